Context: an optimization exercise on an open-source flow, tuned for small area. The choices shown serve that exercise and are no tape-out recipe. RTL that was checked went through simulation tests only; none was proved equivalent to the original. Order is by start time. A run may have started before the one above it ended, and the first run may already hold edits. The series may have gaps, and a smaller design here may also do less where the tests do not look. For runs 1, 2 and 8, only the layout was checked, not whether the RTL still works. The flow treats the clock pin as an ideal source, which a real chip does not have. Power is estimated from default activity; no workload was simulated.

`design/flow/run.sh`:
```
#!/bin/bash
# synth_recipe.tcl (not shown) runs the flow's synth.tcl, then flattens the netlist and writes it again
# the make line also repeats each setting of config.mk as NAME=value (left out here)
make -C /OpenROAD-flow-scripts/flow DESIGN_CONFIG=/design/flow/config.mk WORK_HOME=/design/flow/orfs CLKGATE_MAP_FILE= SYNTH_SCRIPT=/design/flow/synth_recipe.tcl finish
```
`design/flow/config.mk`:
```
export PLATFORM = sky130hd
export DESIGN_NAME = top_tx_srrc
export DESIGN_NICKNAME = top_tx_srrc
export VERILOG_FILES = /design/flow/design.v
export SDC_FILE = /design/flow/constraint.sdc
export NUM_CORES = 4
export LEC_CHECK = 0
export CAP_MARGIN = 20
export CORE_MARGIN = 2
export CORE_UTILIZATION = 40
export SLEW_MARGIN = 20
```
`design/flow/constraint.sdc`:
```
create_clock -name core_clock -period 12.0 [get_ports {clock}]
set_input_delay 2.4000 -clock core_clock [delete_from_list [all_inputs] [get_ports {clock}]]
set_output_delay 2.4000 -clock core_clock [all_outputs]
set_load 0.01 [all_outputs]
```
`design/flow/design.v`:
```
module prbsx
  #(
    parameter NB_PRBS         = 9         ,  
    parameter PRBS_LOW_ORDER  = 5  ,  
    parameter PRBS_HIGH_ORDER = 9 ,  
    parameter PRBS_SEED       = 9'h1AA        
	)
    (
    output    out_data  ,  
    input     in_enable ,  
    input     in_reset  ,  
    input     clock        
     );
   reg [NB_PRBS - 1 : 0] data;   
   assign                out_data = data[NB_PRBS-1];
   always @(posedge clock) begin:rnum
	  if(in_reset)
	    data <= PRBS_SEED;
      else 
        if(in_enable)
	      data <= {data[NB_PRBS-2 -: NB_PRBS-1], data[PRBS_HIGH_ORDER-1] ^ data[PRBS_LOW_ORDER-1]};
        else
          data <= data;
   end
endmodule  
module tx_fcsg
  #(
    parameter NB_PERIOD_COUNTER     = 10     ,  
    parameter LOG2_8MHZ             = 2             ,  
    parameter LOG2_1oTMHZ_QPSK      = 5         
    )
	(
    output reg  out_ctrl_valid_8MHz   ,  
    output reg  out_ctrl_valid_1oTMHz ,  
    input wire  in_reset              ,  
    input wire  clock                    
   );
   (* USE_DSP48="YES" *)
   reg [NB_PERIOD_COUNTER             - 1 : 0] period_counter     ;  
   wire [NB_PERIOD_COUNTER            - 1 : 0] limit_counter      ;  
   assign limit_counter = {{NB_PERIOD_COUNTER-LOG2_1oTMHZ_QPSK{1'b0}},{LOG2_1oTMHZ_QPSK{1'b1}}};
   always@(posedge clock) begin: countReg
      if(in_reset) begin
         period_counter <= {NB_PERIOD_COUNTER{1'b0}};
      end
      else begin
         if(period_counter == limit_counter)
             period_counter <= {NB_PERIOD_COUNTER{1'b0}};
         else
           period_counter <= period_counter + {{NB_PERIOD_COUNTER-1{1'b0}},{1'b1}};
        end
   end  
   always@(posedge clock) begin:OutModel
	  if(in_reset) begin
         out_ctrl_valid_8MHz          <= 1'b0;
         out_ctrl_valid_1oTMHz        <= 1'b0;
	  end
	  else begin
         out_ctrl_valid_8MHz   <= (period_counter[LOG2_8MHZ-1:0]  == {LOG2_8MHZ{1'b0}})  ? 1'b1 : 1'b0; 
         out_ctrl_valid_1oTMHz <= (period_counter[LOG2_1oTMHZ_QPSK-1:0] == {LOG2_1oTMHZ_QPSK{1'b0}})      ? 1'b1 : 1'b0;
      end
   end  
endmodule
module tx_srrc
  #(
    parameter NUM_COEF           = 512        ,  
    parameter DATA_BUFFER_LEN    = 8 ,  
    parameter NB_COEF            = 14         ,  
    parameter NBF_COEF           = 12        ,  
    parameter NB_OUT_SRRC        = 14          ,  
    parameter NBF_OUT_SRRC       = 12            
    )
    (
    output [NB_OUT_SRRC - 1 : 0]    out_srrc                ,  
    input                           in_srrc                 ,  
    input                           in_reset                ,  
    input                           in_enable               ,  
    input                           ctrl_valid_8MHz         ,  
    input                           ctrl_valid_1oTMHz       ,  
    input                           clock                      
     );
   localparam N_PARALLEL	    = 2                               ;  
   localparam NB_ROW			    = 6                               ;  
   localparam NB_COL			    = 3                               ;  
   localparam ROW_COEFF			 = NUM_COEF/DATA_BUFFER_LEN        ;  
   localparam NB_ACCUM_PROD    = NB_COEF + (DATA_BUFFER_LEN-1)   ;  
   localparam NBF_ACCUM_PROD   = NBF_COEF                        ;  
   localparam NBI_ACCUM_PROD   = NB_ACCUM_PROD - NBF_ACCUM_PROD  ;  
   localparam NBI_COEF         = NB_COEF - NBF_COEF              ;  
   localparam NBI_OUT_SRRC     = NB_OUT_SRRC - NBF_OUT_SRRC      ;  
   reg [DATA_BUFFER_LEN               - 1 : 0] 	 shift_inp_srrc		                   ;  
   reg [DATA_BUFFER_LEN               - 1 : 0] 	 shift_samp                             ;  
   wire                                          shift_samp_rew[N_PARALLEL - 1 : 0]     ;  
   wire [NUM_COEF*NB_COEF             - 1 : 0] 	 coeff_vec                              ;  
   wire [(DATA_BUFFER_LEN*NB_COEF)    - 1 : 0] 	 shift_coef[ROW_COEFF      - 1 : 0]     ;  
   wire signed [NB_ACCUM_PROD         - 1 : 0] 	 prod_sam_coef[N_PARALLEL  - 1 : 0]     ;  
   wire signed [NB_ACCUM_PROD         - 1 : 0] 	 accum_prod[N_PARALLEL     - 1 : 0]     ;  
   reg signed [NB_ACCUM_PROD          - 1 : 0] 	 r_accum_prod[N_PARALLEL   - 1 : 0]     ;  
   reg signed [NB_ACCUM_PROD          - 1 : 0] 	 r_srrc                                 ;  
   reg signed [NB_ACCUM_PROD          - 1 : 0] 	 r_srrc_tmp                             ;  
   wire                                          pos_sat                                ;  
   wire                                          neg_sat                                ;  
   reg [NB_ROW                        - 1 : 0] 	 ptr_row                                ;  
   reg [NB_COL                        - 1 : 0] 	 ptr_col                                ;  
   wire [NB_ROW                       - 1 : 0] 	 step                                   ;  
   integer                                       ptr_sum				                      ;  
assign coeff_vec = {
         {14'd8192},
           {14'd0},
           {14'd8192},
           {14'd0},
           {14'd4096},
           {14'd8192},
           {14'd0},
           {14'd8192},
           {14'd16382},
           {14'd9},
           {14'd16362},
           {14'd59},
           {14'd4094},
           {14'd16327},
           {14'd22},
           {14'd16376},
           {14'd16379},
           {14'd18},
           {14'd16338},
           {14'd121},
           {14'd4089},
           {14'd16271},
           {14'd43},
           {14'd16367},
           {14'd16376},
           {14'd28},
           {14'd16315},
           {14'd185},
           {14'd4080},
           {14'd16218},
           {14'd64},
           {14'd16359},
           {14'd16373},
           {14'd38},
           {14'd16290},
           {14'd251},
           {14'd4068},
           {14'd16167},
           {14'd84},
           {14'd16351},
           {14'd16369},
           {14'd48},
           {14'd16265},
           {14'd319},
           {14'd4052},
           {14'd16118},
           {14'd103},
           {14'd16343},
           {14'd16366},
           {14'd58},
           {14'd16240},
           {14'd389},
           {14'd4034},
           {14'd16072},
           {14'd122},
           {14'd16336},
           {14'd16363},
           {14'd69},
           {14'd16215},
           {14'd461},
           {14'd4011},
           {14'd16028},
           {14'd140},
           {14'd16329},
           {14'd16359},
           {14'd79},
           {14'd16189},
           {14'd534},
           {14'd3986},
           {14'd15986},
           {14'd157},
           {14'd16322},
           {14'd16355},
           {14'd90},
           {14'd16163},
           {14'd609},
           {14'd3957},
           {14'd15947},
           {14'd173},
           {14'd16316},
           {14'd16352},
           {14'd101},
           {14'd16137},
           {14'd685},
           {14'd3925},
           {14'd15910},
           {14'd188},
           {14'd16310},
           {14'd16348},
           {14'd112},
           {14'd16111},
           {14'd763},
           {14'd3890},
           {14'd15876},
           {14'd202},
           {14'd16305},
           {14'd16344},
           {14'd122},
           {14'd16085},
           {14'd842},
           {14'd3851},
           {14'd15844},
           {14'd216},
           {14'd16300},
           {14'd16340},
           {14'd133},
           {14'd16059},
           {14'd923},
           {14'd3810},
           {14'd15814},
           {14'd228},
           {14'd16295},
           {14'd16336},
           {14'd144},
           {14'd16033},
           {14'd1005},
           {14'd3765},
           {14'd15787},
           {14'd240},
           {14'd16291},
           {14'd16332},
           {14'd155},
           {14'd16007},
           {14'd1088},
           {14'd3718},
           {14'd15762},
           {14'd250},
           {14'd16287},
           {14'd16329},
           {14'd165},
           {14'd15981},
           {14'd1172},
           {14'd3668},
           {14'd15739},
           {14'd260},
           {14'd16284},
           {14'd16325},
           {14'd176},
           {14'd15956},
           {14'd1256},
           {14'd3615},
           {14'd15719},
           {14'd269},
           {14'd16281},
           {14'd16321},
           {14'd186},
           {14'd15931},
           {14'd1342},
           {14'd3559},
           {14'd15701},
           {14'd276},
           {14'd16278},
           {14'd16317},
           {14'd196},
           {14'd15907},
           {14'd1428},
           {14'd3501},
           {14'd15686},
           {14'd283},
           {14'd16276},
           {14'd16313},
           {14'd206},
           {14'd15883},
           {14'd1515},
           {14'd3440},
           {14'd15672},
           {14'd289},
           {14'd16274},
           {14'd16309},
           {14'd216},
           {14'd15860},
           {14'd1602},
           {14'd3377},
           {14'd15661},
           {14'd294},
           {14'd16272},
           {14'd16306},
           {14'd225},
           {14'd15838},
           {14'd1689},
           {14'd3311},
           {14'd15652},
           {14'd298},
           {14'd16271},
           {14'd16302},
           {14'd234},
           {14'd15816},
           {14'd1777},
           {14'd3244},
           {14'd15645},
           {14'd302},
           {14'd16270},
           {14'd16299},
           {14'd243},
           {14'd15795},
           {14'd1864},
           {14'd3174},
           {14'd15640},
           {14'd304},
           {14'd16269},
           {14'd16295},
           {14'd251},
           {14'd15775},
           {14'd1952},
           {14'd3102},
           {14'd15637},
           {14'd306},
           {14'd16269},
           {14'd16292},
           {14'd259},
           {14'd15756},
           {14'd2039},
           {14'd3028},
           {14'd15636},
           {14'd306},
           {14'd16269},
           {14'd16289},
           {14'd266},
           {14'd15739},
           {14'd2126},
           {14'd2953},
           {14'd15637},
           {14'd306},
           {14'd16270},
           {14'd16286},
           {14'd273},
           {14'd15722},
           {14'd2213},
           {14'd2876},
           {14'd15640},
           {14'd305},
           {14'd16271},
           {14'd16284},
           {14'd279},
           {14'd15707},
           {14'd2299},
           {14'd2797},
           {14'd15645},
           {14'd304},
           {14'd16272},
           {14'd16281},
           {14'd285},
           {14'd15693},
           {14'd2384},
           {14'd2717},
           {14'd15651},
           {14'd301},
           {14'd16273},
           {14'd16279},
           {14'd290},
           {14'd15680},
           {14'd2469},
           {14'd2635},
           {14'd15659},
           {14'd298},
           {14'd16275},
           {14'd16277},
           {14'd295},
           {14'd15669},
           {14'd2553},
           {14'd2553},
           {14'd15669},
           {14'd295},
           {14'd16277},
           {14'd16275},
           {14'd298},
           {14'd15659},
           {14'd2635},
           {14'd2469},
           {14'd15680},
           {14'd290},
           {14'd16279},
           {14'd16273},
           {14'd301},
           {14'd15651},
           {14'd2717},
           {14'd2384},
           {14'd15693},
           {14'd285},
           {14'd16281},
           {14'd16272},
           {14'd304},
           {14'd15645},
           {14'd2797},
           {14'd2299},
           {14'd15707},
           {14'd279},
           {14'd16284},
           {14'd16271},
           {14'd305},
           {14'd15640},
           {14'd2876},
           {14'd2213},
           {14'd15722},
           {14'd273},
           {14'd16286},
           {14'd16270},
           {14'd306},
           {14'd15637},
           {14'd2953},
           {14'd2126},
           {14'd15739},
           {14'd266},
           {14'd16289},
           {14'd16269},
           {14'd306},
           {14'd15636},
           {14'd3028},
           {14'd2039},
           {14'd15756},
           {14'd259},
           {14'd16292},
           {14'd16269},
           {14'd306},
           {14'd15637},
           {14'd3102},
           {14'd1952},
           {14'd15775},
           {14'd251},
           {14'd16295},
           {14'd16269},
           {14'd304},
           {14'd15640},
           {14'd3174},
           {14'd1864},
           {14'd15795},
           {14'd243},
           {14'd16299},
           {14'd16270},
           {14'd302},
           {14'd15645},
           {14'd3244},
           {14'd1777},
           {14'd15816},
           {14'd234},
           {14'd16302},
           {14'd16271},
           {14'd298},
           {14'd15652},
           {14'd3311},
           {14'd1689},
           {14'd15838},
           {14'd225},
           {14'd16306},
           {14'd16272},
           {14'd294},
           {14'd15661},
           {14'd3377},
           {14'd1602},
           {14'd15860},
           {14'd216},
           {14'd16309},
           {14'd16274},
           {14'd289},
           {14'd15672},
           {14'd3440},
           {14'd1515},
           {14'd15883},
           {14'd206},
           {14'd16313},
           {14'd16276},
           {14'd283},
           {14'd15686},
           {14'd3501},
           {14'd1428},
           {14'd15907},
           {14'd196},
           {14'd16317},
           {14'd16278},
           {14'd276},
           {14'd15701},
           {14'd3559},
           {14'd1342},
           {14'd15931},
           {14'd186},
           {14'd16321},
           {14'd16281},
           {14'd269},
           {14'd15719},
           {14'd3615},
           {14'd1256},
           {14'd15956},
           {14'd176},
           {14'd16325},
           {14'd16284},
           {14'd260},
           {14'd15739},
           {14'd3668},
           {14'd1172},
           {14'd15981},
           {14'd165},
           {14'd16329},
           {14'd16287},
           {14'd250},
           {14'd15762},
           {14'd3718},
           {14'd1088},
           {14'd16007},
           {14'd155},
           {14'd16332},
           {14'd16291},
           {14'd240},
           {14'd15787},
           {14'd3765},
           {14'd1005},
           {14'd16033},
           {14'd144},
           {14'd16336},
           {14'd16295},
           {14'd228},
           {14'd15814},
           {14'd3810},
           {14'd923},
           {14'd16059},
           {14'd133},
           {14'd16340},
           {14'd16300},
           {14'd216},
           {14'd15844},
           {14'd3851},
           {14'd842},
           {14'd16085},
           {14'd122},
           {14'd16344},
           {14'd16305},
           {14'd202},
           {14'd15876},
           {14'd3890},
           {14'd763},
           {14'd16111},
           {14'd112},
           {14'd16348},
           {14'd16310},
           {14'd188},
           {14'd15910},
           {14'd3925},
           {14'd685},
           {14'd16137},
           {14'd101},
           {14'd16352},
           {14'd16316},
           {14'd173},
           {14'd15947},
           {14'd3957},
           {14'd609},
           {14'd16163},
           {14'd90},
           {14'd16355},
           {14'd16322},
           {14'd157},
           {14'd15986},
           {14'd3986},
           {14'd534},
           {14'd16189},
           {14'd79},
           {14'd16359},
           {14'd16329},
           {14'd140},
           {14'd16028},
           {14'd4011},
           {14'd461},
           {14'd16215},
           {14'd69},
           {14'd16363},
           {14'd16336},
           {14'd122},
           {14'd16072},
           {14'd4034},
           {14'd389},
           {14'd16240},
           {14'd58},
           {14'd16366},
           {14'd16343},
           {14'd103},
           {14'd16118},
           {14'd4052},
           {14'd319},
           {14'd16265},
           {14'd48},
           {14'd16369},
           {14'd16351},
           {14'd84},
           {14'd16167},
           {14'd4068},
           {14'd251},
           {14'd16290},
           {14'd38},
           {14'd16373},
           {14'd16359},
           {14'd64},
           {14'd16218},
           {14'd4080},
           {14'd185},
           {14'd16315},
           {14'd28},
           {14'd16376},
           {14'd16367},
           {14'd43},
           {14'd16271},
           {14'd4089},
           {14'd121},
           {14'd16338},
           {14'd18},
           {14'd16379},
           {14'd16376},
           {14'd22},
           {14'd16327},
           {14'd4094},
           {14'd59},
           {14'd16362},
           {14'd9},
           {14'd16382}
           };
   generate
      genvar                ptr_row_c; 
      genvar                ptr_col_c; 
      for(ptr_row_c=0;ptr_row_c<ROW_COEFF;ptr_row_c=ptr_row_c+1) begin:gen_matrix_row
	     for(ptr_col_c=0;ptr_col_c<DATA_BUFFER_LEN;ptr_col_c=ptr_col_c+1) begin:gen_matrix_col
            assign shift_coef[ptr_row_c][(ptr_col_c+1)*NB_COEF-1 -: NB_COEF] = coeff_vec[(((ptr_row_c*DATA_BUFFER_LEN)+(ptr_col_c+1))*NB_COEF)-1 -: NB_COEF];
	     end
      end
   endgenerate
   always@(posedge clock) begin: shiftModel
      if(in_reset) begin
         shift_inp_srrc <= {DATA_BUFFER_LEN{1'b0}};
         shift_samp     <= {DATA_BUFFER_LEN{1'b0}};
      end
      else if(in_enable) begin
         if(ctrl_valid_1oTMHz==1'b1) begin
            shift_inp_srrc <= {{shift_inp_srrc[(DATA_BUFFER_LEN-1)-1 -: DATA_BUFFER_LEN-1]},in_srrc};   
	        shift_samp     <= shift_inp_srrc;
	     end
	     else begin
	        shift_inp_srrc <= shift_inp_srrc;
	        shift_samp     <= {{shift_samp[(DATA_BUFFER_LEN-N_PARALLEL)-1 -: (DATA_BUFFER_LEN-N_PARALLEL)]},
			                   {shift_samp[DATA_BUFFER_LEN-1 -: N_PARALLEL]}};
         end
      end  
      else begin
	     shift_inp_srrc <= shift_inp_srrc;
	     shift_samp     <= shift_samp;
      end  
   end  
   generate
      genvar          ptr_parallel;
      for(ptr_parallel=0; ptr_parallel<N_PARALLEL; ptr_parallel=ptr_parallel+1) begin:gen_regs
	     always@(posedge clock) begin
	        if(in_reset) begin
       	       r_accum_prod[ptr_parallel]   <= {NB_ACCUM_PROD{1'b0}}   ;
	        end
	        else begin
               if(in_enable) begin
		          if(ctrl_valid_8MHz==1'b1) begin
		             r_accum_prod[ptr_parallel]   <= {NB_ACCUM_PROD{1'b0}}   ;
		          end
		          else begin
		             r_accum_prod[ptr_parallel]   <=  accum_prod[ptr_parallel]   ;
		          end
               end  
	        end  
	     end  
      end  
   endgenerate
   always@(posedge clock) begin:ptrModels     
      if(in_reset) begin
         r_srrc         <= {NB_ACCUM_PROD{1'b0}}   ;
      end
      else begin
         if(in_enable) begin
	        if(ctrl_valid_8MHz==1'b1) begin
	           r_srrc        <= r_srrc_tmp;
	        end
	        else begin
	           r_srrc        <= r_srrc                              ;
	        end
         end  
         else begin
            r_srrc        <= r_srrc;
         end  
      end  
      if(in_reset) begin
         ptr_row       <= {NB_ROW{1'b0}};
         ptr_col       <= {NB_COL{1'b0}};
      end
      else if(in_enable) begin
	     if(ctrl_valid_1oTMHz==1'b1) begin
            ptr_row       <= {NB_ROW{1'b0}};
         end
         else if(ctrl_valid_8MHz==1'b1) begin
            ptr_row       <= ptr_row + step;
	     end
	     else begin
	        ptr_row       <= ptr_row;
         end
	     if(ctrl_valid_8MHz==1'b1) begin
	        ptr_col       <= {NB_COL{1'b0}}                ;
	     end
	     else begin
	        ptr_col       <= ptr_col + {{NB_COL-1{1'b0}},{1'b1}} ;
	     end
      end  
      else begin
         ptr_row       <= ptr_row;
         ptr_col       <= ptr_col;
      end  
   end  
   assign step  = {6'b01000};
   generate
      genvar ptr_parall;
      for(ptr_parall=0; ptr_parall<N_PARALLEL; ptr_parall=ptr_parall+1) begin:gen_prod_0_
         wire [NB_COL - 1 : 0] col_idx = N_PARALLEL*ptr_col+ptr_parall;
         assign prod_sam_coef[ptr_parall]  = {{NBI_ACCUM_PROD-NBI_COEF{shift_coef[ptr_row][((DATA_BUFFER_LEN-col_idx)*NB_COEF)-1]}},
					                          shift_coef[ptr_row][((DATA_BUFFER_LEN-col_idx)*NB_COEF)-1 -: NB_COEF]};
	      assign shift_samp_rew[ptr_parall] = shift_samp[DATA_BUFFER_LEN-ptr_parall-1];
         assign accum_prod[ptr_parall] = (shift_samp_rew[ptr_parall]) ? 
 					                     r_accum_prod[ptr_parall] - prod_sam_coef[ptr_parall] :
					                     r_accum_prod[ptr_parall] + prod_sam_coef[ptr_parall] ;
      end   
   endgenerate
   always@(*) begin
      r_srrc_tmp = {NB_ACCUM_PROD{1'b0}};
      for(ptr_sum=0; ptr_sum<N_PARALLEL; ptr_sum=ptr_sum+1) begin:gen_sum
	     r_srrc_tmp = r_srrc_tmp + accum_prod[ptr_sum];
      end
   end
   assign pos_sat   = (~r_srrc[NB_ACCUM_PROD-1]) &   (|r_srrc[NB_ACCUM_PROD-2 -: NBI_ACCUM_PROD-NBI_OUT_SRRC]);
   assign neg_sat   = ( r_srrc[NB_ACCUM_PROD-1]) & (~(&r_srrc[NB_ACCUM_PROD-2 -: NBI_ACCUM_PROD-NBI_OUT_SRRC]));
   assign out_srrc  = (pos_sat)?{{1'b0},{NB_OUT_SRRC-1{1'b1}}} :
		              (neg_sat)?{{1'b1},{NB_OUT_SRRC-1{1'b0}}} :
		              r_srrc[NBI_OUT_SRRC+NBF_ACCUM_PROD-1 -: NB_OUT_SRRC];
endmodule  
module top_tx_srrc #(
                     parameter NB_PRBS                 = 9,                   
                     parameter PRBS_LOW_ORDER          = 5,            
                     parameter PRBS_HIGH_ORDER         = 9,           
                     parameter PRBS_SEED_I             = 9'h1AA,              
                     parameter PRBS_SEED_Q             = 9'h1FE,              
                     parameter SRRC_TX_NUM_COEF        = 512,          
                     parameter SRRC_TX_DATA_BUFFER_LEN = 8,   
                     parameter NB_SRRC_TX_COEF         = 14,           
                     parameter NBF_SRRC_TX_COEF        = 12,          
                     parameter NB_SRRC_TX_OUT          = 14,            
                     parameter NBF_SRRC_TX_OUT         = 12            
                     )(
                      output [NB_SRRC_TX_OUT - 1 : 0]      o_data_i,                     
                      output [NB_SRRC_TX_OUT - 1 : 0]      o_data_q,                     
                      input                                i_prbs_enable,                
                      input                                i_enable_srrc,                
                      input                                i_soft_reset,                 
                      input                                clock                         
                   );
   wire                              fcsg_ctrl_valid_8MHz;        
   wire                              fcsg_ctrl_valid_1oTMHz;      
   wire                              prbsi_data;                  
   wire                              prbsq_data;                  
   reg                               prbs_enable;                 
   reg                               enable_srrc;                 
   reg                               soft_reset;                  
   always@(posedge clock) begin: regInput
      prbs_enable            <= i_prbs_enable;
      enable_srrc            <= i_enable_srrc;
      soft_reset             <= ~i_soft_reset;
   end
   prbsx #(
           .NB_PRBS         (NB_PRBS        ),
           .PRBS_LOW_ORDER  (PRBS_LOW_ORDER ),
           .PRBS_HIGH_ORDER (PRBS_HIGH_ORDER),
           .PRBS_SEED       (PRBS_SEED_I    )
	         )
   u_prbsx_ber_I(
                 .out_data  (prbsi_data                          ),
                 .in_enable (prbs_enable & fcsg_ctrl_valid_1oTMHz),
                 .in_reset  (soft_reset                          ),
                 .clock     (clock                               )
                 );
   prbsx #(
           .NB_PRBS         (NB_PRBS        ),
           .PRBS_LOW_ORDER  (PRBS_LOW_ORDER ),
           .PRBS_HIGH_ORDER (PRBS_HIGH_ORDER),
           .PRBS_SEED       (PRBS_SEED_Q    )
	         )
   u_prbsx_ber_Q(
                 .out_data  (prbsq_data                          ),
                 .in_enable (prbs_enable & fcsg_ctrl_valid_1oTMHz),
                 .in_reset  (soft_reset                          ),
                 .clock     (clock                               )
                 );
   tx_srrc #(
             .NUM_COEF                     (SRRC_TX_NUM_COEF                  ),
             .DATA_BUFFER_LEN              (SRRC_TX_DATA_BUFFER_LEN           ),
             .NB_COEF                      (NB_SRRC_TX_COEF                   ),
             .NBF_COEF                     (NBF_SRRC_TX_COEF                  ),
             .NB_OUT_SRRC                  (NB_SRRC_TX_OUT                    ),
             .NBF_OUT_SRRC                 (NBF_SRRC_TX_OUT                   )
             )
   u_tx_srrc_I(
               .out_srrc                  (o_data_i                          ),
               .in_srrc                   (prbsi_data                        ),
               .in_reset                  (soft_reset                        ),
               .in_enable                 (enable_srrc                       ),
               .ctrl_valid_8MHz           (fcsg_ctrl_valid_8MHz              ),
               .ctrl_valid_1oTMHz         (fcsg_ctrl_valid_1oTMHz            ),
               .clock                     (clock                             )
               );
   tx_srrc #(
             .NUM_COEF                     (SRRC_TX_NUM_COEF                  ),
             .DATA_BUFFER_LEN              (SRRC_TX_DATA_BUFFER_LEN           ),
             .NB_COEF                      (NB_SRRC_TX_COEF                   ),
             .NBF_COEF                     (NBF_SRRC_TX_COEF                  ),
             .NB_OUT_SRRC                  (NB_SRRC_TX_OUT                    ),
             .NBF_OUT_SRRC                 (NBF_SRRC_TX_OUT                   )
             )
   u_tx_srrc_Q(
               .out_srrc                  (o_data_q                          ),
               .in_srrc                   (prbsq_data                        ),
               .in_reset                  (soft_reset                        ),
               .in_enable                 (enable_srrc                       ),
               .ctrl_valid_8MHz           (fcsg_ctrl_valid_8MHz              ),
               .ctrl_valid_1oTMHz         (fcsg_ctrl_valid_1oTMHz            ),
               .clock                     (clock                             )
               );
   tx_fcsg
     u_tx_fcsg(
               .out_ctrl_valid_8MHz     (fcsg_ctrl_valid_8MHz  ),
               .out_ctrl_valid_1oTMHz   (fcsg_ctrl_valid_1oTMHz),
               .in_reset                (soft_reset            ),
               .clock                   (clock                 )
               );
endmodule  
```
==> results.py, run 1 <==
metrics = {
    "timing": {
        "max_slew_margin": 0.126,
        "finalCritPeriodShare": 0.786,
        "slew_violations": 0,
        "setup_tns_ns": 0,
        "setup_viol": 0,
        "fin_skew_ns": 0.0156,
        "final_hold_viol_count": 0,
        "max_freq_ghz": 0.106,
        "grt_setup_unrepaired": "no",
        "fin_crit_ns": 9.43,
        "tightest_slew_ns": 1.31,
        "hold_ws_ns": 0.454,
    },
    "worst_setup_path": {
        "r2r-end": "u_tx_srrc_I.r_srrc[20]$_SDFFE_PP0P_",
        "r2r_start": "u_tx_srrc_I.ptr_col[0]$_SDFFE_PP0P_",
        "endpoint_kind": "flop",
        "crit_slowest_cell": "nor2b_1",
        "critPathKind": "flop to flop",
        "cpMostUsedCell": "a2111oi_0",
        "crit_path_max_fanout": 40,
        "reg2reg_depth": 31,
        "crit_required_ns": 12.42,
        "setup.worst_path.start_class": "flop",
        "worstSetupEndpoint": "u_tx_srrc_I.r_srrc[20]$_SDFFE_PP0P_",
        "critPathLaunch": "u_tx_srrc_I.ptr_col[0]$_SDFFE_PP0P_",
        "r2r_slack_ns": 2.57,
        "cpPeakStageDelay_ns": 0.78,
        "critical_path_arrival_ns": 9.85,
    },
    "floorplanning": {
        "dieArea_sq_um": 68300,
        "fp.coreArea_sq_um": 65600,
        "die_w_um": 261,
        "rows": 94,
        "start_util": 0.404,
        "die_h_um": 261,
        "pin_count": 32,
    },
    "outcome": {
        "run_status": "complete, no violations",
    },
    "clocking": {
        "clk_path_buf_depth": 3,
        "cts_made_buffers": 23,
        "postCtsSetupRepairBufs": 0,
        "cts_root_buf": "clkbuf_16",
        "cts_tree": "built",
        "cts_resized": 0,
        "clk_pin_slew_ns": 0.06,
        "holdBufCountCts": 0,
        "insertion_delay_ns": 0.54,
        "clkSinkCount": 201,
        "htree_num_levels": 1,
    },
    "finish": {
        "nets": 3840,
        "final_cell_mix": "a21oi_1 (473), nor2_1 (383), nand2_1 (356), o21ai_0 (343), dfxtp_1 (191)",
        "final_common_cell": "a21oi_1",
        "syn_to_final_growth_pct": 4.46,
        "fillers": 7060,
        "final_area_sq_um": 27700,
        "layout-drive-gt1-share": 0.0621,
    },
    "detailed_routing": {
        "drt_iter0_drc": 5231,
        "first_pass_iters": 10,
        "drc": 0,
        "num_vias": 31100,
        "ant_nets": 0,
        "viasPerCell": 6.80,
        "wl_um": 116000,
        "wl_per_cell_um": 25.4,
    },
    "synth": {
        "syn_avg_cell_area_sq_um": 6.77,
        "syn_inst": 3916,
        "synth_area_leaders": "dfxtp_1 (15%), a21oi_1 (8.9%), ha_1 (6.8%)",
        "synth_top_area_share": 0.152,
        "synth_edf_count": 0,
        "syn_area_sq_um": 26500,
        "ys_ff_latch": 201,
        "synthArstFlopShare": 0,
        "yosysSeqAreaShare": 0.152,
        "synthFlopType": "dfxtp_1",
        "yosysTopAreaCell": "dfxtp_1",
        "synth_warnings": 6,
        "synth_fp_nets": 4070,
        "yosysUniqueCellTypes": 110,
    },
    "placed_design": {
        "gp_congestion": 1.05,
        "dpl-instance-area_sq_um": 26900,
        "portBuffers": 31,
        "hpwl_um": 76700,
    },
    "min_path": {
        "holdPathStages": 2,
        "min_path_type": "flop to flop",
    },
    "power": {
        "power_density_nw_per_um2": 286,
        "p_leak_nw": 10.2,
        "ir_drop_mv": 0.211,
    },
    "global_routing": {
        "overflow": 0,
        "grt_usage": 0.325,
        "antenna_found_initial": 3,
        "grt_pass1_wl_um": 175000,
        "first_global_vias": 28500,
        "grt_max_degree": 156,
    },
    "flow_run": {
        "maxCapViolations": 0,
    },
}
-- critical path: cells and delay by family, from the launching register on --
| kind | cells | cell delay (ns) |
|---|---|---|
| compound gates | 13 | 3.61 |
| simple gates | 10 | 2.83 |
| fa+ha+maj | 3 | 1.11 |
| buf+inv | 3 | 0.87 |
| flops | 1 | 0.48 |
| xor+xnor | 2 | 0.37 |
-- through the flow --
step / cells / total power [mW] / setup WS, ns / utilization
floorplan: 3916 / 5.38 / 3.58 / -
global placement: 4524 / 7.01 / 2.96 / 0.409
detailed placement: 4524 / 7.01 / 2.98 / 0.409
CTS: 4566 / 7.82 / 2.90 / 0.421
global route: 4567 / 8.59 / 1.92 / 0.422
finish: 4568 / 7.90 / 2.57 / 0.422
-- cell usage after synthesis (59+ instances only) --
cell	count
nor2_1	384
inv_1	83
buf_2	104
nor3_1	95
dfxtp_1	201
a31oi_1	63
o21ai_0	343
nand3_1	89
nor2b_1	128
ha_1	144
nand2_1	356
a211oi_1	86
xor2_1	59
o22ai_1	62
xnor2_1	125
clkbuf_1	201
a21oi_1	473
-- cell families after synthesis --
logic type,after synthesis,synth area share
fa+ha+maj,151,0.0729
flops,201,0.152
xor+xnor,193,0.0677
simple gates,1321,0.240
buf+inv,469,0.0810
mux,37,0.0146
compound gates,1544,0.372
-- power breakdown --
part           internal (mW)  switching (mW)
Clock                  0.437           0.318
Sequential             0.822           0.114
Combinational           2.62            3.59
-- final cells by class --
cell class | instances | area (sq um) | share of cell area
multi-input cells | 3246 | 20400 | 0.736
flip-flops and latches | 201 | 4050 | 0.146
well taps | 864 | 1080 | 0.0391
repair buffers | 126 | 1030 | 0.0373
clock buffers | 30 | 663 | 0.0240
inverters | 88 | 330 | 0.0119
clock inverters | 12 | 141 | 0.00511
diodes | 1 | 2.50 | 0.0000904
-- layer usage --
| metal | up-vias | routed length [um] | GRT usage |
|---|---|---|---|
| met5 | - | 13 | 0 |
| met4 | 2 | 8430 | 0.196 |
| met3 | 628 | 14200 | 0.0869 |
| met2 | 2176 | 47700 | 0.482 |
| met1 | 14300 | 45700 | 0.421 |
| li1 | 14000 | - | - |
-- how the worst min path moves through the flow --
stage	from	endpoint
6_report	u_tx_srrc_Q.r_srrc[4]$_SDFFE_PP0P_	u_tx_srrc_Q.r_srrc[4]$_SDFFE_PP0P_
2_1_floorplan	u_tx_fcsg.period_counter[0]$_SDFF_PP0_	u_tx_fcsg.period_counter[0]$_SDFF_PP0_
3_5_place_dp	u_prbsx_ber_I.data[3]$_SDFFE_PP1P_	u_prbsx_ber_I.data[4]$_SDFFE_PP0P_
4_1_cts	u_tx_srrc_I.r_srrc[10]$_SDFFE_PP0P_	u_tx_srrc_I.r_srrc[10]$_SDFFE_PP0P_
5_1_grt	u_tx_srrc_Q.shift_inp_srrc[7]$_SDFFE_PP0P_	u_tx_srrc_Q.shift_inp_srrc[7]$_SDFFE_PP0P_
3_3_place_gp	u_tx_srrc_I.shift_inp_srrc[7]$_SDFFE_PP0P_	u_tx_srrc_I.shift_inp_srrc[7]$_SDFFE_PP0P_
-- state kept, by name, indices dropped and copies added, names as in the netlist, 2 cells and up --
| signal | count |
|---|---|
| u_tx_srrc_I.r_accum_prod | 42 |
| u_tx_srrc_Q.r_accum_prod | 42 |
| u_tx_srrc_I.r_srrc | 21 |
| u_tx_srrc_Q.r_srrc | 21 |
| u_tx_fcsg.period_counter | 10 |
| u_prbsx_ber_I.data | 9 |
| u_prbsx_ber_Q.data | 9 |
| u_tx_srrc_I.shift_inp_srrc | 8 |
| u_tx_srrc_I.shift_samp | 8 |
| u_tx_srrc_Q.shift_inp_srrc | 8 |
| u_tx_srrc_Q.shift_samp | 8 |
| u_tx_srrc_I.ptr_row | 3 |
| u_tx_srrc_Q.ptr_row | 3 |
| u_tx_srrc_I.ptr_col | 2 |
| u_tx_srrc_Q.ptr_col | 2 |
==> inputs of run 2 (changes only) <==
==> design/flow/design.v (replaced) <==
module prbsx (
    output     out_data_i ,  
    output     out_data_q ,  
    input      in_enable  ,  
    input      in_reset   ,  
    input      clock         
    );
   reg [9-1:0] data;
   assign out_data_i = data[8];
   assign out_data_q = data[6] ^ data[5];
   always @(posedge clock) begin
      if (in_reset)
        data <= 9'h1AA;
      else if (in_enable)
        data <= {data[7:0], data[8] ^ data[4]};
   end
endmodule
module tx_fcsg (
    output      out_ctrl_valid_8MHz   ,  
    output      out_ctrl_valid_1oTMHz ,  
    input wire  in_reset              ,  
    input wire  clock                    
   );
   reg [4:0] period_counter;
   always @(posedge clock) begin
      if (in_reset)
        period_counter <= 5'd0;
      else
        period_counter <= period_counter + 5'd1;
   end
   assign out_ctrl_valid_8MHz   = (period_counter[1:0] == 2'd1);
   assign out_ctrl_valid_1oTMHz = (period_counter      == 5'd1);
endmodule
module tx_srrc_rom (
    input      [4:0]  addr,    
    output reg [13:0] t_sum,
    output reg [13:0] t_dif
);
   always @(*) begin
      case (addr)
        5'd0 : begin t_sum = 14'h000e; t_dif = 14'h3fe2; end
        5'd1 : begin t_sum = 14'h0fc5; t_dif = 14'h2fc9; end
        5'd2 : begin t_sum = 14'h0025; t_dif = 14'h0051; end
        5'd3 : begin t_sum = 14'h0007; t_dif = 14'h000b; end
        5'd4 : begin t_sum = 14'h0069; t_dif = 14'h3f0f; end
        5'd5 : begin t_sum = 14'h0dc0; t_dif = 14'h2ed6; end
        5'd6 : begin t_sum = 14'h0184; t_dif = 14'h033e; end
        5'd7 : begin t_sum = 14'h003d; t_dif = 14'h0077; end
        5'd8 : begin t_sum = 14'h00a6; t_dif = 14'h3e8c; end
        5'd9 : begin t_sum = 14'h0b86; t_dif = 14'h2f48; end
        5'd10: begin t_sum = 14'h033c; t_dif = 14'h0694; end
        5'd11: begin t_sum = 14'h0075; t_dif = 14'h00eb; end
        5'd12: begin t_sum = 14'h00bf; t_dif = 14'h3e5b; end
        5'd13: begin t_sum = 14'h0933; t_dif = 14'h30f7; end
        5'd14: begin t_sum = 14'h053f; t_dif = 14'h0a01; end
        5'd15: begin t_sum = 14'h00a2; t_dif = 14'h0154; end
        5'd16: begin t_sum = 14'h00b9; t_dif = 14'h3e75; end
        5'd17: begin t_sum = 14'h06e5; t_dif = 14'h339b; end
        5'd18: begin t_sum = 14'h0776; t_dif = 14'h0d20; end
        5'd19: begin t_sum = 14'h00bd; t_dif = 14'h0197; end
        5'd20: begin t_sum = 14'h0098; t_dif = 14'h3ec4; end
        5'd21: begin t_sum = 14'h04b9; t_dif = 14'h36d7; end
        5'd22: begin t_sum = 14'h09c9; t_dif = 14'h0f8f; end
        5'd23: begin t_sum = 14'h00bc; t_dif = 14'h01a0; end
        5'd24: begin t_sum = 14'h0067; t_dif = 14'h3f31; end
        5'd25: begin t_sum = 14'h02c7; t_dif = 14'h3a47; end
        5'd26: begin t_sum = 14'h0c18; t_dif = 14'h10f4; end
        5'd27: begin t_sum = 14'h0099; t_dif = 14'h015b; end
        5'd28: begin t_sum = 14'h0030; t_dif = 14'h3fa6; end
        5'd29: begin t_sum = 14'h0124; t_dif = 14'h3d8a; end
        5'd30: begin t_sum = 14'h0e47; t_dif = 14'h110f; end
        5'd31: begin t_sum = 14'h0055; t_dif = 14'h00c3; end
        default: begin t_sum = 14'h0000; t_dif = 14'h0000; end
      endcase
   end
endmodule
module top_tx_srrc (
    output [13:0] o_data_i,
    output [13:0] o_data_q,
    input         i_prbs_enable,
    input         i_enable_srrc,
    input         i_soft_reset,
    input         clock
    );
   reg prbs_enable;
   reg enable_srrc;
   reg soft_reset;
   always @(posedge clock) begin
      prbs_enable <= i_prbs_enable;
      enable_srrc <= i_enable_srrc;
      soft_reset  <= ~i_soft_reset;
   end
   wire v8, v1;
   wire bit_i, bit_q;
   tx_fcsg u_tx_fcsg (
      .out_ctrl_valid_8MHz   (v8),
      .out_ctrl_valid_1oTMHz (v1),
      .in_reset              (soft_reset),
      .clock                 (clock)
   );
   prbsx u_prbsx (
      .out_data_i (bit_i),
      .out_data_q (bit_q),
      .in_enable  (prbs_enable & v1),
      .in_reset   (soft_reset),
      .clock      (clock)
   );
   reg [2:0] ph;     
   reg [1:0] pcol;   
   reg [1:0] rot;    
   always @(posedge clock) begin
      if (soft_reset) begin
         ph   <= 3'd0;
         pcol <= 2'd0;
         rot  <= 2'd0;
      end
      else if (enable_srrc) begin
         if (v1)
           ph <= 3'd0;
         else if (v8)
           ph <= ph + 3'd1;
         pcol <= v8 ? 2'd0 : pcol + 2'd1;
         rot  <= v1 ? 2'd0 : rot + 2'd1;
      end
   end
   wire [13:0] t_sum, t_dif;
   tx_srrc_rom u_rom (
      .addr  ({ph, pcol}),
      .t_sum (t_sum),
      .t_dif (t_dif)
   );
   tx_srrc_ch u_ch_i (
      .out_srrc (o_data_i),
      .in_srrc  (bit_i),
      .t_sum    (t_sum),
      .t_dif    (t_dif),
      .rot      (rot),
      .in_reset (soft_reset),
      .in_enable(enable_srrc),
      .v8       (v8),
      .v1       (v1),
      .clock    (clock)
   );
   tx_srrc_ch u_ch_q (
      .out_srrc (o_data_q),
      .in_srrc  (bit_q),
      .t_sum    (t_sum),
      .t_dif    (t_dif),
      .rot      (rot),
      .in_reset (soft_reset),
      .in_enable(enable_srrc),
      .v8       (v8),
      .v1       (v1),
      .clock    (clock)
   );
endmodule
module tx_srrc_ch (
    output reg [13:0] out_srrc,
    input             in_srrc,
    input      [13:0] t_sum,
    input      [13:0] t_dif,
    input      [1:0]  rot,
    input             in_reset,
    input             in_enable,
    input             v8,
    input             v1,
    input             clock
    );
   reg [7:0]  shift_inp;   
   reg        drop;        
   reg [20:0] accum;
   reg b0, b1;
   always @(*) begin
      case (rot)
        2'd0: begin b0 = drop;         b1 = shift_inp[7]; end
        2'd1: begin b0 = shift_inp[6]; b1 = shift_inp[5]; end
        2'd2: begin b0 = shift_inp[4]; b1 = shift_inp[3]; end
        default: begin b0 = shift_inp[2]; b1 = shift_inp[1]; end
      endcase
   end
   wire [13:0] mag  = (b0 ^ b1) ? t_dif : t_sum;
   wire [13:0] tx   = mag ^ {14{b0}};
   wire [20:0] sum  = accum + {{7{tx[13]}}, tx} + {20'd0, b0};
   wire pos_sat = ~sum[20] &  (|sum[19:13]);
   wire neg_sat =  sum[20] & ~(&sum[19:13]);
   wire [13:0] sat = pos_sat ? 14'h1fff : neg_sat ? 14'h2000 : sum[13:0];
   always @(posedge clock) begin
      if (in_reset) begin
         shift_inp <= 8'd0;
         drop      <= 1'b0;
         accum     <= 21'd0;
         out_srrc  <= 14'd0;
      end
      else if (in_enable) begin
         if (v1) begin
            shift_inp <= {shift_inp[6:0], in_srrc};
            drop      <= shift_inp[7];
         end
         accum <= v8 ? 21'd0 : sum;
         if (v8)
           out_srrc <= sat;
      end
   end
endmodule
--- a/design/flow/config.mk
+++ b/design/flow/config.mk
@@ -5,6 +5,7 @@
 export SDC_FILE = /design/flow/constraint.sdc
 export NUM_CORES = 4
 export LEC_CHECK = 0
+export ABC_AREA = 1
 export CAP_MARGIN = 20
 export CORE_MARGIN = 2
 export CORE_UTILIZATION = 40
==> run 2 against run 1 <==
Effect of this change:
- still clean
- synthesized area down 68%
- sequential power decreased by 53%
- register-to-register slack gained 4.2 ns
- clock power shrank 57%
- die area shrank 67%
- largest cell class unchanged
==> results.py, run 2 <==
metrics = {
    "outcome": {
        "run_status": "complete, no violations",
    },
    "synth": {
        "syn_inst": 1268,
        "syn_avg_cell_area_sq_um": 6.68,
        "yosysUniqueCellTypes": 51,
        "synth_warnings": 5,
        "synth_area_leaders": "dfxtp_1 (26%), nand2_1 (14%), ha_1 (9.6%)",
        "synth_most_common_cell": "nand2_1",
        "yosysTopAreaCell": "dfxtp_1",
        "syn_area_sq_um": 8470,
        "ys_ff_latch": 112,
        "synth_edf_count": 0,
        "synthArstFlopShare": 0,
        "yosys-top-cells-count": "nand2_1 (326), a21oi_1 (125), inv_1 (114)",
        "synthFlopType": "dfxtp_1",
        "synth_top_area_share": 0.265,
        "synth_fp_nets": 1339,
        "yosysSeqAreaShare": 0.265,
    },
    "worst_setup_path": {
        "critical_path_arrival_ns": 5.41,
        "critPathKind": "flop to flop",
        "worstSetupEndpoint": "u_ch_q.out_srrc[2]$_SDFFE_PP0P_",
        "crit_path_max_fanout": 20,
        "crit_chain": "inv_1 > ha_1 > nand2_1 > nand2_1 > o21ai_1 > buf_4 > inv_1 > xor2_2 > o21ai_0 > xor2_1 > fa_1 > nand3b_1 > nand2_1 > nand2_1 > nand2_1 > nand3_1 > nand3_1 > nand4_1 > nor2_1 > nand2_1 > nor2_1 > nand3_1 > a21oi_2 > a21oi_1",
        "r2r_start": "rot[0]$_SDFFE_PP0P_",
        "cpPeakStageDelay_ns": 0.65,
        "endpoint_kind": "flop",
        "r2r_slack_ns": 6.81,
        "critPathLaunch": "rot[0]$_SDFFE_PP0P_",
        "cpMostUsedCell": "nand2_1",
        "reg2reg_depth": 24,
        "crit_required_ns": 12.22,
        "setup.worst_path.start_class": "flop",
        "crit_slowest_cell": "a21oi_2",
        "r2r-end": "u_ch_q.out_srrc[2]$_SDFFE_PP0P_",
    },
    "finish": {
        "nets": 1340,
        "syn_to_final_growth_pct": 9.63,
        "layout-drive-gt1-share": 0.0911,
        "diodes": 0,
        "reg_top3": "u_ch_i.accum (21), u_ch_q.accum (21)",
        "final_common_cell": "nand2_1",
        "fin_util": 0.445,
        "fillers": 2180,
        "final_cell_mix": "nand2_1 (326), a21oi_1 (125), inv_1 (114), o21ai_0 (113), dfxtp_1 (111)",
    },
    "detailed_routing": {
        "num_vias": 8142,
        "wl_um": 23100,
        "viasPerCell": 5.26,
        "first_pass_iters": 5,
        "wl_per_cell_um": 14.9,
        "ant_nets": 0,
        "drt_iter0_drc": 672,
        "drc": 0,
    },
    "placed_design": {
        "portBuffers": 31,
        "hpwl_um": 17400,
        "gp_congestion": 0.959,
    },
    "clocking": {
        "clk_pin_slew_ns": 0.09,
        "htree_num_levels": 3,
        "clk_path_buf_depth": 2,
        "clkSinkCount": 112,
        "insertion_delay_ns": 0.37,
        "cts_tree": "built",
        "cts_root_buf": "clkbuf_16",
        "cts_made_buffers": 9,
        "cts_resized": 0,
        "postCtsSetupRepairBufs": 0,
        "holdBufCountCts": 0,
    },
    "floorplanning": {
        "pin_count": 32,
        "die_w_um": 150,
        "fp.coreArea_sq_um": 20900,
        "start_util": 0.406,
        "rows": 53,
        "dieArea_sq_um": 22400,
        "die_h_um": 150,
    },
    "timing": {
        "max_freq_ghz": 0.193,
        "hold_ws_ns": 0.461,
        "max_slew_margin": 0.408,
        "final_hold_viol_count": 0,
        "setup_viol": 0,
        "fin_crit_ns": 5.19,
        "fin_skew_ns": 0.0112,
        "tightest_slew_ns": 0.888,
        "setup_tns_ns": 0,
        "slew_violations": 0,
        "grt_setup_unrepaired": "no",
        "finalCritPeriodShare": 0.433,
    },
    "min_path": {
        "min_path_type": "flop to flop",
    },
    "global_routing": {
        "grt_pass1_wl_um": 38000,
        "first_global_vias": 7469,
        "antenna_found_initial": 0,
        "overflow": 0,
        "grt_usage": 0.212,
        "grt_max_degree": 55,
    },
    "power": {
        "p_leak_nw": 4.16,
        "ir_drop_mv": 0.0757,
        "power_density_nw_per_um2": 165,
    },
    "flow_run": {
        "maxCapViolations": 0,
    },
}
-- run 2: cell types whose count changed after synthesis, moves of 113 or more --
cell,delta
clkbuf_1,-159
xnor2_1,-113
a21oi_1,-348
o21ai_0,-230
nor2b_1,-128
nor2_1,-290
-- run 2: final cells by class --
type	instances	area, sq um	area share
flip-flops and latches	112	2240	0.242
multi-input cells	985	5550	0.597
inverters	120	450	0.0485
well taps	275	344	0.0370
repair buffers	41	385	0.0415
clock inverters	7	93.8	0.0101
clock buffers	9	225	0.0242
-- run 2: where the power goes --
part	switching (mW)	internal, mW	total (mW)
Combinational	0.504	0.262	0.766
Sequential	0.0273	0.415	0.443
Clock	0.174	0.154	0.328
Total	0.705	0.831	1.54
-- run 2: routing by layer --
layer	wire (um)	track usage	vias up	share of wire
met4	362	0.0543	0	0.016
met3	1240	0.0271	27	0.054
li1	-	-	4186	-
met5	0	0	-	0
met2	9930	0.325	221	0.43
met1	11600	0.312	3708	0.50
-- run 2: logic make-up after synthesis --
logic type	Yosys count	synth area share
adders and majority gates	67	0.101
AOI/OAI and AO/OA	314	0.210
and+or+nand+nor	541	0.277
xor gates and xnor gates	61	0.0631
DFF	112	0.265
muxes	2	0.00251
buffers and inverters	171	0.0825
-- run 2: worst max-delay path, delay by kind of cell, from the launching register on --
kind / cells / cell delay [ns]
and+or+nand+nor: 13 / 1.39
AOI/OAI and AO/OA: 4 / 1.19
xor gates and xnor gates: 2 / 0.85
adders and majority gates: 2 / 0.75
buffers and inverters: 3 / 0.48
DFF: 1 / 0.38
-- run 2: how the worst min path moves through the flow --
stage	start	to	slack [ns]	cells past startpoint
4_1_cts	u_ch_q.shift_inp[3]$_SDFFE_PP0P_	u_ch_q.shift_inp[4]$_SDFFE_PP0P_	0.47	2
6_report	u_ch_q.shift_inp[3]$_SDFFE_PP0P_	u_ch_q.shift_inp[4]$_SDFFE_PP0P_	0.46	2
3_5_place_dp	u_ch_q.shift_inp[3]$_SDFFE_PP0P_	u_ch_q.shift_inp[4]$_SDFFE_PP0P_	0.45	2
5_1_grt	u_ch_q.shift_inp[3]$_SDFFE_PP0P_	u_ch_q.shift_inp[4]$_SDFFE_PP0P_	0.49	2
2_1_floorplan	u_prbsx.data[0]$_SDFFE_PP0P_	u_prbsx.data[0]$_SDFFE_PP0P_	0.43	2
3_3_place_gp	u_prbsx.data[0]$_SDFFE_PP0P_	u_prbsx.data[0]$_SDFFE_PP0P_	0.45	2
-- run 2: per-stage QoR --
stage / instances / instance area, sq um / worst slack, ns / total power [mW]
finish: 1549 / 9290 / 6.81 / 1.54
global route: 1549 / 9290 / 6.23 / 1.65
CTS: 1549 / 9280 / 6.53 / 1.54
detailed placement: 1533 / 8960 / 6.54 / 1.21
global placement: 1533 / 8960 / 6.59 / 1.21
floorplan: 1268 / 8470 / 7.83 / 1.02
==> inputs of run 3 (changes only) <==
--- a/design/flow/design.v
+++ b/design/flow/design.v
@@ -168,7 +168,7 @@
     );
    reg [7:0]  shift_inp;   
    reg        drop;        
-   reg [20:0] accum;
+   reg [20:0] accum;       
    reg b0, b1;
    always @(*) begin
       case (rot)
@@ -178,17 +178,31 @@
         default: begin b0 = shift_inp[2]; b1 = shift_inp[1]; end
       endcase
    end
-   wire [13:0] mag  = (b0 ^ b1) ? t_dif : t_sum;
-   wire [13:0] tx   = mag ^ {14{b0}};
-   wire [20:0] sum  = accum + {{7{tx[13]}}, tx} + {20'd0, b0};
+   wire        sel_dif = in_enable &  (b0 ^ b1);
+   wire        sel_sum = in_enable & ~(b0 ^ b1);
+   wire        neg     = in_enable & b0;
+   wire [13:0] mag     = ({14{sel_dif}} & t_dif) | ({14{sel_sum}} & t_sum);
+   wire [13:0] tx      = mag ^ {14{neg}};
+   wire [20:0] addend = {{7{tx[13]}}, tx};
+   wire [21:0] carry;
+   wire [20:0] sum;
+   assign carry[0] = neg;
+   genvar gi;
+   generate
+      for (gi = 0; gi < 21; gi = gi + 1) begin : g_add
+         assign sum[gi]     = accum[gi] ^ addend[gi] ^ carry[gi];
+         assign carry[gi+1] = (accum[gi] & addend[gi]) | (carry[gi] & (accum[gi] ^ addend[gi]));
+      end
+   endgenerate
    wire pos_sat = ~sum[20] &  (|sum[19:13]);
    wire neg_sat =  sum[20] & ~(&sum[19:13]);
    wire [13:0] sat = pos_sat ? 14'h1fff : neg_sat ? 14'h2000 : sum[13:0];
-   always @(posedge clock) begin
+   wire clr = in_reset | (in_enable & v8);
+   always @(posedge clock) begin
+      accum <= clr ? 21'd0 : sum;
       if (in_reset) begin
          shift_inp <= 8'd0;
          drop      <= 1'b0;
-         accum     <= 21'd0;
          out_srrc  <= 14'd0;
       end
       else if (in_enable) begin
@@ -196,7 +210,6 @@
             shift_inp <= {shift_inp[6:0], in_srrc};
             drop      <= shift_inp[7];
          end
-         accum <= v8 ? 21'd0 : sum;
          if (v8)
            out_srrc <= sat;
       end
==> run 3 against run 2 <==
Effect of this change:
- still clean
- flip-flop and latch count did not move
- via count is 32% lower
- combinational power down 45%
- critical endpoint is now u_ch_i.out_srrc[0]$_SDFFE_PP0P_
- largest power group is now sequential cells
==> results.py, run 3 <==
metrics = {
    "placed_design": {
        "hpwl_um": 11000,
        "gp_congestion": 0.933,
        "portBuffers": 31,
    },
    "power": {
        "power_mw": 1.15,
        "ir_drop_mv": 0.0923,
        "p_leak_nw": 3.30,
        "power_density_nw_per_um2": 156,
    },
    "timing": {
        "setup_viol": 0,
        "grt_setup_unrepaired": "no",
        "max_slew_margin": 0.381,
        "max_freq_ghz": 0.0927,
        "fin_skew_ns": 0.00851,
        "setup_tns_ns": 0,
        "final_hold_viol_count": 0,
        "fin_crit_ns": 10.78,
        "slew_violations": 0,
        "tightest_slew_ns": 0.927,
        "finalCritPeriodShare": 0.899,
    },
    "flow_run": {
        "maxCapViolations": 0,
    },
    "clocking": {
        "cts_resized": 0,
        "clkSinkCount": 112,
        "cts_made_buffers": 9,
        "holdBufCountCts": 0,
        "cts_root_buf": "clkbuf_16",
        "clk_path_buf_depth": 2,
        "clk_pin_slew_ns": 0.07,
        "htree_num_levels": 3,
        "cts_tree": "built",
        "postCtsSetupRepairBufs": 0,
        "insertion_delay_ns": 0.36,
    },
    "finish": {
        "diodes": 0,
        "reg_top3": "u_ch_i.accum (21), u_ch_q.accum (21)",
        "multi_input_area_sq_um": 3800,
        "regArea_sq_um": 2240,
        "syn_to_final_growth_pct": 10.7,
        "final_cell_mix": "nand2_1 (196), dfxtp_1 (112), nor2_1 (104), inv_1 (103), o21ai_0 (56)",
        "layout-drive-gt1-share": 0.0543,
        "final_common_cell": "nand2_1",
        "nets": 967,
        "fillers": 1657,
    },
    "global_routing": {
        "antenna_found_initial": 0,
        "grt_usage": 0.180,
        "grt_max_degree": 45,
        "first_global_vias": 5263,
        "overflow": 0,
        "grt_pass1_wl_um": 25900,
    },
    "synth": {
        "synth_most_common_cell": "nand2_1",
        "synth_top_area_share": 0.337,
        "syn_area_sq_um": 6660,
        "synth_warnings": 5,
        "syn_avg_cell_area_sq_um": 7.49,
        "syn_inst": 889,
        "synth_area_leaders": "dfxtp_1 (34%), fa_1 (11%), nand2_1 (11%)",
        "synthFlopType": "dfxtp_1",
        "yosysSeqAreaShare": 0.337,
        "yosysTopAreaCell": "dfxtp_1",
        "synthArstFlopShare": 0,
        "synth_fp_nets": 957,
        "yosysUniqueCellTypes": 45,
        "synth_edf_count": 0,
        "ys_ff_latch": 112,
        "yosys-top-cells-count": "nand2_1 (196), dfxtp_1 (112), nor2_1 (104)",
    },
    "worst_setup_path": {
        "critPathKind": "flop to flop",
        "crit_slowest_cell": "dfxtp_1",
        "setup.worst_path.start_class": "flop",
        "crit_required_ns": 12.29,
        "critical_path_arrival_ns": 11.07,
        "crit_path_max_fanout": 13,
        "cpMostUsedCell": "fa_1",
        "cpPeakStageDelay_ns": 0.50,
        "endpoint_kind": "flop",
    },
    "floorplanning": {
        "fp.coreArea_sq_um": 16400,
        "rows": 47,
        "die_w_um": 133,
        "start_util": 0.406,
        "die_h_um": 133,
        "dieArea_sq_um": 17700,
        "pin_count": 32,
    },
    "detailed_routing": {
        "wl_per_cell_um": 13.5,
        "drc": 0,
        "ant_nets": 0,
        "drt_iter0_drc": 358,
        "first_pass_iters": 5,
        "num_vias": 5563,
        "viasPerCell": 4.96,
        "wl_um": 15100,
    },
    "outcome": {
        "run_status": "complete, no violations",
    },
    "min_path": {
        "min_path_type": "flop to flop",
    },
}
run 3: cell types whose count changed after synthesis, sizes merged, moves of 19 or more:
cell,delta
fa,+36
xor2,-19
a21oi,-103
ha,-39
clkbuf,-24
nand2,-164
o21ai,-53
run 3: layout make-up:
type,count,area share
timing repair buffer,41,0.0522
tap,220,0.0373
clock buffer,9,0.0305
clock inverter,5,0.00458
multi-input combinational,624,0.515
inverter,111,0.0568
sequential,112,0.304
run 3: stage by stage:
step	setup WS, ns	std cells	hold slack [ns]	util	instance area, sq um
5_1_grt	0.482	1122	0.464	0.450	7380
3_5_place_dp	1.25	1108	0.441	0.434	7120
4_1_cts	1.18	1122	0.455	0.450	7380
2_1_floorplan	2.03	889	0.430	-	6660
3_3_place_gp	1.33	1108	0.439	0.434	7120
6_report	1.22	1122	0.452	0.450	7380
run 3: cells by family after synthesis:
| kind of cell | Yosys count | synth area share |
|---|---|---|
| adders and majority gates | 64 | 0.163 |
| and+or+nand+nor | 378 | 0.235 |
| xor gates and xnor gates | 31 | 0.0408 |
| DFF | 112 | 0.337 |
| AOI/OAI and AO/OA | 151 | 0.131 |
| buffers and inverters | 153 | 0.0935 |
run 3: worst max-delay path, delay by kind of cell (launching register included):
| family | cells | cell delay [ns] |
|---|---|---|
| DFF | 1 | 0.50 |
| xor gates and xnor gates | 1 | 0.09 |
| AOI/OAI and AO/OA | 3 | 0.57 |
| buffers and inverters | 5 | 0.52 |
| adders and majority gates | 20 | 7.94 |
| and+or+nand+nor | 7 | 1.12 |
run 3: routing by layer:
layer  track usage  routed length, um  up-vias
met3        0.0291                712       29
met1         0.244               7110     2543
met5             0                  0        -
met2         0.285               6820      149
met4        0.0777                461        0
li1              -                  -     2842
run 3: where the power goes:
part / switching, mW / total, mW / internal, mW
sequential: 0.0276 / 0.458 / 0.430
clock: 0.137 / 0.275 / 0.139
combinational: 0.256 / 0.418 / 0.163
run 3: final timing paths:
kind	start	endpoint	slack (ns)	cells past startpoint
max	pcol[0]$_SDFFE_PP0P_	u_ch_i.out_srrc[0]$_SDFFE_PP0P_	1.22	36
min	u_ch_i.out_srrc[12]$_SDFFE_PP0P_	u_ch_i.out_srrc[12]$_SDFFE_PP0P_	0.45	2
max reg2reg	pcol[0]$_SDFFE_PP0P_	u_ch_i.out_srrc[0]$_SDFFE_PP0P_	1.22	36
min reg2reg	u_ch_i.out_srrc[12]$_SDFFE_PP0P_	u_ch_i.out_srrc[12]$_SDFFE_PP0P_	0.45	2
==> inputs of run 4 (changes only) <==
--- a/design/flow/design.v
+++ b/design/flow/design.v
@@ -31,48 +31,347 @@
    assign out_ctrl_valid_8MHz   = (period_counter[1:0] == 2'd1);
    assign out_ctrl_valid_1oTMHz = (period_counter      == 5'd1);
 endmodule
-module tx_srrc_rom (
-    input      [4:0]  addr,    
-    output reg [13:0] t_sum,
-    output reg [13:0] t_dif
-);
-   always @(*) begin
-      case (addr)
-        5'd0 : begin t_sum = 14'h000e; t_dif = 14'h3fe2; end
-        5'd1 : begin t_sum = 14'h0fc5; t_dif = 14'h2fc9; end
-        5'd2 : begin t_sum = 14'h0025; t_dif = 14'h0051; end
-        5'd3 : begin t_sum = 14'h0007; t_dif = 14'h000b; end
-        5'd4 : begin t_sum = 14'h0069; t_dif = 14'h3f0f; end
-        5'd5 : begin t_sum = 14'h0dc0; t_dif = 14'h2ed6; end
-        5'd6 : begin t_sum = 14'h0184; t_dif = 14'h033e; end
-        5'd7 : begin t_sum = 14'h003d; t_dif = 14'h0077; end
-        5'd8 : begin t_sum = 14'h00a6; t_dif = 14'h3e8c; end
-        5'd9 : begin t_sum = 14'h0b86; t_dif = 14'h2f48; end
-        5'd10: begin t_sum = 14'h033c; t_dif = 14'h0694; end
-        5'd11: begin t_sum = 14'h0075; t_dif = 14'h00eb; end
-        5'd12: begin t_sum = 14'h00bf; t_dif = 14'h3e5b; end
-        5'd13: begin t_sum = 14'h0933; t_dif = 14'h30f7; end
-        5'd14: begin t_sum = 14'h053f; t_dif = 14'h0a01; end
-        5'd15: begin t_sum = 14'h00a2; t_dif = 14'h0154; end
-        5'd16: begin t_sum = 14'h00b9; t_dif = 14'h3e75; end
-        5'd17: begin t_sum = 14'h06e5; t_dif = 14'h339b; end
-        5'd18: begin t_sum = 14'h0776; t_dif = 14'h0d20; end
-        5'd19: begin t_sum = 14'h00bd; t_dif = 14'h0197; end
-        5'd20: begin t_sum = 14'h0098; t_dif = 14'h3ec4; end
-        5'd21: begin t_sum = 14'h04b9; t_dif = 14'h36d7; end
-        5'd22: begin t_sum = 14'h09c9; t_dif = 14'h0f8f; end
-        5'd23: begin t_sum = 14'h00bc; t_dif = 14'h01a0; end
-        5'd24: begin t_sum = 14'h0067; t_dif = 14'h3f31; end
-        5'd25: begin t_sum = 14'h02c7; t_dif = 14'h3a47; end
-        5'd26: begin t_sum = 14'h0c18; t_dif = 14'h10f4; end
-        5'd27: begin t_sum = 14'h0099; t_dif = 14'h015b; end
-        5'd28: begin t_sum = 14'h0030; t_dif = 14'h3fa6; end
-        5'd29: begin t_sum = 14'h0124; t_dif = 14'h3d8a; end
-        5'd30: begin t_sum = 14'h0e47; t_dif = 14'h110f; end
-        5'd31: begin t_sum = 14'h0055; t_dif = 14'h00c3; end
-        default: begin t_sum = 14'h0000; t_dif = 14'h0000; end
-      endcase
-   end
+module tx_srrc_rom(addr, t_sum, t_dif);
+  input [4:0] addr;
+  wire [4:0] addr;
+  output [13:0] t_sum;
+  wire [13:0] t_sum;
+  output [13:0] t_dif;
+  wire [13:0] t_dif;
+  wire _000_;
+  wire _001_;
+  wire _002_;
+  wire _003_;
+  wire _004_;
+  wire _005_;
+  wire _006_;
+  wire _007_;
+  wire _008_;
+  wire _009_;
+  wire _010_;
+  wire _011_;
+  wire _012_;
+  wire _013_;
+  wire _014_;
+  wire _015_;
+  wire _016_;
+  wire _017_;
+  wire _018_;
+  wire _019_;
+  wire _020_;
+  wire _021_;
+  wire _022_;
+  wire _023_;
+  wire _024_;
+  wire _025_;
+  wire _026_;
+  wire _027_;
+  wire _028_;
+  wire _029_;
+  wire _030_;
+  wire _031_;
+  wire _032_;
+  wire _033_;
+  wire _034_;
+  wire _035_;
+  wire _036_;
+  wire _037_;
+  wire _038_;
+  wire _039_;
+  wire _040_;
+  wire _041_;
+  wire _042_;
+  wire _043_;
+  wire _044_;
+  wire _045_;
+  wire _046_;
+  wire _047_;
+  wire _048_;
+  wire _049_;
+  wire _050_;
+  wire _051_;
+  wire _052_;
+  wire _053_;
+  wire _054_;
+  wire _055_;
+  wire _056_;
+  wire _057_;
+  wire _058_;
+  wire _059_;
+  wire _060_;
+  wire _061_;
+  wire _062_;
+  wire _063_;
+  wire _064_;
+  wire _065_;
+  wire _066_;
+  wire _067_;
+  wire _068_;
+  wire _069_;
+  wire _070_;
+  wire _071_;
+  wire _072_;
+  wire _073_;
+  wire _074_;
+  wire _075_;
+  wire _076_;
+  wire _077_;
+  wire _078_;
+  wire _079_;
+  wire _080_;
+  wire _081_;
+  wire _082_;
+  wire _083_;
+  wire _084_;
+  wire _085_;
+  wire _086_;
+  wire _087_;
+  wire _088_;
+  wire _089_;
+  wire _090_;
+  wire _091_;
+  wire _092_;
+  wire _093_;
+  wire _094_;
+  wire _095_;
+  wire _096_;
+  wire _097_;
+  wire _098_;
+  wire _099_;
+  wire _100_;
+  wire _101_;
+  wire _102_;
+  wire _103_;
+  wire _104_;
+  wire _105_;
+  wire _106_;
+  wire _107_;
+  wire _108_;
+  wire _109_;
+  wire _110_;
+  wire _111_;
+  wire _112_;
+  wire _113_;
+  wire _114_;
+  wire _115_;
+  wire _116_;
+  wire _117_;
+  wire _118_;
+  wire _119_;
+  wire _120_;
+  wire _121_;
+  wire _122_;
+  wire _123_;
+  wire _124_;
+  wire _125_;
+  wire _126_;
+  wire _127_;
+  wire _128_;
+  wire _129_;
+  wire _130_;
+  wire _131_;
+  wire _132_;
+  wire _133_;
+  wire _134_;
+  wire _135_;
+  wire _136_;
+  wire _137_;
+  wire _138_;
+  wire _139_;
+  wire _140_;
+  wire _141_;
+  wire _142_;
+  wire _143_;
+  wire _144_;
+  wire _145_;
+  wire _146_;
+  wire _147_;
+  wire _148_;
+  wire _149_;
+  wire _150_;
+  wire _151_;
+  wire _152_;
+  wire _153_;
+  assign _091_ = 4'h2 >> addr[2:1];
+  assign _092_ = 4'h1 >> { _091_, addr[3] };
+  assign _093_ = 4'h2 >> { addr[2], addr[0] };
+  assign _094_ = 4'h1 >> { _093_, _092_ };
+  assign _095_ = 4'h4 >> addr[1:0];
+  assign _096_ = 4'h2 >> addr[1:0];
+  assign _097_ = 4'h1 >> { _096_, _095_ };
+  assign _098_ = 4'h4 >> { _097_, addr[4] };
+  assign _099_ = 4'h2 >> { _098_, _094_ };
+  assign _100_ = 4'h4 >> { _098_, _094_ };
+  assign t_sum[7] = 4'h1 >> { _100_, _099_ };
+  assign _101_ = 4'h2 >> { addr[0], addr[3] };
+  assign _102_ = 4'h1 >> { _101_, addr[4] };
+  assign _103_ = 4'h8 >> { _102_, t_sum[7] };
+  assign _104_ = 4'h1 >> { _103_, addr[1] };
+  assign _105_ = 4'h8 >> { _101_, addr[4] };
+  assign t_dif[12] = 4'he >> { _105_, _104_ };
+  assign _106_ = 4'h1 >> { addr[1], addr[3] };
+  assign _107_ = 4'h1 >> { _106_, addr[4] };
+  assign _108_ = 4'h8 >> { addr[2], addr[0] };
+  assign _109_ = 4'h2 >> { _091_, addr[3] };
+  assign _110_ = 4'h4 >> { _109_, _108_ };
+  assign _111_ = 4'h2 >> { _110_, _107_ };
+  assign _112_ = 4'h1 >> { addr[0], addr[3] };
+  assign _113_ = 4'h2 >> { _112_, addr[4] };
+  assign _114_ = 4'h2 >> { addr[1], addr[3] };
+  assign _115_ = 4'h2 >> { _114_, _113_ };
+  assign t_dif[11] = 4'h1 >> { _115_, _111_ };
+  assign _116_ = 4'h1 >> { _093_, addr[1] };
+  assign _117_ = 4'h2 >> { _116_, _113_ };
+  assign _118_ = 4'h4 >> { _101_, addr[4] };
+  assign _119_ = 4'h2 >> { _118_, addr[1] };
+  assign _120_ = 4'h1 >> { _119_, _108_ };
+  assign _121_ = 4'h8 >> { _095_, addr[2] };
+  assign _122_ = 4'h2 >> { _121_, _120_ };
+  assign _123_ = 4'h2 >> { _122_, _107_ };
+  assign t_dif[10] = 4'h1 >> { _123_, _117_ };
+  assign _124_ = 4'h8 >> { _097_, addr[2] };
+  assign _125_ = 4'h4 >> { addr[2], addr[0] };
+  assign _126_ = 4'h1 >> { _125_, addr[3] };
+  assign _127_ = 4'h8 >> { _116_, addr[3] };
+  assign _128_ = 4'h1 >> { _127_, _126_ };
+  assign _129_ = 4'h2 >> { _128_, _124_ };
+  assign _130_ = 4'h2 >> { _129_, _092_ };
+  assign t_dif[9] = 4'he >> { _130_, _120_ };
+  assign _131_ = 4'h8 >> { _091_, addr[3] };
+  assign _132_ = 4'h2 >> { _131_, addr[4] };
+  assign _133_ = 4'h1 >> { _097_, addr[2] };
+  assign _134_ = 4'h1 >> { _133_, addr[3] };
+  assign _135_ = 4'h2 >> { _134_, _132_ };
+  assign _136_ = 4'h8 >> { addr[4], addr[1] };
+  assign _137_ = 4'h1 >> { _136_, _135_ };
+  assign _138_ = 4'h4 >> { _091_, addr[0] };
+  assign _139_ = 4'h4 >> addr[2:1];
+  assign _140_ = 4'h1 >> { _139_, _091_ };
+  assign _141_ = 4'h8 >> { _140_, addr[0] };
+  assign _142_ = 4'h1 >> { _141_, _138_ };
+  assign _143_ = 4'h2 >> { _142_, addr[3] };
+  assign _144_ = 4'h1 >> { _143_, _137_ };
+  assign _145_ = 4'h1 >> addr[2:1];
+  assign _146_ = 4'h2 >> { _145_, _126_ };
+  assign _147_ = 4'h1 >> { _146_, addr[4] };
+  assign _148_ = 4'h2 >> { _141_, addr[3] };
+  assign _149_ = 4'h2 >> { _148_, _147_ };
+  assign t_dif[8] = 4'he >> { _149_, _144_ };
+  assign _150_ = 4'h1 >> { _148_, _106_ };
+  assign _151_ = 4'h1 >> { _150_, _125_ };
+  assign _152_ = 4'h1 >> { _151_, addr[4] };
+  assign _153_ = 4'h1 >> { _140_, addr[0] };
+  assign _000_ = 4'h1 >> { _153_, _108_ };
+  assign _001_ = 4'h2 >> { _000_, addr[3] };
+  assign _002_ = 4'h1 >> { addr[2], addr[0] };
+  assign _003_ = 4'h1 >> { _002_, addr[3] };
+  assign _004_ = 4'h2 >> { _003_, addr[4] };
+  assign _005_ = 4'h4 >> { _004_, _001_ };
+  assign t_dif[7] = 4'h1 >> { _005_, _152_ };
+  assign _006_ = 4'h1 >> { _126_, addr[0] };
+  assign _007_ = 4'h4 >> { _006_, _129_ };
+  assign _008_ = 4'h4 >> { addr[1], addr[3] };
+  assign _009_ = 4'h8 >> { _008_, _093_ };
+  assign _010_ = 4'h1 >> { _009_, _007_ };
+  assign _011_ = 4'h1 >> { _010_, addr[4] };
+  assign _012_ = 4'h8 >> { _144_, _132_ };
+  assign t_dif[6] = 4'h1 >> { _012_, _011_ };
+  assign _013_ = 4'h1 >> { _008_, addr[4] };
+  assign _014_ = 4'h4 >> { _013_, _002_ };
+  assign _015_ = 4'h4 >> { _107_, addr[2] };
+  assign _016_ = 4'h1 >> { _015_, _014_ };
+  assign _017_ = 4'h8 >> { _148_, addr[0] };
+  assign _018_ = 4'h1 >> { _017_, _016_ };
+  assign _019_ = 4'h2 >> { _002_, addr[4] };
+  assign _020_ = 4'h4 >> { _019_, _129_ };
+  assign t_dif[5] = 4'h1 >> { _020_, _018_ };
+  assign _021_ = 4'h4 >> { _138_, addr[3] };
+  assign _022_ = 4'h1 >> { _021_, addr[4] };
+  assign _023_ = 4'h2 >> { _002_, _092_ };
+  assign _024_ = 4'h1 >> { _023_, _131_ };
+  assign _025_ = 4'h8 >> { _024_, _022_ };
+  assign _026_ = 4'h2 >> { _008_, _147_ };
+  assign _027_ = 4'h1 >> { _026_, _025_ };
+  assign _028_ = 4'h1 >> { _027_, _001_ };
+  assign _029_ = 4'h4 >> { _095_, addr[3] };
+  assign _030_ = 4'h1 >> { _096_, addr[2] };
+  assign _031_ = 4'h4 >> { _030_, _029_ };
+  assign _032_ = 4'h4 >> { _096_, addr[3] };
+  assign _033_ = 4'h2 >> { _032_, addr[4] };
+  assign _034_ = 4'h4 >> { _033_, _031_ };
+  assign t_dif[4] = 4'h1 >> { _034_, _028_ };
+  assign _035_ = 4'h4 >> { _126_, _116_ };
+  assign _036_ = 4'h2 >> { _035_, addr[4] };
+  assign _037_ = 4'h1 >> { _036_, _136_ };
+  assign _038_ = 4'h1 >> { _017_, _121_ };
+  assign _039_ = 4'h4 >> { _038_, _037_ };
+  assign _040_ = 4'h2 >> { _101_, addr[2] };
+  assign _041_ = 4'h2 >> { _040_, _095_ };
+  assign _042_ = 4'h1 >> { _041_, _032_ };
+  assign _043_ = 4'h8 >> { _042_, _006_ };
+  assign _044_ = 4'h1 >> { _093_, addr[4] };
+  assign _045_ = 4'h4 >> { _044_, _043_ };
+  assign t_dif[3] = 4'h1 >> { _045_, _039_ };
+  assign _046_ = 4'h8 >> { _002_, addr[3] };
+  assign _047_ = 4'h1 >> { _046_, addr[4] };
+  assign _048_ = 4'h4 >> { _047_, _040_ };
+  assign _049_ = 4'h4 >> { _142_, addr[3] };
+  assign _050_ = 4'h1 >> { _133_, _125_ };
+  assign _051_ = 4'h2 >> { _050_, addr[3] };
+  assign _052_ = 4'h2 >> { _051_, addr[4] };
+  assign _053_ = 4'h4 >> { _052_, _049_ };
+  assign t_dif[2] = 4'h1 >> { _053_, _048_ };
+  assign _054_ = 4'h1 >> { _040_, _097_ };
+  assign _055_ = 4'h4 >> { _047_, _143_ };
+  assign _056_ = 4'h4 >> { _055_, _054_ };
+  assign _057_ = 4'h8 >> { _097_, _092_ };
+  assign _058_ = 4'h2 >> { _057_, _019_ };
+  assign t_dif[1] = 4'he >> { _058_, _056_ };
+  assign _059_ = 4'h1 >> { _036_, _096_ };
+  assign _060_ = 4'h2 >> { _095_, addr[4] };
+  assign t_sum[11] = 4'h1 >> { _060_, _059_ };
+  assign t_sum[10] = 4'h1 >> { _042_, _015_ };
+  assign _061_ = 4'h2 >> { _153_, _109_ };
+  assign _062_ = 4'h2 >> { _061_, _036_ };
+  assign _063_ = 4'h2 >> { _062_, _054_ };
+  assign t_sum[9] = 4'h4 >> { _063_, _123_ };
+  assign _064_ = 4'h8 >> { _017_, addr[2] };
+  assign _065_ = 4'h1 >> { _064_, _029_ };
+  assign _066_ = 4'h2 >> { _065_, addr[4] };
+  assign _067_ = 4'h4 >> { _022_, _097_ };
+  assign t_sum[8] = 4'he >> { _067_, _066_ };
+  assign _068_ = 4'h4 >> { _014_, _109_ };
+  assign _069_ = 4'h1 >> { _032_, _109_ };
+  assign _070_ = 4'h4 >> { _069_, _029_ };
+  assign _071_ = 4'h2 >> { _139_, addr[4] };
+  assign _072_ = 4'h4 >> { _071_, _070_ };
+  assign t_sum[6] = 4'he >> { _072_, _068_ };
+  assign _073_ = 4'h2 >> { _128_, addr[4] };
+  assign _074_ = 4'h1 >> { _138_, _124_ };
+  assign _075_ = 4'h4 >> { _074_, _148_ };
+  assign _076_ = 4'h1 >> { _075_, addr[4] };
+  assign t_sum[5] = 4'he >> { _076_, _073_ };
+  assign _077_ = 4'h2 >> { _145_, _101_ };
+  assign _078_ = 4'h1 >> { _077_, addr[4] };
+  assign _079_ = 4'h2 >> { _018_, addr[0] };
+  assign _080_ = 4'h2 >> { _079_, _078_ };
+  assign _081_ = 4'h1 >> { _124_, _091_ };
+  assign _082_ = 4'h4 >> { _081_, _137_ };
+  assign t_sum[4] = 4'h1 >> { _082_, _080_ };
+  assign _083_ = 4'h4 >> { _078_, _057_ };
+  assign t_sum[3] = 4'h1 >> { _083_, _135_ };
+  assign _084_ = 4'h8 >> { _040_, _013_ };
+  assign t_sum[2] = 4'h1 >> { _084_, _062_ };
+  assign _085_ = 4'h2 >> { _070_, _005_ };
+  assign t_sum[1] = 4'he >> { _085_, _025_ };
+  assign _086_ = 4'h4 >> { _075_, _093_ };
+  assign _087_ = 4'h2 >> { _086_, _055_ };
+  assign _088_ = 4'h2 >> { _153_, addr[4] };
+  assign _089_ = 4'h4 >> { _088_, _129_ };
+  assign _090_ = 4'h4 >> { _089_, _064_ };
+  assign t_dif[0] = 4'he >> { _090_, _087_ };
+  assign t_dif[13] = 2'h1 >> addr[1];
+  assign { t_sum[13:12], t_sum[0] } = { 2'h0, t_dif[0] };
 endmodule
 module top_tx_srrc (
     output [13:0] o_data_i,
==> design/flow/flow/run.sh (new file) <==
#!/bin/bash
# Own flow: the standard synthesis, then the combinational logic re-mapped for
# area (registers untouched), then the standard ORFS layout with small port
# buffers and a clock tree of small buffers.
set -euo pipefail
W=$(pwd)
F=$W/flow
R=$W/orfs/results/$FLOW_PLATFORM/top_tx_srrc/base
YOSYS=$FLOW_HOME/../tools/install/yosys/bin/yosys

sed "s#\$(FLOW_FLOW_DIR)#$F#" $F/extra.mk >> $W/config.mk

bash $W/standard.sh synth > $W/flow_synth.log 2>&1

cp $R/1_2_yosys.v $W/std_1_2_yosys.v
export REOPT_LIB=$FLOW_HOME/platforms/$FLOW_PLATFORM/lib/sky130_fd_sc_hd__tt_025C_1v80.lib
export REOPT_TOP=$FLOW_TOP
export REOPT_IN=$W/std_1_2_yosys.v
export REOPT_OUT=$R/1_2_yosys.v
export REOPT_STAT=$W/reopt_stat.txt
export REOPT_DONT_USE="$(sed -n 's/.*DONT_USE_CELLS *+\?= *//p; /^ \+sky130/p' $FLOW_HOME/platforms/$FLOW_PLATFORM/config.mk | tr -d '\\' | tr -s ' \n' ' ')"
export REOPT_SCRIPT='+&get,-n;&st;&dch,-f;&nf,-R,1000;&put'
$YOSYS -c $F/reopt.tcl > $W/flow_reopt.log 2>&1
rm -f $R/1_synth.odb $R/1_synth.sdc

bash $W/standard.sh > $W/flow_layout.log 2>&1
==> design/flow/flow/extra.mk (new file) <==

export BUFFER_PORTS_ARGS = -buffer_cell sky130_fd_sc_hd__buf_1
# clock tree: small buffers, no dummy loads
export CTS_ARGS = -sink_clustering_enable -repair_clock_nets -dont_use_dummy_load -buf_list sky130_fd_sc_hd__clkbuf_4 -root_buf sky130_fd_sc_hd__clkbuf_4
# clock tree: upsize the buffers whose sinks see a high slew (flow/post_cts.tcl)
export POST_CTS_TCL = $(FLOW_FLOW_DIR)/post_cts.tcl
==> design/flow/flow/post_cts.tcl (new file) <==
# Resize the clock tree buffers for the clock-pin slew limit: the CTS builds the
# whole tree from one small buffer type; a buffer whose sinks see a slew above
# the target gets the next larger clock buffer.
set target 0.115
set next(sky130_fd_sc_hd__clkbuf_4) sky130_fd_sc_hd__clkbuf_8
set next(sky130_fd_sc_hd__clkbuf_8) sky130_fd_sc_hd__clkbuf_16
for {set pass 0} {$pass < 3} {incr pass} {
  estimate_parasitics -placement
  set n_up 0
  foreach inst [get_cells clkbuf_*] {
    set net [get_nets -of_objects [get_pins [get_full_name $inst]/X]]
    set worst 0
    foreach p [get_pins -of_objects $net -filter "direction == input"] {
      set s [get_property $p slew_max]
      if {$s > $worst} { set worst $s }
    }
    set ref [get_property $inst ref_name]
    if {$worst > $target && [info exists next($ref)]} {
      replace_cell $inst $next($ref)
      incr n_up
    }
  }
  puts "post_cts pass $pass: resized $n_up clock buffers"
  if {$n_up == 0} { break }
}
estimate_parasitics -placement
detailed_placement
check_placement -verbose
==> design/flow/flow/reopt.tcl (new file) <==
# Re-map the combinational logic of the standard synthesis netlist for area.
# The registers stay as they are (same instances, names and cell types).
yosys -import
set lib $::env(REOPT_LIB)
set top $::env(REOPT_TOP)
read_liberty -ignore_miss_func $lib
read_verilog $::env(REOPT_IN)
hierarchy -top $top
# sequential cells stay black boxes, so flatten only dissolves combinational cells
foreach c {dfxtp_1 conb_1 fa_1} { blackbox sky130_fd_sc_hd__$c }
flatten
yosys rename -hide w:_*
opt_clean -purge
blackbox sky130_fd_sc_hd__*
set du {}
foreach c $::env(REOPT_DONT_USE) { lappend du -dont_use $c }
abc -liberty $lib {*}$du -script $::env(REOPT_SCRIPT)
opt_clean -purge
setundef -zero
hilomap -singleton -hicell sky130_fd_sc_hd__conb_1 HI -locell sky130_fd_sc_hd__conb_1 LO
splitnets
opt_clean -purge
#insbuf
tee -o $::env(REOPT_STAT) stat -liberty $lib
write_verilog -noattr -nohex -nodec $::env(REOPT_OUT)
==> design/flow/standard.sh (new file) <==
#!/bin/bash
# synth_recipe.tcl (not shown) runs the flow's synth.tcl, then flattens the netlist and writes it again
# the make line also repeats each setting of config.mk as NAME=value (left out here)
make -C /OpenROAD-flow-scripts/flow DESIGN_CONFIG=/design/flow/config.mk WORK_HOME=/design/flow/orfs CLKGATE_MAP_FILE= SYNTH_SCRIPT=/design/flow/synth_recipe.tcl "${@:-finish}"
--- a/design/flow/config.mk
+++ b/design/flow/config.mk
@@ -8,5 +8,14 @@
 export ABC_AREA = 1
 export CAP_MARGIN = 20
 export CORE_MARGIN = 2
-export CORE_UTILIZATION = 40
+export CORE_UTILIZATION = 65
+export GPL_TIMING_DRIVEN = 0
 export SLEW_MARGIN = 20
+
+# Settings of this version's own flow (appended to bench's config.mk by run.sh)
+# port buffers: the smallest buffer
+export BUFFER_PORTS_ARGS = -buffer_cell sky130_fd_sc_hd__buf_1
+# clock tree: small buffers, no dummy loads
+export CTS_ARGS = -sink_clustering_enable -repair_clock_nets -dont_use_dummy_load -buf_list sky130_fd_sc_hd__clkbuf_4 -root_buf sky130_fd_sc_hd__clkbuf_4
+# clock tree: upsize the buffers whose sinks see a high slew (flow/post_cts.tcl)
+export POST_CTS_TCL = /design/flow/flow/post_cts.tcl
removed: design/flow/run.sh
==> run 4 against run 3 <==
Effect of this change:
- final cell count fell by 28%
- critical path type unchanged
- utilization rose by 29 points
- via count fell by 15%
- clock-buffer cell count did not move
- worst hold slack got worse by 0.019 ns
- register-to-register slack got worse by 0.69 ns
- combinational power fell by 22%
- worst setup slack got worse by 0.69 ns
- synthesized cell count fell by 26%
- first-iteration DRC count fell by 4.7%
- global-route usage rose by 10 points
- die area fell by 47%
- largest power group unchanged
==> results.py, run 4 <==
metrics = {
    "finish": {
        "reg_top3": "u_ch_i.accum (21), u_ch_q.accum (21)",
        "final_area_sq_um": 6130,
        "syn_to_final_growth_pct": 9.04,
        "final_cell_count_no_fill": 807,
        "fin_util": 0.738,
        "diodes": 0,
        "final_common_cell": "nand2_1",
        "final_cell_mix": "nand2_1 (111), dfxtp_1 (108), nor2_1 (84), a21oi_1 (49), clkinv_1 (43)",
        "fillers": 580,
        "layout-drive-gt1-share": 0.0385,
        "nets": 746,
    },
    "timing": {
        "max_slew_margin": 0.417,
        "fin_crit_ns": 11.47,
        "hold_ws_ns": 0.433,
        "fin_skew_ns": 0.0311,
        "max_freq_ghz": 0.0872,
        "setup_tns_ns": 0,
        "slew_violations": 0,
        "tightest_slew_ns": 0.873,
        "setup_viol": 0,
        "finalCritPeriodShare": 0.956,
        "finalWorstSetupSlack_ns": 0.530,
        "final_hold_viol_count": 0,
    },
    "detailed_routing": {
        "viasPerCell": 5.88,
        "wl_per_cell_um": 16.2,
        "met2WireLength_um": 6330,
        "drc": 0,
        "route.met3.wl_um": 849,
        "highest_layer": "met4",
        "num_vias": 4745,
        "first_pass_iters": 6,
        "drt_iter0_drc": 341,
        "ant_nets": 0,
        "m1WireLength_um": 5640,
        "wl_um": 13100,
    },
    "worst_setup_path": {
        "endpoint_kind": "flop",
        "r2r_slack_ns": 0.53,
        "cp_top_family": "adder cells",
        "setup.worst_path.start_class": "flop",
        "crit_slowest_cell": "fa_1",
        "r2r_start": "pcol[0]$_SDFFE_PP0P_",
        "critical_path_arrival_ns": 11.71,
        "crit_path_max_fanout": 15,
        "reg2reg_depth": 36,
        "cpMostUsedCell": "fa_1",
        "critPathBufInv": 5,
        "critPathKind": "flop to flop",
        "cpPeakStageDelay_ns": 0.60,
        "crit_required_ns": 12.24,
        "r2r-end": "u_ch_i.out_srrc[8]$_SDFFE_PP0P_",
    },
    "min_path": {
        "min_path_type": "flop to flop",
        "hold_path_end": "u_ch_i.shift_inp[1]$_SDFFE_PP0P_",
        "hold_start": "u_ch_i.shift_inp[0]$_SDFFE_PP0P_",
        "holdPathStages": 2,
    },
    "placed_design": {
        "dpl-instance-area_sq_um": 5930,
        "place_ws_ns": -0.779,
        "portBuffers": 31,
        "place_inst": 795,
        "gp_congestion": 0.952,
        "hpwl_um": 9510,
    },
    "clocking": {
        "insertion_delay_ns": 0.37,
        "clkSinkCount": 112,
        "cts_tree": "built",
        "clk_pin_slew_ns": 0.11,
    },
    "floorplanning": {
        "fp.coreArea_sq_um": 8300,
        "start_util": 0.677,
        "rows": 33,
        "die_h_um": 97.0,
        "die_w_um": 97.0,
        "pin_count": 32,
        "dieArea_sq_um": 9400,
    },
    "global_routing": {
        "antenna_found_initial": 0,
        "grt_max_degree": 32,
        "grt_usage": 0.281,
        "first_global_vias": 4518,
        "grt_pass1_wl_um": 21400,
        "overflow": 0,
    },
    "power": {
        "p_leak_nw": 2.16,
        "ir_drop_mv": 0.0853,
        "power_mw": 0.951,
        "power_density_nw_per_um2": 155,
    },
    "synth": {
        "synth_warnings": 4,
        "syn_avg_cell_area_sq_um": 8.55,
        "syn_inst": 657,
        "synth_fp_nets": 699,
        "syn_area_sq_um": 5620,
    },
    "flow_run": {
        "maxCapViolations": 0,
    },
    "outcome": {
        "run_status": "complete, no violations",
    },
}
==> run 4: changes by cell type in the layout (fill, tap and decap cells not counted), sizes merged, moves of 23 or more <==
cell           delta
o21ai            -26
nand2            -92
ha               -26
and2             +23
clkdlybuf4s50    -31
xnor2            +29
buf              +26
clkinv           +37
inv             -108
nand3            -47
==> run 4: final cells by class <==
| type | count | area, sq um | share of cell area |
|---|---|---|---|
| clock buffer | 9 | 111 | 0.0182 |
| inverter | 43 | 161 | 0.0263 |
| multi-input combinational | 502 | 3270 | 0.533 |
| sequential | 112 | 2250 | 0.367 |
| tap | 105 | 131 | 0.0214 |
| timing repair buffer | 36 | 206 | 0.0337 |
==> run 4: where the power goes <==
| part | total (mW) | leakage (nW) | internal [mW] | switching, mW |
|---|---|---|---|---|
| combinational | 0.327 | 1.18 | 0.129 | 0.198 |
| clock | 0.169 | 0.0595 | 0.0608 | 0.108 |
| sequential | 0.454 | 0.915 | 0.418 | 0.0363 |
==> run 4: worst max-delay path by stage <==
stage,to,start,cells past startpoint
finish,u_ch_i.out_srrc[8]$_SDFFE_PP0P_,pcol[0]$_SDFFE_PP0P_,36
detailed placement,u_ch_i.out_srrc[1]$_SDFFE_PP0P_,pcol[0]$_SDFFE_PP0P_,36
global placement,u_ch_i.out_srrc[8]$_SDFFE_PP0P_,pcol[0]$_SDFFE_PP0P_,36
floorplan,u_ch_i.out_srrc[0]$_SDFFE_PP0P_,pcol[0]$_SDFFE_PP0P_,36
global route,u_ch_i.out_srrc[5]$_SDFFE_PP0P_,pcol[0]$_SDFFE_PP0P_,38
==> run 4: worst min-delay path, delay by kind of cell (launching register included) <==
family / cells / cell delay (ns)
simple gates: 1 / 0.05
flops: 1 / 0.32
compound gates: 1 / 0.05
==> run 4: per-layer routing <==
metal,up-vias,global-route usage
met3,25,0.0621
met2,162,0.458
met1,2244,0.379
met4,0,0.0834
met5,-,0
li1,2314,-
==> inputs of run 5 (changes only) <==
--- a/design/flow/config.mk
+++ b/design/flow/config.mk
@@ -6,11 +6,11 @@
 export NUM_CORES = 4
 export LEC_CHECK = 0
 export ABC_AREA = 1
-export CAP_MARGIN = 20
+export CAP_MARGIN = 0
 export CORE_MARGIN = 2
 export CORE_UTILIZATION = 65
 export GPL_TIMING_DRIVEN = 0
-export SLEW_MARGIN = 20
+export SLEW_MARGIN = 0
 
 # Settings of this version's own flow (appended to bench's config.mk by run.sh)
 # port buffers: the smallest buffer
==> run 5 against run 4 <==
Effect of this change:
- maximum frequency down 0.62%
- clock skew down 0.0036 ns
- synthesized cell count unchanged
- first-iteration DRC count up 11%
- synthesized area unchanged
- worst hold slack better by 0.0086 ns
- clock power up 9%
- die area unchanged
- via count up 3.0%
- worst setup slack worse by 0.072 ns
- routed wire length up 2.4%
- critical endpoint is now u_ch_i.out_srrc[11]$_SDFFE_PP0P_
- largest power group unchanged
==> results.py, run 5 <==
metrics = {
    "outcome": {
        "run_status": "complete, no violations",
    },
    "finish": {
        "syn_to_final_growth_pct": 9.29,
        "reg_top3": "u_ch_i.accum (21), u_ch_q.accum (21)",
        "nets": 748,
        "final_common_cell": "nand2_1",
        "diodes": 0,
        "final_cell_mix": "nand2_1 (111), dfxtp_1 (108), nor2_1 (84), a21oi_1 (49), clkinv_1 (42)",
        "layout-drive-gt1-share": 0.0412,
    },
    "placed_design": {
        "hpwl_um": 9580,
        "portBuffers": 31,
        "gp_congestion": 0.952,
    },
    "global_routing": {
        "antenna_found_initial": 0,
        "first_global_vias": 4584,
        "grt_pass1_wl_um": 22000,
        "overflow": 0,
        "grt_usage": 0.288,
        "grt_max_degree": 48,
    },
    "synth": {
        "syn_area_sq_um": 5620,
        "syn_avg_cell_area_sq_um": 8.55,
        "synth_warnings": 4,
        "syn_inst": 657,
        "synth_fp_nets": 699,
    },
    "detailed_routing": {
        "wl_um": 13400,
        "drt_iter0_drc": 378,
        "wl_per_cell_um": 16.6,
        "ant_nets": 0,
        "drc": 0,
        "first_pass_iters": 5,
        "num_vias": 4888,
        "viasPerCell": 6.04,
    },
    "worst_setup_path": {
        "critPathKind": "flop to flop",
        "r2r_start": "pcol[0]$_SDFFE_PP0P_",
        "worstSetupEndpoint": "u_ch_i.out_srrc[11]$_SDFFE_PP0P_",
        "r2r_slack_ns": 0.46,
        "crit_required_ns": 12.21,
        "r2r-end": "u_ch_i.out_srrc[11]$_SDFFE_PP0P_",
        "cp.depth": 38,
        "critPathBufInv": 7,
        "cp_top_family": "adder cells",
        "endpoint_kind": "flop",
        "crit_slowest_cell": "dfxtp_2",
        "crit_path_max_fanout": 15,
        "critical_path_arrival_ns": 11.75,
        "reg2reg_depth": 38,
        "cpMostUsedCell": "fa_1",
        "critPathLaunch": "pcol[0]$_SDFFE_PP0P_",
        "setup.worst_path.start_class": "flop",
        "cpPeakStageDelay_ns": 0.54,
    },
    "power": {
        "power_mw": 0.978,
        "ir_drop_mv": 0.0894,
        "p_leak_nw": 2.17,
        "switching_share": 0.358,
        "p_sw_mw": 0.350,
        "p_int_mw": 0.628,
        "power_density_nw_per_um2": 159,
        "power_frac_seq": 0.468,
        "clockPowerShare": 0.188,
        "combPwrFrac": 0.344,
    },
    "timing": {
        "slew_violations": 0,
        "max_slew_margin": 0.230,
        "setup_tns_ns": 0,
        "setup_viol": 0,
        "fin_crit_ns": 11.54,
        "grt_setup_unrepaired": "no",
        "fin_skew_ns": 0.0274,
        "final_hold_viol_count": 0,
        "max_freq_ghz": 0.0866,
        "finalCritPeriodShare": 0.962,
        "tightest_slew_ns": 1.15,
    },
    "clocking": {
        "insertion_delay_ns": 0.33,
        "cts_tree": "built",
        "clk_pin_slew_ns": 0.09,
        "clkSinkCount": 112,
    },
    "floorplanning": {
        "fp.coreArea_sq_um": 8300,
        "dieArea_sq_um": 9400,
        "pin_count": 32,
        "die_h_um": 97.0,
        "die_w_um": 97.0,
        "rows": 33,
        "start_util": 0.677,
    },
    "flow_run": {
        "maxCapViolations": 0,
    },
    "min_path": {
        "min_path_type": "flop to flop",
    },
}
==> run 5: cell type report <==
type | count | area [sq um]
repair buffers | 38 | 201
clock buffers | 9 | 134
flip-flops and latches | 112 | 2250
multi-input cells | 502 | 3260
inverters | 43 | 165
fillers | 587 | 2160
well taps | 105 | 131
==> run 5: worst reg2reg max path, delay by kind of cell, from the launching register on <==
family                     cells  cell delay (ns)
AOI/OAI and AO/OA              4             0.81
DFF                            1             0.54
buffers and inverters          7             0.99
adders and majority gates     19             7.52
xor gates and xnor gates       2             0.39
and+or+nand+nor                6             1.19
==> run 5: how the worst min path moves through the flow <==
stage / depth (start not counted) / slack [ns] / endpoint / startpoint
final: 2 / 0.44 / u_prbsx.data[3]$_SDFFE_PP1P_ / u_prbsx.data[3]$_SDFFE_PP1P_
after global routing: 2 / 0.46 / u_prbsx.data[1]$_SDFFE_PP1P_ / u_prbsx.data[1]$_SDFFE_PP1P_
after global placement: 2 / 0.42 / u_prbsx.data[8]$_SDFFE_PP1P_ / u_prbsx.data[7]$_SDFFE_PP1P_
after floorplan: 2 / 0.42 / u_prbsx.data[1]$_SDFFE_PP1P_ / u_prbsx.data[1]$_SDFFE_PP1P_
after detailed placement: 2 / 0.43 / u_prbsx.data[3]$_SDFFE_PP1P_ / u_prbsx.data[3]$_SDFFE_PP1P_
==> run 5: metrics by stage <==
stage	setup WS (ns)	utilization	hold WS, ns	instances	cell area [sq um]
2_1_floorplan	0.914	-	0.415	657	5620
3_3_place_gp	-0.891	0.707	0.423	793	5870
3_5_place_dp	-0.894	0.711	0.432	794	5900
5_1_grt	0.0233	0.740	0.464	809	6140
6_report	0.458	0.740	0.441	809	6140
==> run 5: layer usage <==
metal	GRT usage	wire length, um	vias up
met5	0	0	-
met4	0.0921	333	0
met3	0.0556	948	34
met2	0.467	6420	216
met1	0.391	5710	2312
li1	-	-	2326
==> run 5: power by group through the flow <==
stage,registers [mW],clock network (mW),logic (mW)
floorplan,0.458,0,0.223
global placement,0.461,0,0.298
finish,0.458,0.184,0.336
detailed placement,0.463,0,0.308
global route,0.463,0.197,0.370
==> inputs of run 6 (changes only) <==
--- a/design/flow/flow/run.sh
+++ b/design/flow/flow/run.sh
@@ -1,6 +1,7 @@
 #!/bin/bash
 # Own flow: the standard synthesis, then the combinational logic re-mapped for
-# area (registers untouched), then the standard ORFS layout with small port
+# area (registers untouched; full adders kept, their polarities chosen to save
+# inverters), then the standard ORFS layout with small port
 # buffers and a clock tree of small buffers.
 set -euo pipefail
 W=$(pwd)
@@ -19,6 +20,8 @@
 export REOPT_OUT=$R/1_2_yosys.v
 export REOPT_STAT=$W/reopt_stat.txt
 export REOPT_DONT_USE="$(sed -n 's/.*DONT_USE_CELLS *+\?= *//p; /^ \+sky130/p' $FLOW_HOME/platforms/$FLOW_PLATFORM/config.mk | tr -d '\\' | tr -s ' \n' ' ')"
+export REOPT_POL=$F/fa_polarity.py
+export REOPT_TMP=$W
 export REOPT_SCRIPT='+&get,-n;&st;&dch,-f;&nf,-R,1000;&put'
 $YOSYS -c $F/reopt.tcl > $W/flow_reopt.log 2>&1
 rm -f $R/1_synth.odb $R/1_synth.sdc
==> design/flow/flow/fa_polarity.py (new file) <==
#!/usr/bin/env python3
"""Choose the polarity of each full-adder cell so that fewer inverters sit
between full adders, flip-flops and ports.  FA(~a,~b,~c) = ~FA(a,b,c): a
flipped adder gets an inverter on each input and each output; the mapper then
cancels the inverter pairs.  Reads and writes a Yosys JSON netlist."""
import json, sys
from collections import defaultdict

FA = 'sky130_fd_sc_hd__fa_1'
src, dst, top = sys.argv[1], sys.argv[2], sys.argv[3]
d = json.load(open(src))
m = d['modules'][top]
cells = m['cells']

drv = {}
loads = defaultdict(list)
for pn, p in m['ports'].items():
    for b in p['bits']:
        if p['direction'] == 'input':
            drv[b] = ('PI', pn, None)
        else:
            loads[b].append(('PO', pn, None))
for cn, c in cells.items():
    for pin, bits in c['connections'].items():
        dirn = c.get('port_directions', {}).get(pin)
        for b in bits:
            if isinstance(b, str):
                continue
            if dirn == 'output':
                drv[b] = (c['type'], cn, pin)
            else:
                loads[b].append((c['type'], cn, pin))

def kind(t):
    if t == FA: return 'fa'
    if t == 'PI' or t == 'PO': return 'port'
    if 'dfxtp' in t: return 'ff'
    return None

# edges: (src_cell or None, dst_cell or None, parity) between boundary pins
edges = []
for cn, c in cells.items():
    if c['type'] != FA:
        continue
    for pin in ('A', 'B', 'CIN'):
        b = c['connections'][pin][0]
        par = 0
        while not isinstance(b, str) and b in drv and drv[b][0] == '$_NOT_':
            par ^= 1
            b = cells[drv[b][1]]['connections']['A'][0]
        if isinstance(b, str) or b not in drv:
            continue
        t, sc, sp = drv[b]
        k = kind(t)
        if k is None:
            continue
        edges.append((sc if k == 'fa' else None, cn, par))
# FA outputs to flip-flop inputs or ports through inverters only
for cn, c in cells.items():
    if c['type'] != FA:
        continue
    for pin in ('SUM', 'COUT'):
        stack = [(c['connections'][pin][0], 0)]
        while stack:
            b, par = stack.pop()
            for t, lc, lp in loads[b]:
                if t == '$_NOT_':
                    stack.append((cells[lc]['connections']['Y'][0], par ^ 1))
                elif kind(t) in ('ff', 'port'):
                    edges.append((cn, None, par))

fas = [cn for cn, c in cells.items() if c['type'] == FA]
p = {cn: 0 for cn in fas}
def cost():
    return sum((par ^ (p[s] if s else 0) ^ (p[t] if t else 0)) for s, t, par in edges)
inc = defaultdict(list)
for e in edges:
    if e[0]: inc[e[0]].append(e)
    if e[1]: inc[e[1]].append(e)
before = cost()
changed = True
while changed:
    changed = False
    for f in fas:
        def local():
            return sum((par ^ (p[s] if s else 0) ^ (p[t] if t else 0)) for s, t, par in inc[f])
        c0 = local(); p[f] ^= 1; c1 = local()
        if c1 < c0:
            changed = True
        else:
            p[f] ^= 1
after = cost()

nxt = max([b for c in cells.values() for bits in c['connections'].values() for b in bits if not isinstance(b, str)] +
          [b for pp in m['ports'].values() for b in pp['bits'] if not isinstance(b, str)]) + 1
n_not = 0
def new_not(a, y):
    global n_not
    n_not += 1
    cells['$fapol$not%d' % n_not] = {'hide_name': 1, 'type': '$_NOT_', 'parameters': {}, 'attributes': {},
        'port_directions': {'A': 'input', 'Y': 'output'}, 'connections': {'A': [a], 'Y': [y]}}
def root(b):
    par = 0
    while not isinstance(b, str) and b in drv and drv[b][0] == '$_NOT_':
        par ^= 1
        b = cells[drv[b][1]]['connections']['A'][0]
    return b, par
# roots of the FA inputs, taken before any rewiring
fa_in = {}
for f in fas:
    fa_in[f] = {pin: root(cells[f]['connections'][pin][0]) for pin in ('A', 'B', 'CIN')}
# flipped adders drive new nets; the old output nets keep their value through one inverter
phys = {}   # old output bit -> (new physical bit, parity of physical relative to old)
for f in fas:
    if not p[f]:
        continue
    con = cells[f]['connections']
    for pin in ('SUM', 'COUT'):
        b = con[pin][0]; nb = nxt; nxt += 1
        con[pin] = [nb]; new_not(nb, b)
        phys[b] = (nb, 1)
inv_cache = {}
def inverted(b):
    if b not in inv_cache:
        global nxt
        nb = nxt; nxt += 1
        new_not(b, nb); inv_cache[b] = nb
    return inv_cache[b]
for f in fas:
    con = cells[f]['connections']
    for pin in ('A', 'B', 'CIN'):
        rb, par = fa_in[f][pin]
        need = par ^ p[f]
        if not isinstance(rb, str) and rb in phys:
            rb, pp = phys[rb]
            need ^= pp
        con[pin] = [inverted(rb) if need else rb]
json.dump(d, open(dst, 'w'))
print('fa_polarity: %d adders, %d flipped, boundary inverters %d -> %d' % (len(fas), sum(p.values()), before, after))
--- a/design/flow/flow/reopt.tcl
+++ b/design/flow/flow/reopt.tcl
@@ -12,6 +12,13 @@
 yosys rename -hide w:_*
 opt_clean -purge
 blackbox sky130_fd_sc_hd__*
+opt -purge
+# choose full-adder polarities (flow/fa_polarity.py), then map
+write_json $::env(REOPT_TMP)/pre_pol.json
+puts [exec python3 $::env(REOPT_POL) $::env(REOPT_TMP)/pre_pol.json $::env(REOPT_TMP)/post_pol.json $top]
+design -reset
+read_json $::env(REOPT_TMP)/post_pol.json
+hierarchy -top $top
 set du {}
 foreach c $::env(REOPT_DONT_USE) { lappend du -dont_use $c }
 abc -liberty $lib {*}$du -script $::env(REOPT_SCRIPT)
--- a/design/flow/config.mk
+++ b/design/flow/config.mk
@@ -6,11 +6,11 @@
 export NUM_CORES = 4
 export LEC_CHECK = 0
 export ABC_AREA = 1
-export CAP_MARGIN = 0
+export CAP_MARGIN = 20
 export CORE_MARGIN = 2
 export CORE_UTILIZATION = 65
 export GPL_TIMING_DRIVEN = 0
-export SLEW_MARGIN = 0
+export SLEW_MARGIN = 20
 
 # Settings of this version's own flow (appended to bench's config.mk by run.sh)
 # port buffers: the smallest buffer
==> run 6 against run 5 <==
Effect of this change:
- maximum frequency is 1.1% lower
- synthesized cell count decreased by 5.8%
- routed wire length is 7.9% higher
- worst hold slack gained 0.0065 ns
- largest power group unchanged
- still clean on timing, DRC and antenna
==> results.py, run 6 <==
metrics = {
    "timing": {
        "final_hold_viol_count": 0,
        "fin_crit_ns": 11.67,
        "finalCritPeriodShare": 0.973,
        "fin_skew_ns": 0.0288,
        "max_slew_margin": 0.361,
        "hold_ws_ns": 0.448,
        "finalWorstSetupSlack_ns": 0.326,
        "slew_violations": 0,
        "setup_viol": 0,
        "max_freq_ghz": 0.0857,
        "tightest_slew_ns": 0.957,
    },
    "synth": {
        "syn_avg_cell_area_sq_um": 8.93,
        "syn_area_sq_um": 5530,
        "syn_inst": 619,
        "synth_fp_nets": 661,
        "synth_warnings": 4,
    },
    "outcome": {
        "run_status": "complete, no violations",
    },
    "detailed_routing": {
        "ant_nets": 0,
        "wl_um": 14500,
        "drt_iter0_drc": 363,
        "viasPerCell": 6.39,
        "first_pass_iters": 6,
        "drc": 0,
        "wl_per_cell_um": 18.8,
        "num_vias": 4925,
    },
    "finish": {
        "nets": 710,
        "layout-drive-gt1-share": 0.0826,
        "final_cell_count_no_fill": 771,
        "fillers": 590,
        "final_common_cell": "dfxtp_1",
        "diodes": 0,
        "reg_top3": "u_ch_i.accum (21), u_ch_q.accum (21)",
        "regArea_sq_um": 2260,
        "syn_to_final_growth_pct": 11.5,
        "final_area_sq_um": 6170,
        "final_cell_mix": "dfxtp_1 (106), nand2_1 (104), o21ai_0 (49), nor2_1 (48), a21oi_1 (48)",
        "multi_input_area_sq_um": 3400,
    },
    "floorplanning": {
        "dieArea_sq_um": 9260,
        "pin_count": 32,
        "fp.coreArea_sq_um": 8220,
        "rows": 33,
        "die_h_um": 96.2,
        "start_util": 0.673,
        "die_w_um": 96.2,
    },
    "worst_setup_path": {
        "setup.worst_path.start_class": "flop",
        "endpoint_kind": "flop",
        "cp_top_family": "adder cells",
        "critPathBufInv": 0,
        "r2r-end": "u_ch_q.out_srrc[12]$_SDFFE_PP0P_",
        "crit_path_max_fanout": 11,
        "reg2reg_depth": 30,
        "critPathKind": "flop to flop",
        "cpPeakStageDelay_ns": 0.67,
        "critPathLaunch": "rot[1]$_SDFFE_PP0P_",
        "r2r_start": "rot[1]$_SDFFE_PP0P_",
        "crit_slowest_cell": "fa_2",
        "critical_path_arrival_ns": 11.92,
        "crit_required_ns": 12.25,
        "r2r_slack_ns": 0.33,
        "cpMostUsedCell": "fa_1",
    },
    "min_path": {
        "hold_start": "u_prbsx.data[3]$_SDFFE_PP1P_",
        "hold_path_end": "u_prbsx.data[3]$_SDFFE_PP1P_",
        "min_path_type": "flop to flop",
        "holdPathStages": 2,
    },
    "global_routing": {
        "overflow": 0,
        "antenna_found_initial": 0,
        "grt_pass1_wl_um": 21900,
        "grt_usage": 0.306,
        "first_global_vias": 4571,
        "grt_max_degree": 48,
    },
    "placed_design": {
        "gp_congestion": 0.912,
        "dpl-instance-area_sq_um": 5810,
        "hpwl_um": 9320,
        "portBuffers": 31,
        "place_ws_ns": -0.936,
        "place_inst": 757,
    },
    "flow_run": {
        "maxCapViolations": 0,
    },
    "clocking": {
        "clkSinkCount": 112,
        "insertion_delay_ns": 0.34,
        "cts_tree": "built",
        "clk_pin_slew_ns": 0.10,
    },
    "power": {
        "power_density_nw_per_um2": 157,
        "ir_drop_mv": 0.0911,
        "p_leak_nw": 2.49,
    },
}
==> run 6: per-layer routing <==
layer | vias up | routed length, um | global-route usage
li1 | 2282 | - | -
met4 | 0 | 484 | 0.135
met2 | 226 | 7350 | 0.512
met1 | 2372 | 5780 | 0.398
met5 | - | 0 | 0
met3 | 45 | 872 | 0.0423
==> run 6: cell type report <==
type                       instances  share of cell area
multi-input combinational        494               0.551
sequential                       112               0.367
timing repair buffer              37              0.0300
clock buffer                       9              0.0217
tap                              105              0.0213
inverter                          14             0.00893
==> run 6: tightest hold or removal path: stages, from the launching register on <==
cell and delay [ns]:
dfxtp_1 0.32, nand2_1 0.05, nand2_1 0.04
==> run 6: how the worst max path moves through the flow <==
stage | endpoint | slack (ns) | cells after the start
2_1_floorplan | u_ch_q.out_srrc[10]$_SDFFE_PP0P_ | 0.19 | 31
3_3_place_gp | u_ch_q.out_srrc[8]$_SDFFE_PP0P_ | -1.14 | 31
3_5_place_dp | u_ch_q.out_srrc[7]$_SDFFE_PP0P_ | -0.94 | 31
5_1_grt | u_ch_i.out_srrc[5]$_SDFFE_PP0P_ | -0.08 | 30
6_report | u_ch_q.out_srrc[12]$_SDFFE_PP0P_ | 0.33 | 30
==> run 6: where the power goes <==
part           switching (mW)  internal (mW)
logic                   0.196          0.133
registers              0.0355          0.416
clock network           0.114         0.0758
==> run 6: per-stage QoR <==
step,util,setup TNS [ns],total power [mW]
floorplan,-,0,0.664
global placement,0.703,-15.36,0.736
detailed placement,0.707,-14.87,0.748
global route,0.751,-0.373,1.02
finish,0.751,0,0.970
==> inputs of run 7 (changes only) <==
--- a/design/flow/flow/fa_polarity.py
+++ b/design/flow/flow/fa_polarity.py
@@ -126,14 +126,25 @@
         nb = nxt; nxt += 1
         new_not(b, nb); inv_cache[b] = nb
     return inv_cache[b]
+n_swap = 0
 for f in fas:
     con = cells[f]['connections']
+    newcon = {}
+    carry_pin = None
     for pin in ('A', 'B', 'CIN'):
         rb, par = fa_in[f][pin]
+        if not isinstance(rb, str) and rb in drv and drv[rb][0] == FA and drv[rb][2] == 'COUT':
+            carry_pin = pin
         need = par ^ p[f]
         if not isinstance(rb, str) and rb in phys:
             rb, pp = phys[rb]
             need ^= pp
-        con[pin] = [inverted(rb) if need else rb]
+        newcon[pin] = [inverted(rb) if need else rb]
+    # the three inputs are interchangeable: the carry goes to CIN, the fastest input
+    if carry_pin is not None and carry_pin != 'CIN':
+        newcon[carry_pin], newcon['CIN'] = newcon['CIN'], newcon[carry_pin]
+        n_swap += 1
+    for pin in ('A', 'B', 'CIN'):
+        con[pin] = newcon[pin]
 json.dump(d, open(dst, 'w'))
-print('fa_polarity: %d adders, %d flipped, boundary inverters %d -> %d' % (len(fas), sum(p.values()), before, after))
+print('fa_polarity: %d adders, %d flipped, boundary inverters %d -> %d, %d carries moved to CIN' % (len(fas), sum(p.values()), before, after, n_swap))
==> run 7 against run 6 <==
Effect of this change:
- final area decreased by 3.0%
- clock skew shrank 0.0026 ns
- critical path type unchanged
- critical path depth up 1
- non-clock buffer count is 3 lower
- clock-buffer cell count unchanged
==> results.py, run 7 <==
metrics = {
    "timing": {
        "fin_crit_ns": 11.52,
        "finalWorstSetupSlack_ns": 0.482,
        "slew_violations": 0,
        "fin_skew_ns": 0.0262,
        "setup_tns_ns": 0,
        "max_freq_ghz": 0.0868,
        "max_slew_margin": 0.354,
        "setup_viol": 0,
        "finalCritPeriodShare": 0.960,
        "final_hold_viol_count": 0,
        "tightest_slew_ns": 0.967,
    },
    "detailed_routing": {
        "route.met3.wl_um": 815,
        "wl_um": 13100,
        "drt_iter0_drc": 336,
        "ant_nets": 0,
        "first_pass_iters": 10,
        "highest_layer": "met4",
        "drc": 0,
        "num_vias": 4786,
        "met2WireLength_um": 6580,
        "m1WireLength_um": 5390,
        "viasPerCell": 6.24,
        "wl_per_cell_um": 17.1,
    },
    "worst_setup_path": {
        "crit_required_ns": 12.23,
        "setup.worst_path.start_class": "flop",
        "crit_path_max_fanout": 11,
        "endpoint_kind": "flop",
        "reg2reg_depth": 31,
        "r2r-end": "u_ch_i.out_srrc[6]$_SDFFE_PP0P_",
        "critical_path_arrival_ns": 11.75,
        "cpMostUsedCell": "fa_1",
        "cpPeakStageDelay_ns": 0.60,
        "critPathKind": "flop to flop",
        "r2r_start": "pcol[1]$_SDFFE_PP0P_",
        "critPathLaunch": "pcol[1]$_SDFFE_PP0P_",
        "r2r_slack_ns": 0.48,
        "crit_slowest_cell": "dfxtp_1",
    },
    "synth": {
        "synth_fp_nets": 661,
        "syn_inst": 619,
        "syn_avg_cell_area_sq_um": 8.93,
        "syn_area_sq_um": 5530,
        "synth_warnings": 4,
    },
    "global_routing": {
        "overflow": 0,
        "grt_pass1_wl_um": 21500,
        "antenna_found_initial": 0,
        "first_global_vias": 4433,
        "grt_usage": 0.300,
        "grt_max_degree": 48,
    },
    "power": {
        "power_mw": 0.943,
        "power_density_nw_per_um2": 158,
        "p_leak_nw": 2.44,
        "ir_drop_mv": 0.0880,
    },
    "finish": {
        "syn_to_final_growth_pct": 8.12,
        "layout-drive-gt1-share": 0.0332,
        "final_cell_mix": "nand2_1 (108), dfxtp_1 (108), nor2_1 (51), o21ai_0 (51), a21oi_1 (48)",
        "final_area_sq_um": 5980,
        "diodes": 0,
        "fin_util": 0.728,
        "fillers": 627,
        "nets": 706,
        "reg_top3": "u_ch_i.accum (21), u_ch_q.accum (21)",
    },
    "clocking": {
        "cts_tree": "built",
        "clkSinkCount": 112,
        "clk_pin_slew_ns": 0.11,
        "insertion_delay_ns": 0.34,
    },
    "placed_design": {
        "gp_congestion": 0.913,
        "hpwl_um": 9220,
        "dpl-instance-area_sq_um": 5820,
        "portBuffers": 31,
        "place_ws_ns": 0.105,
    },
    "floorplanning": {
        "pin_count": 32,
        "start_util": 0.673,
        "die_h_um": 96.2,
        "die_w_um": 96.2,
        "rows": 33,
        "dieArea_sq_um": 9260,
        "fp.coreArea_sq_um": 8220,
    },
    "min_path": {
        "min_path_type": "flop to flop",
        "hold_path_end": "u_prbsx.data[1]$_SDFFE_PP1P_",
        "holdPathStages": 2,
        "hold_start": "u_prbsx.data[1]$_SDFFE_PP1P_",
    },
    "outcome": {
        "run_status": "complete, no violations",
    },
    "flow_run": {
        "maxCapViolations": 0,
    },
}
## run 7: worst max path at each step
stage	end	slack (ns)	cells after the start
finish	u_ch_i.out_srrc[6]$_SDFFE_PP0P_	0.48	31
global route	u_ch_i.out_srrc[6]$_SDFFE_PP0P_	-0.0002	31
detailed placement	u_ch_q.out_srrc[6]$_SDFFE_PP0P_	0.10	31
global placement	u_ch_q.out_srrc[5]$_SDFFE_PP0P_	0.05	31
floorplan	u_ch_q.out_srrc[10]$_SDFFE_PP0P_	1.27	31
## run 7: critical path: cells and delay by family, from the launching register on
family	cells	cell delay (ns)
fa+ha+maj	19	7.66
simple gates	7	1.54
compound gates	3	1.05
flops	1	0.60
buf+inv	1	0.37
mux	1	0.20
## run 7: per-stage QoR
stage | cells | hold WS, ns
floorplan | 619 | 0.415
global placement | 755 | 0.426
detailed placement | 758 | 0.437
global route | 767 | 0.474
finish | 767 | 0.448
## run 7: area by class of cell
type                       count  area, sq um  area share
multi-input combinational    493         3260       0.545
sequential                   112         2250       0.376
timing repair buffer          34          154      0.0257
clock buffer                   9          134      0.0224
tap                          105          131      0.0220
inverter                      14         56.3     0.00942
## run 7: power breakdown
group	total, mW	internal, mW	switching, mW
clock	0.187	0.0757	0.111
sequential	0.455	0.416	0.0391
combinational	0.301	0.120	0.182
total	0.943	0.611	0.332
## run 7: per-layer routing
| layer | GRT usage | vias up |
|---|---|---|
| met5 | 0 | - |
| met1 | 0.391 | 2290 |
| li1 | - | 2274 |
| met3 | 0.0540 | 33 |
| met4 | 0.102 | 0 |
| met2 | 0.504 | 189 |
==> inputs of run 8 (changes only) <==
--- a/design/flow/design.v
+++ b/design/flow/design.v
@@ -482,15 +482,26 @@
    wire        neg     = in_enable & b0;
    wire [13:0] mag     = ({14{sel_dif}} & t_dif) | ({14{sel_sum}} & t_sum);
    wire [13:0] tx      = mag ^ {14{neg}};
-   wire [20:0] addend = {{7{tx[13]}}, tx};
-   wire [21:0] carry;
+   wire [14:0] carry;
    wire [20:0] sum;
    assign carry[0] = neg;
    genvar gi;
    generate
-      for (gi = 0; gi < 21; gi = gi + 1) begin : g_add
-         assign sum[gi]     = accum[gi] ^ addend[gi] ^ carry[gi];
-         assign carry[gi+1] = (accum[gi] & addend[gi]) | (carry[gi] & (accum[gi] ^ addend[gi]));
+      for (gi = 0; gi < 14; gi = gi + 1) begin : g_add
+         assign sum[gi]     = accum[gi] ^ tx[gi] ^ carry[gi];
+         assign carry[gi+1] = (accum[gi] & tx[gi]) | (carry[gi] & (accum[gi] ^ tx[gi]));
+      end
+   endgenerate
+   wire       up = carry[14] & ~tx[13];
+   wire       dn = ~carry[14] & tx[13];
+   wire [7:0] all1, all0;    
+   assign all1[0] = 1'b1;
+   assign all0[0] = 1'b1;
+   generate
+      for (gi = 0; gi < 7; gi = gi + 1) begin : g_cnt
+         assign all1[gi+1]  = all1[gi] &  accum[14+gi];
+         assign all0[gi+1]  = all0[gi] & ~accum[14+gi];
+         assign sum[14+gi]  = accum[14+gi] ^ ((up & all1[gi]) | (dn & all0[gi]));
       end
    endgenerate
    wire pos_sat = ~sum[20] &  (|sum[19:13]);
==> run 8 against run 7 <==
Effect of this change:
- still clean
- non-clock buffer count shrank 2
- sequential power shrank 1%
- synthesized area grew 0.75%
- routed wire length shrank 8.9%
- clock-buffer cell count is the same
- critical path depth shrank 3
- clock skew grew 0.0019 ns
- combinational power shrank 16%
- die area grew 0.72%
- via count shrank 1.5%
- largest power group unchanged
==> results.py, run 8 <==
metrics = {
    "outcome": {
        "run_status": "complete, no violations",
    },
    "detailed_routing": {
        "viasPerCell": 5.83,
        "wl_per_cell_um": 14.8,
        "wl_um": 12000,
        "drc": 0,
        "first_pass_iters": 5,
        "ant_nets": 0,
        "num_vias": 4716,
        "drt_iter0_drc": 340,
    },
    "global_routing": {
        "antenna_found_initial": 0,
        "grt_max_degree": 39,
        "grt_usage": 0.277,
        "grt_pass1_wl_um": 20100,
        "first_global_vias": 4319,
        "overflow": 0,
    },
    "floorplanning": {
        "rows": 33,
        "fp.coreArea_sq_um": 8260,
        "start_util": 0.675,
        "die_w_um": 96.6,
        "die_h_um": 96.6,
        "pin_count": 32,
        "dieArea_sq_um": 9330,
    },
    "min_path": {
        "min_path_type": "flop to flop",
    },
    "synth": {
        "synth_fp_nets": 693,
        "synth_warnings": 4,
        "syn_avg_cell_area_sq_um": 8.40,
        "syn_inst": 663,
        "syn_area_sq_um": 5570,
    },
    "finish": {
        "multi_input_area_sq_um": 3270,
        "final_common_cell": "dfxtp_1",
        "fillers": 686,
        "final_cell_mix": "dfxtp_1 (111), nor2_1 (98), nand2_1 (98), o21ai_0 (53), and2_0 (42)",
        "final_area_sq_um": 5990,
        "reg_top3": "u_ch_i.accum (21), u_ch_q.accum (21)",
        "nets": 736,
        "regArea_sq_um": 2240,
        "diodes": 0,
        "syn_to_final_growth_pct": 7.48,
        "layout-drive-gt1-share": 0.0199,
    },
    "worst_setup_path": {
        "crit_required_ns": 12.23,
        "r2r_slack_ns": 1.63,
        "r2r-end": "u_ch_q.out_srrc[4]$_SDFFE_PP0P_",
        "critPathLaunch": "ph[0]$_SDFFE_PP0P_",
        "cpMostUsedCell": "fa_1",
        "critical_path_arrival_ns": 10.60,
        "setup.worst_path.start_class": "flop",
        "endpoint_kind": "flop",
        "cpPeakStageDelay_ns": 0.82,
        "crit_path_max_fanout": 21,
        "crit_slowest_cell": "nor2_1",
        "reg2reg_depth": 28,
        "r2r_start": "ph[0]$_SDFFE_PP0P_",
        "worstSetupEndpoint": "u_ch_q.out_srrc[4]$_SDFFE_PP0P_",
        "critPathKind": "flop to flop",
    },
    "timing": {
        "finalCritPeriodShare": 0.864,
        "tightest_slew_ns": 1.03,
        "final_hold_viol_count": 0,
        "slew_violations": 0,
        "finalWorstSetupSlack_ns": 1.63,
        "setup_tns_ns": 0,
        "max_slew_margin": 0.312,
        "fin_crit_ns": 10.37,
        "grt_setup_unrepaired": "no",
        "fin_skew_ns": 0.0281,
        "setup_viol": 0,
        "max_freq_ghz": 0.0964,
    },
    "flow_run": {
        "maxCapViolations": 0,
    },
    "clocking": {
        "cts_tree": "built",
        "clk_pin_slew_ns": 0.11,
        "insertion_delay_ns": 0.33,
        "clkSinkCount": 112,
    },
    "placed_design": {
        "gp_congestion": 0.976,
        "portBuffers": 31,
        "hpwl_um": 8940,
        "dpl-instance-area_sq_um": 5860,
        "place_ws_ns": 1.74,
    },
    "power": {
        "p_leak_nw": 2.27,
        "clockPowerShare": 0.203,
        "p_int_mw": 0.592,
        "p_sw_mw": 0.288,
        "power_frac_seq": 0.512,
        "ir_drop_mv": 0.0995,
        "power_density_nw_per_um2": 147,
        "switching_share": 0.327,
        "combPwrFrac": 0.286,
    },
}
[run 8: layout make-up]
cell class | count | area share
Timing Repair Buffer | 32 | 0.0240
Clock buffer | 9 | 0.0215
Tap cell | 105 | 0.0219
Sequential cell | 112 | 0.375
Multi-Input combinational cell | 533 | 0.547
Inverter | 18 | 0.0113
[run 8: per-stage QoR]
step	power [mW]	utilization	hold WS, ns	cells
after floorplan	0.638	-	0.415	663
after global placement	0.694	0.705	0.422	799
after detailed placement	0.709	0.709	0.435	800
after global routing	0.942	0.725	0.465	809
final	0.880	0.725	0.451	809
[run 8: metal layers]
metal,share of wire,vias up,GRT usage
met2,0.50,130,0.472
met1,0.43,2198,0.355
met4,0.020,0,0.0951
met3,0.048,25,0.0497
met5,0,-,0
li1,-,2363,-
[run 8: how the worst min path moves through the flow]
stage / endpoint / from / slack (ns) / cells after the start
3_5_place_dp: u_prbsx.data[1]$_SDFFE_PP1P_ / u_prbsx.data[1]$_SDFFE_PP1P_ / 0.43 / 2
6_report: u_prbsx.data[8]$_SDFFE_PP1P_ / u_prbsx.data[7]$_SDFFE_PP1P_ / 0.45 / 2
3_3_place_gp: u_prbsx.data[8]$_SDFFE_PP1P_ / u_prbsx.data[7]$_SDFFE_PP1P_ / 0.42 / 2
5_1_grt: u_prbsx.data[7]$_SDFFE_PP1P_ / u_prbsx.data[7]$_SDFFE_PP1P_ / 0.47 / 2
2_1_floorplan: u_prbsx.data[1]$_SDFFE_PP1P_ / u_prbsx.data[1]$_SDFFE_PP1P_ / 0.42 / 2
[run 8: critical path, delay by kind of cell (launching register included)]
kind	cells	cell delay (ns)
muxes	1	0.19
xor gates and xnor gates	1	0.18
adders and majority gates	13	5.26
DFF	1	0.75
and+or+nand+nor	8	2.49
AOI/OAI and AO/OA	4	1.18
buffers and inverters	1	0.21
[run 8: power by group through the flow]
| stage | sequential (mW) | clock [mW] | combinational [mW] |
|---|---|---|---|
| 2_1_floorplan | 0.457 | 0 | 0.181 |
| 3_3_place_gp | 0.457 | 0 | 0.237 |
| 3_5_place_dp | 0.459 | 0 | 0.250 |
| 5_1_grt | 0.457 | 0.195 | 0.289 |
| 6_report | 0.450 | 0.178 | 0.252 |
==> inputs of run 9 (changes only) <==
==> design/flow/design.v (replaced) <==
module prbsx (
    output     out_data_i ,  
    output     out_data_q ,  
    input      in_enable  ,  
    input      in_reset   ,  
    input      clock         
    );
   reg [9-1:0] data;
   assign out_data_i = data[8];
   assign out_data_q = data[6] ^ data[5];
   always @(posedge clock) begin
      if (in_reset)
        data <= 9'h1AA;
      else if (in_enable)
        data <= {data[7:0], data[8] ^ data[4]};
   end
endmodule
module tx_fcsg (
    output      out_ctrl_valid_8MHz   ,  
    output      out_ctrl_valid_1oTMHz ,  
    input wire  in_reset              ,  
    input wire  clock                    
   );
   reg [4:0] period_counter;
   always @(posedge clock) begin
      if (in_reset)
        period_counter <= 5'd0;
      else
        period_counter <= period_counter + 5'd1;
   end
   assign out_ctrl_valid_8MHz   = (period_counter[1:0] == 2'd1);
   assign out_ctrl_valid_1oTMHz = (period_counter      == 5'd1);
endmodule
module tx_srrc_rom(addr, m_sum, m_dif, s_sum, s_dif);
  input [4:0] addr;
  wire [4:0] addr;
  output [12:0] m_sum;
  wire [12:0] m_sum;
  output [12:0] m_dif;
  wire [12:0] m_dif;
  output s_sum;
  wire s_sum;
  output s_dif;
  wire s_dif;
  wire _000_;
  wire _001_;
  wire _002_;
  wire _003_;
  wire _004_;
  wire _005_;
  wire _006_;
  wire _007_;
  wire _008_;
  wire _009_;
  wire _010_;
  wire _011_;
  wire _012_;
  wire _013_;
  wire _014_;
  wire _015_;
  wire _016_;
  wire _017_;
  wire _018_;
  wire _019_;
  wire _020_;
  wire _021_;
  wire _022_;
  wire _023_;
  wire _024_;
  wire _025_;
  wire _026_;
  wire _027_;
  wire _028_;
  wire _029_;
  wire _030_;
  wire _031_;
  wire _032_;
  wire _033_;
  wire _034_;
  wire _035_;
  wire _036_;
  wire _037_;
  wire _038_;
  wire _039_;
  wire _040_;
  wire _041_;
  wire _042_;
  wire _043_;
  wire _044_;
  wire _045_;
  wire _046_;
  wire _047_;
  wire _048_;
  wire _049_;
  wire _050_;
  wire _051_;
  wire _052_;
  wire _053_;
  wire _054_;
  wire _055_;
  wire _056_;
  wire _057_;
  wire _058_;
  wire _059_;
  wire _060_;
  wire _061_;
  wire _062_;
  wire _063_;
  wire _064_;
  wire _065_;
  wire _066_;
  wire _067_;
  wire _068_;
  wire _069_;
  wire _070_;
  wire _071_;
  wire _072_;
  wire _073_;
  wire _074_;
  wire _075_;
  wire _076_;
  wire _077_;
  wire _078_;
  wire _079_;
  wire _080_;
  wire _081_;
  wire _082_;
  wire _083_;
  wire _084_;
  wire _085_;
  wire _086_;
  wire _087_;
  wire _088_;
  wire _089_;
  wire _090_;
  wire _091_;
  wire _092_;
  wire _093_;
  wire _094_;
  wire _095_;
  wire _096_;
  wire _097_;
  wire _098_;
  wire _099_;
  wire _100_;
  wire _101_;
  wire _102_;
  wire _103_;
  wire _104_;
  wire _105_;
  wire _106_;
  wire _107_;
  wire _108_;
  wire _109_;
  wire _110_;
  wire _111_;
  wire _112_;
  wire _113_;
  wire _114_;
  wire _115_;
  wire _116_;
  wire _117_;
  wire _118_;
  wire _119_;
  wire _120_;
  wire _121_;
  wire _122_;
  wire _123_;
  wire _124_;
  wire _125_;
  wire _126_;
  wire _127_;
  wire _128_;
  wire _129_;
  wire _130_;
  wire _131_;
  wire _132_;
  wire _133_;
  wire _134_;
  wire _135_;
  assign _074_ = 4'h4 >> addr[1:0];
  assign _075_ = 4'h8 >> { _074_, addr[4] };
  assign _076_ = 4'h4 >> { _075_, addr[3] };
  assign _077_ = 4'h2 >> { addr[2], addr[0] };
  assign _078_ = 4'h4 >> { _077_, addr[1] };
  assign _079_ = 4'h8 >> { _078_, addr[4] };
  assign _080_ = 4'h1 >> { _079_, _076_ };
  assign _081_ = 4'h2 >> addr[1:0];
  assign _082_ = 4'h1 >> { _081_, _074_ };
  assign _083_ = 4'h2 >> addr[4:3];
  assign _084_ = 4'h4 >> { addr[3], addr[1] };
  assign _085_ = 4'h1 >> { _084_, _083_ };
  assign _086_ = 4'h1 >> { _085_, _078_ };
  assign _087_ = 4'h4 >> { _086_, _082_ };
  assign _088_ = 4'h2 >> addr[2:1];
  assign _089_ = 4'h4 >> addr[2:1];
  assign _090_ = 4'h1 >> { _089_, _088_ };
  assign _091_ = 4'h1 >> { _090_, addr[4] };
  assign _092_ = 4'h8 >> { _091_, _087_ };
  assign m_dif[10] = 4'hd >> { _092_, _080_ };
  assign _093_ = 4'h4 >> addr[4:3];
  assign _094_ = 4'h4 >> { addr[2], addr[0] };
  assign _095_ = 4'h2 >> { _094_, _093_ };
  assign _096_ = 4'h4 >> { _081_, addr[4] };
  assign _097_ = 4'h1 >> { _096_, _075_ };
  assign m_sum[11] = 4'h1 >> { _097_, _095_ };
  assign m_dif[12] = 4'h4 >> { m_sum[11], m_dif[10] };
  assign _098_ = 4'h8 >> { _083_, addr[2] };
  assign _099_ = 4'h1 >> { _098_, _093_ };
  assign m_dif[11] = 4'h1 >> { _099_, _082_ };
  assign _100_ = 4'h8 >> { _074_, addr[2] };
  assign _101_ = 4'h4 >> { _100_, addr[3] };
  assign m_dif[9] = 4'he >> { _101_, _087_ };
  assign _102_ = 4'h1 >> { _096_, _093_ };
  assign _103_ = 4'h1 >> { _102_, _078_ };
  assign _104_ = 4'h8 >> { _083_, _074_ };
  assign _105_ = 4'h8 >> { _077_, addr[4] };
  assign _106_ = 4'h8 >> { _105_, addr[3] };
  assign _107_ = 4'h4 >> { _083_, _077_ };
  assign _108_ = 4'h1 >> { _107_, _100_ };
  assign _109_ = 4'h4 >> { _108_, _106_ };
  assign _110_ = 4'h1 >> { _109_, _104_ };
  assign m_dif[8] = 4'he >> { _110_, _103_ };
  assign _111_ = 4'h8 >> addr[4:3];
  assign _112_ = 4'h1 >> { _111_, _088_ };
  assign _113_ = 4'h1 >> { _112_, _105_ };
  assign _114_ = 4'h1 >> { _113_, _081_ };
  assign _115_ = 4'h1 >> { _114_, addr[3] };
  assign _116_ = 4'h8 >> { _090_, addr[4] };
  assign _117_ = 4'h2 >> { _116_, addr[2] };
  assign _118_ = 4'h1 >> { _090_, addr[0] };
  assign _119_ = 4'h4 >> { _118_, addr[4] };
  assign _120_ = 4'h2 >> { _119_, _117_ };
  assign _121_ = 4'h8 >> { _077_, addr[1] };
  assign _122_ = 4'h1 >> { _121_, _094_ };
  assign _123_ = 4'h2 >> { _122_, _111_ };
  assign _124_ = 4'h1 >> addr[1:0];
  assign _125_ = 4'h1 >> { addr[4], addr[2] };
  assign _126_ = 4'h8 >> { _125_, _124_ };
  assign _127_ = 4'h1 >> { _126_, _123_ };
  assign _128_ = 4'h4 >> { _127_, _120_ };
  assign m_dif[7] = 4'h4 >> { _128_, _115_ };
  assign _129_ = 4'h1 >> { _119_, _079_ };
  assign _130_ = 4'h1 >> { _129_, addr[3] };
  assign _131_ = 4'h8 >> addr[1:0];
  assign _132_ = 4'h8 >> { _131_, _117_ };
  assign _133_ = 4'h1 >> { _132_, _130_ };
  assign _134_ = 4'h4 >> { _111_, _090_ };
  assign _135_ = 4'h2 >> { _089_, addr[3] };
  assign _000_ = 4'h8 >> { _135_, _082_ };
  assign _001_ = 4'h1 >> { _000_, _134_ };
  assign m_dif[6] = 4'h7 >> { _001_, _133_ };
  assign _002_ = 4'h1 >> { _083_, _081_ };
  assign _003_ = 4'h2 >> { _124_, _107_ };
  assign _004_ = 4'h1 >> { _003_, _002_ };
  assign _005_ = 4'h2 >> addr[3:2];
  assign _006_ = 4'h1 >> { _005_, _075_ };
  assign _007_ = 4'h8 >> { _075_, addr[2] };
  assign _008_ = 4'h1 >> { _007_, _006_ };
  assign m_dif[5] = 4'he >> { _008_, _004_ };
  assign _009_ = 4'h1 >> { _116_, _091_ };
  assign _010_ = 4'h2 >> { _009_, _129_ };
  assign _011_ = 4'h4 >> { _098_, addr[0] };
  assign _012_ = 4'h1 >> { _011_, m_dif[11] };
  assign m_dif[4] = 4'h4 >> { _012_, _010_ };
  assign _013_ = 4'h2 >> { _010_, addr[3] };
  assign _014_ = 4'h2 >> { _077_, addr[4] };
  assign _015_ = 4'h4 >> { _014_, _094_ };
  assign _016_ = 4'h1 >> { _015_, _091_ };
  assign _017_ = 4'h4 >> { _016_, _013_ };
  assign _018_ = 4'h2 >> { _016_, _013_ };
  assign _019_ = 4'h1 >> { _018_, _017_ };
  assign _020_ = 4'h2 >> { _019_, addr[0] };
  assign _021_ = 4'h4 >> { addr[4], addr[0] };
  assign _022_ = 4'h1 >> addr[4:3];
  assign _023_ = 4'h1 >> { _022_, _021_ };
  assign _024_ = 4'h1 >> { _023_, _118_ };
  assign _025_ = 4'h1 >> { _131_, addr[2] };
  assign _026_ = 4'h1 >> { _025_, _112_ };
  assign m_dif[1] = 4'he >> { _026_, _024_ };
  assign _027_ = 4'h8 >> { _005_, addr[4] };
  assign _028_ = 4'h1 >> { _027_, addr[0] };
  assign _029_ = 4'h4 >> { _028_, m_dif[1] };
  assign _030_ = 4'h8 >> { _131_, addr[2] };
  assign _031_ = 4'h1 >> { _030_, _029_ };
  assign m_dif[3] = 4'h4 >> { _031_, _020_ };
  assign _032_ = 4'h2 >> { _089_, _084_ };
  assign _033_ = 4'h1 >> { _126_, _098_ };
  assign _034_ = 4'h4 >> { _033_, _032_ };
  assign _035_ = 4'h2 >> { _034_, _082_ };
  assign m_dif[2] = 4'hd >> { _035_, _019_ };
  assign _036_ = 4'h8 >> { _100_, addr[3] };
  assign _037_ = 4'h2 >> { _114_, _085_ };
  assign _038_ = 4'h8 >> { _037_, m_dif[5] };
  assign m_sum[10] = 4'he >> { _038_, _036_ };
  assign _039_ = 4'h1 >> { m_sum[11], m_dif[10] };
  assign _040_ = 4'h8 >> { _098_, addr[0] };
  assign _041_ = 4'h4 >> { _021_, _088_ };
  assign _042_ = 4'h4 >> { _041_, _135_ };
  assign _043_ = 4'h8 >> { _111_, _088_ };
  assign _044_ = 4'h4 >> { _005_, addr[1] };
  assign _045_ = 4'h1 >> { _044_, _043_ };
  assign _046_ = 4'h4 >> { _045_, _042_ };
  assign m_sum[2] = 4'h4 >> { _046_, _040_ };
  assign m_sum[9] = 4'h4 >> { m_sum[2], _039_ };
  assign _047_ = 4'h1 >> { _096_, _076_ };
  assign m_sum[8] = 4'hb >> { _047_, m_dif[9] };
  assign _048_ = 4'h8 >> { _022_, _082_ };
  assign _049_ = 4'h1 >> { _048_, _113_ };
  assign m_sum[7] = 4'h4 >> { _049_, _087_ };
  assign _050_ = 4'h8 >> { _010_, _135_ };
  assign _051_ = 4'h1 >> { addr[4], addr[1] };
  assign _052_ = 4'h8 >> { _051_, _034_ };
  assign _053_ = 4'h2 >> { _052_, _080_ };
  assign m_sum[6] = 4'hb >> { _053_, _050_ };
  assign _054_ = 4'h1 >> { _095_, _086_ };
  assign m_sum[5] = 4'h7 >> { _054_, _133_ };
  assign _055_ = 4'h1 >> { _040_, _081_ };
  assign _056_ = 4'h1 >> { _055_, _103_ };
  assign _057_ = 4'h2 >> { _030_, _022_ };
  assign _058_ = 4'h1 >> { _032_, _007_ };
  assign _059_ = 4'h4 >> { _058_, _057_ };
  assign m_sum[4] = 4'h4 >> { _059_, _056_ };
  assign _060_ = 4'h8 >> { _114_, _109_ };
  assign _061_ = 4'h1 >> { _060_, _027_ };
  assign _062_ = 4'h1 >> { _043_, _104_ };
  assign _063_ = 4'h4 >> { _062_, _011_ };
  assign m_sum[3] = 4'h7 >> { _063_, _061_ };
  assign _064_ = 4'h2 >> { m_dif[7], _075_ };
  assign _065_ = 4'h8 >> { _022_, _121_ };
  assign _066_ = 4'h2 >> { _065_, _034_ };
  assign m_sum[1] = 4'hb >> { _066_, _064_ };
  assign _067_ = 4'h8 >> { _061_, _005_ };
  assign _068_ = 4'h2 >> { m_dif[1], _131_ };
  assign _069_ = 4'h8 >> { _025_, _083_ };
  assign _070_ = 4'h1 >> { _124_, _113_ };
  assign _071_ = 4'h2 >> { _070_, _009_ };
  assign _072_ = 4'h1 >> { _071_, _069_ };
  assign _073_ = 4'h4 >> { _072_, _068_ };
  assign m_dif[0] = 4'h4 >> { _073_, _067_ };
  assign s_dif = 2'h1 >> addr[1];
  assign s_sum = 1'h0;
  assign { m_sum[12], m_sum[0] } = { 1'h0, m_dif[0] };
endmodule
module top_tx_srrc (
    output [13:0] o_data_i,
    output [13:0] o_data_q,
    input         i_prbs_enable,
    input         i_enable_srrc,
    input         i_soft_reset,
    input         clock
    );
   reg prbs_enable;
   reg enable_srrc;
   reg soft_reset;
   always @(posedge clock) begin
      prbs_enable <= i_prbs_enable;
      enable_srrc <= i_enable_srrc;
      soft_reset  <= ~i_soft_reset;
   end
   wire v8, v1;
   wire bit_i, bit_q;
   tx_fcsg u_tx_fcsg (
      .out_ctrl_valid_8MHz   (v8),
      .out_ctrl_valid_1oTMHz (v1),
      .in_reset              (soft_reset),
      .clock                 (clock)
   );
   prbsx u_prbsx (
      .out_data_i (bit_i),
      .out_data_q (bit_q),
      .in_enable  (prbs_enable & v1),
      .in_reset   (soft_reset),
      .clock      (clock)
   );
   reg [2:0] ph;     
   reg [1:0] pcol;   
   reg [1:0] rot;    
   always @(posedge clock) begin
      if (soft_reset) begin
         ph   <= 3'd0;
         pcol <= 2'd0;
         rot  <= 2'd0;
      end
      else if (enable_srrc) begin
         if (v1)
           ph <= 3'd0;
         else if (v8)
           ph <= ph + 3'd1;
         pcol <= v8 ? 2'd0 : pcol + 2'd1;
         rot  <= v1 ? 2'd0 : rot + 2'd1;
      end
   end
   wire [12:0] m_sum, m_dif;    
   wire        s_sum, s_dif;    
   tx_srrc_rom u_rom (
      .addr  ({ph, pcol}),
      .m_sum (m_sum),
      .m_dif (m_dif),
      .s_sum (s_sum),
      .s_dif (s_dif)
   );
   tx_srrc_ch u_ch_i (
      .out_srrc (o_data_i),
      .in_srrc  (bit_i),
      .m_sum    (m_sum),
      .m_dif    (m_dif),
      .s_sum    (s_sum),
      .s_dif    (s_dif),
      .rot      (rot),
      .in_reset (soft_reset),
      .in_enable(enable_srrc),
      .v8       (v8),
      .v1       (v1),
      .clock    (clock)
   );
   tx_srrc_ch u_ch_q (
      .out_srrc (o_data_q),
      .in_srrc  (bit_q),
      .m_sum    (m_sum),
      .m_dif    (m_dif),
      .s_sum    (s_sum),
      .s_dif    (s_dif),
      .rot      (rot),
      .in_reset (soft_reset),
      .in_enable(enable_srrc),
      .v8       (v8),
      .v1       (v1),
      .clock    (clock)
   );
endmodule
module tx_srrc_ch (
    output reg [13:0] out_srrc,
    input             in_srrc,
    input      [12:0] m_sum,
    input      [12:0] m_dif,
    input             s_sum,
    input             s_dif,
    input      [1:0]  rot,
    input             in_reset,
    input             in_enable,
    input             v8,
    input             v1,
    input             clock
    );
   reg [7:0]  shift_inp;   
   reg        drop;        
   reg [20:0] accum;       
   reg b0, b1;
   always @(*) begin
      case (rot)
        2'd0: begin b0 = drop;         b1 = shift_inp[7]; end
        2'd1: begin b0 = shift_inp[6]; b1 = shift_inp[5]; end
        2'd2: begin b0 = shift_inp[4]; b1 = shift_inp[3]; end
        default: begin b0 = shift_inp[2]; b1 = shift_inp[1]; end
      endcase
   end
   wire        x       = b0 ^ b1;
   wire        sel_dif = in_enable &  x;
   wire        sel_sum = in_enable & ~x;
   wire        neg     = in_enable & (b0 ^ (x ? s_dif : s_sum));
   wire [12:0] mag     = ({13{sel_dif}} & m_dif) | ({13{sel_sum}} & m_sum);
   wire [13:0] tx      = {neg, mag ^ {13{neg}}};
   wire [14:0] carry;
   wire [20:0] sum;
   assign carry[0] = neg;
   genvar gi;
   generate
      for (gi = 0; gi < 14; gi = gi + 1) begin : g_add
         assign sum[gi]     = accum[gi] ^ tx[gi] ^ carry[gi];
         assign carry[gi+1] = (accum[gi] & tx[gi]) | (carry[gi] & (accum[gi] ^ tx[gi]));
      end
   endgenerate
   wire       up = carry[14] & ~tx[13];
   wire       dn = ~carry[14] & tx[13];
   wire [7:0] all1, all0;    
   assign all1[0] = 1'b1;
   assign all0[0] = 1'b1;
   generate
      for (gi = 0; gi < 7; gi = gi + 1) begin : g_cnt
         assign all1[gi+1]  = all1[gi] &  accum[14+gi];
         assign all0[gi+1]  = all0[gi] & ~accum[14+gi];
         assign sum[14+gi]  = accum[14+gi] ^ ((up & all1[gi]) | (dn & all0[gi]));
      end
   endgenerate
   wire pos_sat = ~sum[20] &  (|sum[19:13]);
   wire neg_sat =  sum[20] & ~(&sum[19:13]);
   wire [13:0] sat = pos_sat ? 14'h1fff : neg_sat ? 14'h2000 : sum[13:0];
   wire clr = in_reset | (in_enable & v8);
   always @(posedge clock) begin
      accum <= clr ? 21'd0 : sum;
      if (in_reset) begin
         shift_inp <= 8'd0;
         drop      <= 1'b0;
         out_srrc  <= 14'd0;
      end
      else if (in_enable) begin
         if (v1) begin
            shift_inp <= {shift_inp[6:0], in_srrc};
            drop      <= shift_inp[7];
         end
         if (v8)
           out_srrc <= sat;
      end
   end
endmodule
==> design/flow/flow/post_cts.tcl (replaced) <==
# Resize the clock tree buffers for the clock-pin slew limit: the CTS builds the
# whole tree from one small buffer type; a buffer that drives flip-flop clock
# pins seeing a slew above the target gets the next larger clock buffer, and a
# buffer that drives only buffers is upsized only if their input slew is high.
set target 0.115
set target_tree 0.250
set next(sky130_fd_sc_hd__clkbuf_4) sky130_fd_sc_hd__clkbuf_8
set next(sky130_fd_sc_hd__clkbuf_8) sky130_fd_sc_hd__clkbuf_16
for {set pass 0} {$pass < 3} {incr pass} {
  estimate_parasitics -placement
  set n_up 0
  foreach inst [get_cells clkbuf_*] {
    set net [get_nets -of_objects [get_pins [get_full_name $inst]/X]]
    set worst 0
    set has_ff 0
    foreach p [get_pins -of_objects $net -filter "direction == input"] {
      if {[get_property $p is_register_clock]} { set has_ff 1 }
      set s [get_property $p slew_max]
      if {$s > $worst} { set worst $s }
    }
    set lim [expr {$has_ff ? $target : $target_tree}]
    set ref [get_property $inst ref_name]
    if {$worst > $lim && [info exists next($ref)]} {
      replace_cell $inst $next($ref)
      incr n_up
    }
  }
  puts "post_cts pass $pass: resized $n_up clock buffers"
  if {$n_up == 0} { break }
}
estimate_parasitics -placement
detailed_placement
check_placement -verbose
==> run 9 against run 8 <==
Effect of this change:
- still clean on timing, DRC and antenna
- power is 2.2% lower
- final cell count is 1.6% lower
- utilization is 0.29 points lower
- die area is 1.2% lower
- routed wire length is 3.2% higher
- largest cell class unchanged
==> results.py, run 9 <==
metrics = {
    "power": {
        "p_int_mw": 0.578,
        "clockPowerShare": 0.205,
        "power_density_nw_per_um2": 145,
        "power_mw": 0.861,
        "combPwrFrac": 0.274,
        "switching_share": 0.329,
        "ir_drop_mv": 0.0861,
        "power_frac_seq": 0.521,
        "p_leak_nw": 2.34,
        "p_sw_mw": 0.283,
    },
    "clocking": {
        "clk_pin_slew_ns": 0.09,
        "cts_tree": "built",
        "clkSinkCount": 112,
        "insertion_delay_ns": 0.47,
    },
    "timing": {
        "grt_setup_unrepaired": "no",
        "final_hold_viol_count": 0,
        "fin_skew_ns": 0.0308,
        "fin_crit_ns": 10.77,
        "setup_viol": 0,
        "finalCritPeriodShare": 0.897,
        "max_freq_ghz": 0.0929,
        "setup_tns_ns": 0,
        "max_slew_margin": 0.302,
        "slew_violations": 0,
        "tightest_slew_ns": 1.05,
    },
    "worst_setup_path": {
        "endpoint_kind": "flop",
        "critPathLaunch": "ph[0]$_SDFFE_PP0P_",
        "critical_path_arrival_ns": 11.14,
        "cp_top_family": "adder cells",
        "critPathKind": "flop to flop",
        "crit_slowest_cell": "a21oi_1",
        "crit_required_ns": 12.38,
        "cpMostUsedCell": "fa_1",
        "r2r_start": "ph[0]$_SDFFE_PP0P_",
        "crit_path_max_fanout": 18,
        "cpPeakStageDelay_ns": 0.82,
        "setup.worst_path.start_class": "flop",
        "critPathBufInv": 1,
    },
    "placed_design": {
        "hpwl_um": 9110,
        "gp_congestion": 1.03,
        "portBuffers": 31,
        "dpl-instance-area_sq_um": 5810,
        "place_inst": 787,
    },
    "detailed_routing": {
        "viasPerCell": 5.86,
        "wl_per_cell_um": 15.5,
        "num_vias": 4661,
        "ant_nets": 0,
        "drc": 0,
        "drt_iter0_drc": 371,
        "first_pass_iters": 6,
        "wl_um": 12300,
    },
    "synth": {
        "synth_warnings": 4,
        "syn_avg_cell_area_sq_um": 8.49,
        "synth_fp_nets": 678,
        "syn_inst": 648,
        "syn_area_sq_um": 5500,
    },
    "finish": {
        "syn_to_final_growth_pct": 7.82,
        "fillers": 676,
        "reg_top3": "u_ch_i.accum (21), u_ch_q.accum (21)",
        "final_common_cell": "dfxtp_1",
        "final_area_sq_um": 5930,
        "final_cell_mix": "dfxtp_1 (111), nor2_1 (105), nand2_1 (97), o21ai_0 (47), and2_0 (37)",
        "final_cell_count_no_fill": 796,
        "fin_util": 0.722,
        "layout-drive-gt1-share": 0.0246,
        "nets": 723,
        "diodes": 0,
    },
    "floorplanning": {
        "die_h_um": 96.0,
        "fp.coreArea_sq_um": 8220,
        "pin_count": 32,
        "die_w_um": 96.0,
        "dieArea_sq_um": 9220,
        "rows": 33,
        "start_util": 0.670,
    },
    "global_routing": {
        "grt_max_degree": 40,
        "antenna_found_initial": 0,
        "overflow": 0,
        "first_global_vias": 4196,
        "grt_pass1_wl_um": 20000,
        "grt_usage": 0.280,
    },
    "outcome": {
        "run_status": "complete, no violations",
    },
    "min_path": {
        "hold_start": "u_prbsx.data[7]$_SDFFE_PP1P_",
        "min_path_type": "flop to flop",
    },
    "flow_run": {
        "maxCapViolations": 0,
    },
}
-- run 9: worst paths after layout --
path                                     endpoint  slack [ns]  cells past startpoint
setup / recovery  u_ch_i.out_srrc[0]$_SDFFE_PP0P_        1.23                     31
hold / removal       u_prbsx.data[8]$_SDFFE_PP1P_        0.45                      2
setup reg to reg  u_ch_i.out_srrc[0]$_SDFFE_PP0P_        1.23                     31
hold reg to reg      u_prbsx.data[8]$_SDFFE_PP1P_        0.45                      2
-- run 9: final cells by class --
cell class	instances	area, sq um	share of cell area
well taps	105	131	0.0221
flip-flops and latches	112	2240	0.378
clock buffers	9	123	0.0207
inverters	6	22.5	0.00380
repair buffers	34	159	0.0268
multi-input cells	530	3260	0.549
-- run 9: worst min-delay path: cells and delay by family (launching register included) --
family           cells  cell delay [ns]
DFF                  1             0.31
and+or+nand+nor      2             0.09
-- run 9: power groups by stage --
| stage | sequential (mW) | combinational [mW] | clock (mW) |
|---|---|---|---|
| floorplan | 0.455 | 0.169 | 0 |
| global placement | 0.455 | 0.220 | 0 |
| detailed placement | 0.457 | 0.233 | 0 |
| global route | 0.456 | 0.269 | 0.191 |
| finish | 0.449 | 0.236 | 0.176 |
-- run 9: per-stage QoR --
step | hold slack, ns | setup WS (ns)
2_1_floorplan | 0.415 | 2.25
5_1_grt | 0.471 | 0.560
6_report | 0.445 | 1.23
3_5_place_dp | 0.435 | 1.34
3_3_place_gp | 0.425 | 0.607
-- run 9: per-layer routing --
metal	vias up	GRT usage	routed length [um]
met2	134	0.489	6190
met5	-	0	0
met1	2209	0.356	5360
met3	20	0.0446	528
li1	2298	-	-
met4	0	0.0798	257
==> inputs of run 10 (changes only) <==
--- a/design/flow/config.mk
+++ b/design/flow/config.mk
@@ -8,7 +8,7 @@
 export ABC_AREA = 1
 export CAP_MARGIN = 20
 export CORE_MARGIN = 2
-export CORE_UTILIZATION = 65
+export CORE_UTILIZATION = 80
 export GPL_TIMING_DRIVEN = 0
 export SLEW_MARGIN = 20
 
==> run 10 against run 9 <==
Effect of this change:
- clock power decreased by 9%
- non-clock buffer count increased by 1
- maximum frequency decreased by 3.8%
- combinational power increased by 2%
==> results.py, run 10 <==
metrics = {
    "floorplanning": {
        "rows": 30,
        "pin_count": 32,
        "die_w_um": 86.9,
        "dieArea_sq_um": 7560,
        "die_h_um": 86.9,
        "start_util": 0.819,
        "fp.coreArea_sq_um": 6720,
    },
    "power": {
        "ir_drop_mv": 0.110,
        "power_density_nw_per_um2": 145,
        "p_leak_nw": 2.32,
    },
    "finish": {
        "layout-drive-gt1-share": 0.0231,
        "regArea_sq_um": 2240,
        "final_common_cell": "dfxtp_1",
        "final_cell_mix": "dfxtp_1 (111), nor2_1 (105), nand2_1 (97), o21ai_0 (47), and2_0 (37)",
        "multi_input_area_sq_um": 3250,
        "diodes": 0,
        "syn_to_final_growth_pct": 6.80,
        "fillers": 369,
        "reg_top3": "u_ch_i.accum (21), u_ch_q.accum (21)",
        "nets": 724,
        "final_cell_count_no_fill": 772,
    },
    "global_routing": {
        "grt_max_degree": 40,
        "antenna_found_initial": 0,
        "grt_usage": 0.343,
        "first_global_vias": 4566,
        "overflow": 0,
        "grt_pass1_wl_um": 20600,
    },
    "placed_design": {
        "hpwl_um": 8600,
        "place_inst": 763,
        "portBuffers": 31,
        "gp_congestion": 1.12,
    },
    "worst_setup_path": {
        "crit_path_max_fanout": 18,
        "crit_slowest_cell": "a21oi_1",
        "critPathKind": "flop to flop",
        "cpMostUsedCell": "fa_1",
        "crit_required_ns": 12.35,
        "endpoint_kind": "flop",
        "cpPeakStageDelay_ns": 0.81,
        "critical_path_arrival_ns": 11.53,
        "setup.worst_path.start_class": "flop",
    },
    "timing": {
        "max_freq_ghz": 0.0894,
        "slew_violations": 0,
        "max_slew_margin": 0.312,
        "grt_setup_unrepaired": "no",
        "finalCritPeriodShare": 0.932,
        "fin_crit_ns": 11.19,
        "tightest_slew_ns": 1.03,
        "setup_viol": 0,
        "setup_tns_ns": 0,
        "fin_skew_ns": 0.0282,
        "final_hold_viol_count": 0,
    },
    "synth": {
        "syn_inst": 648,
        "synth_warnings": 4,
        "synth_fp_nets": 678,
        "syn_area_sq_um": 5500,
        "syn_avg_cell_area_sq_um": 8.49,
    },
    "detailed_routing": {
        "num_vias": 4793,
        "first_pass_iters": 7,
        "ant_nets": 0,
        "drc": 0,
        "wl_um": 11900,
        "wl_per_cell_um": 15.5,
        "drt_iter0_drc": 719,
        "viasPerCell": 6.21,
    },
    "clocking": {
        "cts_tree": "built",
        "insertion_delay_ns": 0.46,
        "clkSinkCount": 112,
        "clk_pin_slew_ns": 0.11,
    },
    "outcome": {
        "run_status": "complete, no violations",
    },
    "min_path": {
        "min_path_type": "flop to flop",
    },
    "flow_run": {
        "maxCapViolations": 0,
    },
}
[run 10: layout make-up]
type | instances | share of cell area
Clock buffer | 9 | 0.0168
Tap cell | 80 | 0.0170
Multi-Input combinational cell | 530 | 0.553
Timing Repair Buffer | 35 | 0.0277
Inverter | 6 | 0.00383
Sequential cell | 112 | 0.382
[run 10: worst paths after layout]
check	start	to	slack, ns	cells past startpoint
hold / removal	u_prbsx.data[1]$_SDFFE_PP1P_	u_prbsx.data[2]$_SDFFE_PP0P_	0.45	2
setup / recovery	ph[0]$_SDFFE_PP0P_	u_ch_i.out_srrc[9]$_SDFFE_PP0P_	0.81	29
hold reg to reg	u_prbsx.data[1]$_SDFFE_PP1P_	u_prbsx.data[2]$_SDFFE_PP0P_	0.45	2
setup reg to reg	ph[0]$_SDFFE_PP0P_	u_ch_i.out_srrc[9]$_SDFFE_PP0P_	0.81	29
[run 10: per-layer routing]
metal,routed length (um),share of wire,GRT usage,vias to the layer above
met5,0,0,0,-
li1,-,-,-,2301
met1,4930,0.41,0.432,2227
met2,5850,0.49,0.575,203
met3,721,0.060,0.0739,62
met4,437,0.037,0.135,0
[run 10: worst max-delay path, delay by kind of cell (launching register included)]
kind | cells | cell delay [ns]
adders and majority gates | 13 | 5.22
xor gates and xnor gates | 1 | 0.15
DFF | 1 | 0.77
AOI/OAI and AO/OA | 4 | 1.92
buffers and inverters | 2 | 0.61
and+or+nand+nor | 7 | 1.77
muxes | 2 | 0.62
[run 10: report_power, final]
group / internal (mW) / switching, mW / leakage, nW
Combinational: 0.0971 / 0.143 / 1.36
Clock: 0.0528 / 0.109 / 0.0544
Sequential: 0.415 / 0.0342 / 0.914
Total: 0.565 / 0.286 / 2.32
[run 10: through the flow]
step | util | cell area, sq um | hold WS (ns) | power [mW] | worst slack (ns)
finish | 0.875 | 5880 | 0.450 | 0.851 | 0.814
global placement | 0.851 | 5720 | 0.423 | 0.671 | 1.10
floorplan | - | 5500 | 0.415 | 0.623 | 2.25
global route | 0.875 | 5880 | 0.466 | 0.907 | 0.244
detailed placement | 0.860 | 5780 | 0.432 | 0.692 | 1.02
==> inputs of run 11 (changes only) <==
--- a/design/flow/flow/run.sh
+++ b/design/flow/flow/run.sh
@@ -22,7 +22,7 @@
 export REOPT_DONT_USE="$(sed -n 's/.*DONT_USE_CELLS *+\?= *//p; /^ \+sky130/p' $FLOW_HOME/platforms/$FLOW_PLATFORM/config.mk | tr -d '\\' | tr -s ' \n' ' ')"
 export REOPT_POL=$F/fa_polarity.py
 export REOPT_TMP=$W
-export REOPT_SCRIPT='+&get,-n;&st;&dch,-f;&nf,-R,1000;&put'
+export REOPT_SCRIPT='+strash;dc2;dch,-f;amap'
 $YOSYS -c $F/reopt.tcl > $W/flow_reopt.log 2>&1
 rm -f $R/1_synth.odb $R/1_synth.sdc
 
--- a/design/flow/flow/post_cts.tcl
+++ b/design/flow/flow/post_cts.tcl
@@ -2,7 +2,7 @@
 # whole tree from one small buffer type; a buffer that drives flip-flop clock
 # pins seeing a slew above the target gets the next larger clock buffer, and a
 # buffer that drives only buffers is upsized only if their input slew is high.
-set target 0.115
+set target 0.110
 set target_tree 0.250
 set next(sky130_fd_sc_hd__clkbuf_4) sky130_fd_sc_hd__clkbuf_8
 set next(sky130_fd_sc_hd__clkbuf_8) sky130_fd_sc_hd__clkbuf_16
==> run 11 against run 10 <==
Effect of this change:
- still clean on timing, DRC and antenna
- final area is 0.87% lower
- worst setup slack worse by 0.20 ns
- synthesized cell count is 5.1% higher
- synthesized area is 1.2% lower
- register-to-register slack worse by 0.20 ns
- clock-buffer cell count stayed put
- global-route usage is 3.7 points higher
- critical endpoint is now u_ch_i.out_srrc[10]$_SDFFE_PP0P_
==> results.py, run 11 <==
metrics = {
    "outcome": {
        "run_status": "complete, no violations",
    },
    "worst_setup_path": {
        "endpoint_kind": "flop",
        "crit_path_max_fanout": 12,
        "reg2reg_depth": 34,
        "setup.worst_path.start_class": "flop",
        "cp_top_family": "adder cells",
        "critPathLaunch": "pcol[1]$_SDFFE_PP0P_",
        "cpMostUsedCell": "fa_1",
        "r2r_start": "pcol[1]$_SDFFE_PP0P_",
        "critPathBufInv": 3,
        "critPathKind": "flop to flop",
        "crit_required_ns": 12.37,
        "crit_slowest_cell": "a221oi_1",
        "r2r-end": "u_ch_i.out_srrc[10]$_SDFFE_PP0P_",
        "critical_path_arrival_ns": 11.76,
        "r2r_slack_ns": 0.61,
        "cpPeakStageDelay_ns": 0.79,
    },
    "synth": {
        "syn_avg_cell_area_sq_um": 7.98,
        "syn_inst": 681,
        "synth_fp_nets": 711,
        "syn_area_sq_um": 5440,
        "synth_warnings": 4,
    },
    "floorplanning": {
        "die_w_um": 86.4,
        "rows": 30,
        "start_util": 0.814,
        "fp.coreArea_sq_um": 6680,
        "dieArea_sq_um": 7470,
        "pin_count": 32,
        "die_h_um": 86.4,
    },
    "detailed_routing": {
        "viasPerCell": 6.48,
        "wl_per_cell_um": 16.8,
        "num_vias": 5207,
        "first_pass_iters": 6,
        "drc": 0,
        "wl_um": 13500,
        "ant_nets": 0,
        "drt_iter0_drc": 824,
    },
    "global_routing": {
        "met2_usage": 0.631,
        "antenna_found_initial": 0,
        "overflow": 0,
        "grt_usage": 0.380,
        "grt_max_degree": 43,
        "gr-usage-met3": 0.106,
        "first_global_vias": 4890,
        "use_met1": 0.463,
        "grt_pass1_wl_um": 22200,
        "busiest_layer": "met2",
    },
    "clocking": {
        "cts_tree": "built",
        "insertion_delay_ns": 0.46,
        "clkSinkCount": 112,
        "clk_pin_slew_ns": 0.10,
    },
    "timing": {
        "tightest_slew_ns": 0.857,
        "grt_setup_unrepaired": "no",
        "max_slew_margin": 0.429,
        "slew_violations": 0,
        "max_freq_ghz": 0.0878,
        "finalWorstSetupSlack_ns": 0.609,
        "finalCritPeriodShare": 0.949,
        "fin_skew_ns": 0.0224,
        "fin_crit_ns": 11.39,
        "setup_tns_ns": 0,
        "final_hold_viol_count": 0,
        "setup_viol": 0,
    },
    "power": {
        "power_density_nw_per_um2": 138,
        "p_leak_nw": 2.14,
        "ir_drop_mv": 0.134,
    },
    "finish": {
        "fillers": 354,
        "layout-drive-gt1-share": 0.0194,
        "nets": 755,
        "final_area_sq_um": 5830,
        "final_cell_mix": "nor2_1 (123), dfxtp_1 (112), clkinv_1 (94), o21ai_0 (75), o22ai_1 (47)",
        "syn_to_final_growth_pct": 7.16,
        "reg_top3": "u_ch_i.accum (21), u_ch_q.accum (21)",
        "diodes": 0,
        "final_common_cell": "nor2_1",
    },
    "flow_run": {
        "maxCapViolations": 0,
    },
    "placed_design": {
        "dpl-instance-area_sq_um": 5700,
        "hpwl_um": 8890,
        "place_ws_ns": 0.971,
        "portBuffers": 31,
        "gp_congestion": 1.11,
    },
    "min_path": {
        "hold_start": "u_ch_q.out_srrc[4]$_SDFFE_PP0P_",
        "min_path_type": "flop to flop",
        "holdPathStages": 2,
        "hold_path_end": "u_ch_q.out_srrc[4]$_SDFFE_PP0P_",
    },
}
[run 11: worst reg2reg max path, delay by kind of cell, from the launching register on]
family,cells,cell delay (ns)
AO/OA/AOI/OAI,7,2.11
adder cells (fa/ha/maj),13,5.51
buffers and inverters,3,0.63
flip-flops,1,0.61
AND/OR/NAND/NOR,11,2.43
[run 11: power breakdown]
group	switching, mW	internal, mW	leakage, nW
registers	0.0256	0.407	0.913
clock network	0.110	0.0668	0.0647
logic	0.121	0.0735	1.16
[run 11: metal layers]
| layer | wire length, um | share of wire |
|---|---|---|
| met1 | 5260 | 0.39 |
| met2 | 6500 | 0.48 |
| met3 | 1170 | 0.087 |
| met4 | 566 | 0.042 |
| met5 | 0 | 0 |
[run 11: how the worst max path moves through the flow]
| stage | endpoint | slack, ns | cells past startpoint |
|---|---|---|---|
| after global placement | u_ch_q.out_srrc[12]$_SDFFE_PP0P_ | 0.93 | 31 |
| after floorplan | u_ch_q.out_srrc[10]$_SDFFE_PP0P_ | 2.27 | 31 |
| final | u_ch_i.out_srrc[10]$_SDFFE_PP0P_ | 0.61 | 34 |
| after global routing | u_ch_i.out_srrc[10]$_SDFFE_PP0P_ | 0.06 | 34 |
| after detailed placement | u_ch_q.out_srrc[12]$_SDFFE_PP0P_ | 0.97 | 33 |
[run 11: area by class of cell]
type	instances	area, sq um	share of cell area
inverters	95	358	0.0614
flip-flops and latches	112	2240	0.385
clock buffers	9	123	0.0210
multi-input cells	474	2850	0.490
repair buffers	33	151	0.0260
well taps	80	100	0.0172
[run 11: through the flow]
stage / util / total power [mW] / hold WS [ns] / cells
after floorplan: - / 0.564 / 0.415 / 681
after global placement: 0.846 / 0.603 / 0.429 / 792
after detailed placement: 0.853 / 0.616 / 0.453 / 794
after global routing: 0.872 / 0.841 / 0.482 / 803
final: 0.872 / 0.805 / 0.463 / 803
==> inputs of run 12 (changes only) <==
--- a/design/flow/flow/post_cts.tcl
+++ b/design/flow/flow/post_cts.tcl
@@ -2,7 +2,7 @@
 # whole tree from one small buffer type; a buffer that drives flip-flop clock
 # pins seeing a slew above the target gets the next larger clock buffer, and a
 # buffer that drives only buffers is upsized only if their input slew is high.
-set target 0.110
+set target 0.120
 set target_tree 0.250
 set next(sky130_fd_sc_hd__clkbuf_4) sky130_fd_sc_hd__clkbuf_8
 set next(sky130_fd_sc_hd__clkbuf_8) sky130_fd_sc_hd__clkbuf_16
==> run 12 against run 11 <==
Effect of this change:
- final area decreased by 0.41%
- maximum frequency increased by 0.75%
- sequential power barely moved
- first-iteration DRC count shrank 15%
==> results.py, run 12 <==
metrics = {
    "power": {
        "switching_share": 0.322,
        "p_int_mw": 0.533,
        "combPwrFrac": 0.244,
        "power_frac_seq": 0.550,
        "power_mw": 0.785,
        "ir_drop_mv": 0.107,
        "clockPowerShare": 0.206,
        "power_density_nw_per_um2": 135,
        "p_leak_nw": 2.13,
        "p_sw_mw": 0.253,
    },
    "global_routing": {
        "grt_max_degree": 43,
        "first_global_vias": 4859,
        "overflow": 0,
        "grt_usage": 0.370,
        "grt_pass1_wl_um": 21900,
        "antenna_found_initial": 0,
    },
    "worst_setup_path": {
        "reg2reg_depth": 36,
        "critical_path_arrival_ns": 11.69,
        "crit_path_max_fanout": 14,
        "setup.worst_path.start_class": "flop",
        "endpoint_kind": "flop",
        "crit_slowest_cell": "dfxtp_1",
        "cpPeakStageDelay_ns": 0.64,
        "crit_required_ns": 12.38,
        "critPathKind": "flop to flop",
        "cpMostUsedCell": "fa_1",
    },
    "placed_design": {
        "portBuffers": 31,
        "hpwl_um": 8890,
        "gp_congestion": 1.11,
    },
    "timing": {
        "max_slew_margin": 0.459,
        "fin_skew_ns": 0.0397,
        "setup_viol": 0,
        "tightest_slew_ns": 0.811,
        "finalCritPeriodShare": 0.942,
        "final_hold_viol_count": 0,
        "fin_crit_ns": 11.31,
        "grt_setup_unrepaired": "no",
        "max_freq_ghz": 0.0885,
        "slew_violations": 0,
        "setup_tns_ns": 0,
    },
    "finish": {
        "fillers": 358,
        "final_cell_mix": "nor2_1 (123), dfxtp_1 (112), clkinv_1 (94), o21ai_0 (75), o22ai_1 (47)",
        "reg_top3": "u_ch_i.accum (21), u_ch_q.accum (21)",
        "syn_to_final_growth_pct": 6.72,
        "nets": 755,
        "final_common_cell": "nor2_1",
        "layout-drive-gt1-share": 0.0194,
        "diodes": 0,
    },
    "clocking": {
        "clk_pin_slew_ns": 0.12,
        "insertion_delay_ns": 0.46,
        "cts_tree": "built",
        "clkSinkCount": 112,
    },
    "synth": {
        "syn_avg_cell_area_sq_um": 7.98,
        "syn_inst": 681,
        "synth_fp_nets": 711,
        "syn_area_sq_um": 5440,
        "synth_warnings": 4,
    },
    "detailed_routing": {
        "wl_um": 13200,
        "drc": 0,
        "wl_per_cell_um": 16.4,
        "ant_nets": 0,
        "drt_iter0_drc": 699,
        "viasPerCell": 6.44,
        "first_pass_iters": 9,
        "num_vias": 5173,
    },
    "floorplanning": {
        "start_util": 0.814,
        "die_w_um": 86.4,
        "dieArea_sq_um": 7470,
        "pin_count": 32,
        "fp.coreArea_sq_um": 6680,
        "rows": 30,
        "die_h_um": 86.4,
    },
    "flow_run": {
        "maxCapViolations": 0,
    },
    "min_path": {
        "min_path_type": "flop to flop",
        "holdPathStages": 2,
    },
    "outcome": {
        "run_status": "complete, no violations",
    },
}
[run 12: metrics by stage]
step | cells | utilization | hold WS [ns] | worst slack [ns] | instance area (sq um)
2_1_floorplan | 681 | - | 0.415 | 2.27 | 5440
3_3_place_gp | 792 | 0.846 | 0.429 | 0.934 | 5650
3_5_place_dp | 794 | 0.853 | 0.453 | 0.971 | 5700
5_1_grt | 803 | 0.869 | 0.481 | 0.172 | 5800
6_report | 803 | 0.869 | 0.465 | 0.694 | 5800
[run 12: worst max-delay path: cells and delay by family (launching register included)]
kind | cells | cell delay (ns)
AND/OR/NAND/NOR | 13 | 2.90
flip-flops | 1 | 0.64
buffers and inverters | 1 | 0.43
AO/OA/AOI/OAI | 9 | 1.87
adder cells (fa/ha/maj) | 13 | 5.36
[run 12: metal layers]
layer / GRT usage / routed length, um / vias to the layer above
li1: - / - / 2443
met3: 0.100 / 1180 / 78
met1: 0.456 / 5090 / 2357
met2: 0.625 / 6380 / 295
met4: 0.136 / 535 / 0
met5: 0 / 0 / -
[run 12: final timing paths]
path                                         from                          endpoint  slack (ns)
setup / recovery             pcol[0]$_SDFFE_PP0P_  u_ch_i.out_srrc[10]$_SDFFE_PP0P_        0.69
hold / removal    u_ch_q.out_srrc[6]$_SDFFE_PP0P_   u_ch_q.out_srrc[6]$_SDFFE_PP0P_        0.47
setup reg to reg             pcol[0]$_SDFFE_PP0P_  u_ch_i.out_srrc[10]$_SDFFE_PP0P_        0.69
hold reg to reg   u_ch_q.out_srrc[6]$_SDFFE_PP0P_   u_ch_q.out_srrc[6]$_SDFFE_PP0P_        0.47
[run 12: layout make-up]
cell class              count  area [sq um]  share of cell area
multi-input cells         474          2850               0.492
well taps                  80           100              0.0172
repair buffers             33           151              0.0261
flip-flops and latches    112          2240               0.386
clock buffers               9          98.8              0.0170
inverters                  95           358              0.0617
[run 12: power groups by stage]
| stage | logic, mW | clock network, mW | registers (mW) |
|---|---|---|---|
| 2_1_floorplan | 0.125 | 0 | 0.439 |
| 3_5_place_dp | 0.178 | 0 | 0.439 |
| 3_3_place_gp | 0.166 | 0 | 0.437 |
| 6_report | 0.191 | 0.162 | 0.432 |
| 5_1_grt | 0.212 | 0.175 | 0.436 |
==> inputs of run 13 (changes only) <==
--- a/design/flow/flow/post_cts.tcl
+++ b/design/flow/flow/post_cts.tcl
@@ -2,7 +2,7 @@
 # whole tree from one small buffer type; a buffer that drives flip-flop clock
 # pins seeing a slew above the target gets the next larger clock buffer, and a
 # buffer that drives only buffers is upsized only if their input slew is high.
-set target 0.120
+set target 0.112
 set target_tree 0.250
 set next(sky130_fd_sc_hd__clkbuf_4) sky130_fd_sc_hd__clkbuf_8
 set next(sky130_fd_sc_hd__clkbuf_8) sky130_fd_sc_hd__clkbuf_16
--- a/design/flow/config.mk
+++ b/design/flow/config.mk
@@ -8,7 +8,7 @@
 export ABC_AREA = 1
 export CAP_MARGIN = 20
 export CORE_MARGIN = 2
-export CORE_UTILIZATION = 80
+export CORE_UTILIZATION = 88
 export GPL_TIMING_DRIVEN = 0
 export SLEW_MARGIN = 20
 
==> run 13 against run 12 <==
Effect of this change:
- the run now fails in 3_1_place_gp_skip_io
- synthesized cell count is the same
- synthesized area unchanged
==> results.py, run 13 <==
metrics = {
    "outcome": {
        "run_status": "stopped before the end",
        "haltStage": "3_1_place_gp_skip_io",
        "error": "[ERROR GPL-0301] Utilization 104.045 % exceeds 100%.",
    },
    "synth": {
        "syn_area_sq_um": 5440,
        "synth_warnings": 4,
        "synth_fp_nets": 711,
        "syn_inst": 681,
        "syn_avg_cell_area_sq_um": 7.98,
    },
    "floorplanning": {
        "rows": 28,
        "die_w_um": 82.6,
        "die_h_um": 82.6,
        "start_util": 0.913,
    },
}
==> inputs of run 14 (changes only) <==
--- a/design/flow/flow/run.sh
+++ b/design/flow/flow/run.sh
@@ -22,7 +22,7 @@
 export REOPT_DONT_USE="$(sed -n 's/.*DONT_USE_CELLS *+\?= *//p; /^ \+sky130/p' $FLOW_HOME/platforms/$FLOW_PLATFORM/config.mk | tr -d '\\' | tr -s ' \n' ' ')"
 export REOPT_POL=$F/fa_polarity.py
 export REOPT_TMP=$W
-export REOPT_SCRIPT='+strash;dc2;dch,-f;amap'
+export REOPT_SCRIPT='+strash;dc2;dch,-f;amap;&get,-n;&st;&dch,-f;&nf,-R,1000;&put'
 $YOSYS -c $F/reopt.tcl > $W/flow_reopt.log 2>&1
 rm -f $R/1_synth.odb $R/1_synth.sdc
 
--- a/design/flow/flow/post_cts.tcl
+++ b/design/flow/flow/post_cts.tcl
@@ -2,7 +2,7 @@
 # whole tree from one small buffer type; a buffer that drives flip-flop clock
 # pins seeing a slew above the target gets the next larger clock buffer, and a
 # buffer that drives only buffers is upsized only if their input slew is high.
-set target 0.112
+set target 0.110
 set target_tree 0.250
 set next(sky130_fd_sc_hd__clkbuf_4) sky130_fd_sc_hd__clkbuf_8
 set next(sky130_fd_sc_hd__clkbuf_8) sky130_fd_sc_hd__clkbuf_16
--- a/design/flow/config.mk
+++ b/design/flow/config.mk
@@ -8,7 +8,7 @@
 export ABC_AREA = 1
 export CAP_MARGIN = 20
 export CORE_MARGIN = 2
-export CORE_UTILIZATION = 88
+export CORE_UTILIZATION = 72
 export GPL_TIMING_DRIVEN = 0
 export SLEW_MARGIN = 20
 
==> run 14 against run 13 <==
Effect of this change:
- synthesized area shrank 1.2%
- now clean on timing, DRC and antenna
- synthesized cell count shrank 11%
==> results.py, run 14 <==
metrics = {
    "outcome": {
        "run_status": "complete, no violations",
    },
    "finish": {
        "fin_util": 0.802,
        "reg_top3": "u_ch_i.accum (21), u_ch_q.accum (21)",
        "final_cell_count_no_fill": 750,
        "syn_to_final_growth_pct": 8.31,
        "nets": 683,
        "fillers": 489,
        "layout-drive-gt1-share": 0.0292,
        "final_common_cell": "dfxtp_1",
        "final_cell_mix": "dfxtp_1 (112), nor2_1 (85), nand2_1 (75), o21ai_0 (44), xnor2_1 (41)",
        "diodes": 0,
    },
    "power": {
        "p_leak_nw": 2.22,
        "power_frac_seq": 0.534,
        "switching_share": 0.317,
        "ir_drop_mv": 0.144,
        "power_density_nw_per_um2": 141,
        "p_int_mw": 0.561,
        "clockPowerShare": 0.211,
        "combPwrFrac": 0.255,
        "p_sw_mw": 0.260,
    },
    "worst_setup_path": {
        "crit_path_max_fanout": 15,
        "cpPeakStageDelay_ns": 0.83,
        "critPathKind": "flop to flop",
        "crit_slowest_cell": "o21ai_0",
        "setup.worst_path.start_class": "flop",
        "critical_path_arrival_ns": 10.83,
        "endpoint_kind": "flop",
        "crit_required_ns": 12.26,
        "reg2reg_depth": 30,
        "cpMostUsedCell": "fa_1",
    },
    "global_routing": {
        "antenna_found_initial": 0,
        "grt_pass1_wl_um": 20300,
        "first_global_vias": 4298,
        "overflow": 0,
        "grt_usage": 0.304,
        "grt_max_degree": 37,
    },
    "timing": {
        "fin_skew_ns": 0.0224,
        "final_hold_viol_count": 0,
        "slew_violations": 0,
        "max_slew_margin": 0.279,
        "grt_setup_unrepaired": "no",
        "finalWorstSetupSlack_ns": 1.43,
        "max_freq_ghz": 0.0946,
        "setup_tns_ns": 0,
        "hold_ws_ns": 0.450,
        "finalCritPeriodShare": 0.881,
        "tightest_slew_ns": 1.07,
        "fin_crit_ns": 10.57,
        "setup_viol": 0,
    },
    "min_path": {
        "min_path_type": "flop to flop",
        "holdPathStages": 2,
    },
    "floorplanning": {
        "die_w_um": 90.4,
        "die_h_um": 90.4,
        "pin_count": 32,
        "fp.coreArea_sq_um": 7250,
        "dieArea_sq_um": 8170,
        "rows": 31,
        "start_util": 0.741,
    },
    "detailed_routing": {
        "num_vias": 4528,
        "wl_per_cell_um": 16.2,
        "wl_um": 12100,
        "viasPerCell": 6.04,
        "first_pass_iters": 7,
        "drc": 0,
        "ant_nets": 0,
        "drt_iter0_drc": 620,
    },
    "synth": {
        "synth_warnings": 4,
        "syn_inst": 605,
        "syn_area_sq_um": 5370,
        "synth_fp_nets": 635,
        "syn_avg_cell_area_sq_um": 8.88,
    },
    "placed_design": {
        "hpwl_um": 8640,
        "place_inst": 740,
        "gp_congestion": 0.947,
        "portBuffers": 31,
        "place_ws_ns": 1.56,
    },
    "clocking": {
        "cts_tree": "built",
        "clk_pin_slew_ns": 0.09,
        "insertion_delay_ns": 0.44,
        "clkSinkCount": 112,
    },
    "flow_run": {
        "maxCapViolations": 0,
    },
}
==> run 14: critical path, delay by kind of cell (launching register included) <==
family	cells	cell delay, ns
AOI/OAI and AO/OA	6	1.57
xor gates and xnor gates	1	0.17
adders and majority gates	13	5.22
buffers and inverters	1	0.21
DFF	1	0.67
and+or+nand+nor	9	2.53
==> run 14: power by group through the flow <==
stage,Combinational [mW],Clock [mW],Sequential (mW)
finish,0.209,0.173,0.438
global route,0.237,0.188,0.444
detailed placement,0.204,0,0.446
global placement,0.191,0,0.444
floorplan,0.145,0,0.445
==> run 14: worst paths after layout <==
kind / slack [ns] / from / endpoint
max: 1.43 / ph[1]$_SDFFE_PP0P_ / u_ch_i.out_srrc[2]$_SDFFE_PP0P_
min: 0.45 / u_prbsx.data[1]$_SDFFE_PP1P_ / u_prbsx.data[1]$_SDFFE_PP1P_
max reg2reg: 1.43 / ph[1]$_SDFFE_PP0P_ / u_ch_i.out_srrc[2]$_SDFFE_PP0P_
min reg2reg: 0.45 / u_prbsx.data[1]$_SDFFE_PP1P_ / u_prbsx.data[1]$_SDFFE_PP1P_
==> run 14: layer usage <==
metal | GRT usage | up-vias | share of wire
met4 | 0.106 | 0 | 0.027
met5 | 0 | - | 0
met1 | 0.390 | 2114 | 0.43
met2 | 0.524 | 174 | 0.50
li1 | - | 2209 | -
met3 | 0.0484 | 31 | 0.049
==> run 14: metrics by stage <==
step / power [mW] / area, sq um
after floorplan: 0.590 / 5370
after global placement: 0.635 / 5610
after detailed placement: 0.651 / 5680
after global routing: 0.869 / 5820
final: 0.821 / 5820
==> run 14: cell type report <==
type / count / area, sq um / share of cell area
inverter: 9 / 33.8 / 0.00581
clock buffer: 9 / 123 / 0.0211
timing repair buffer: 37 / 181 / 0.0312
tap: 99 / 124 / 0.0213
sequential: 112 / 2240 / 0.385
multi-input combinational: 484 / 3120 / 0.535
==> inputs of run 15 (changes only) <==
--- a/design/flow/flow/post_cts.tcl
+++ b/design/flow/flow/post_cts.tcl
@@ -2,7 +2,7 @@
 # whole tree from one small buffer type; a buffer that drives flip-flop clock
 # pins seeing a slew above the target gets the next larger clock buffer, and a
 # buffer that drives only buffers is upsized only if their input slew is high.
-set target 0.110
+set target 0.113
 set target_tree 0.250
 set next(sky130_fd_sc_hd__clkbuf_4) sky130_fd_sc_hd__clkbuf_8
 set next(sky130_fd_sc_hd__clkbuf_8) sky130_fd_sc_hd__clkbuf_16
--- a/design/flow/config.mk
+++ b/design/flow/config.mk
@@ -8,7 +8,7 @@
 export ABC_AREA = 1
 export CAP_MARGIN = 20
 export CORE_MARGIN = 2
-export CORE_UTILIZATION = 72
+export CORE_UTILIZATION = 84
 export GPL_TIMING_DRIVEN = 0
 export SLEW_MARGIN = 20
 
==> run 15 against run 14 <==
Effect of this change:
- sequential power about the same
- clock skew is 0.0050 ns higher
- register-to-register slack worse by 0.22 ns
- final cell count decreased by 2.9%
- first-iteration DRC count grew 35%
- still clean
- largest power group unchanged
- critical path depth did not move
- final area fell by 0.49%
- non-clock buffer count unchanged
==> results.py, run 15 <==
metrics = {
    "worst_setup_path": {
        "setup.worst_path.start_class": "flop",
        "critPathKind": "flop to flop",
        "r2r_slack_ns": 1.22,
        "crit_path_max_fanout": 21,
        "endpoint_kind": "flop",
        "critPathLaunch": "ph[0]$_SDFFE_PP0P_",
        "worstSetupEndpoint": "u_ch_q.out_srrc[1]$_SDFFE_PP0P_",
        "crit_required_ns": 12.36,
        "r2r_start": "ph[0]$_SDFFE_PP0P_",
        "crit_slowest_cell": "dfxtp_1",
        "reg2reg_depth": 30,
        "critical_path_arrival_ns": 11.15,
        "r2r-end": "u_ch_q.out_srrc[1]$_SDFFE_PP0P_",
        "cpMostUsedCell": "fa_1",
        "cpPeakStageDelay_ns": 0.82,
    },
    "finish": {
        "reg_top3": "u_ch_i.accum (21), u_ch_q.accum (21)",
        "fillers": 247,
        "final_cell_mix": "dfxtp_1 (112), nor2_1 (84), nand2_1 (75), o21ai_0 (43), xnor2_1 (41)",
        "syn_to_final_growth_pct": 7.78,
        "final_area_sq_um": 5790,
        "diodes": 0,
        "nets": 683,
        "multi_input_area_sq_um": 3120,
        "final_common_cell": "dfxtp_1",
        "final_cell_count_no_fill": 728,
        "layout-drive-gt1-share": 0.0307,
        "regArea_sq_um": 2240,
    },
    "placed_design": {
        "hpwl_um": 9200,
        "gp_congestion": 1.09,
        "place_inst": 719,
        "dpl-instance-area_sq_um": 5670,
        "portBuffers": 31,
    },
    "timing": {
        "fin_skew_ns": 0.0275,
        "setup_tns_ns": 0,
        "max_freq_ghz": 0.0927,
        "grt_setup_unrepaired": "no",
        "slew_violations": 0,
        "max_slew_margin": 0.352,
        "tightest_slew_ns": 0.964,
        "fin_crit_ns": 10.78,
        "final_hold_viol_count": 0,
        "finalCritPeriodShare": 0.899,
        "setup_viol": 0,
    },
    "outcome": {
        "run_status": "complete, no violations",
    },
    "detailed_routing": {
        "met2WireLength_um": 6650,
        "first_pass_iters": 9,
        "viasPerCell": 6.72,
        "drt_iter0_drc": 838,
        "route.met3.wl_um": 1180,
        "m1WireLength_um": 4890,
        "num_vias": 4889,
        "drc": 0,
        "wl_per_cell_um": 18.6,
        "ant_nets": 0,
        "highest_layer": "met4",
        "wl_um": 13500,
    },
    "synth": {
        "syn_avg_cell_area_sq_um": 8.88,
        "syn_area_sq_um": 5370,
        "syn_inst": 605,
        "synth_warnings": 4,
        "synth_fp_nets": 635,
    },
    "floorplanning": {
        "die_h_um": 84.0,
        "fp.coreArea_sq_um": 6280,
        "start_util": 0.856,
        "rows": 29,
        "die_w_um": 84.0,
        "pin_count": 32,
        "dieArea_sq_um": 7050,
    },
    "global_routing": {
        "overflow": 0,
        "first_global_vias": 4740,
        "grt_pass1_wl_um": 22300,
        "grt_usage": 0.401,
        "grt_max_degree": 31,
        "antenna_found_initial": 0,
    },
    "clocking": {
        "insertion_delay_ns": 0.47,
        "clk_pin_slew_ns": 0.09,
        "cts_tree": "built",
        "clkSinkCount": 112,
    },
    "power": {
        "power_density_nw_per_um2": 144,
        "ir_drop_mv": 0.120,
        "p_leak_nw": 2.22,
    },
    "flow_run": {
        "maxCapViolations": 0,
    },
    "min_path": {
        "min_path_type": "flop to flop",
    },
}
[run 15: layout make-up]
cell class                 instances  share of cell area
clock buffer                       9              0.0192
inverter                           9             0.00583
multi-input combinational        484               0.538
sequential                       112               0.387
tap                               77              0.0166
timing repair buffer              37              0.0326
[run 15: worst min-delay path by stage]
| stage | start | to | cells past startpoint |
|---|---|---|---|
| detailed placement | u_ch_q.out_srrc[4]$_SDFFE_PP0P_ | u_ch_q.out_srrc[4]$_SDFFE_PP0P_ | 2 |
| floorplan | u_prbsx.data[7]$_SDFFE_PP1P_ | u_prbsx.data[7]$_SDFFE_PP1P_ | 2 |
| global placement | u_prbsx.data[1]$_SDFFE_PP1P_ | u_prbsx.data[1]$_SDFFE_PP1P_ | 2 |
| finish | u_ch_q.out_srrc[4]$_SDFFE_PP0P_ | u_ch_q.out_srrc[4]$_SDFFE_PP0P_ | 2 |
| global route | u_prbsx.data[1]$_SDFFE_PP1P_ | u_prbsx.data[1]$_SDFFE_PP1P_ | 2 |
[run 15: worst max-delay path, delay by kind of cell (launching register included)]
family          cells  cell delay, ns
fa+ha+maj          13            5.46
compound gates      9            2.34
simple gates        6            1.66
flops               1            0.82
xor+xnor            2            0.39
[run 15: through the flow]
step	hold slack, ns	setup slack [ns]	power (mW)	utilization
after floorplan	0.416	2.70	0.590	-
after global placement	0.427	1.86	0.632	0.890
after detailed placement	0.441	1.37	0.656	0.903
after global routing	0.471	0.880	0.868	0.922
final	0.457	1.22	0.832	0.922
[run 15: layer usage]
| metal | global-route usage | up-vias |
|---|---|---|
| met1 | 0.463 | 2227 |
| met4 | 0.216 | 0 |
| li1 | - | 2209 |
| met3 | 0.118 | 106 |
| met2 | 0.672 | 347 |
| met5 | 0 | - |
[run 15: power breakdown]
part	total (mW)	internal (mW)	switching (mW)
Sequential	0.440	0.409	0.0312
Clock	0.169	0.0596	0.109
Combinational	0.223	0.0872	0.135
Total	0.832	0.556	0.276

[port drivers added, routing unchanged]
In the flow no input, the clock included, has a driving cell. The finished layouts below were timed again as built, in two steps. Step 1 sets driving cells, clkbuf_16 on the clock port and buf_2 on the other inputs (assumed; they add their load-dependent delay and slew). Step 2, shift: input delay + t, output delay - t, t = (earliest + latest rising clock arrival at the registers) / 2. This alone moves slack from input paths to output paths. Three values: no drivers, after step 1, after step 2; two values: the first two.
run | shift t [ns] | slack for setup (ns) | worst register clock-pin slew, ns
run 1 | 0.594 | 2.568 / 2.568 / 2.568 | 0.07 / 0.07
run 2 | 0.406 | 6.809 / 6.809 / 6.809 | 0.09 / 0.09
run 3 | 0.395 | 1.216 / 1.216 / 1.216 | 0.07 / 0.07
run 4 | 0.388 | 0.530 / 0.530 / 0.530 | 0.11 / 0.11
run 5 | 0.360 | 0.458 / 0.458 / 0.458 | 0.11 / 0.11
run 6 | 0.366 | 0.326 / 0.326 / 0.326 | 0.11 / 0.11
run 7 | 0.363 | 0.482 / 0.482 / 0.482 | 0.11 / 0.11
run 8 | 0.357 | 1.630 / 1.630 / 1.630 | 0.11 / 0.11
run 9 | 0.485 | 1.234 / 1.234 / 1.234 | 0.11 / 0.11
run 10 | 0.479 | 0.814 / 0.814 / 0.814 | 0.12 / 0.12
run 11 | 0.484 | 0.609 / 0.609 / 0.609 | 0.10 / 0.10
run 12 | 0.471 | 0.694 / 0.694 / 0.694 | 0.12 / 0.12
run 14 | 0.458 | 1.432 / 1.432 / 1.432 | 0.10 / 0.10
run 15 | 0.486 | 1.215 / 1.215 / 1.215 | 0.10 / 0.10
After both steps setup and hold are still met in every run listed.
